What follows belongs to an exercise in optimizing a design on an open flow for small area, a short achievable clock period and few clock cycles; a production flow would make more cautious choices.
Where RTL was checked, it was by simulation tests only, not by an equivalence proof against the original.
The runs stand in the order in which they began. Some may have run side by side, so a run need not build on the results above it, and the first need not be the original design.
The series may have gaps, and a smaller design here may also do less where the tests do not look.
Only the layout flow was run in run 2; the RTL was not checked for function there.

===== flow/run.sh =====
#!/bin/bash
# synth_recipe.tcl (not shown) runs the flow's synth.tcl, then flattens the netlist and writes it again
# the make line also repeats each setting of config.mk as NAME=value (left out here)
make -C /OpenROAD-flow-scripts/flow DESIGN_CONFIG=/design/flow/config.mk WORK_HOME=/design/flow/orfs CLKGATE_MAP_FILE= SYNTH_SCRIPT=/design/flow/synth_recipe.tcl finish

===== flow/config.mk =====
export PLATFORM = sky130hd
export DESIGN_NAME = YK_Core
export DESIGN_NICKNAME = YK_Core
export VERILOG_FILES = /design/flow/design.v
export SDC_FILE = /design/flow/constraint.sdc
export NUM_CORES = 4
export LEC_CHECK = 0
export CAP_MARGIN = 20
export CORE_MARGIN = 2
export CORE_UTILIZATION = 40
export SLEW_MARGIN = 20

===== flow/constraint.sdc =====
create_clock -name core_clock -period 20.0 [get_ports {clk}]
set_input_delay 4.0000 -clock core_clock [delete_from_list [all_inputs] [get_ports {clk}]]
set_output_delay 4.0000 -clock core_clock [all_outputs]
set_load 0.01 [all_outputs]

===== flow/design.v =====
module alu(
  input  wire [18:0] alu_op,
  input  wire [31:0] alu_src1,
  input  wire [31:0] alu_src2,
  output wire [31:0] alu_result
);
wire op_add     ;    
wire op_sub     ;    
wire op_slt     ;    
wire op_sltu    ;   
wire op_and     ;    
wire op_nor     ;    
wire op_or      ;     
wire op_xor     ;    
wire op_sll     ;    
wire op_srl     ;    
wire op_sra     ;    
wire op_lui     ;    
wire op_mod_u   ;  
wire op_mod_s   ;
wire op_div_u   ;
wire op_div_s   ;
wire op_mul_u_h ;
wire op_mul_s_h ;
wire op_mul_s_l ;
assign op_add     = alu_op[ 0];
assign op_sub     = alu_op[ 1];
assign op_slt     = alu_op[ 2];
assign op_sltu    = alu_op[ 3];
assign op_and     = alu_op[ 4];
assign op_nor     = alu_op[ 5];
assign op_or      = alu_op[ 6];
assign op_xor     = alu_op[ 7];
assign op_sll     = alu_op[ 8];
assign op_srl     = alu_op[ 9];
assign op_sra     = alu_op[10];
assign op_lui     = alu_op[11];
assign op_mod_u   = alu_op[12];  
assign op_mod_s   = alu_op[13];
assign op_div_u   = alu_op[14];
assign op_div_s   = alu_op[15];
assign op_mul_u_h = alu_op[16];
assign op_mul_s_h = alu_op[17];
assign op_mul_s_l = alu_op[18];
wire [31:0] add_sub_result;
wire [31:0] slt_result;
wire [31:0] sltu_result;
wire [31:0] and_result;
wire [31:0] nor_result;
wire [31:0] or_result;
wire [31:0] xor_result;
wire [31:0] lui_result;
wire [31:0] sll_result;
wire [63:0] sr64_result;
wire [31:0] sr_result;
wire [31:0] mod_u_result;
wire [31:0] mod_s_result;
wire [31:0] div_u_result;
wire [31:0] div_s_result;
wire [31:0] mul_u_h_result;
wire [31:0] mul_s_h_result;
wire [31:0] mul_s_l_result;
wire [31:0] adder_a;
wire [31:0] adder_b;
wire        adder_cin;
wire [31:0] adder_result;
wire        adder_cout;
assign adder_a   = alu_src1;
assign adder_b   = (op_sub | op_slt | op_sltu) ? ~alu_src2 : alu_src2;   
assign adder_cin = (op_sub | op_slt | op_sltu) ? 1'b1      : 1'b0;
assign {adder_cout, adder_result} = adder_a + adder_b + adder_cin;
assign add_sub_result = adder_result;
assign slt_result[31:1] = 31'b0;    
assign slt_result[0]    = (alu_src1[31] & ~alu_src2[31])
                        | ((alu_src1[31] ^~ alu_src2[31]) & adder_result[31]);
assign sltu_result[31:1] = 31'b0;
assign sltu_result[0]    = ~adder_cout;
assign and_result = alu_src1 & alu_src2;
assign or_result  = alu_src1 | alu_src2;
assign nor_result = ~or_result;
assign xor_result = alu_src1 ^ alu_src2;
assign lui_result = alu_src2;
assign sll_result = alu_src1 << alu_src2[4:0];    
assign sr64_result = {{32{op_sra & alu_src1[31]}}, alu_src1[31:0]} >> alu_src2[4:0];  
assign sr_result   = sr64_result[31:0];
wire [63:0] unsigned_prod, signed_prod;
assign unsigned_prod  =  alu_src1 * alu_src2;
assign signed_prod    =  $signed(alu_src1)*$signed(alu_src2);
assign mul_s_l_result =   signed_prod[31: 0];
assign mul_s_h_result =   signed_prod[63:32];
assign mul_u_h_result = unsigned_prod[63:32];
assign mod_u_result = 32'b0; 
assign mod_s_result = 32'b0; 
assign div_u_result = 32'b0; 
assign div_s_result = 32'b0; 
assign alu_result = ({32{op_add|op_sub}} & add_sub_result)
                  | ({32{op_slt       }} & slt_result)
                  | ({32{op_sltu      }} & sltu_result)
                  | ({32{op_and       }} & and_result)
                  | ({32{op_nor       }} & nor_result)
                  | ({32{op_or        }} & or_result)
                  | ({32{op_xor       }} & xor_result)
                  | ({32{op_lui       }} & lui_result)
                  | ({32{op_sll       }} & sll_result)
                  | ({32{op_srl|op_sra}} & sr_result)
                  | ({32{op_mod_u     }} & mod_u_result)
                  | ({32{op_mod_s     }} & mod_s_result)
                  | ({32{op_div_u     }} & div_u_result)
                  | ({32{op_div_s     }} & div_s_result)
                  | ({32{op_mul_u_h   }} & mul_u_h_result)
                  | ({32{op_mul_s_h   }} & mul_s_h_result)
                  | ({32{op_mul_s_l   }} & mul_s_l_result);
endmodule
module RegFile(
	input  wire			clk,
	input  wire[4:0]	r_addr1,
	input  wire[4:0]	r_addr2,
	output wire[31:0]	r_data1,
	output wire[31:0]	r_data2,
	input  wire[31:0]	w_data,
	input  wire[4:0]	w_addr,
	input  wire			w_en 
    );
	reg[31:0]	RegFile[31:0];
	always@(posedge clk)
	begin
		if(w_en)
			RegFile[w_addr]<=w_data;
	end
	assign r_data1=(r_addr1==5'b0)?32'b0:RegFile[r_addr1];
	assign r_data2=(r_addr2==5'b0)?32'b0:RegFile[r_addr2];
endmodule
module BranchUnit(
    input 							reset,
    input  wire[46-1:0]  inst_type,
    input  wire[31:0]               pred_PC,
    input  wire[31:0]               BranchUnit_src1 ,
    input  wire                     src_1_ready     ,
    input  wire[31:0]               BranchUnit_src2 ,
    input  wire                     src_2_ready     ,
    input  wire[31:0]               offset          ,
    input  wire[31:0]               inst_PC         , 
    output reg [31:0]               next_PC,
    output wire                     br_taken_cancel
);
    assign{
            inst_addi_w     ,
            inst_add_w      ,
            inst_sub_w      ,
            inst_or         ,
            inst_ori        ,
            inst_nor        ,
            inst_andi       ,
            inst_and        ,
            inst_xor        ,
            inst_xori       ,
            inst_srl_w      ,
            inst_srli_w     ,
            inst_sll_w      ,
            inst_slli_w     ,
            inst_sra_w      ,
            inst_srai_w     ,
            inst_lu12i_w    ,
            inst_pcaddu12i  ,
            inst_slt        ,
            inst_slti       ,
            inst_sltu       ,
            inst_sltui      ,
            inst_mul_w      ,
            inst_mulh_w     ,
            inst_mulh_wu    ,
            inst_div_w      ,
            inst_mod_w      ,
            inst_div_wu     ,
            inst_mod_wu     ,
            inst_jirl       ,
            inst_b          ,
            inst_beq        ,
            inst_bne        ,
            inst_bge        ,
            inst_bgeu       ,
            inst_bl         ,
            inst_blt        ,
            inst_bltu       ,
            inst_st_w       ,
            inst_ld_w       ,
            inst_st_h       ,
            inst_ld_h       ,
            inst_st_b       ,
            inst_ld_b       ,
            inst_ld_bu      ,
            inst_ld_hu      
    }=inst_type;
    assign is_branch=(inst_jirl | inst_b | inst_beq | inst_bne | inst_bl | inst_bge | inst_bgeu | inst_blt | inst_bltu);
    always@(*)
    begin
        if(reset)
            next_PC<=32'b0;
        else if(inst_jirl)
            next_PC<=BranchUnit_src1+offset;
        else if(inst_b)
            next_PC<=inst_PC+offset;
        else if(inst_beq)
            if(src_1_ready & src_2_ready  && BranchUnit_src1==BranchUnit_src2)
                next_PC<=inst_PC+offset;
            else 
                next_PC<=inst_PC+32'h0000_0004;
        else if(inst_bne)
            if(src_1_ready & src_2_ready  && BranchUnit_src1!=BranchUnit_src2)
                next_PC<=inst_PC+offset;
            else 
                next_PC<=inst_PC+32'h0000_0004;
        else if(inst_bge)
            if(src_1_ready & src_2_ready  && $signed(BranchUnit_src1)>=$signed(BranchUnit_src2))
                next_PC<=inst_PC+offset;
            else 
                next_PC<=inst_PC+32'h0000_0004;
        else if(inst_bgeu)
            if(src_1_ready & src_2_ready  && $unsigned(BranchUnit_src1)>=$unsigned(BranchUnit_src2))
                next_PC<=inst_PC+offset;
            else 
                next_PC<=inst_PC+32'h0000_0004;
        else if(inst_blt)
            if(src_1_ready & src_2_ready  && $signed(BranchUnit_src1)<$signed(BranchUnit_src2))
                next_PC<=inst_PC+offset;
            else 
                next_PC<=inst_PC+32'h0000_0004;
        else if(inst_bltu)
            if(src_1_ready & src_2_ready  && $unsigned(BranchUnit_src1)<$unsigned(BranchUnit_src2))
                next_PC<=inst_PC+offset;
            else 
                next_PC<=inst_PC+32'h0000_0004;
        else if(inst_bl)
            next_PC<=inst_PC+offset;
        else 
            next_PC<=inst_PC+32'h0000_0004;
    end
    assign br_taken_cancel=reset?1'b0:is_branch&(~(pred_PC==next_PC));
endmodule
module Bypassing(
	input  wire[40-1:0]	EXE_to_BY_bus,
	input wire[43-1:0]	PMEM_to_BY_bus,
	input  wire[82-1:0]	MEM_to_BY_bus,
	input  wire[40-1:0]	WB_to_BY_bus,
	output wire[160-1:0]	BY_to_ID_bus
    );
	wire [ 4: 0]	EXE_RegFile_w_addr	;
	wire [31: 0]	EXE_alu_result		;
	wire 	EXE_sel_RF_w_data_valid		;
	wire 	EXE_sel_rf_w_en				;
	wire [31: 0]	EXE_RegFile_w_data	;
	wire [ 2: 0]	PMEM_sel_rf_w_data_valid_stage;
	wire [ 4: 0]	PMEM_RegFile_w_addr	;
	wire [31: 0]	PMEM_alu_result		;
	wire 	PMEM_sel_RF_w_data_valid	;
	wire 	PMEM_valid					;
	wire 	PMEM_sel_rf_w_en			;
	wire [31: 0]	PMEM_RegFile_w_data	;
	wire [ 2: 0]	MEM_sel_RF_w_data_valid_stage;
	wire [ 3: 0]	MEM_data_ram_b_en	;
	wire [ 4: 0]	MEM_RegFile_w_addr	;
	wire [31: 0]	MEM_data_ram_r_data	;
	wire [31: 0]	MEM_alu_result		;
	wire 	MEM_sel_RF_w_data_valid		;
	wire [ 1: 0]	MEM_sel_data_ram_wd			;
	wire 	MEM_sel_rf_w_en				;
	reg  [31: 0]	MEM_RegFile_w_data	;
	wire [ 4: 0]	WB_RegFile_w_addr	;
	wire [31: 0]	WB_RegFile_w_data	;
	wire WB_sel_RF_w_data_valid			;
	wire WB_sel_rf_w_en				 	;
	assign EXE_RegFile_w_data=(EXE_RegFile_w_addr==5'b0)?32'b0:EXE_alu_result;
	assign PMEM_RegFile_w_data=(PMEM_RegFile_w_addr==5'b0)?32'b0:PMEM_alu_result;
    always@(*)
    begin
		if(MEM_RegFile_w_addr==5'b0_0000)
			MEM_RegFile_w_data<=32'b0;
		else if(MEM_sel_RF_w_data_valid_stage[0])
			MEM_RegFile_w_data<=MEM_alu_result;
        else if(MEM_sel_data_ram_wd[1]==1)
            if(MEM_data_ram_b_en==4'b0001)
                if(MEM_sel_data_ram_extend)
					MEM_RegFile_w_data<={24'b0,MEM_data_ram_r_data[7:0]};
				else
					MEM_RegFile_w_data<={{24{MEM_data_ram_r_data[7]}},MEM_data_ram_r_data[7:0]};
            else if(MEM_data_ram_b_en==4'b0010)
                if(MEM_sel_data_ram_extend)
					MEM_RegFile_w_data<={24'b0,MEM_data_ram_r_data[15:8]};
				else
					MEM_RegFile_w_data<={{24{MEM_data_ram_r_data[15]}},MEM_data_ram_r_data[15:8]};
            else if(MEM_data_ram_b_en==4'b0100)
                if(MEM_sel_data_ram_extend)
					MEM_RegFile_w_data<={24'b0,MEM_data_ram_r_data[23:16]};
				else
					MEM_RegFile_w_data<={{24{MEM_data_ram_r_data[23]}},MEM_data_ram_r_data[23:16]};
            else if(MEM_data_ram_b_en==4'b1000)
                if(MEM_sel_data_ram_extend)
					MEM_RegFile_w_data<={24'b0,MEM_data_ram_r_data[31:24]};
				else
					MEM_RegFile_w_data<={{24{MEM_data_ram_r_data[31]}},MEM_data_ram_r_data[31:24]};
            else 
                MEM_RegFile_w_data<=32'b0;
        else if(MEM_sel_data_ram_wd[0]==1)
            if(MEM_data_ram_b_en==4'b0011)
                if(MEM_sel_data_ram_extend)
					MEM_RegFile_w_data<={16'b0,MEM_data_ram_r_data[15: 0]};
				else
					MEM_RegFile_w_data<={{16{MEM_data_ram_r_data[15]}},MEM_data_ram_r_data[15: 0]};
            else if(MEM_data_ram_b_en==4'b1100)
                if(MEM_sel_data_ram_extend)
					MEM_RegFile_w_data<={16'b0,MEM_data_ram_r_data[31:16]};
				else
					MEM_RegFile_w_data<={{16{MEM_data_ram_r_data[31]}},MEM_data_ram_r_data[31:16]};
            else 
                MEM_RegFile_w_data<=32'b0;
		else 
            MEM_RegFile_w_data<=MEM_data_ram_r_data;
    end
	assign {
		EXE_RegFile_w_addr			, 
		EXE_alu_result				, 
		EXE_sel_RF_w_data_valid		, 
		EXE_valid					, 
		EXE_sel_rf_w_en				  
	}=EXE_to_BY_bus;
	assign {
		PMEM_sel_rf_w_data_valid_stage	, 
		PMEM_RegFile_w_addr				, 
		PMEM_alu_result					, 
		PMEM_sel_RF_w_data_valid		, 
		PMEM_valid						, 
		PMEM_sel_rf_w_en				  
	}=PMEM_to_BY_bus;
	assign {
		MEM_sel_RF_w_data_valid_stage	, 
		MEM_data_ram_b_en				, 
		MEM_RegFile_w_addr				, 
		MEM_data_ram_r_data				, 
		MEM_alu_result					, 
		MEM_sel_RF_w_data_valid			, 
		MEM_sel_data_ram_wd				, 
		MEM_sel_data_ram_extend			, 
		MEM_valid						, 
		MEM_sel_rf_w_en					  
	}=MEM_to_BY_bus;
	assign {
		WB_RegFile_w_addr			, 
		WB_RegFile_w_data			, 
		WB_sel_RF_w_data_valid		, 
		WB_valid					, 
		WB_sel_rf_w_en				  
	}=WB_to_BY_bus;
	assign BY_to_ID_bus={
		EXE_RegFile_w_addr			, 
		EXE_RegFile_w_data			, 
		EXE_sel_RF_w_data_valid		, 
		EXE_valid					, 
		EXE_sel_rf_w_en				, 
		PMEM_RegFile_w_addr			, 
		PMEM_RegFile_w_data			, 
		PMEM_sel_RF_w_data_valid	, 
		PMEM_valid					, 
		PMEM_sel_rf_w_en			, 
		MEM_RegFile_w_addr			, 
		MEM_RegFile_w_data			, 
		MEM_sel_RF_w_data_valid		, 
		MEM_valid					, 
		MEM_sel_rf_w_en				, 
		WB_RegFile_w_addr			, 
		WB_RegFile_w_data			, 
		WB_sel_RF_w_data_valid		, 
		WB_valid					, 
		WB_sel_rf_w_en				  
	};
endmodule
module WakeUP(
	input  wire[ 1: 0]					sel_alu_src1,
	input  wire[ 2: 0]					sel_alu_src2,
	input  wire							sel_bu_src1,
	input  wire							sel_bu_src2,
	input  wire[ 4: 0]					RegFile_r_addr1,
	input  wire[ 4: 0]					RegFile_r_addr2,
	input  wire							sel_data_ram_we,
	input  wire[32-1:0]	BY_to_WK_bus,
	output reg 							alu_src_1_ready,
	output reg							alu_src_2_ready,
	output reg 							bu_src_1_ready,
	output reg							bu_src_2_ready,
	output reg 							mem_w_data_ready
    );
	wire [ 4: 0]	EXE_RegFile_w_addr	;
	wire 	EXE_sel_RF_w_data_valid		;
	wire	EXE_valid					;
	wire 	EXE_sel_rf_w_en				;
	wire [ 4: 0]MEM_RegFile_w_addr		;
	wire MEM_sel_RF_w_data_valid		;
	wire MEM_valid						;
	wire MEM_sel_rf_w_en				;
	wire [ 4: 0]PMEM_RegFile_w_addr		;
	wire PMEM_sel_RF_w_data_valid		;
	wire PMEM_valid						;
	wire PMEM_sel_rf_w_en				;
	wire [ 4: 0]	WB_RegFile_w_addr	;
	wire WB_sel_RF_w_data_valid			;
	wire WB_valid						;
	wire WB_sel_rf_w_en				 	;
	always@(*)
	begin
		if(sel_bu_src1)
			if(RegFile_r_addr1==EXE_RegFile_w_addr && EXE_sel_rf_w_en && EXE_valid)
				if(EXE_sel_RF_w_data_valid)
					bu_src_1_ready<=1'b1;
				else 
					bu_src_1_ready<=1'b0;
			else if(RegFile_r_addr1==PMEM_RegFile_w_addr && PMEM_sel_rf_w_en && PMEM_valid)
				if(PMEM_sel_RF_w_data_valid)
					bu_src_1_ready<=1'b1;
				else
					bu_src_1_ready<=1'b0;
			else if(RegFile_r_addr1==MEM_RegFile_w_addr && MEM_sel_rf_w_en && MEM_valid)
				if(MEM_sel_RF_w_data_valid)
					bu_src_1_ready<=1'b1;
				else
					bu_src_1_ready<=1'b0;
			else if(RegFile_r_addr1==WB_RegFile_w_addr && WB_sel_rf_w_en && WB_valid)
				if(WB_sel_RF_w_data_valid)
					bu_src_1_ready<=1'b1;
				else
					bu_src_1_ready<=1'b0;
			else 
				bu_src_1_ready<=1'b1;
		else
			bu_src_1_ready<=1'b1;
	end
	always@(*)
	begin
		if(sel_bu_src2)
			if(RegFile_r_addr2==EXE_RegFile_w_addr && EXE_sel_rf_w_en && EXE_valid)
				if(EXE_sel_RF_w_data_valid)
					bu_src_2_ready<=1'b1;
				else 
					bu_src_2_ready<=1'b0;
			else if(RegFile_r_addr2==PMEM_RegFile_w_addr && PMEM_sel_rf_w_en && PMEM_valid)
				if(PMEM_sel_RF_w_data_valid)
					bu_src_2_ready<=1'b1;
				else
					bu_src_2_ready<=1'b0;
			else if(RegFile_r_addr2==MEM_RegFile_w_addr && MEM_sel_rf_w_en && MEM_valid)
				if(MEM_sel_RF_w_data_valid)
					bu_src_2_ready<=1'b1;
				else
					bu_src_2_ready<=1'b0;
			else if(RegFile_r_addr2==WB_RegFile_w_addr && WB_sel_rf_w_en && WB_valid)
				if(WB_sel_RF_w_data_valid)
					bu_src_2_ready<=1'b1;
				else
					bu_src_2_ready<=1'b0;
			else 
				bu_src_2_ready<=1'b1;
		else
			bu_src_2_ready<=1'b1;
	end
	always@(*)
	begin
		if(sel_alu_src1[1])
			if(RegFile_r_addr1==EXE_RegFile_w_addr && EXE_sel_rf_w_en && EXE_valid)
				if(EXE_sel_RF_w_data_valid)
					alu_src_1_ready<=1'b1;
				else 
					alu_src_1_ready<=1'b0;
			else if(RegFile_r_addr1==PMEM_RegFile_w_addr && PMEM_sel_rf_w_en && PMEM_valid)
				if(PMEM_sel_RF_w_data_valid)
					alu_src_1_ready<=1'b1;
				else
					alu_src_1_ready<=1'b0;
			else if(RegFile_r_addr1==MEM_RegFile_w_addr && MEM_sel_rf_w_en && MEM_valid)
				if(MEM_sel_RF_w_data_valid)
					alu_src_1_ready<=1'b1;
				else
					alu_src_1_ready<=1'b0;
			else if(RegFile_r_addr1==WB_RegFile_w_addr && WB_sel_rf_w_en && WB_valid)
				if(WB_sel_rf_w_en)
					alu_src_1_ready<=1'b1;
				else
					alu_src_1_ready<=1'b0;
			else 
				alu_src_1_ready<=1'b1;
		else 
			alu_src_1_ready<=1'b1;
	end
	always@(*)
	begin
		if(sel_alu_src2[1])
			if(RegFile_r_addr2==EXE_RegFile_w_addr && EXE_sel_rf_w_en && EXE_valid)
				if(EXE_sel_RF_w_data_valid)
					alu_src_2_ready<=1'b1;
				else 
					alu_src_2_ready<=1'b0;
			else if(RegFile_r_addr2==PMEM_RegFile_w_addr && PMEM_sel_rf_w_en && PMEM_valid)
				if(PMEM_sel_RF_w_data_valid)
					alu_src_2_ready<=1'b1;
				else
					alu_src_2_ready<=1'b0;
			else if(RegFile_r_addr2==MEM_RegFile_w_addr && MEM_sel_rf_w_en && MEM_valid)
				if(MEM_sel_RF_w_data_valid)
					alu_src_2_ready<=1'b1;
				else
					alu_src_2_ready<=1'b0;
			else if(RegFile_r_addr2==WB_RegFile_w_addr && WB_sel_rf_w_en && WB_valid)
				if(WB_sel_rf_w_en)
					alu_src_2_ready<=1'b1;
				else
					alu_src_2_ready<=1'b0;
			else 
				alu_src_2_ready<=1'b1;
		else 
			alu_src_2_ready<=1'b1;
	end
	always@(*)
	begin
		if(sel_data_ram_we)
			if(RegFile_r_addr2==EXE_RegFile_w_addr && EXE_sel_rf_w_en && EXE_valid)
				if(EXE_sel_RF_w_data_valid)
					mem_w_data_ready<=1'b1;
				else 
					mem_w_data_ready<=1'b0;
			else if(RegFile_r_addr2==PMEM_RegFile_w_addr && PMEM_sel_rf_w_en && PMEM_valid)
				if(PMEM_sel_RF_w_data_valid)
					mem_w_data_ready<=1'b1;
				else
					mem_w_data_ready<=1'b0;
			else if(RegFile_r_addr2==MEM_RegFile_w_addr && MEM_sel_rf_w_en && MEM_valid)
				if(MEM_sel_RF_w_data_valid)
					mem_w_data_ready<=1'b1;
				else
					mem_w_data_ready<=1'b0;
			else if(RegFile_r_addr2==WB_RegFile_w_addr && WB_sel_rf_w_en && WB_valid)
				if(WB_sel_RF_w_data_valid)
					mem_w_data_ready<=1'b1;
				else
					mem_w_data_ready<=1'b0;
			else 
				mem_w_data_ready<=1'b1;
		else
			mem_w_data_ready<=1'b1;
	end
	assign {
		EXE_RegFile_w_addr			, 
		EXE_sel_RF_w_data_valid		, 
		EXE_valid					, 
		EXE_sel_rf_w_en				, 
		PMEM_RegFile_w_addr			, 
		PMEM_sel_RF_w_data_valid	, 
		PMEM_valid					, 
		PMEM_sel_rf_w_en			, 
		MEM_RegFile_w_addr			, 
		MEM_sel_RF_w_data_valid		, 
		MEM_valid					, 
		MEM_sel_rf_w_en				, 
		WB_RegFile_w_addr			, 
		WB_sel_RF_w_data_valid		, 
		WB_valid					, 
		WB_sel_rf_w_en				  
	}=BY_to_WK_bus;
endmodule
module IF_stage(
	input 								clk,
	input 								reset,
	input  wire[33-1:0]	ID_to_IF_bus,
	output wire[64-1:0]	IF_to_IPD_bus,
	output wire							inst_ram_en, 
	output wire[31:0]					inst_ram_addr,
	output wire[3:0]					inst_ram_w_en,
    input  wire[31:0]					inst_ram_r_data,
	output wire[31:0]					inst_ram_w_data, 
	input  wire							IPD_allow_in,
	output wire							IF_to_IPD_valid,
	output wire							IF_allow_in,
	input  wire 						sel_strcture_hazard
);
	wire [31: 0]		PC_plus_4		;
	reg  [31: 0]		PC				;
	wire [31: 0]		next_PC			;
	wire				br_taken_cancel	;
	wire [31: 0]		PC_fromID		;
	wire [31: 0]		pred_PC			;
	wire				IF_ready_go		;
	reg 				IF_valid		;
	always@(posedge clk) 
	begin
		if(reset)
			IF_valid<=1'b0; 
		else if(IF_allow_in)
			IF_valid<=Pre_to_IF_valid;
		else if(br_taken_cancel)
			IF_valid<=1'b0;
		else
			IF_valid<=IF_valid;
	end
	assign IF_ready_go 		= ~sel_strcture_hazard;
	assign IF_allow_in 		= (~IF_valid) | (IF_ready_go & IPD_allow_in);
	assign Pre_to_IF_valid	= ~reset;
	assign IF_to_IPD_valid	= IF_valid & IF_ready_go;
	assign pred_PC=PC_plus_4;
	always@(posedge clk)
	begin
		if(reset)
			PC<=32'h8000_0000-32'b100; 
		else if(IF_allow_in & Pre_to_IF_valid)
			PC<=next_PC;
		else 
			PC<=PC;
	end
	assign PC_plus_4=PC+3'b100;
	assign next_PC=br_taken_cancel?PC_fromID:pred_PC;
	assign inst_ram_en=1'b1;
	assign inst_ram_addr=PC;
	assign inst_ram_w_data=32'b0;
	assign inst_ram_w_en=4'b0;
	assign {
		br_taken_cancel	, 
		PC_fromID		  
	}=ID_to_IF_bus;
	assign IF_to_IPD_bus={
			PC			 	, 
			inst_ram_r_data	  
		};
endmodule
module IPreD_stage(
    input								clk,
	input								reset,
	input  wire[64-1:0]	IF_to_IPD_bus,
	output wire[161-1:0]	IPD_to_ID_bus,
    input  wire[33-1:0]  ID_to_IPD_bus,
    output  wire[31:0]                  IPD_to_BU_bus,
	input  wire							ID_allow_in,
	input  wire							IF_to_IPD_valid,
	output wire							IPD_allow_in,
	output wire							IPD_to_ID_valid
);
    wire [31: 0]    inst_ram_r_data;
	wire [31: 0]	inst_PC;
    wire			IPD_ready_go    ;
	reg				IPD_valid       ;
    reg [64-1:0] IF_to_IPD_reg   ;
    wire            br_taken_cancel ;
    wire [31: 0]    PC_fromID       ;
    wire [46-1: 0]	inst_type;
    wire    inst_addi_w     ;
    wire    inst_add_w      ;
    wire    inst_sub_w      ;
    wire    inst_or         ;
    wire    inst_ori        ;
    wire    inst_nor        ;
    wire    inst_andi       ;
    wire    inst_and        ;
    wire    inst_xor        ;
    wire    inst_xori       ;
    wire    inst_srl_w      ;
    wire    inst_srli_w     ;
    wire    inst_sll_w      ;
    wire    inst_slli_w     ;
    wire    inst_sra_w      ;
    wire    inst_srai_w     ;
    wire    inst_lu12i_w    ;
    wire    inst_pcaddu12i  ;
    wire    inst_slt        ;
    wire    inst_slti       ;
    wire    inst_sltu       ;
    wire    inst_sltui      ;
    wire    inst_mul_w      ;
    wire    inst_mulh_w     ;
    wire    inst_mulh_wu    ;
    wire    inst_div_w      ;
    wire    inst_mod_w      ;
    wire    inst_div_wu     ;
    wire    inst_mod_wu     ;
    wire    inst_jirl       ;
    wire    inst_b          ;
    wire    inst_beq        ;
    wire    inst_bne        ;
    wire    inst_bge        ;
    wire    inst_bgeu       ;
    wire    inst_bl         ;
    wire    inst_blt        ;
    wire    inst_bltu       ;
    wire    inst_st_w       ;
    wire    inst_ld_w       ;
    wire    inst_st_h       ;
    wire    inst_ld_h       ;
    wire    inst_st_b       ;
    wire    inst_ld_b       ;
    wire    inst_ld_bu      ;
    wire    inst_ld_hu      ;
    wire [ 4: 0]                RegFile_r_addr1 ;
    wire [ 4: 0]                RegFile_r_addr2 ;
    wire [ 4: 0]                RegFile_w_addr  ;
    wire [31: 0]                immediate       ;
    wire [31: 0]                inst            ;
    wire [ 4: 0]                rk              ;
    wire [ 4: 0]                rj              ;
    wire [ 4: 0]                rd              ;
    wire [21: 0]                opcode_22b      ;
    wire [16: 0]                opcode_17b      ;
    wire [ 9: 0]                opcode_10b      ;
    wire [ 7: 0]                opcode_08b      ;
    wire [ 6: 0]                opcode_07b      ;
    wire [ 5: 0]                opcode_06b      ;
    wire [ 1: 0]                sel_alu_src1    ;
    wire [ 2: 0]                sel_alu_src2    ;
    wire                        sel_bu_src1     ;
    wire                        sel_bu_src2     ;
    wire [ 1: 0]                sel_rf_r_addr_1    ;
    wire [ 1: 0]                sel_rf_r_addr_2    ;
    wire [ 1: 0]                sel_rf_w_addr      ;
    wire [18: 0]                alu_op          ;
    wire    op_mul_s_l;
    wire    op_mul_s_h;
    wire    op_mul_u_h;
    wire    op_div_s  ;
    wire    op_div_u  ;
    wire    op_mod_s  ;
    wire    op_mod_u  ;
    wire    op_lui;
    wire    op_sra;
    wire    op_srl;
    wire    op_sll;
    wire    op_xor;
    wire    op_or ;
    wire    op_nor;
    wire    op_and;
    wire    op_sltu;
    wire    op_slt;
    wire    op_sub;
    wire    op_add;
    wire            sel_data_ram_we ;
    wire            sel_data_ram_en ;
    wire            sel_data_ram_extend ;
    wire[ 1: 0]     sel_data_ram_wd ;
    wire    sel_rf_w_en     ;
    wire    sel_rf_w_data   ;  
    wire [ 2: 0]    sel_rf_w_data_valid_stage;
    assign IPD_ready_go=1'b1;
	assign IPD_allow_in=(~IPD_valid)|(IPD_ready_go & ID_allow_in);
	assign IPD_to_ID_valid=IPD_ready_go&IPD_valid;
    always@(posedge clk)
    begin
        if(reset)
            IPD_valid<=1'b0;
        else if(IPD_allow_in)
            IPD_valid<=IF_to_IPD_valid;
        else 
            IPD_valid<=IPD_valid;
    end
    assign inst=inst_ram_r_data;
    assign rk=inst[14:10];
    assign rj=inst[ 9: 5];
    assign rd=inst[ 4: 0];
    assign opcode_22b=inst[31:10];
    assign opcode_17b=inst[31:15];
    assign opcode_10b=inst[31:22];
    assign opcode_08b=inst[31:24];
    assign opcode_07b=inst[31:25];
    assign opcode_06b=inst[31:26];
    assign inst_addi_w      = opcode_10b==10'b00_0000_1010;
    assign inst_add_w       = opcode_17b==17'b0_0000_0000_0010_0000;
    assign inst_sub_w       = opcode_17b==17'b0_0000_0000_0010_0010;
    assign inst_or          = opcode_17b==17'b0_0000_0000_0010_1010;
    assign inst_ori         = opcode_10b==10'b00_0000_1110;
    assign inst_nor         = opcode_17b==17'b0_0000_0000_0010_1000;
    assign inst_andi        = opcode_10b==10'b00_0000_1101;
    assign inst_and         = opcode_17b==17'b0_0000_0000_0010_1001;
    assign inst_xor         = opcode_17b==17'b0_0000_0000_0010_1011;
    assign inst_xori        = opcode_10b==10'b00_0000_1111;
    assign inst_srl_w       = opcode_17b==17'b0_0000_0000_0010_1111;
    assign inst_srli_w      = opcode_17b==17'b0_0000_0000_1000_1001;
    assign inst_sll_w       = opcode_17b==17'b0_0000_0000_0010_1110;
    assign inst_slli_w      = opcode_17b==17'b0_0000_0000_1000_0001;
    assign inst_sra_w       = opcode_17b==17'b0_0000_0000_0011_0000;
    assign inst_srai_w      = opcode_17b==17'b0_0000_0000_1001_0001;
    assign inst_lu12i_w     = opcode_07b==6'b000_1010;
    assign inst_pcaddu12i   = opcode_07b==6'b000_1110;
    assign inst_slt         = opcode_17b==17'b0_0000_0000_0010_0100;
    assign inst_slti        = opcode_10b==10'b00_0000_1000;
    assign inst_sltu        = opcode_17b==17'b0_0000_0000_0010_0101;
    assign inst_sltui       = opcode_10b==10'b00_0000_1001;
    assign inst_mul_w       = opcode_17b==17'b0_0000_0000_0011_1000;
    assign inst_mulh_w      = opcode_17b==17'b0_0000_0000_0011_1001;
    assign inst_mulh_wu     = opcode_17b==17'b0_0000_0000_0011_1010;
    assign inst_div_w       = opcode_17b==17'b0_0000_0000_0100_0000;
    assign inst_mod_w       = opcode_17b==17'b0_0000_0000_0100_0001;
    assign inst_div_wu      = opcode_17b==17'b0_0000_0000_0100_0010;
    assign inst_mod_wu      = opcode_17b==17'b0_0000_0000_0100_0011;
    assign inst_jirl        = opcode_06b==6'b01_0011;
    assign inst_b           = opcode_06b==6'b01_0100;
    assign inst_beq         = opcode_06b==6'b01_0110;
    assign inst_bne         = opcode_06b==6'b01_0111;
    assign inst_bge         = opcode_06b==6'b01_1001;
    assign inst_bgeu        = opcode_06b==6'b01_1011;
    assign inst_bl          = opcode_06b==6'b01_0101;
    assign inst_blt         = opcode_06b==6'b01_1000;
    assign inst_bltu        = opcode_06b==6'b01_1010;
    assign inst_st_w        = opcode_10b==10'b00_1010_0110;
    assign inst_ld_w        = opcode_10b==10'b00_1010_0010;
    assign inst_st_h        = opcode_10b==10'b00_1010_0101;
    assign inst_ld_h        = opcode_10b==10'b00_1010_0001;
    assign inst_st_b        = opcode_10b==10'b00_1010_0100;
    assign inst_ld_b        = opcode_10b==10'b00_1010_0000;
    assign inst_ld_bu       = opcode_10b==10'b00_1010_1000;
    assign inst_ld_hu       = opcode_10b==10'b00_1010_1001;
    assign inst_type        ={
            inst_addi_w     ,
            inst_add_w      ,
            inst_sub_w      ,
            inst_or         ,
            inst_ori        ,
            inst_nor        ,
            inst_andi       ,
            inst_and        ,
            inst_xor        ,
            inst_xori       ,
            inst_srl_w      ,
            inst_srli_w     ,
            inst_sll_w      ,
            inst_slli_w     ,
            inst_sra_w      ,
            inst_srai_w     ,
            inst_lu12i_w    ,
            inst_pcaddu12i  ,
            inst_slt        ,
            inst_slti       ,
            inst_sltu       ,
            inst_sltui      ,
            inst_mul_w      ,
            inst_mulh_w     ,
            inst_mulh_wu    ,
            inst_div_w      ,
            inst_mod_w      ,
            inst_div_wu     ,
            inst_mod_wu     ,
            inst_jirl       ,
            inst_b          ,
            inst_beq        ,
            inst_bne        ,
            inst_bge        ,
            inst_bgeu       ,
            inst_bl         ,
            inst_blt        ,
            inst_bltu       ,
            inst_st_w       ,
            inst_ld_w       ,
            inst_st_h       ,
            inst_ld_h       ,
            inst_st_b       ,
            inst_ld_b       ,
            inst_ld_bu      ,
            inst_ld_hu      
    };
    assign sel_rf_r_addr_1[1] = 1'b0;
    assign sel_rf_r_addr_1[0] = inst_add_w | inst_addi_w | inst_sub_w 
                                | inst_mul_w | inst_mulh_w | inst_mulh_wu
                                | inst_div_w | inst_div_wu | inst_mod_w | inst_mod_wu
                                | inst_or | inst_ori | inst_nor | inst_and | inst_andi | inst_xor | inst_xori
                                | inst_srl_w | inst_sll_w | inst_sra_w 
                                | inst_srli_w | inst_slli_w | inst_srai_w
                                | inst_slt | inst_sltu | inst_slti | inst_sltui
                                | inst_jirl | inst_beq | inst_bne | inst_bge | inst_bgeu | inst_blt | inst_bltu 
                                | inst_st_w | inst_st_h | inst_st_b | inst_ld_w | inst_ld_h | inst_ld_b
                                | inst_ld_bu | inst_ld_hu;
    assign RegFile_r_addr1    = sel_rf_r_addr_1[0]?rj:5'b0;
    assign sel_rf_r_addr_2[1] =  inst_add_w | inst_sub_w 
                                | inst_mul_w | inst_mulh_w | inst_mulh_wu 
                                | inst_div_w | inst_div_wu | inst_mod_w | inst_mod_wu
                                | inst_or | inst_nor | inst_and | inst_xor 
                                | inst_srl_w | inst_sll_w | inst_sra_w
                                | inst_slt | inst_sltu;
    assign sel_rf_r_addr_2[0] = inst_beq | inst_bne | inst_bge | inst_bgeu | inst_blt | inst_bltu
                                | inst_st_w | inst_st_h | inst_st_b;
    assign RegFile_r_addr2    = sel_rf_r_addr_2[1]?rk:
                                sel_rf_r_addr_2[0]?rd:5'b0;
    assign sel_rf_w_addr[1] = inst_addi_w | inst_add_w | inst_sub_w | inst_mul_w | inst_mulh_w | inst_mulh_wu 
                                | inst_div_w | inst_div_wu | inst_mod_w | inst_mod_wu
                                | inst_or | inst_ori | inst_nor | inst_andi | inst_and | inst_xor | inst_xori
                                | inst_srl_w | inst_srli_w | inst_sll_w | inst_slli_w | inst_sra_w | inst_srai_w   
                                | inst_lu12i_w | inst_pcaddu12i 
                                | inst_slt | inst_slti | inst_sltu | inst_sltui | inst_jirl     
                                | inst_ld_w | inst_ld_h | inst_ld_b | inst_ld_bu | inst_ld_hu;
    assign sel_rf_w_addr[0] = inst_bl;
    assign RegFile_w_addr   = sel_rf_w_addr[1]?rd:
                            sel_rf_w_addr[0]?5'b0_0001:5'b0;
    assign immediate =  (inst_addi_w | inst_st_w | inst_ld_w | inst_st_h | inst_ld_h | inst_st_b | inst_ld_b | inst_ld_bu | inst_ld_hu | inst_slti | inst_sltui)?{{20{inst[21]}},inst[21:10]}:
                        (inst_ori | inst_andi | inst_xori)?{20'b0,inst[21:10]}:
                        (inst_srli_w | inst_slli_w | inst_srai_w)?{27'b0,inst[14:10]}:
                        (inst_lu12i_w | inst_pcaddu12i)?{inst[24: 5],12'b0}:
                        (inst_jirl | inst_beq | inst_bne | inst_bge | inst_bgeu | inst_blt | inst_bltu)?{{14{inst[25]}},inst[25:10],2'b0}:
                        (inst_b | inst_bl)?{{4{inst[9]}},inst[ 9: 0],inst[25:10],2'b0}:32'b0;
    assign sel_bu_src1 = inst_jirl | inst_beq | inst_bne | inst_bge | inst_bgeu | inst_blt | inst_bltu;
    assign sel_bu_src2 = inst_beq | inst_bne | inst_bge | inst_bgeu | inst_blt | inst_bltu;
    assign op_mul_s_l  = inst_mul_w;
    assign op_mul_s_h  = inst_mulh_w;
	assign op_mul_u_h  = inst_mulh_wu;
	assign op_div_s    = inst_div_w;
	assign op_div_u    = inst_div_wu;
	assign op_mod_s    = inst_mod_w;
	assign op_mod_u    = inst_mod_wu;
	assign op_lui      = inst_lu12i_w;
	assign op_sra      = inst_srai_w | inst_sra_w;
	assign op_srl      = inst_srli_w | inst_srl_w;
	assign op_sll      = inst_slli_w | inst_sll_w;
	assign op_xor      = inst_xor | inst_xori;
	assign op_or       = inst_or | inst_ori;
	assign op_nor      = inst_nor;
	assign op_and      = inst_and | inst_andi;
	assign op_sltu     = inst_sltu | inst_sltui; 
	assign op_slt      = inst_slt | inst_slti;
	assign op_sub      = inst_sub_w;
	assign op_add      = inst_addi_w | inst_add_w 
					    | inst_jirl | inst_bl
					    | inst_st_w | inst_ld_w | inst_st_h | inst_ld_h | inst_st_b | inst_ld_b 
					    | inst_ld_bu | inst_ld_hu
                        | inst_pcaddu12i;
	assign alu_op  = {
        op_mul_s_l  ,
        op_mul_s_h  ,
        op_mul_u_h  ,
        op_div_s    ,
        op_div_u    ,
        op_mod_s    ,
        op_mod_u    ,
		op_lui	    ,
		op_sra	    ,
		op_srl	    ,
		op_sll	    ,
		op_xor	    ,
		op_or 	    ,
		op_nor	    ,
		op_and	    ,
		op_sltu	    ,
		op_slt	    ,
		op_sub	    ,
		op_add	
	};
	assign sel_alu_src1[1] =  inst_addi_w | inst_add_w | inst_sub_w
                            | inst_mul_w | inst_mulh_w | inst_mulh_wu 
                            | inst_div_w | inst_div_wu | inst_mod_w | inst_mod_wu
							| inst_or | inst_nor| inst_and | inst_xor 
                            | inst_ori | inst_andi | inst_xori
							| inst_srli_w | inst_slli_w | inst_srai_w 
                            | inst_srl_w | inst_sll_w |inst_sra_w
							| inst_slt | inst_sltu | inst_slti | inst_sltui
							| inst_st_w | inst_st_h | inst_st_b
                            | inst_ld_w | inst_ld_h | inst_ld_b
                            | inst_ld_bu | inst_ld_hu;
	assign sel_alu_src1[0] = inst_pcaddu12i | inst_bl | inst_jirl;
    assign sel_alu_src2[2] = inst_bl | inst_jirl;
	assign sel_alu_src2[1] =  inst_add_w | inst_sub_w | inst_mul_w | inst_mulh_w | inst_mulh_wu 
                            | inst_div_w | inst_div_wu | inst_mod_w | inst_mod_wu
							| inst_or | inst_nor | inst_and | inst_xor
                            | inst_srl_w | inst_sll_w | inst_sra_w
							| inst_slt | inst_sltu; 
	assign sel_alu_src2[0]=   inst_addi_w | inst_ori | inst_andi | inst_xori
                            | inst_srli_w | inst_slli_w | inst_srai_w
                            | inst_slti | inst_sltui
							| inst_lu12i_w | inst_pcaddu12i
							| inst_st_w | inst_st_h |  inst_st_b
                            | inst_ld_w | inst_ld_h | inst_ld_b
                            | inst_ld_bu | inst_ld_hu;
	assign sel_data_ram_we = inst_st_b | inst_st_w | inst_st_h;
	assign sel_data_ram_en =  inst_st_b | inst_st_w | inst_st_h
							| inst_ld_b | inst_ld_w | inst_ld_h
                            | inst_ld_bu | inst_ld_hu;
    assign sel_data_ram_extend = inst_ld_bu | inst_ld_hu;
	assign sel_data_ram_wd[1]= inst_st_b | inst_ld_b | inst_ld_bu;
    assign sel_data_ram_wd[0]= inst_st_h | inst_ld_h | inst_ld_hu;
	assign sel_rf_w_en =      inst_addi_w | inst_add_w | inst_sub_w 
                            | inst_mul_w | inst_mulh_w | inst_mulh_wu
                            | inst_div_w | inst_div_wu | inst_mod_w | inst_mod_wu
							| inst_or | inst_and | inst_xor | inst_nor
                            | inst_ori | inst_andi | inst_xori
							| inst_srli_w | inst_slli_w | inst_srai_w | 
                            | inst_srl_w | inst_sll_w | inst_sra_w
							| inst_lu12i_w | inst_pcaddu12i
                            | inst_slt | inst_sltu
                            | inst_slti | inst_sltui
                            | inst_jirl | inst_bl
                            | inst_ld_w | inst_ld_b | inst_ld_h | inst_ld_hu | inst_ld_bu;
	assign sel_rf_w_data = inst_ld_w | inst_ld_b | inst_ld_h | inst_ld_bu | inst_ld_hu;
    assign sel_rf_w_data_valid_stage[2] = 1'b0; 
    assign sel_rf_w_data_valid_stage[1] = inst_ld_w | inst_ld_b | inst_ld_h | inst_ld_hu | inst_ld_bu;
    assign sel_rf_w_data_valid_stage[0] = inst_addi_w | inst_add_w | inst_sub_w 
                                        | inst_mul_w | inst_mulh_w | inst_mulh_wu
                                        | inst_div_w | inst_div_wu | inst_mod_w | inst_mod_wu
                                        | inst_or  | inst_and | inst_xor | inst_nor 
                                        | inst_ori | inst_andi | inst_xori
                                        | inst_srli_w | inst_slli_w | inst_srai_w 
                                        | inst_srl_w | inst_sll_w | inst_sra_w
                                        | inst_lu12i_w | inst_pcaddu12i
                                        | inst_slt | inst_sltu
                                        | inst_slti | inst_sltui
                                        | inst_jirl | inst_bl;
    always@(posedge clk)
	begin
        if(reset)
            IF_to_IPD_reg<=0;
        else if(br_taken_cancel)
            IF_to_IPD_reg<=0;
        else if(IF_to_IPD_valid & IPD_allow_in)
			IF_to_IPD_reg<=IF_to_IPD_bus;
		else
			IF_to_IPD_reg<=IF_to_IPD_reg;
	end
    assign {
		inst_PC 	    , 
		inst_ram_r_data  
    } = IF_to_IPD_reg;
    assign inst=inst_ram_r_data;
    assign {
		br_taken_cancel	, 
		PC_fromID		  
	}=ID_to_IPD_bus;
    assign IPD_to_ID_bus={
            sel_rf_w_data_valid_stage   , 
            sel_alu_src2                , 
            sel_alu_src1                , 
            sel_bu_src1                 , 
            sel_bu_src2                 , 
            sel_rf_w_en		            , 
		    sel_rf_w_data	            , 
		    sel_data_ram_wd	            , 
            sel_data_ram_extend         , 
		    sel_data_ram_we	            , 
		    sel_data_ram_en	            , 
            inst_type                   , 
		    alu_op			            , 
            inst_PC                     , 
            immediate                   , 
            RegFile_w_addr              , 
            RegFile_r_addr2             , 
            RegFile_r_addr1               
    };
    assign IPD_to_BU_bus=inst_PC;
endmodule
module ID_stage(
	input								clk,
	input								reset,
    input  wire[161-1:0]	IPD_to_ID_bus,
	output wire[162-1:0]	ID_to_EXE_bus,
	output wire[33-1:0]	ID_to_IF_bus,
    output wire[33-1:0]  ID_to_IPD_bus,
	input  wire[38-1:0]	WB_to_ID_bus,
	input  wire[160-1:0]	BY_to_ID_bus,
	input  wire[31:0]					IPD_to_BU_bus,
	input  wire							IF_allow_in,
	input  wire							EXE_allow_in,
	input  wire							IPD_to_ID_valid,
	output wire							ID_allow_in,
	output wire							ID_to_EXE_valid
);
	wire [31: 0]	inst_PC;
	wire ID_ready_go;
	reg  ID_valid;
	reg [161-1:0]	IPD_to_ID_reg;
	wire [ 4: 0]	RegFile_r_addr1;
	wire [ 4: 0]	RegFile_r_addr2;
	wire [31: 0]	RegFile_r_data1;
	wire [31: 0]	RegFile_r_data2;
	wire 			w_en;
	wire [31: 0]	w_data;
	wire [ 4: 0]	w_addr;
	wire [ 4: 0]	RegFile_w_addr; 
	wire [31: 0]	immediate;
	wire [ 1: 0]	sel_alu_src1;
	wire [ 2: 0]	sel_alu_src2;
	reg  [31: 0]	alu_src1;
	reg  [31: 0]	alu_src2;
	wire [18: 0]	alu_op;
	wire 			sel_bu_src1;
	wire			sel_bu_src2;
	reg  [31: 0]	bu_src1;
	reg  [31: 0]	bu_src2;
	wire		sel_data_ram_en;
	wire 		sel_data_ram_we;
	wire [ 1:0]	sel_data_ram_wd;
	wire		sel_data_ram_extend;
	reg  [31:0]	data_ram_wdata;
	wire 		sel_rf_w_en;
	wire		sel_rf_w_data;
	wire [46-1: 0]	inst_type;
	wire [31: 0] 				pred_PC;
	wire [31: 0]				PC_fromID;
	wire 						br_taken_cancel;
	wire [32-1:0]	BY_to_WK_bus	;
	wire [ 2: 0]				sel_rf_w_data_valid_stage;
	wire 						alu_src_1_ready	;
	wire 						alu_src_2_ready	;
	wire 						bu_src_1_ready	;
	wire 						bu_src_2_ready	;
	wire						mem_w_data_ready;
	wire [ 4: 0]	EXE_RegFile_w_addr		;
	wire 			EXE_sel_RF_w_data_valid	;
	wire 			EXE_sel_rf_w_en			;
	wire [31: 0]	EXE_RegFile_w_data		;
	wire [ 4: 0]	MEM_RegFile_w_addr		;
	wire 			MEM_sel_RF_w_data_valid	;
	wire 			MEM_sel_rf_w_en			;
	wire [31: 0]	MEM_RegFile_w_data		;
	wire [ 4: 0]	PMEM_RegFile_w_addr		;
	wire 			PMEM_sel_RF_w_data_valid;
	wire 			PMEM_sel_rf_w_en		;
	wire [31: 0]	PMEM_RegFile_w_data		;
	wire [ 4: 0]	WB_RegFile_w_addr		;
	wire [31: 0]	WB_RegFile_w_data		;
	wire 			WB_sel_RF_w_data_valid	;
	wire 			WB_sel_rf_w_en			;
    assign ID_ready_go=alu_src_1_ready & alu_src_2_ready & bu_src_1_ready & bu_src_2_ready & mem_w_data_ready;
	assign ID_allow_in=(~ID_valid)|(ID_ready_go & EXE_allow_in);
	assign ID_to_EXE_valid=ID_ready_go&ID_valid;
    always@(posedge clk)
    begin
        if(reset)
            ID_valid<=1'b0;
        else if(ID_allow_in)
            ID_valid<=IPD_to_ID_valid;
        else if(br_taken_cancel)
			if(IF_allow_in)
            	ID_valid<=1'b0;
			else 
				ID_valid<=ID_valid;
        else 
            ID_valid<=ID_valid;
    end
	RegFile RF(
		.clk		(				clk),
		.r_addr1	(	RegFile_r_addr1),
		.r_addr2	(	RegFile_r_addr2),
		.r_data1	(	RegFile_r_data1),
		.r_data2	(	RegFile_r_data2),
		.w_data		(w_data	),
		.w_addr		(w_addr	),
		.w_en 		(w_en	)
    );
	assign BY_to_WK_bus={
		EXE_RegFile_w_addr			, 
		EXE_sel_RF_w_data_valid		, 
		EXE_valid					, 
		EXE_sel_rf_w_en				, 
		PMEM_RegFile_w_addr			, 
		PMEM_sel_RF_w_data_valid	, 
		PMEM_valid					, 
		PMEM_sel_rf_w_en			, 
		MEM_RegFile_w_addr			, 
		MEM_sel_RF_w_data_valid		, 
		MEM_valid					, 
		MEM_sel_rf_w_en				, 
		WB_RegFile_w_addr			, 
		WB_sel_RF_w_data_valid		, 
		WB_valid					, 
		WB_sel_rf_w_en				  
	};
	WakeUP Wake_UP(
		.sel_alu_src1			(sel_alu_src1),
		.sel_alu_src2			(sel_alu_src2),
		.sel_bu_src1			(sel_bu_src1),
		.sel_bu_src2			(sel_bu_src2),
		.RegFile_r_addr1		(RegFile_r_addr1),
		.RegFile_r_addr2		(RegFile_r_addr2),
		.sel_data_ram_we		(sel_data_ram_we),
		.BY_to_WK_bus			(BY_to_WK_bus	),
		.alu_src_1_ready		(alu_src_1_ready),
		.alu_src_2_ready		(alu_src_2_ready),
		.bu_src_1_ready			(bu_src_1_ready),
		.bu_src_2_ready			(bu_src_2_ready),
		.mem_w_data_ready		(mem_w_data_ready)
	);
	always@(*)
	begin
		if(sel_bu_src1)
			if(RegFile_r_addr1==EXE_RegFile_w_addr && EXE_sel_rf_w_en && EXE_valid)
				if(EXE_sel_RF_w_data_valid)
					bu_src1<=EXE_RegFile_w_data;
				else 
					bu_src1<=32'b0;
			else if(RegFile_r_addr1==PMEM_RegFile_w_addr && PMEM_sel_rf_w_en && PMEM_valid)
				if(PMEM_sel_RF_w_data_valid)
					bu_src1<=PMEM_RegFile_w_data;
				else
					bu_src1<=32'b0;
			else if(RegFile_r_addr1==MEM_RegFile_w_addr && MEM_sel_rf_w_en && MEM_valid)
				if(MEM_sel_RF_w_data_valid)
					bu_src1<=MEM_RegFile_w_data;
				else
					bu_src1<=32'b0;
			else if(RegFile_r_addr1==WB_RegFile_w_addr && WB_sel_rf_w_en && WB_valid)
				if(WB_sel_RF_w_data_valid)
					bu_src1<=WB_RegFile_w_data;
				else
					bu_src1<=32'b0;
			else 
				bu_src1<=RegFile_r_data1;
		else
			bu_src1<=32'b0;
	end
	always@(*)
	begin
		if(sel_bu_src2)
			if(RegFile_r_addr2==EXE_RegFile_w_addr && EXE_sel_rf_w_en && EXE_valid)
				if(EXE_sel_RF_w_data_valid)
					bu_src2<=EXE_RegFile_w_data;
				else 
					bu_src2<=32'b0;
			else if(RegFile_r_addr2==PMEM_RegFile_w_addr && PMEM_sel_rf_w_en && PMEM_valid)
				if(PMEM_sel_RF_w_data_valid)
					bu_src2<=PMEM_RegFile_w_data;
				else
					bu_src2<=32'b0;
			else if(RegFile_r_addr2==MEM_RegFile_w_addr && MEM_sel_rf_w_en && MEM_valid)
				if(MEM_sel_RF_w_data_valid)
					bu_src2<=MEM_RegFile_w_data;
				else
					bu_src2<=32'b0;
			else if(RegFile_r_addr2==WB_RegFile_w_addr && WB_sel_rf_w_en && WB_valid)
				if(WB_sel_RF_w_data_valid)
					bu_src2<=WB_RegFile_w_data;
				else
					bu_src2<=32'b0;
			else 
				bu_src2<=RegFile_r_data2;
		else
			bu_src2<=32'b0;
	end
	assign pred_PC = IPD_to_BU_bus;
	BranchUnit BU(
		.reset				(reset			),
		.inst_type			(inst_type		),
    	.pred_PC			(pred_PC		),
    	.BranchUnit_src1	(bu_src1		),
		.src_1_ready		(bu_src_1_ready	),
    	.BranchUnit_src2	(bu_src2		),
		.src_2_ready		(bu_src_2_ready	),
		.offset				(immediate		),
		.inst_PC			(inst_PC		),
    	.next_PC			(PC_fromID		),
    	.br_taken_cancel	(br_taken_cancel)
	);
	always@(*)
	begin
		if(sel_alu_src1[1])
			if(RegFile_r_addr1==EXE_RegFile_w_addr && EXE_sel_rf_w_en && EXE_valid)
				if(EXE_sel_RF_w_data_valid)
					alu_src1<=EXE_RegFile_w_data;
				else 
					alu_src1<=32'b0;
			else if(RegFile_r_addr1==PMEM_RegFile_w_addr && PMEM_sel_rf_w_en && PMEM_valid)
				if(PMEM_sel_RF_w_data_valid)
					alu_src1<=PMEM_RegFile_w_data;
				else
					alu_src1<=32'b0;
			else if(RegFile_r_addr1==MEM_RegFile_w_addr && MEM_sel_rf_w_en && MEM_valid)
				if(MEM_sel_RF_w_data_valid)
					alu_src1<=MEM_RegFile_w_data;
				else
					alu_src1<=32'b0;
			else if(RegFile_r_addr1==WB_RegFile_w_addr && WB_sel_rf_w_en && WB_valid)
				if(WB_sel_RF_w_data_valid)
					alu_src1<=WB_RegFile_w_data;
				else
					alu_src1<=32'b0;
			else 
				alu_src1<=RegFile_r_data1;
		else if(sel_alu_src1[0])
			alu_src1<=inst_PC;
		else
			alu_src1<=32'b0;
	end
	always@(*)
	begin
		if(sel_alu_src2[1])
			if(RegFile_r_addr2==EXE_RegFile_w_addr && EXE_sel_rf_w_en && EXE_valid)
				if(EXE_sel_RF_w_data_valid)
					alu_src2<=EXE_RegFile_w_data;
				else 
					alu_src2<=32'b0;
			else if(RegFile_r_addr2==PMEM_RegFile_w_addr && PMEM_sel_rf_w_en && PMEM_valid)
				if(PMEM_sel_RF_w_data_valid)
					alu_src2<=PMEM_RegFile_w_data;
				else
					alu_src2<=32'b0;
			else if(RegFile_r_addr2==MEM_RegFile_w_addr && MEM_sel_rf_w_en && MEM_valid)
				if(MEM_sel_RF_w_data_valid)
					alu_src2<=MEM_RegFile_w_data;
				else
					alu_src2<=32'b0;
			else if(RegFile_r_addr2==WB_RegFile_w_addr && WB_sel_rf_w_en && WB_valid)
				if(WB_sel_RF_w_data_valid)
					alu_src2<=WB_RegFile_w_data;
				else
					alu_src2<=32'b0;
			else 
				alu_src2<=RegFile_r_data2;
		else if(sel_alu_src2[2])
			alu_src2<=32'h0000_0004;
		else if(sel_alu_src2[0])
			alu_src2<=immediate;
		else
			alu_src2<=32'b0;
	end
	always@(*)
	begin
		if(sel_data_ram_we)
			if(RegFile_r_addr2==EXE_RegFile_w_addr && EXE_sel_rf_w_en && EXE_valid)
				if(EXE_sel_RF_w_data_valid)
					data_ram_wdata<=EXE_RegFile_w_data;
				else 
					data_ram_wdata<=32'b0;
			else if(RegFile_r_addr2==PMEM_RegFile_w_addr && PMEM_sel_rf_w_en && PMEM_valid)
				if(PMEM_sel_RF_w_data_valid)
					data_ram_wdata<=PMEM_RegFile_w_data;
				else
					data_ram_wdata<=32'b0;
			else if(RegFile_r_addr2==MEM_RegFile_w_addr && MEM_sel_rf_w_en && MEM_valid)
				if(MEM_sel_RF_w_data_valid)
					data_ram_wdata<=MEM_RegFile_w_data;
				else
					data_ram_wdata<=32'b0;
			else if(RegFile_r_addr2==WB_RegFile_w_addr && WB_sel_rf_w_en && WB_valid)
				if(WB_sel_RF_w_data_valid)
					data_ram_wdata<=WB_RegFile_w_data;
				else
					data_ram_wdata<=32'b0;
			else 
				data_ram_wdata<=RegFile_r_data2;
		else 
			data_ram_wdata<=32'b0;
	end
	always@(posedge clk)
	begin
		if(reset)
			IPD_to_ID_reg<=0;
		else if(br_taken_cancel)
			if(IF_allow_in)
				IPD_to_ID_reg<=0;
			else
				IPD_to_ID_reg<=IPD_to_ID_reg;
		else if(IPD_to_ID_valid & ID_allow_in)
			IPD_to_ID_reg<=IPD_to_ID_bus;
		else
			IPD_to_ID_reg<=IPD_to_ID_reg;
	end
	assign {
			sel_rf_w_data_valid_stage   , 
            sel_alu_src2                , 
            sel_alu_src1                , 
            sel_bu_src1                 , 
            sel_bu_src2                 , 
            sel_rf_w_en		            , 
		    sel_rf_w_data	            , 
		    sel_data_ram_wd	            , 
            sel_data_ram_extend         , 
		    sel_data_ram_we	            , 
		    sel_data_ram_en	            , 
            inst_type                   , 
		    alu_op			            , 
            inst_PC                     , 
            immediate                   , 
            RegFile_w_addr              , 
            RegFile_r_addr2             , 
            RegFile_r_addr1               
    } = IPD_to_ID_reg;
	assign {
		EXE_RegFile_w_addr			, 
		EXE_RegFile_w_data			, 
		EXE_sel_RF_w_data_valid		, 
		EXE_valid					, 
		EXE_sel_rf_w_en				, 
		PMEM_RegFile_w_addr			, 
		PMEM_RegFile_w_data			, 
		PMEM_sel_RF_w_data_valid	, 
		PMEM_valid					, 
		PMEM_sel_rf_w_en			, 
		MEM_RegFile_w_addr			, 
		MEM_RegFile_w_data			, 
		MEM_sel_RF_w_data_valid		, 
		MEM_valid					, 
		MEM_sel_rf_w_en				, 
		WB_RegFile_w_addr			, 
		WB_RegFile_w_data			, 
		WB_sel_RF_w_data_valid		, 
		WB_valid					, 
		WB_sel_rf_w_en				  
	}=BY_to_ID_bus;
	assign {
		w_en	    , 
		w_data		, 
		w_addr	 	  
	}=WB_to_ID_bus;
	assign ID_to_IF_bus={
			br_taken_cancel	, 
			PC_fromID		  
	};
	assign ID_to_IPD_bus = {
			br_taken_cancel	, 
			PC_fromID		  
	};
	assign ID_to_EXE_bus ={
		sel_rf_w_data_valid_stage	, 
		sel_rf_w_en					, 
		sel_rf_w_data				, 
		sel_data_ram_wd				, 
		sel_data_ram_extend			, 
		sel_data_ram_we				, 
		sel_data_ram_en				, 
		data_ram_wdata				, 
		RegFile_w_addr				, 
		alu_op						, 
		alu_src2					, 
		alu_src1					, 
		inst_PC						  
	};
endmodule
module EXE_stage(
	input  wire							clk,
	input  wire							reset,
	input  wire[162-1:0]	ID_to_EXE_bus,
	output wire[111-1:0]EXE_to_PMEM_bus,
	output wire[40-1:0]	EXE_to_BY_bus,
	input  wire							PMEM_allow_in,
	output wire							EXE_to_PMEM_valid,
	input  wire							ID_to_EXE_valid,
	output wire							EXE_allow_in
    );
	wire [31: 0]	inst_PC;
	wire EXE_ready_go;
	reg  EXE_valid;
	reg [162-1:0]	ID_to_EXE_reg;
	wire [18: 0]	alu_op;
	wire [31: 0]	alu_bu_src1;
	wire [31: 0]	alu_bu_src2;
	wire [31: 0]	alu_result;
	wire sel_data_ram_en;
	wire sel_data_ram_we;
	wire sel_data_ram_extend;
	wire [ 1: 0]	sel_data_ram_wd;
	wire [31: 0]	data_ram_wdata;
	wire [ 2: 0]    sel_rf_w_data_valid_stage;
	wire 			EXE_sel_rf_w_data_valid;
	wire [ 4: 0]	RegFile_w_addr;
	wire	sel_rf_w_data;
	wire 	sel_rf_w_en;
    assign EXE_ready_go=1'b1;
	assign EXE_allow_in=(~EXE_valid)|(EXE_ready_go & PMEM_allow_in);
	assign EXE_to_PMEM_valid=EXE_ready_go&EXE_valid;
    always@(posedge clk)
    begin
        if(reset)
            EXE_valid<=1'b0;
        else if(EXE_allow_in)
            EXE_valid<=ID_to_EXE_valid;
        else 
            EXE_valid<=EXE_valid;
    end
	alu ALU(
  		.alu_op			(alu_op 	),
  		.alu_src1		(alu_bu_src1),
  		.alu_src2		(alu_bu_src2),
  		.alu_result		(alu_result	)
	);
	assign EXE_sel_rf_w_data_valid = EXE_ready_go & EXE_valid & sel_rf_w_data_valid_stage[0];
	always@(posedge clk)
	begin
		if(reset)
			ID_to_EXE_reg<=0;
		else if(ID_to_EXE_valid & EXE_allow_in)
			ID_to_EXE_reg<=ID_to_EXE_bus;
		else
			ID_to_EXE_reg<=ID_to_EXE_reg;
	end
	assign  {
		sel_rf_w_data_valid_stage	, 
		sel_rf_w_en					, 
		sel_rf_w_data				, 
		sel_data_ram_wd				, 
		sel_data_ram_extend			, 
		sel_data_ram_we				, 
		sel_data_ram_en				, 
		data_ram_wdata				, 
		RegFile_w_addr				, 
		alu_op						, 
		alu_bu_src2					, 
		alu_bu_src1					, 
		inst_PC						  
	}=ID_to_EXE_reg;
	assign EXE_to_PMEM_bus = {
		sel_rf_w_data_valid_stage	, 
		sel_rf_w_en					, 
		sel_rf_w_data				, 
		sel_data_ram_wd				, 
		sel_data_ram_extend			, 
        sel_data_ram_we				, 
        sel_data_ram_en				, 
        data_ram_wdata				, 
		RegFile_w_addr				, 
		alu_result					, 
		inst_PC						  
	};
	assign EXE_to_BY_bus={
		RegFile_w_addr				, 
		alu_result					, 
		EXE_sel_rf_w_data_valid		, 
		EXE_valid					, 
		sel_rf_w_en					  
	};
endmodule
module PreMEM_stage(
    input  wire 						clk,
	input  wire							reset,
	input  wire[111-1:0]EXE_to_PMEM_bus,
	output wire[113-1:0]PMEM_to_MEM_bus,
	output wire[43-1:0]	PMEM_to_BY_bus,
	input  wire							EXE_to_PMEM_valid,
	output wire							PMEM_allow_in,
	input  wire							MEM_allow_in,
	output wire							PMEM_to_MEM_valid,
	output wire							data_ram_en,
	output wire[31:0]					data_ram_addr,
	output wire[3:0]					data_ram_w_en,
	input  wire[31:0]					data_ram_r_data,
	output reg [31:0]					data_ram_w_data
);
	wire [31: 0]	inst_PC;
	wire PMEM_ready_go;
	reg  PMEM_valid;
	wire [31: 0]	alu_result;
	wire sel_data_ram_en;
	wire sel_data_ram_we;
	wire sel_data_ram_extend;
	wire [ 1: 0]	sel_data_ram_wd;
	reg  [ 3: 0]	data_ram_b_en;
	wire [31: 0]	data_ram_wdata;
	wire [31: 0]	data_ram_addr_from_alu;
    wire [ 2: 0]    sel_rf_w_data_valid_stage;
	wire 			PMEM_sel_rf_w_data_valid;
	wire [ 4: 0]	RegFile_w_addr;
	wire	sel_rf_w_data;
	wire 	sel_rf_w_en;
	reg [111-1:0]	EXE_to_PMEM_reg;
    assign PMEM_ready_go=1'b1;
	assign PMEM_allow_in=(~PMEM_valid)|(MEM_allow_in & PMEM_ready_go);
	assign PMEM_to_MEM_valid=PMEM_valid & PMEM_ready_go;
	always@(posedge clk)
	begin
		if(reset)
			PMEM_valid<=1'b0;
		else if(PMEM_allow_in)
			PMEM_valid<=EXE_to_PMEM_valid;
		else
			PMEM_valid<=PMEM_valid;
	end
	assign PMEM_sel_rf_w_data_valid = PMEM_valid & PMEM_ready_go & sel_rf_w_data_valid_stage[0];
	assign data_ram_en=sel_data_ram_en & PMEM_valid;
	assign data_ram_addr=data_ram_addr_from_alu;
	assign data_ram_addr_from_alu=alu_result;
	always@(*)
	begin
		if(sel_data_ram_wd[1])
			begin
				if(data_ram_addr_from_alu[1:0]==2'b00)
					data_ram_b_en<=4'b0001;
				else if(data_ram_addr_from_alu[1:0]==2'b01)
					data_ram_b_en<=4'b0010;
				else if(data_ram_addr_from_alu[1:0]==2'b10)
					data_ram_b_en<=4'b0100;
				else if(data_ram_addr_from_alu[1:0]==2'b11)
					data_ram_b_en<=4'b1000;
				else 
					data_ram_b_en<=4'b0000; 
			end
		else if(sel_data_ram_wd[0])
			begin
				if(data_ram_addr_from_alu[1:0]==2'b00)
					data_ram_b_en<=4'b0011;
				else if(data_ram_addr_from_alu[1:0]==2'b01)
					data_ram_b_en<=4'b1100;
				else if(data_ram_addr_from_alu[1:0]==2'b10)
					data_ram_b_en<=4'b1100;
				else if(data_ram_addr_from_alu[1:0]==2'b11)
					data_ram_b_en<=4'b1100;
				else 
					data_ram_b_en<=4'b0000; 
			end
		else 
			data_ram_b_en<=4'b1111; 
	end
	assign data_ram_w_en = sel_data_ram_we?data_ram_b_en:4'b0000;
	always@(*)
	begin
		if(sel_data_ram_wd[1])
			begin
				if(data_ram_addr_from_alu[1:0]==2'b00)
					data_ram_w_data<={24'b0,data_ram_wdata[7:0]};
				else if(data_ram_addr_from_alu[1:0]==2'b01)
					data_ram_w_data<={16'b0,data_ram_wdata[7:0],8'b0};
				else if(data_ram_addr_from_alu[1:0]==2'b10)
					data_ram_w_data<={8'b0,data_ram_wdata[7:0],16'b0};
				else if(data_ram_addr_from_alu[1:0]==2'b11)
					data_ram_w_data<={data_ram_wdata[7:0],24'b0};
				else 
					data_ram_w_data<=32'b0; 
			end
		else if(sel_data_ram_wd[0])
			begin
				if(data_ram_addr_from_alu[1:0]==2'b00)
					data_ram_w_data<={16'b0,data_ram_wdata[15:0]};
				else if(data_ram_addr_from_alu[1:0]==2'b01)
					data_ram_w_data<={data_ram_wdata[15:0],16'b0};
				else if(data_ram_addr_from_alu[1:0]==2'b10)
					data_ram_w_data<={data_ram_wdata[15:0],16'b0};
				else if(data_ram_addr_from_alu[1:0]==2'b11)
					data_ram_w_data<={data_ram_wdata[15:0],16'b0};
				else 
					data_ram_w_data<=32'b0; 
			end
		else 
			data_ram_w_data<=data_ram_wdata; 
	end
    always@(posedge clk)
	begin
		if(reset)
			EXE_to_PMEM_reg<=0;
		else if(EXE_to_PMEM_valid & PMEM_allow_in)
			EXE_to_PMEM_reg<=EXE_to_PMEM_bus;
		else
			EXE_to_PMEM_reg<=EXE_to_PMEM_reg;
	end
    assign {
		sel_rf_w_data_valid_stage	, 
		sel_rf_w_en					, 
		sel_rf_w_data				, 
		sel_data_ram_wd				, 
		sel_data_ram_extend			, 
        sel_data_ram_we				, 
        sel_data_ram_en				, 
        data_ram_wdata				, 
		RegFile_w_addr				, 
		alu_result					, 
		inst_PC						  
	}=EXE_to_PMEM_reg;
    assign PMEM_to_MEM_bus = {
		sel_rf_w_data_valid_stage	, 
		sel_rf_w_en					, 
		sel_rf_w_data				, 
		sel_data_ram_wd				, 
		sel_data_ram_extend			, 
		data_ram_b_en				, 
		data_ram_r_data				, 
		RegFile_w_addr				, 
		alu_result					, 
		inst_PC						  
    };
	assign PMEM_to_BY_bus={
		sel_rf_w_data_valid_stage	, 
		RegFile_w_addr				, 
		alu_result					, 
		PMEM_sel_rf_w_data_valid	, 
		PMEM_valid					, 
		sel_rf_w_en					  
	};
endmodule
module MEM_stage(
    input  wire 						clk,
	input  wire							reset,
	input  wire[113-1:0]PMEM_to_MEM_bus,
	output wire[113-1:0]	MEM_to_WB_bus,
	output wire[82-1:0]	MEM_to_BY_bus,
	input  wire							PMEM_to_MEM_valid,
	output wire							MEM_allow_in,
	input  wire							WB_allow_in,
	output wire							MEM_to_WB_valid
    );
	wire [31: 0]	inst_PC;
	wire MEM_ready_go;
	reg  MEM_valid;
    reg [113-1:0]    PMEM_to_MEM_reg;
	wire [ 2: 0]    sel_rf_w_data_valid_stage;
	wire 			MEM_sel_rf_w_data_valid;
	wire [31: 0]	data_ram_r_data;
    wire [31: 0]    alu_result;
    wire [ 4: 0]    RegFile_w_addr;
    wire [ 3: 0]	data_ram_b_en;
    wire [ 1: 0]	sel_data_ram_wd;
	wire 	sel_data_ram_extend;
    wire    sel_rf_w_data;
    wire    sel_rf_w_en;
    assign MEM_ready_go=1'b1;
	assign MEM_allow_in=(~MEM_valid)|(WB_allow_in & MEM_ready_go);
	assign MEM_to_WB_valid=MEM_valid & MEM_ready_go;
	always@(posedge clk)
	begin
		if(reset)
			MEM_valid<=1'b0;
		else if(MEM_allow_in)
			MEM_valid<=PMEM_to_MEM_valid;
		else
			MEM_valid<=MEM_valid;
	end
	assign MEM_sel_rf_w_data_valid = MEM_valid & MEM_ready_go & (sel_rf_w_data_valid_stage[0] | sel_rf_w_data_valid_stage[1]);
    always@(posedge clk)
	begin
		if(reset)
			PMEM_to_MEM_reg<=0;
		else if(PMEM_to_MEM_valid & MEM_allow_in)
			PMEM_to_MEM_reg<=PMEM_to_MEM_bus;
		else
			PMEM_to_MEM_reg<=PMEM_to_MEM_bus;
	end
    assign {
		sel_rf_w_data_valid_stage	, 
		sel_rf_w_en					, 
		sel_rf_w_data				, 
		sel_data_ram_wd				, 
		sel_data_ram_extend			, 
		data_ram_b_en				, 
		data_ram_r_data				, 
		RegFile_w_addr				, 
		alu_result					, 
		inst_PC						  
	}=PMEM_to_MEM_reg;
    assign MEM_to_WB_bus = {
		sel_rf_w_data_valid_stage	, 
        sel_rf_w_en					, 
		sel_rf_w_data				, 
        sel_data_ram_wd 			, 
		sel_data_ram_extend			, 
		data_ram_b_en				, 
        data_ram_r_data 			, 
        RegFile_w_addr  			, 
		alu_result					, 
        inst_PC         			  
    };
	assign MEM_to_BY_bus={
		sel_rf_w_data_valid_stage	, 
		data_ram_b_en				, 
		RegFile_w_addr				, 
		data_ram_r_data				, 
		alu_result					, 
		MEM_sel_rf_w_data_valid		, 
		sel_data_ram_wd				, 
		sel_data_ram_extend			, 
		MEM_valid					, 
		sel_rf_w_en					  
	};
endmodule
module WB_stage(
	input  wire							clk,
	input  wire							reset,
	input  wire[113-1:0]	MEM_to_WB_bus,
	output wire[38-1:0]	WB_to_ID_bus,
    output wire[40-1:0]	WB_to_BY_bus,
	output [31:0] 						debug_wb_pc     ,
    output [3:0] 						debug_wb_rf_wen ,
    output [4:0] 						debug_wb_rf_wnum,
    output [31:0] 						debug_wb_rf_wdata,
	input  wire							MEM_to_WB_valid,
	output wire							WB_allow_in
    );
	wire [31: 0]	inst_PC;
	wire WB_ready_go;
    wire WB_to_RF_valid;
	reg  WB_valid;
    reg [113-1:0] MEM_to_WB_reg;
    wire [31: 0]	RF_w_data_from_ALU;
    reg  [31: 0]	RF_w_data_from_RAM;
    wire [31: 0]	data_ram_r_data;
    wire [31: 0]	alu_result;
    wire [ 4: 0]	RegFile_w_addr;
    wire [31: 0]    RegFile_w_data;
    wire [ 3: 0]    data_ram_b_en;
    wire    sel_rf_w_data;
    wire [ 1: 0]    sel_data_ram_wd;
    wire    sel_data_ram_extend;
    wire [ 2: 0]    sel_rf_w_data_valid_stage;
    wire RegFile_w_en;
    wire sel_rf_w_en;
    assign WB_ready_go=1'b1;
	assign WB_allow_in=(~WB_valid)|(WB_ready_go); 
    assign WB_to_RF_valid = WB_valid & WB_ready_go;
	always@(posedge clk)
	begin
		if(reset)
			WB_valid<=1'b0;
		else if(WB_allow_in)
			WB_valid<=MEM_to_WB_valid;
		else
			WB_valid<=WB_valid;
	end
    assign RegFile_w_en = WB_to_RF_valid & sel_rf_w_en;
    assign RF_w_data_from_ALU=alu_result;
    always@(*)
    begin
        if(sel_data_ram_wd[1]==1)
            if(data_ram_b_en==4'b0001)
                if(sel_data_ram_extend)
                    RF_w_data_from_RAM<={24'b0,data_ram_r_data[ 7: 0]};
                else 
                    RF_w_data_from_RAM<={{24{data_ram_r_data[7]}},data_ram_r_data[ 7: 0]};
            else if(data_ram_b_en==4'b0010)
                if(sel_data_ram_extend)
                    RF_w_data_from_RAM<={24'b0,data_ram_r_data[15:8]};
                else 
                    RF_w_data_from_RAM<={{24{data_ram_r_data[15]}},data_ram_r_data[15:8]};
            else if(data_ram_b_en==4'b0100)
                if(sel_data_ram_extend)
                    RF_w_data_from_RAM<={24'b0,data_ram_r_data[23:16]};
                else
                    RF_w_data_from_RAM<={{24{data_ram_r_data[23]}},data_ram_r_data[23:16]};
            else if(data_ram_b_en==4'b1000)
                if(sel_data_ram_extend)
                    RF_w_data_from_RAM<={24'b0,data_ram_r_data[31:24]};
                else
                    RF_w_data_from_RAM<={{24{data_ram_r_data[31]}},data_ram_r_data[31:24]};
            else 
                RF_w_data_from_RAM<=32'b0;
        else if(sel_data_ram_wd[0]==1)
            if(data_ram_b_en==4'b0011)
                if(sel_data_ram_extend)
                    RF_w_data_from_RAM<={16'b0,data_ram_r_data[15: 0]};
                else
                    RF_w_data_from_RAM<={{16{data_ram_r_data[15]}},data_ram_r_data[15: 0]};
            else if(data_ram_b_en==4'b1100)
                if(sel_data_ram_extend)
                    RF_w_data_from_RAM<={16'b0,data_ram_r_data[31:16]};
                else
                    RF_w_data_from_RAM<={{16{data_ram_r_data[31]}},data_ram_r_data[31:16]};
            else 
                RF_w_data_from_RAM<=32'b0;
        else 
            RF_w_data_from_RAM<=data_ram_r_data;
    end
    assign RegFile_w_data = (RegFile_w_addr==5'b0_0000)?32'b0:sel_rf_w_data?RF_w_data_from_RAM:RF_w_data_from_ALU;
    assign WB_sel_rf_w_data_valid = WB_valid & WB_ready_go 
                & ( sel_rf_w_data_valid_stage[0] | sel_rf_w_data_valid_stage[1] | sel_rf_w_data_valid_stage[2]);
    always@(posedge clk)
	begin
        if(reset)
            MEM_to_WB_reg<=0;
		else if(MEM_to_WB_valid & WB_allow_in)
			MEM_to_WB_reg<=MEM_to_WB_bus;
		else
			MEM_to_WB_reg<=MEM_to_WB_reg;
	end
	assign{
        sel_rf_w_data_valid_stage	, 
        sel_rf_w_en					, 
		sel_rf_w_data				, 
        sel_data_ram_wd 			, 
		sel_data_ram_extend			, 
		data_ram_b_en				, 
        data_ram_r_data 			, 
        RegFile_w_addr  			, 
		alu_result					, 
        inst_PC         			  
    }=MEM_to_WB_reg;
    assign WB_to_ID_bus={
		RegFile_w_en        , 
		RegFile_w_data	    , 
		RegFile_w_addr	      
	};
    assign WB_to_BY_bus={
		RegFile_w_addr			, 
		RegFile_w_data			, 
		WB_sel_rf_w_data_valid	, 
        WB_valid                , 
		sel_rf_w_en 		      
    };
    assign debug_wb_pc          = inst_PC;
    assign debug_wb_rf_wen      = {4{RegFile_w_en}};
    assign debug_wb_rf_wnum     = RegFile_w_addr;
    assign debug_wb_rf_wdata    = RegFile_w_data;
endmodule
module YK_Core(
    input  wire        clk,
    input  wire        reset,
    output wire        inst_sram_en,
    output wire [ 3:0] inst_sram_we,
    output wire [31:0] inst_sram_addr,
    output wire [31:0] inst_sram_wdata,
    input  wire [31:0] inst_sram_rdata,
    output wire        data_sram_en,
    output wire [ 3:0] data_sram_we,
    output wire [31:0] data_sram_addr,
    output wire [31:0] data_sram_wdata,
    input  wire [31:0] data_sram_rdata
);
	wire sel_strcture_hazard = 1'b0;
	wire 			IF_allow_in		;
    wire            IPD_allow_in    ;
    wire            IF_to_IPD_valid ;
    wire            ID_allow_in     ;
    wire            IPD_to_ID_valid ;
    wire            EXE_allow_in    ;
    wire            ID_to_EXE_valid ;
    wire            MEM_allow_in    ;    
    wire            EXE_to_MEM_valid;    
    wire            WB_allow_in     ;
    wire            MEM_to_WB_valid ;
    wire [64-1:0]    IF_to_IPD_bus   ;
    wire [161-1:0]    IPD_to_ID_bus   ;
    wire [162-1:0]    ID_to_EXE_bus   ;
    wire [111-1:0]	EXE_to_PMEM_bus	;
	wire [113-1:0]	PMEM_to_MEM_bus	;
    wire [113-1:0]    MEM_to_WB_bus   ;
    wire [38-1:0]     WB_to_ID_bus    ;
    wire [33-1:0]     ID_to_IF_bus    ;
    wire [33-1:0]    ID_to_IPD_bus   ;
	wire [31:0]						IPD_to_BU_bus	;
	wire[40-1:0]		EXE_to_BY_bus	;
	wire[43-1:0]	PMEM_to_BY_bus	;
	wire[82-1:0]		MEM_to_BY_bus	;
	wire[40-1:0]		WB_to_BY_bus	;
	wire[160-1:0]		BY_to_ID_bus	;
	wire [31:0] 					debug_wb_pc     ;
    wire [3:0] 						debug_wb_rf_we  ;
    wire [4:0] 						debug_wb_rf_wnum;
    wire [31:0] 					debug_wb_rf_wdata;
    IF_stage IF_stage(
        .clk                (clk),
        .reset              (reset),
        .ID_to_IF_bus       (ID_to_IF_bus),
        .IF_to_IPD_bus      (IF_to_IPD_bus),
        .inst_ram_en        (inst_sram_en), 
        .inst_ram_addr      (inst_sram_addr),
        .inst_ram_w_en      (inst_sram_we),
        .inst_ram_r_data    (inst_sram_rdata),
        .inst_ram_w_data    (inst_sram_wdata), 
		.IF_allow_in		(IF_allow_in),
        .IPD_allow_in       (IPD_allow_in),
        .IF_to_IPD_valid    (IF_to_IPD_valid),
        .sel_strcture_hazard(sel_strcture_hazard)
    );
    IPreD_stage IPreD_stage(
        .clk                (clk),
	    .reset              (reset),
	    .IF_to_IPD_bus      (IF_to_IPD_bus),
	    .IPD_to_ID_bus      (IPD_to_ID_bus),
        .ID_to_IPD_bus      (ID_to_IPD_bus),
		.IPD_to_BU_bus		(IPD_to_BU_bus),
	    .ID_allow_in        (ID_allow_in),
	    .IF_to_IPD_valid    (IF_to_IPD_valid),
	    .IPD_allow_in       (IPD_allow_in),
	    .IPD_to_ID_valid    (IPD_to_ID_valid)
    );
    ID_stage ID_stage(
	    .clk                (clk),
	    .reset              (reset),
        .IPD_to_ID_bus      (IPD_to_ID_bus),
	    .ID_to_EXE_bus      (ID_to_EXE_bus),
	    .ID_to_IF_bus       (ID_to_IF_bus),  
        .ID_to_IPD_bus      (ID_to_IPD_bus),
	    .WB_to_ID_bus       (WB_to_ID_bus),  
		.BY_to_ID_bus		(BY_to_ID_bus),
		.IPD_to_BU_bus		(IPD_to_BU_bus),
		.IF_allow_in		(IF_allow_in),
	    .EXE_allow_in       (EXE_allow_in),
	    .IPD_to_ID_valid    (IPD_to_ID_valid),
	    .ID_allow_in        (ID_allow_in),
	    .ID_to_EXE_valid    (ID_to_EXE_valid)
    );
    EXE_stage EXE_stage(
	    .clk                (clk),
	    .reset              (reset),
	    .ID_to_EXE_bus      (ID_to_EXE_bus),
	    .EXE_to_PMEM_bus    (EXE_to_PMEM_bus),
		.EXE_to_BY_bus		(EXE_to_BY_bus),
	    .PMEM_allow_in      (PMEM_allow_in),
	    .EXE_to_PMEM_valid  (EXE_to_PMEM_valid),
	    .ID_to_EXE_valid    (ID_to_EXE_valid),
	    .EXE_allow_in       (EXE_allow_in)
    );
	PreMEM_stage PreMEM_stage(
    	.clk				(clk),
		.reset				(reset),
		.EXE_to_PMEM_bus	(EXE_to_PMEM_bus),
		.PMEM_to_MEM_bus	(PMEM_to_MEM_bus),
		.PMEM_to_BY_bus		(PMEM_to_BY_bus),
		.EXE_to_PMEM_valid	(EXE_to_PMEM_valid),
		.PMEM_allow_in		(PMEM_allow_in),
		.MEM_allow_in		(MEM_allow_in),
		.PMEM_to_MEM_valid	(PMEM_to_MEM_valid),
	    .data_ram_en        (data_sram_en),
	    .data_ram_addr      (data_sram_addr),
	    .data_ram_w_en      (data_sram_we),
	    .data_ram_r_data    (data_sram_rdata),
	    .data_ram_w_data    (data_sram_wdata)
);
    MEM_stage MEM_stage(
        .clk                (clk),
	    .reset              (reset),
	    .PMEM_to_MEM_bus    (PMEM_to_MEM_bus),
	    .MEM_to_WB_bus      (MEM_to_WB_bus),
		.MEM_to_BY_bus		(MEM_to_BY_bus),
	    .PMEM_to_MEM_valid  (PMEM_to_MEM_valid),
	    .MEM_allow_in       (MEM_allow_in),
	    .WB_allow_in        (WB_allow_in),
	    .MEM_to_WB_valid    (MEM_to_WB_valid)
    );
    WB_stage WB_stage(
	    .clk                (clk),
	    .reset              (reset),
	    .MEM_to_WB_bus      (MEM_to_WB_bus),
	    .WB_to_ID_bus       (WB_to_ID_bus),
		.WB_to_BY_bus		(WB_to_BY_bus),
	    .debug_wb_pc        (debug_wb_pc),
        .debug_wb_rf_wen    (debug_wb_rf_we),
        .debug_wb_rf_wnum   (debug_wb_rf_wnum),
        .debug_wb_rf_wdata  (debug_wb_rf_wdata),
	    .MEM_to_WB_valid    (MEM_to_WB_valid),
	    .WB_allow_in        (WB_allow_in)
    );
	Bypassing Bypassing(
	.EXE_to_BY_bus			(EXE_to_BY_bus),
	.PMEM_to_BY_bus			(PMEM_to_BY_bus),
	.MEM_to_BY_bus			(MEM_to_BY_bus),
	.WB_to_BY_bus			(WB_to_BY_bus),
	.BY_to_ID_bus			(BY_to_ID_bus)
    );
endmodule

==> results of run 1 <==
cell families after synthesis:
logic type                 Yosys count  synth area share
adders and majority gates         2053             0.258
DFF                               1619             0.299
other                                2         0.0000527
xor gates and xnor gates           254            0.0157
AOI/OAI and AO/OA                 2387             0.115
muxes                             1019             0.130
and+or+nand+nor                   3443             0.107
buffers and inverters             2741            0.0749
area by class of cell:
class / count / area [µm²]
Fill cell: 33700 / 199000
Multi-Input combinational cell: 9193 / 89700
Sequential cell: 1619 / 42700
Inverter: 1763 / 6620
Tap cell: 4751 / 5940
Timing Repair Buffer: 576 / 4900
Clock buffer: 216 / 4780
Clock inverter: 101 / 1220
Antenna cell: 27 / 67.6
placed cells by master (no fill, tap or decap), types with 106 or more instances in the layout:
cell type and n:
inv_1 1725, a21oi_1 587, nor2b_1 118, nand2_1 1197
clkdlybuf4s50_1 165, nor2_1 1210, buf_4 398, nor3_1 121
xnor2_1 159, dfxtp_1 570, mux2i_1 322, o21ai_0 391
mux4_2 667, ha_1 579, nand3_1 235, clkbuf_16 182
edfxtp_1 1024, fa_1 1474, nand4_1 106, a211oi_1 196
a21o_1 121
per-stage QoR:
| stage | util | setup WS (ns) | cell area, µm² | hold WS (ns) | instances |
|---|---|---|---|---|---|
| finish | 0.439 | 1.35 | 156000 | 0.452 | 18200 |
| global route | 0.439 | 0.919 | 156000 | 0.465 | 18200 |
| CTS | 0.439 | 1.88 | 156000 | 0.455 | 18200 |
| detailed placement | 0.422 | 1.99 | 150000 | 0.446 | 17900 |
| global placement | 0.422 | 1.92 | 150000 | 0.443 | 17900 |
| floorplan | - | 5.46 | 143000 | 0.431 | 13600 |
layer usage:
metal | up-vias | part of all wire | track usage
met5 | - | 0.00040 | 0
met4 | 32 | 0.086 | 0.228
met3 | 1921 | 0.10 | 0.0769
met2 | 7243 | 0.45 | 0.507
met1 | 57700 | 0.36 | 0.398
li1 | 46800 | - | -
worst max-delay path: cells and delay by family, from the launching register on:
family          cells  cell delay [ns]
compound gates     18             5.68
fa+ha+maj          10             4.95
buf+inv            12             3.51
flops               1             0.31
mux                 1             0.38
simple gates       13             3.65
how the worst max path moves through the flow:
stage,slack (ns),depth (start not counted),from,endpoint
final,1.35,54,EXE_stage.ID_to_EXE_reg[70]$_SDFFE_PP0P_,ID_stage.IPD_to_ID_reg[120]$_SDFFE_PP0P_
after global routing,0.92,48,EXE_stage.ID_to_EXE_reg[65]$_SDFFE_PP0P_,ID_stage.IPD_to_ID_reg[120]$_SDFFE_PP0P_
after CTS,1.88,49,EXE_stage.ID_to_EXE_reg[65]$_SDFFE_PP0P_,ID_stage.IPD_to_ID_reg[120]$_SDFFE_PP0P_
after detailed placement,1.99,49,EXE_stage.ID_to_EXE_reg[65]$_SDFFE_PP0P_,ID_stage.IPD_to_ID_reg[120]$_SDFFE_PP0P_
after global placement,1.92,50,EXE_stage.ID_to_EXE_reg[70]$_SDFFE_PP0P_,ID_stage.IPD_to_ID_reg[120]$_SDFFE_PP0P_
after floorplan,5.46,57,EXE_stage.ID_to_EXE_reg[64]$_SDFFE_PP0P_,ID_stage.IPD_to_ID_reg[11]$_SDFFE_PP0P_
==> results.txt, run 1 <==
* First-pass GRT wire length at 844000 µm
* RSZ-0062 raised after global routing: false
* Row Count at 219
* Reg2reg setup slack at 1.35 ns
* DP HPWL at 441000 µm
* Post-synth top flop: edfxtp_1
* Critical-path maximum fanout at 45
* F_max at 0.0536 GHz
* Crit-path most repeated cell: fa_1
* Reg2Reg Depth at 54
* Synth cell count leaders: inv_1 (1732), fa_1 (1474), nor2_1 (1258), nand2_1 (1200), edfxtp_1 (1024)
* Die area at 0.361 mm²
* Die width at 601 µm
* Via Count at 114k
* Max-cap violations at 0
* Top cells by area, synth: edfxtp_1 (22%), fa_1 (21%), mux4_2 (11%)
* Ys Warns at 71
* H-tree depth at 4
* Final period util at 0.933
* Postcts setup bufs at 0
* Largest net degree at the start of global routing at 82
* Synthesized area at 0.142 mm²
* Hold_sp: EXE_stage.ID_to_EXE_reg[125]$_SDFFE_PP0P_
* Vias in the first global route at 113k
* CTS Sinks at 1619
* CTS Buf Count at 178
* Setup_tns at 0 ns
* Crit path kind: reg -> reg
* Rel. slew slack at 0.155
* Clk buf depth at 4
* CP max-delay cell: clkinv_1
* Port bufs at 166
* Type of origin of the critical path: flip-flop
* Biggest area consumer among synthesized cells: edfxtp_1
* Finish-stage setup viols at 0
* Core Footprint at 0.355 mm²
* Max stage delay on crit path at 0.92 ns
* Initial Util at 0.401
* Worst-Margin Slew at 1.26 ns
* Layout cell share with drive strength beyond 1 at 0.118
* Cells after Synth at 13.5k
* Hold Path Stages at 2
* Critical Path AT at 19.44 ns
* Skew-Pair Late Insertion Delay at 0.92 ns
* Antenna-violating nets left at 0
* Area fraction of the dominant cell type after synthesis at 0.216
* Routed Wire Length at 595000 µm
* Crit path capture type: flip-flop
* Async S/R FF share, synth at 0
* Post-synthesis cell type count at 113
* Fin. max-slew vios at 0
* IO Count at 204
* R2r endpoint: ID_stage.IPD_to_ID_reg[120]$_SDFFE_PP0P_
* Via/cell ratio at 6.23
* Post-synthesis register bit count at 1619
* DR WL/cell at 32.6 µm
* Grt ovf at 0
* Gpl congestion at 1.08
* Layout overhead on the synthesized area at 9.52%
* Syn Area/Cell at 10.5 µm²
* Total track usage at 0.325
* Reg-to-reg startpoint: EXE_stage.ID_to_EXE_reg[70]$_SDFFE_PP0P_
* Worst-path clk slew at 0.06 ns
* Layout Skew at 0.108 ns
* Fin crit period at 18.65 ns
* Outcome: complete, no violations
* Layout Nets at 15.5k
* EDFF count, synth at 1024
* CTS tree: yes
* Number of flip-flops under the largest register name at 1024
* CTS Hold Buffers Added at 0
* Residual DRC at 0
* Seq/Total Area, Yosys at 0.299
* DRT iter0 DRCs at 15.3k
* Hold Path Class: reg -> reg
* Critical Path RT at 20.79 ns
* Final hold viol count at 0
* CTS root buf: clkbuf_16
* DRT Pass-1 Iters at 10
* WHS Endpoint: EXE_stage.ID_to_EXE_reg[125]$_SDFFE_PP0P_
* Initial antenna violation count at 40
* Die Y-Extent at 601 µm
* Most frequent cell after synthesis: inv_1
* Post-cts resize count at 0
Testbench counts, summed over its fixed seeds: cycles 66,269.
Power of run 1 is not shown: the default activity estimate is doubtful for this run.
==> inputs of run 2 (changes only) <==
==> flow/design.v (replaced) <==
module YK_Core(
    input  wire        clk,
    input  wire        reset,
    output wire        inst_sram_en,
    output wire [ 3:0] inst_sram_we,
    output wire [31:0] inst_sram_addr,
    output wire [31:0] inst_sram_wdata,
    input  wire [31:0] inst_sram_rdata,
    output wire        data_sram_en,
    output wire [ 3:0] data_sram_we,
    output wire [31:0] data_sram_addr,
    output wire [31:0] data_sram_wdata,
    input  wire [31:0] data_sram_rdata
);
    reg  [31:0] e_a, e_b, e_c;    
    reg  [ 4:0] e_rd;
    reg         e_we;             
    reg         e_add, e_sub, e_slt, e_sltu;
    reg         e_and, e_or, e_xor, e_nor;
    reg         e_shl, e_shr, e_sra;
    reg         e_mul, e_mulh, e_muls;
    reg         e_link;           
    reg         e_ld, e_st;
    reg  [ 1:0] e_size;           
    reg         e_ldu;
    reg         e_jmp;            
    reg         e_jirl;           
    reg         e_bcc;            
    reg         e_beq;            
    reg         e_bu;             
    reg         e_binv;           
    reg         e_mcyc;           
    reg  [48:0] e_acc;            
    reg  [31:0] pc;               
    wire        cmp_sub = e_sub | e_slt | e_sltu | e_bcc;
    wire [32:0] sum33   = {1'b0, e_a} + {1'b0, e_b ^ {32{cmp_sub}}} + {32'b0, cmp_sub};
    wire [31:0] sum     = sum33[31:0];
    wire        ltu     = ~sum33[32];
    wire        lts     = (e_a[31] ^ e_b[31]) ? e_a[31] : sum[31];
    wire        eq      = (e_a == e_b);
    wire [31:0] a_rev;
    genvar gi;
    generate for (gi = 0; gi < 32; gi = gi + 1) begin : g_rev
        assign a_rev[gi] = e_a[31-gi];
    end endgenerate
    wire [31:0] sh_in  = e_shl ? a_rev : e_a;
    wire [32:0] sh_ext = {e_sra & e_a[31], sh_in};
    wire [32:0] sh_out = $signed(sh_ext) >>> e_b[4:0];
    wire [31:0] sh_rev;
    generate for (gi = 0; gi < 32; gi = gi + 1) begin : g_rev2
        assign sh_rev[gi] = sh_out[31-gi];
    end endgenerate
    wire        [32:0] m_a  = {e_muls & e_a[31], e_a};
    wire        [16:0] m_b  = e_mcyc ? {e_muls & e_b[31], e_b[31:16]} : {1'b0, e_b[15:0]};
    wire        [32:0] m_ad = e_mcyc ? e_acc[48:16] : 33'b0;
    wire signed [48:0] m_s  = $signed(m_a) * $signed(m_b) + $signed(m_ad);
    wire        [31:0] mul_res = e_mulh ? m_s[47:16] : {m_s[15:0], e_acc[15:0]};
    wire [ 1:0] ba = sum[1:0];
    wire [ 7:0] ld_byte = ba[1] ? (ba[0] ? data_sram_rdata[31:24] : data_sram_rdata[23:16])
                                : (ba[0] ? data_sram_rdata[15: 8] : data_sram_rdata[ 7: 0]);
    wire [15:0] ld_half = ba[1] ? data_sram_rdata[31:16] : data_sram_rdata[15:0];
    wire [31:0] ld_res  = e_size[1] ? data_sram_rdata :
                          e_size[0] ? {{16{~e_ldu & ld_half[15]}}, ld_half} :
                                      {{24{~e_ldu & ld_byte[7]}}, ld_byte};
    wire [31:0] alu_res =
          ({32{e_add | e_sub}} & sum)
        | {31'b0, (e_slt & lts) | (e_sltu & ltu)}
        | ({32{e_and}} & (e_a & e_b))
        | ({32{e_or }} & (e_a | e_b))
        | ({32{e_xor}} & (e_a ^ e_b))
        | ({32{e_nor}} & ~(e_a | e_b))
        | ({32{e_shl}} & sh_rev)
        | ({32{e_shr}} & sh_out[31:0])
        | ({32{e_link}} & e_c);
    wire [31:0] e_res = e_ld ? ld_res : e_mul ? mul_res : alu_res;
    wire stall = e_mul & ~e_mcyc;
    wire lt       = e_bu ? ltu : lts;
    wire cond     = (e_beq ? eq : lt) ^ e_binv;
    wire redirect = e_jmp | e_jirl | (e_bcc & cond);
    wire [31:0] fetch_pc = redirect ? (e_jirl ? sum : e_c) : pc;
    assign data_sram_en    = e_ld | e_st;
    assign data_sram_addr  = sum;
    assign data_sram_we    = ~e_st ? 4'b0000 :
                             e_size[1] ? 4'b1111 :
                             e_size[0] ? (ba[1] ? 4'b1100 : 4'b0011) :
                             (4'b0001 << ba);
    assign data_sram_wdata = e_size[1] ? e_c :
                             e_size[0] ? {2{e_c[15:0]}} : {4{e_c[7:0]}};
    assign inst_sram_en    = 1'b1;
    assign inst_sram_we    = 4'b0;
    assign inst_sram_addr  = fetch_pc;
    assign inst_sram_wdata = 32'b0;
    reg  [31:0] rf [1:31];
    wire        rf_we = e_we & ~stall;
    always @(posedge clk) begin
        if (rf_we) rf[e_rd] <= e_res;
    end
    wire [31:0] ir = inst_sram_rdata;
    wire [4:0]  f_rd = ir[4:0];
    wire [4:0]  f_rj = ir[9:5];
    wire [4:0]  f_rk = ir[14:10];
    wire g_br   = ir[30];
    wire g_mem  = ~ir[30] & ir[29];
    wire g_u20  = ~ir[30] & ~ir[29] & ir[28];              
    wire g_i12  = ~ir[30] & ~ir[29] & ~ir[28] & ir[25];    
    wire g_shi  = ~ir[30] & ~ir[29] & ~ir[28] & ~ir[25] & ir[22];
    wire g_3r   = ~ir[30] & ~ir[29] & ~ir[28] & ~ir[25] & ~ir[22];
    wire d_jirl = g_br & ~ir[29] & ~ir[28];
    wire d_jmp  = g_br & ~ir[29] &  ir[28] & ~ir[27];      
    wire d_bl   = d_jmp & ir[26];
    wire d_bcc  = g_br & (ir[29] | (ir[28] & ir[27]));
    wire d_beq  = ~ir[29];
    wire d_st   = g_mem & ir[24];
    wire d_ld   = g_mem & ~ir[24];
    wire d_pcu  = g_u20 & ir[27];
    wire [4:0] f3 = ir[19:15];
    wire r_add  = g_3r & (f3 == 5'b00000);
    wire r_sub  = g_3r & (f3 == 5'b00010);
    wire r_slt  = g_3r & (f3 == 5'b00100);
    wire r_sltu = g_3r & (f3 == 5'b00101);
    wire r_nor  = g_3r & (f3 == 5'b01000);
    wire r_and  = g_3r & (f3 == 5'b01001);
    wire r_or   = g_3r & (f3 == 5'b01010);
    wire r_xor  = g_3r & (f3 == 5'b01011);
    wire r_sll  = g_3r & (f3 == 5'b01110);
    wire r_srl  = g_3r & (f3 == 5'b01111);
    wire r_sra  = g_3r & (f3 == 5'b10000);
    wire r_mul  = g_3r & f3[4] & f3[3];
    wire [2:0] f2 = ir[24:22];
    wire i_slt  = g_i12 & (f2 == 3'b000);
    wire i_sltu = g_i12 & (f2 == 3'b001);
    wire i_add  = g_i12 & (f2 == 3'b010);
    wire i_and  = g_i12 & (f2 == 3'b101);
    wire i_or   = g_i12 & (f2 == 3'b110);
    wire i_xor  = g_i12 & (f2 == 3'b111);
    wire d_writes = g_3r | g_i12 | g_shi | g_u20 | d_ld | d_jirl | d_bl;
    wire [4:0] d_rd = d_bl ? 5'd1 : f_rd;
    wire d_we = d_writes & (d_rd != 5'd0);
    wire [4:0]  ra1 = f_rj;
    wire [4:0]  ra2 = g_3r ? f_rk : f_rd;
    wire [31:0] rf1 = (ra1 == 5'd0) ? 32'b0 : rf[ra1];
    wire [31:0] rf2 = (ra2 == 5'd0) ? 32'b0 : rf[ra2];
    wire        by1 = e_we & (e_rd == ra1);
    wire        by2 = e_we & (e_rd == ra2);
    wire [31:0] v1  = by1 ? e_res : rf1;
    wire [31:0] v2  = by2 ? e_res : rf2;
    wire [31:0] si12  = {{20{ir[21]}}, ir[21:10]};
    wire [31:0] ui12  = {20'b0, ir[21:10]};
    wire [31:0] si20  = {ir[24:5], 12'b0};
    wire [31:0] offs16 = {{14{ir[25]}}, ir[25:10], 2'b0};
    wire [31:0] offs26 = {{4{ir[9]}}, ir[9:0], ir[25:10], 2'b0};
    wire [31:0] br_target = fetch_pc + (d_jmp ? offs26 : offs16);
    wire [31:0] pc4       = fetch_pc + 32'd4;
    wire [31:0] d_a = (d_pcu | d_bl) ? fetch_pc : (g_u20 ? 32'b0 : v1);
    wire [31:0] d_b = (g_3r | d_bcc) ? v2 :
                      g_u20          ? si20 :
                      d_jirl         ? offs16 :
                      d_bl           ? 32'd4 :
                      (g_i12 & ir[24]) ? ui12 : si12;
    wire [31:0] d_c = d_st ? v2 : d_jirl ? pc4 : br_target;
    always @(posedge clk) begin
        if (reset) begin
            pc     <= 32'h8000_0000;
            e_we   <= 1'b0;
            e_mul  <= 1'b0;
            e_mcyc <= 1'b0;
            e_ld   <= 1'b0;
            e_st   <= 1'b0;
            e_jmp  <= 1'b0;
            e_jirl <= 1'b0;
            e_bcc  <= 1'b0;
        end else if (stall) begin
            e_mcyc <= 1'b1;
        end else begin
            pc     <= pc4;
            e_we   <= d_we;
            e_mul  <= r_mul;
            e_mcyc <= 1'b0;
            e_ld   <= d_ld;
            e_st   <= d_st;
            e_jmp  <= d_jmp;
            e_jirl <= d_jirl;
            e_bcc  <= d_bcc;
        end
    end
    always @(posedge clk) begin
        if (stall) begin
            e_acc <= m_s;
        end else begin
            e_a    <= d_a;
            e_b    <= d_b;
            e_c    <= d_c;
            e_rd   <= d_rd;
            e_add  <= r_add | i_add | g_u20 | g_mem | d_bl;
            e_sub  <= r_sub;
            e_slt  <= r_slt | i_slt;
            e_sltu <= r_sltu | i_sltu;
            e_and  <= r_and | i_and;
            e_or   <= r_or | i_or;
            e_xor  <= r_xor | i_xor;
            e_nor  <= r_nor;
            e_shl  <= r_sll | (g_shi & ~ir[19] & ~ir[18]);
            e_shr  <= r_srl | r_sra | (g_shi & (ir[19] | ir[18]));
            e_sra  <= r_sra | (g_shi & ir[19]);
            e_mulh <= ir[15] | ir[16];
            e_muls <= ~ir[16];
            e_link <= d_jirl;
            e_size <= ir[23:22];
            e_ldu  <= ir[25];
            e_beq  <= d_beq;
            e_bu   <= ir[27];
            e_binv <= ir[26];
        end
    end
endmodule
==> results.txt, run 2 <==
* Critical Path AT at 7.80 ns
* Layout Nets at 8885
* Residual DRC at 0
* DP Area at 0.0943 mm²
* Layout cell share with drive strength beyond 1 at 0.117
* CTS tree: yes
* Biggest area consumer among synthesized cells: edfxtp_1
* Seq/Total Area, Yosys at 0.401
* First-pass GRT wire length at 485000 µm
* CTS Hold Buffers Added at 0
* Postcts setup bufs at 0
* Largest net degree at the start of global routing at 143
* Synthesized area at 0.0891 mm²
* Cells after Synth at 8095
* Via/cell ratio at 6.23
* Finish-stage setup viols at 0
* Most common cell after layout, fill and taps aside: edfxtp_1
* Fin. max-slew vios at 0
* Outcome: complete, no violations
* Area fraction of the dominant cell type after synthesis at 0.392
* Fin crit period at 11.80 ns
* RSZ-0062 raised after global routing: false
* DR WL/cell at 30.6 µm
* Final period util at 0.590
* Routed Wire Length at 339000 µm
* Max-cap violations at 0
* Post-synthesis register bit count at 1202
* DRT Pass-1 Iters at 9
* Layout Skew at 0.0431 ns
* Die area at 0.227 mm²
* Initial antenna violation count at 23
* CTS Buf Count at 134
* Number of flip-flops under the largest register name at 992
* Grt ovf at 0
* Post-synth top flop: edfxtp_1
* Crit path capture type: output port
* Die Y-Extent at 476 µm
* Top reg by flops: rf
* Type of origin of the critical path: flip-flop
* Gpl congestion at 1.01
* H-tree depth at 4
* Rel. slew slack at 0.137
* Syn Area/Cell at 11.0 µm²
* IO Count at 204
* Synth cell count leaders: edfxtp_1 (1162), nand2_1 (1146), inv_1 (782), fa_1 (565), clkbuf_1 (515)
* CTS Sinks at 1202
* CTS root buf: clkbuf_16
* Total track usage at 0.297
* Antenna-violating nets left at 0
* DRT iter0 DRCs at 8587
* Ys Warns at 1
* Initial Util at 0.402
* Vias in the first global route at 67.4k
* Post-synthesis cell type count at 99
* Via Count at 69.1k
* Clk buf depth at 3
* Row Count at 173
* F_max at 0.0848 GHz
* Layout overhead on the synthesized area at 10.5%
* Final hold viol count at 0
* Most frequent cell after synthesis: edfxtp_1
* DP HPWL at 234000 µm
* Setup_tns at 0 ns
* Core Footprint at 0.222 mm²
* Die width at 476 µm
* Critical-path maximum fanout at 31
* Critical Path RT at 16.00 ns
* Async S/R FF share, synth at 0
* Worst-Margin Slew at 1.29 ns
* Crit path kind: reg -> out
* Skew-Pair Late Insertion Delay at 0.78 ns
* Post-cts resize count at 0
* Commonest non-fill, non-tap cells in the layout: edfxtp_1 (1162), nand2_1 (1146), inv_1 (781), fa_1 (565), a21oi_1 (393)
* Top cells by area, synth: edfxtp_1 (39%), fa_1 (13%), mux4_2 (8.7%)
* Hold Path Class: reg -> reg
* Worst-path clk slew at 0.06 ns
* Finished Cell Area at 0.0985 mm²
* EDFF count, synth at 1162
* Port bufs at 165
[run 2: changes by cell type after synthesis, sizes merged, moves of 158 or more]
cell / delta
dfxtp: -555
mux4: -322
a21oi: -193
fa: -909
ha: -333
nor2: -892
buf: -183
a311oi: +158
o21ai: -171
and2: +273
inv: -957
[run 2: kinds of logic after synthesis]
| family | count (synthesis) | share of synthesized area |
|---|---|---|
| compound gates | 1577 | 0.121 |
| xor+xnor | 163 | 0.0160 |
| fa+ha+maj | 811 | 0.161 |
| buf+inv | 1433 | 0.0629 |
| flops | 1202 | 0.401 |
| mux | 652 | 0.123 |
| other cells | 2 | 0.0000843 |
| simple gates | 2255 | 0.114 |
[run 2: metrics by stage]
step	util	hold WS [ns]	std cells	setup WS, ns
2_1_floorplan	-	0.432	8130	10.36
3_3_place_gp	0.425	0.441	10800	9.35
3_5_place_dp	0.425	0.451	10800	9.26
4_1_cts	0.444	0.459	11100	8.45
5_1_grt	0.444	0.481	11100	8.14
6_report	0.444	0.459	11100	8.20
[run 2: path summary, 6_finish.rpt]
kind,startpoint,end,slack [ns],cells past startpoint
max reg2reg,e_mcyc$_SDFF_PP0_,e_b[14]$_DFFE_PN_,9.44,30
min,pc[0]$_SDFFE_PP0N_,pc[0]$_SDFFE_PP0N_,0.46,2
min reg2reg,pc[0]$_SDFFE_PP0N_,pc[0]$_SDFFE_PP0N_,0.46,2
max,e_sltu$_DFFE_PN_,inst_sram_addr[6],8.20,16
[run 2: critical path: stages, from the launching register on]
cell,delay (ns)
edfxtp_1,0.45
nor4_2,0.29
buf_4,0.52
xnor2_1,0.16
ha_1,0.42
a21oi_1,0.38
o21ai_0,0.26
a211o_1,0.37
or3_1,0.37
o221ai_1,0.43
a21oi_1,0.20
a21boi_0,0.25
o21ai_4,0.72
buf_4,0.55
mux2i_2,0.73
inv_1,0.34
clkdlybuf4s50_1,0.56
[run 2: final cells by class]
type / count / area [µm²]
Clock buffer: 180 / 3630
Sequential cell: 1202 / 35700
Tap cell: 2975 / 3720
Antenna cell: 13 / 32.5
Multi-Input combinational cell: 5495 / 48500
Clock inverter: 53 / 482
Fill cell: 20500 / 123000
Timing Repair Buffer: 389 / 3460
Inverter: 786 / 2950
[run 2: per-layer routing]
layer	part of all wire	wire length, µm	track usage
met1	0.38	130000	0.390
met3	0.10	34400	0.0627
met4	0.072	24400	0.185
met5	0.00019	63	0
met2	0.44	151000	0.449
Power of run 2 is left out: the tool's default activity adds up to more than one toggle a clock period on the data nets, which glitch-free logic cannot reach.
==> inputs of run 3 (changes only) <==
--- a/flow/design.v
+++ b/flow/design.v
@@ -15,7 +15,7 @@
     reg  [31:0] e_a, e_b, e_c;    
     reg  [ 4:0] e_rd;
     reg         e_we;             
-    reg         e_add, e_sub, e_slt, e_sltu;
+    reg         e_add, e_sub, e_slt, e_cs;
     reg         e_and, e_or, e_xor, e_nor;
     reg         e_shl, e_shr, e_sra;
     reg         e_mul, e_mulh, e_muls;
@@ -27,16 +27,12 @@
     reg         e_jirl;           
     reg         e_bcc;            
     reg         e_beq;            
-    reg         e_bu;             
     reg         e_binv;           
     reg         e_mcyc;           
     reg  [48:0] e_acc;            
     reg  [31:0] pc;               
-    wire        cmp_sub = e_sub | e_slt | e_sltu | e_bcc;
-    wire [32:0] sum33   = {1'b0, e_a} + {1'b0, e_b ^ {32{cmp_sub}}} + {32'b0, cmp_sub};
-    wire [31:0] sum     = sum33[31:0];
-    wire        ltu     = ~sum33[32];
-    wire        lts     = (e_a[31] ^ e_b[31]) ? e_a[31] : sum[31];
+    wire [31:0] sum     = e_a + e_b + {31'b0, e_sub};
+    wire        lt      = $signed({e_cs & e_a[31], e_a}) < $signed({e_cs & e_b[31], e_b});
     wire        eq      = (e_a == e_b);
     wire [31:0] a_rev;
     genvar gi;
@@ -51,9 +47,33 @@
         assign sh_rev[gi] = sh_out[31-gi];
     end endgenerate
     wire        [32:0] m_a  = {e_muls & e_a[31], e_a};
-    wire        [16:0] m_b  = e_mcyc ? {e_muls & e_b[31], e_b[31:16]} : {1'b0, e_b[15:0]};
+    wire        [17:0] m_b  = {e_b[17:16] & {2{e_mcyc}}, e_b[15:0]};
     wire        [32:0] m_ad = e_mcyc ? e_acc[48:16] : 33'b0;
-    wire signed [48:0] m_s  = $signed(m_a) * $signed(m_b) + $signed(m_ad);
+    wire        [18:0] m_bx = {m_b, 1'b0};
+    reg         [48:0] m_rows [0:8];
+    reg         [48:0] m_negs;
+    integer mi;
+    always @* begin
+        m_negs = 49'b0;
+        for (mi = 0; mi < 9; mi = mi + 1) begin : booth
+            reg b0, b1, b2, one, two, neg;
+            reg [33:0] x;
+            b0  = m_bx[2*mi];
+            b1  = m_bx[2*mi+1];
+            b2  = m_bx[2*mi+2];
+            one = b1 ^ b0;
+            two = (b2 & ~b1 & ~b0) | (~b2 & b1 & b0);
+            neg = b2 & ~(b1 & b0);
+            x   = (({34{one}} & {m_a[32], m_a}) | ({34{two}} & {m_a, 1'b0})) ^ {34{neg}};
+            x[33] = ~x[33];
+            m_rows[mi] = {15'b0, x} << (2*mi);
+            m_negs[2*mi] = neg;
+        end
+    end
+    localparam [48:0] M_K = 49'h1_5555_0000_0000;
+    wire        [48:0] m_s = m_rows[0] + m_rows[1] + m_rows[2] + m_rows[3] + m_rows[4]
+                           + m_rows[5] + m_rows[6] + m_rows[7] + m_rows[8]
+                           + m_negs + {16'b0, ~m_ad[32], m_ad[31:0]} + M_K;
     wire        [31:0] mul_res = e_mulh ? m_s[47:16] : {m_s[15:0], e_acc[15:0]};
     wire [ 1:0] ba = sum[1:0];
     wire [ 7:0] ld_byte = ba[1] ? (ba[0] ? data_sram_rdata[31:24] : data_sram_rdata[23:16])
@@ -64,7 +84,7 @@
                                       {{24{~e_ldu & ld_byte[7]}}, ld_byte};
     wire [31:0] alu_res =
           ({32{e_add | e_sub}} & sum)
-        | {31'b0, (e_slt & lts) | (e_sltu & ltu)}
+        | {31'b0, e_slt & lt}
         | ({32{e_and}} & (e_a & e_b))
         | ({32{e_or }} & (e_a | e_b))
         | ({32{e_xor}} & (e_a ^ e_b))
@@ -74,10 +94,9 @@
         | ({32{e_link}} & e_c);
     wire [31:0] e_res = e_ld ? ld_res : e_mul ? mul_res : alu_res;
     wire stall = e_mul & ~e_mcyc;
-    wire lt       = e_bu ? ltu : lts;
     wire cond     = (e_beq ? eq : lt) ^ e_binv;
-    wire redirect = e_jmp | e_jirl | (e_bcc & cond);
-    wire [31:0] fetch_pc = redirect ? (e_jirl ? sum : e_c) : pc;
+    wire br_go    = e_jmp | (e_bcc & cond);
+    wire [31:0] fetch_pc = e_jirl ? sum : br_go ? e_c : pc;
     assign data_sram_en    = e_ld | e_st;
     assign data_sram_addr  = sum;
     assign data_sram_we    = ~e_st ? 4'b0000 :
@@ -138,8 +157,16 @@
     wire d_we = d_writes & (d_rd != 5'd0);
     wire [4:0]  ra1 = f_rj;
     wire [4:0]  ra2 = g_3r ? f_rk : f_rd;
-    wire [31:0] rf1 = (ra1 == 5'd0) ? 32'b0 : rf[ra1];
-    wire [31:0] rf2 = (ra2 == 5'd0) ? 32'b0 : rf[ra2];
+    reg  [31:0] rf1, rf2;
+    integer ri;
+    always @* begin
+        rf1 = 32'b0;
+        rf2 = 32'b0;
+        for (ri = 1; ri < 32; ri = ri + 1) begin
+            rf1 = rf1 | ({32{ra1 == ri}} & rf[ri]);
+            rf2 = rf2 | ({32{ra2 == ri}} & rf[ri]);
+        end
+    end
     wire        by1 = e_we & (e_rd == ra1);
     wire        by2 = e_we & (e_rd == ra2);
     wire [31:0] v1  = by1 ? e_res : rf1;
@@ -184,32 +211,35 @@
         end
     end
     always @(posedge clk) begin
-        if (stall) begin
-            e_acc <= m_s;
-        end else begin
+        if (!stall) begin
             e_a    <= d_a;
-            e_b    <= d_b;
-            e_c    <= d_c;
             e_rd   <= d_rd;
-            e_add  <= r_add | i_add | g_u20 | g_mem | d_bl;
-            e_sub  <= r_sub;
-            e_slt  <= r_slt | i_slt;
-            e_sltu <= r_sltu | i_sltu;
-            e_and  <= r_and | i_and;
-            e_or   <= r_or | i_or;
-            e_xor  <= r_xor | i_xor;
-            e_nor  <= r_nor;
-            e_shl  <= r_sll | (g_shi & ~ir[19] & ~ir[18]);
-            e_shr  <= r_srl | r_sra | (g_shi & (ir[19] | ir[18]));
-            e_sra  <= r_sra | (g_shi & ir[19]);
             e_mulh <= ir[15] | ir[16];
             e_muls <= ~ir[16];
-            e_link <= d_jirl;
-            e_size <= ir[23:22];
-            e_ldu  <= ir[25];
-            e_beq  <= d_beq;
-            e_bu   <= ir[27];
-            e_binv <= ir[26];
-        end
+        end
+    end
+    always @(posedge clk) begin
+        if (stall) e_b <= {{16{e_muls & e_b[31]}}, e_b[31:16]};
+        else       e_b <= d_b ^ {32{r_sub}};
+    end
+    always @(posedge clk) begin
+        e_acc  <= m_s;
+        e_c    <= d_c;
+        e_add  <= r_add | i_add | g_u20 | g_mem | d_bl;
+        e_sub  <= r_sub;
+        e_slt  <= r_slt | i_slt | r_sltu | i_sltu;
+        e_cs   <= r_slt | i_slt | (d_bcc & ~ir[27]);
+        e_and  <= r_and | i_and;
+        e_or   <= r_or | i_or;
+        e_xor  <= r_xor | i_xor;
+        e_nor  <= r_nor;
+        e_shl  <= r_sll | (g_shi & ~ir[19] & ~ir[18]);
+        e_shr  <= r_srl | r_sra | (g_shi & (ir[19] | ir[18]));
+        e_sra  <= r_sra | (g_shi & ir[19]);
+        e_link <= d_jirl;
+        e_size <= ir[23:22];
+        e_ldu  <= ir[25];
+        e_beq  <= d_beq;
+        e_binv <= ir[26];
     end
 endmodule
==> results.txt, run 3 <==
* Most frequent cell after synthesis: edfxtp_1
* Setup_tns at 0 ns
* Biggest area consumer among synthesized cells: edfxtp_1
* Routing usage on met1 at 0.480
* Initial Util at 0.402
* Worst-Margin Slew at 1.41 ns
* Layout Nets at 7695
* First-pass GRT wire length at 546000 µm
* Cell Chain, Critical Path: buf_4 > clkinv_1 > ha_1 > nor2b_1 > o21ai_0 > nand3b_1 > a2111oi_1 > nand4_2 > a21boi_2 > or3_1 > o221ai_1 > inv_1 > clkdlybuf4s50_1
* CTS Sinks at 1201
* Layout overhead on the synthesized area at 13.4%
* Layout cell share with drive strength beyond 1 at 0.111
* RSZ-0062 raised after global routing: false
* Final hold viol count at 0
* Post-cts resize count at 0
* IO Count at 204
* Fin. max-slew vios at 0
* CTS tree: yes
* Synthesized area at 0.0773 mm²
* Seq/Total Area, Yosys at 0.445
* Gr busiest metal: met2
* Critical Path AT at 7.75 ns
* Total track usage at 0.395
* DRT iter0 DRCs at 15.3k
* Cells after Synth at 7113
* Top cells by area, synth: edfxtp_1 (40%), fa_1 (6.6%), a22oi_1 (5.2%)
* Number of flip-flops under the largest register name at 992
* Synth cell count leaders: edfxtp_1 (1031), a22oi_1 (537), clkbuf_1 (499), nand2_1 (404), inv_1 (386)
* Postcts setup bufs at 0
* Via Count at 72.3k
* Port bufs at 165
* Ys Warns at 2
* EDFF count, synth at 1031
* GRT met2 Usage at 0.564
* Via/cell ratio at 7.40
* Max stage delay on crit path at 0.95 ns
* Finish-stage setup viols at 0
* Commonest non-fill, non-tap cells in the layout: edfxtp_1 (1031), a22oi_1 (537), nand2_1 (404), inv_1 (385), a221oi_1 (349)
* Core Footprint at 0.192 mm²
* Vias in the first global route at 67.4k
* Outcome: complete, no violations
* Most common cell after layout, fill and taps aside: edfxtp_1
* Multi-input gate area at 0.0401 mm²
* Clk buf depth at 3
* CTS Buf Count at 130
* Residual DRC at 0
* Syn Area/Cell at 10.9 µm²
* Crit path kind: reg -> out
* Rel. slew slack at 0.0510
* Grt ovf at 0
* Register Area at 0.0344 mm²
* Crit path max-delay family: compound AO/OA/AOI/OAI gates
* DRT Pass-1 Iters at 12
* Top reg by flops: rf
* Fin crit period at 11.75 ns
* Die area at 0.197 mm²
* Critical path buffers and inverters at 4
* Post-synth top flop: edfxtp_1
* GR Layer Usage met3 at 0.163
* Fillers at 17.7k
* CTS root buf: clkbuf_16
* Crit path capture type: output port
* Skew-Pair Late Insertion Delay at 0.83 ns
* Hold Path Class: reg -> reg
* Critical Path RT at 16.00 ns
* DP HPWL at 255000 µm
* Routed Wire Length at 402000 µm
* Largest net degree at the start of global routing at 76
* Initial antenna violation count at 31
* Area fraction of the dominant cell type after synthesis at 0.401
* F_max at 0.0851 GHz
* Die width at 444 µm
* Critical-path maximum fanout at 37
* DR WL/cell at 41.2 µm
* CTS Hold Buffers Added at 0
* Post-synthesis register bit count at 1201
* Layout Skew at 0.0861 ns
* CP max-delay cell: a2111oi_1
* Die Y-Extent at 444 µm
* Gpl congestion at 1.02
* Type of origin of the critical path: flip-flop
* Final period util at 0.588
* Async S/R FF share, synth at 0
* Row Count at 161
* Worst-path clk slew at 0.06 ns
* Post-synthesis cell type count at 104
* Antenna-violating nets left at 0
* Max-cap violations at 0
* H-tree depth at 4
## run 3: changes by cell type in the layout (fill, tap and decap cells not counted), sizes merged, moves of 146 or more
| cell | delta |
|---|---|
| inv | -392 |
| a221oi | +322 |
| mux2i | -146 |
| a311oi | -188 |
| nand2 | -742 |
| a22oi | +498 |
| a22o | +313 |
| a211oi | -187 |
| mux4 | -309 |
| and2 | -270 |
| fa | -312 |
## run 3: final timing paths
| path | from | endpoint | slack (ns) | cells past startpoint |
|---|---|---|---|---|
| worst max-delay path | e_b[3]$_DFF_P_ | inst_sram_addr[19] | 8.25 | 13 |
| worst max register to register | e_b[3]$_DFF_P_ | e_b[5]$_DFF_P_ | 9.79 | 31 |
| worst min-delay path | pc[1]$_SDFFE_PP0N_ | pc[1]$_SDFFE_PP0N_ | 0.45 | 2 |
| worst min register to register | pc[1]$_SDFFE_PP0N_ | pc[1]$_SDFFE_PP0N_ | 0.45 | 2 |
## run 3: cells by family after synthesis
logic type,after synthesis,synth area share
buffers and inverters,1033,0.0530
AND/OR/NAND/NOR,1456,0.0934
other,2,0.0000972
adder cells (fa/ha/maj),522,0.109
XOR/XNOR,404,0.0460
AO/OA/AOI/OAI,2321,0.225
flip-flops,1201,0.445
multiplexers,174,0.0290
## run 3: per-layer routing
| metal | vias up | wire, µm |
|---|---|---|
| met4 | 28 | 37100 |
| met1 | 35200 | 136000 |
| met3 | 2091 | 63600 |
| li1 | 27500 | - |
| met5 | - | 615 |
| met2 | 7491 | 165000 |
## run 3: worst min-delay path, stage by stage, from the launching register on
cell and delay, ns:
dfxtp_1 0.31, nand2_1 0.05, a21oi_1 0.05
## run 3: area by class of cell
type                       instances  share of cell area
clock buffer                     155              0.0394
inverter                         396              0.0170
clock inverter                    77              0.0121
antenna                           38             0.00109
timing repair buffer             464              0.0446
tap                             2526              0.0361
sequential                      1201               0.392
multi-input combinational       4914               0.457
## run 3: stage by stage
step           cell area (µm²)  instances  setup slack (ns)  utilization  hold slack, ns
6_report                 87600       9771              8.25        0.456           0.455
5_1_grt                  87500       9737              8.28        0.456           0.477
4_1_cts                  87400       9730              8.51        0.455           0.455
3_5_place_dp             82900       9498              9.35        0.431           0.449
3_3_place_gp             82900       9498              9.34        0.431           0.435
2_1_floorplan            77400       7148             11.06            -           0.428
Testbench counts for the RTL of run 3, summed over its fixed seeds: cycles 52,834.
Power of run 3 is left out for the same reason.
==> inputs of run 4 (changes only) <==
--- a/flow/design.v
+++ b/flow/design.v
@@ -12,68 +12,93 @@
     output wire [31:0] data_sram_wdata,
     input  wire [31:0] data_sram_rdata
 );
-    reg  [31:0] e_a, e_b, e_c;    
+    reg  [31:0] e_p, e_g;
+    reg  [31:0] e_c;              
     reg  [ 4:0] e_rd;
     reg         e_we;             
-    reg         e_add, e_sub, e_slt, e_cs;
+    reg         e_add, e_slt, e_cs;
     reg         e_and, e_or, e_xor, e_nor;
     reg         e_shl, e_shr, e_sra;
-    reg         e_mul, e_mulh, e_muls;
+    reg         e_mul, e_mulh;
     reg         e_link;           
     reg         e_ld, e_st;
     reg  [ 1:0] e_size;           
     reg         e_ldu;
-    reg         e_jmp;            
+    reg         e_jj;             
     reg         e_jirl;           
-    reg         e_bcc;            
-    reg         e_beq;            
-    reg         e_binv;           
+    reg         e_tbeq, e_tbne;   
+    reg         e_tblt, e_tbge;   
     reg         e_mcyc;           
     reg  [48:0] e_acc;            
+    reg  [32:0] e_ma;             
+    reg  [26:0] e_bd;             
+    reg  [26:0] e_bh;             
+    reg  [ 4:0] e_sh;             
+    reg         e_cin;            
     reg  [31:0] pc;               
-    wire [31:0] sum     = e_a + e_b + {31'b0, e_sub};
-    wire        lt      = $signed({e_cs & e_a[31], e_a}) < $signed({e_cs & e_b[31], e_b});
-    wire        eq      = (e_a == e_b);
+    reg  [32:0] ka_g, ka_p;
+    integer ki, kl;
+    always @* begin
+        ka_g = {e_g, e_cin};
+        ka_p = {e_p, 1'b0};
+        for (kl = 1; kl < 33; kl = kl * 2)
+            for (ki = 32; ki >= kl; ki = ki - 1) begin
+                ka_g[ki] = ka_g[ki] | (ka_p[ki] & ka_g[ki-kl]);
+                ka_p[ki] = ka_p[ki] & ka_p[ki-kl];
+            end
+    end
+    wire [31:0] sum     = e_p ^ ka_g[31:0];
+    wire        ltu     = ~ka_g[32];
+    wire        lt      = (e_cs & ~e_p[31]) ? e_g[31] : ltu;
+    wire        eq      = &e_p;
     wire [31:0] a_rev;
     genvar gi;
     generate for (gi = 0; gi < 32; gi = gi + 1) begin : g_rev
-        assign a_rev[gi] = e_a[31-gi];
+        assign a_rev[gi] = e_p[31-gi];
     end endgenerate
-    wire [31:0] sh_in  = e_shl ? a_rev : e_a;
-    wire [32:0] sh_ext = {e_sra & e_a[31], sh_in};
-    wire [32:0] sh_out = $signed(sh_ext) >>> e_b[4:0];
+    wire [31:0] sh_in  = e_shl ? a_rev : e_p;
+    wire [32:0] sh_ext = {e_sra & e_p[31], sh_in};
+    wire [32:0] sh_out = $signed(sh_ext) >>> e_sh;
     wire [31:0] sh_rev;
     generate for (gi = 0; gi < 32; gi = gi + 1) begin : g_rev2
         assign sh_rev[gi] = sh_out[31-gi];
     end endgenerate
-    wire        [32:0] m_a  = {e_muls & e_a[31], e_a};
-    wire        [17:0] m_b  = {e_b[17:16] & {2{e_mcyc}}, e_b[15:0]};
+    wire        [32:0] m_a  = e_ma;
     wire        [32:0] m_ad = e_mcyc ? e_acc[48:16] : 33'b0;
-    wire        [18:0] m_bx = {m_b, 1'b0};
-    reg         [48:0] m_rows [0:8];
-    reg         [48:0] m_negs;
+    localparam [48:0] M_K = 49'h1_5554_0000_0000;
+    reg         [48:0] m_rows [0:9];
     integer mi;
     always @* begin
-        m_negs = 49'b0;
         for (mi = 0; mi < 9; mi = mi + 1) begin : booth
-            reg b0, b1, b2, one, two, neg;
+            reg one, two, neg;
             reg [33:0] x;
-            b0  = m_bx[2*mi];
-            b1  = m_bx[2*mi+1];
-            b2  = m_bx[2*mi+2];
-            one = b1 ^ b0;
-            two = (b2 & ~b1 & ~b0) | (~b2 & b1 & b0);
-            neg = b2 & ~(b1 & b0);
+            one = e_bd[3*mi];
+            two = e_bd[3*mi+1];
+            neg = e_bd[3*mi+2];
             x   = (({34{one}} & {m_a[32], m_a}) | ({34{two}} & {m_a, 1'b0})) ^ {34{neg}};
             x[33] = ~x[33];
             m_rows[mi] = {15'b0, x} << (2*mi);
-            m_negs[2*mi] = neg;
-        end
-    end
-    localparam [48:0] M_K = 49'h1_5555_0000_0000;
-    wire        [48:0] m_s = m_rows[0] + m_rows[1] + m_rows[2] + m_rows[3] + m_rows[4]
-                           + m_rows[5] + m_rows[6] + m_rows[7] + m_rows[8]
-                           + m_negs + {16'b0, ~m_ad[32], m_ad[31:0]} + M_K;
+            if (mi > 0) m_rows[mi][2*mi-2] = e_bd[3*mi-1];
+        end
+        m_rows[0] = m_rows[0] | M_K;
+        m_rows[9] = {15'b0, ~m_ad[32], m_ad[32], m_ad[31:0]};
+    end
+    function [97:0] csa;
+        input [48:0] x, y, z;
+        begin
+            csa[48:0]  = x ^ y ^ z;
+            csa[97:49] = {(x[47:0] & y[47:0]) | (x[47:0] & z[47:0]) | (y[47:0] & z[47:0]), 1'b0};
+        end
+    endfunction
+    wire [97:0] t1a = csa(m_rows[0], m_rows[1], m_rows[2]);
+    wire [97:0] t1b = csa(m_rows[3], m_rows[4], m_rows[5]);
+    wire [97:0] t1c = csa(m_rows[6], m_rows[7], m_rows[8]);
+    wire [97:0] t2a = csa(t1a[48:0], t1a[97:49], t1b[48:0]);
+    wire [97:0] t2b = csa(t1b[97:49], t1c[48:0], t1c[97:49]);
+    wire [97:0] t3a = csa(t2a[48:0], t2a[97:49], m_rows[9]);
+    wire [97:0] t4a = csa(t3a[48:0], t3a[97:49], t2b[48:0]);
+    wire [97:0] t5a = csa(t4a[48:0], t4a[97:49], t2b[97:49]);
+    wire        [48:0] m_s = t5a[48:0] + t5a[97:49];
     wire        [31:0] mul_res = e_mulh ? m_s[47:16] : {m_s[15:0], e_acc[15:0]};
     wire [ 1:0] ba = sum[1:0];
     wire [ 7:0] ld_byte = ba[1] ? (ba[0] ? data_sram_rdata[31:24] : data_sram_rdata[23:16])
@@ -83,20 +108,21 @@
                           e_size[0] ? {{16{~e_ldu & ld_half[15]}}, ld_half} :
                                       {{24{~e_ldu & ld_byte[7]}}, ld_byte};
     wire [31:0] alu_res =
-          ({32{e_add | e_sub}} & sum)
+          ({32{e_add}} & sum)
         | {31'b0, e_slt & lt}
-        | ({32{e_and}} & (e_a & e_b))
-        | ({32{e_or }} & (e_a | e_b))
-        | ({32{e_xor}} & (e_a ^ e_b))
-        | ({32{e_nor}} & ~(e_a | e_b))
+        | ({32{e_and}} & e_g)
+        | ({32{e_or }} & (e_g | e_p))
+        | ({32{e_xor}} & e_p)
+        | ({32{e_nor}} & ~(e_g | e_p))
         | ({32{e_shl}} & sh_rev)
         | ({32{e_shr}} & sh_out[31:0])
         | ({32{e_link}} & e_c);
-    wire [31:0] e_res = e_ld ? ld_res : e_mul ? mul_res : alu_res;
+    wire [31:0] e_byp = e_ld ? ld_res : alu_res;
+    wire [31:0] e_res = e_mul ? mul_res : e_byp;
     wire stall = e_mul & ~e_mcyc;
-    wire cond     = (e_beq ? eq : lt) ^ e_binv;
-    wire br_go    = e_jmp | (e_bcc & cond);
-    wire [31:0] fetch_pc = e_jirl ? sum : br_go ? e_c : pc;
+    wire        redirect = e_jj | (e_tbeq & eq) | (e_tbne & ~eq) | (e_tblt & lt) | (e_tbge & ~lt);
+    wire [31:0] target   = e_jirl ? sum : e_c;
+    wire [31:0] fetch_pc = redirect ? target : pc;
     assign data_sram_en    = e_ld | e_st;
     assign data_sram_addr  = sum;
     assign data_sram_we    = ~e_st ? 4'b0000 :
@@ -152,6 +178,8 @@
     wire i_and  = g_i12 & (f2 == 3'b101);
     wire i_or   = g_i12 & (f2 == 3'b110);
     wire i_xor  = g_i12 & (f2 == 3'b111);
+    wire d_shift = r_sll | r_srl | r_sra | g_shi;
+    wire d_cin = r_sub | r_slt | r_sltu | i_slt | i_sltu | d_bcc;
     wire d_writes = g_3r | g_i12 | g_shi | g_u20 | d_ld | d_jirl | d_bl;
     wire [4:0] d_rd = d_bl ? 5'd1 : f_rd;
     wire d_we = d_writes & (d_rd != 5'd0);
@@ -169,13 +197,31 @@
     end
     wire        by1 = e_we & (e_rd == ra1);
     wire        by2 = e_we & (e_rd == ra2);
-    wire [31:0] v1  = by1 ? e_res : rf1;
-    wire [31:0] v2  = by2 ? e_res : rf2;
+    wire [31:0] v1  = by1 ? e_byp : rf1;
+    wire [31:0] v2  = by2 ? e_byp : rf2;
+    wire        use1 = ~g_u20 & ~d_jmp;
+    wire        use2 = g_3r | d_bcc | d_st;
+    wire        hazard = e_mul & e_mcyc & ((by1 & use1) | (by2 & use2));
     wire [31:0] si12  = {{20{ir[21]}}, ir[21:10]};
     wire [31:0] ui12  = {20'b0, ir[21:10]};
     wire [31:0] si20  = {ir[24:5], 12'b0};
     wire [31:0] offs16 = {{14{ir[25]}}, ir[25:10], 2'b0};
     wire [31:0] offs26 = {{4{ir[9]}}, ir[9:0], ir[25:10], 2'b0};
+    wire        d_ms = ~ir[16] & v2[31];
+    wire [18:0] d_mlo = {2'b00, v2[15:0], 1'b0};
+    wire [18:0] d_mhi = {d_ms, d_ms, v2[31:16], 1'b0};
+    reg  [26:0] d_bd_lo, d_bd_hi;
+    integer di;
+    always @* begin
+        for (di = 0; di < 9; di = di + 1) begin
+            d_bd_lo[3*di]   = d_mlo[2*di+1] ^ d_mlo[2*di];
+            d_bd_lo[3*di+1] = (d_mlo[2*di+2] & ~d_mlo[2*di+1] & ~d_mlo[2*di]) | (~d_mlo[2*di+2] & d_mlo[2*di+1] & d_mlo[2*di]);
+            d_bd_lo[3*di+2] = d_mlo[2*di+2] & ~(d_mlo[2*di+1] & d_mlo[2*di]);
+            d_bd_hi[3*di]   = d_mhi[2*di+1] ^ d_mhi[2*di];
+            d_bd_hi[3*di+1] = (d_mhi[2*di+2] & ~d_mhi[2*di+1] & ~d_mhi[2*di]) | (~d_mhi[2*di+2] & d_mhi[2*di+1] & d_mhi[2*di]);
+            d_bd_hi[3*di+2] = d_mhi[2*di+2] & ~(d_mhi[2*di+1] & d_mhi[2*di]);
+        end
+    end
     wire [31:0] br_target = fetch_pc + (d_jmp ? offs26 : offs16);
     wire [31:0] pc4       = fetch_pc + 32'd4;
     wire [31:0] d_a = (d_pcu | d_bl) ? fetch_pc : (g_u20 ? 32'b0 : v1);
@@ -185,6 +231,7 @@
                       d_bl           ? 32'd4 :
                       (g_i12 & ir[24]) ? ui12 : si12;
     wire [31:0] d_c = d_st ? v2 : d_jirl ? pc4 : br_target;
+    wire [31:0] d_bx = d_shift ? 32'b0 : d_b ^ {32{d_cin}};
     always @(posedge clk) begin
         if (reset) begin
             pc     <= 32'h8000_0000;
@@ -193,11 +240,24 @@
             e_mcyc <= 1'b0;
             e_ld   <= 1'b0;
             e_st   <= 1'b0;
-            e_jmp  <= 1'b0;
-            e_jirl <= 1'b0;
-            e_bcc  <= 1'b0;
+            e_jj   <= 1'b0;
+            e_tbeq <= 1'b0;
+            e_tbne <= 1'b0;
+            e_tblt <= 1'b0;
+            e_tbge <= 1'b0;
         end else if (stall) begin
             e_mcyc <= 1'b1;
+        end else if (hazard) begin
+            e_we   <= 1'b0;
+            e_mul  <= 1'b0;
+            e_mcyc <= 1'b0;
+            e_ld   <= 1'b0;
+            e_st   <= 1'b0;
+            e_jj   <= 1'b0;
+            e_tbeq <= 1'b0;
+            e_tbne <= 1'b0;
+            e_tblt <= 1'b0;
+            e_tbge <= 1'b0;
         end else begin
             pc     <= pc4;
             e_we   <= d_we;
@@ -205,28 +265,36 @@
             e_mcyc <= 1'b0;
             e_ld   <= d_ld;
             e_st   <= d_st;
-            e_jmp  <= d_jmp;
-            e_jirl <= d_jirl;
-            e_bcc  <= d_bcc;
+            e_jj   <= d_jmp | d_jirl;
+            e_tbeq <= d_bcc & d_beq & ~ir[26];
+            e_tbne <= d_bcc & d_beq & ir[26];
+            e_tblt <= d_bcc & ~d_beq & ~ir[26];
+            e_tbge <= d_bcc & ~d_beq & ir[26];
         end
     end
     always @(posedge clk) begin
         if (!stall) begin
-            e_a    <= d_a;
             e_rd   <= d_rd;
             e_mulh <= ir[15] | ir[16];
-            e_muls <= ~ir[16];
-        end
-    end
-    always @(posedge clk) begin
-        if (stall) e_b <= {{16{e_muls & e_b[31]}}, e_b[31:16]};
-        else       e_b <= d_b ^ {32{r_sub}};
+        end
+    end
+    always @(posedge clk) begin
+        if (stall) begin
+            e_bd <= e_bh;
+        end else if (r_mul) begin
+            e_ma <= {~ir[16] & v1[31], v1};
+            e_bd <= d_bd_lo;
+            e_bh <= d_bd_hi;
+        end
     end
     always @(posedge clk) begin
         e_acc  <= m_s;
+        e_p    <= d_a ^ d_bx;
+        e_g    <= d_a & d_bx;
+        e_cin  <= d_cin;
+        e_sh   <= d_b[4:0];
         e_c    <= d_c;
-        e_add  <= r_add | i_add | g_u20 | g_mem | d_bl;
-        e_sub  <= r_sub;
+        e_add  <= r_add | r_sub | i_add | g_u20 | g_mem | d_bl;
         e_slt  <= r_slt | i_slt | r_sltu | i_sltu;
         e_cs   <= r_slt | i_slt | (d_bcc & ~ir[27]);
         e_and  <= r_and | i_and;
@@ -239,7 +307,6 @@
         e_link <= d_jirl;
         e_size <= ir[23:22];
         e_ldu  <= ir[25];
-        e_beq  <= d_beq;
-        e_binv <= ir[26];
+        e_jirl <= d_jirl;
     end
 endmodule
==> flow/flow/run.sh (new file) <==
#!/bin/bash
# The standard layout, with timing repair aimed below the design's period:
# gate sizing at the floorplan, then sizing and buffering after CTS and global
# routing, each with a setup margin.
set -euo pipefail
SETUP_SLACK_MARGIN=13 bash standard.sh synth floorplan > flow_synth_floorplan.log 2>&1
SETUP_SLACK_MARGIN=12.5 bash standard.sh finish > flow_place_route.log 2>&1
==> flow/standard.sh (new file) <==
#!/bin/bash
# synth_recipe.tcl (not shown) runs the flow's synth.tcl, then flattens the netlist and writes it again
# the make line also repeats each setting of config.mk as NAME=value (left out here)
make -C /OpenROAD-flow-scripts/flow DESIGN_CONFIG=/design/flow/config.mk WORK_HOME=/design/flow/orfs CLKGATE_MAP_FILE= SYNTH_SCRIPT=/design/flow/synth_recipe.tcl "${@:-finish}"
--- a/flow/config.mk
+++ b/flow/config.mk
@@ -7,5 +7,5 @@
 export LEC_CHECK = 0
 export CAP_MARGIN = 20
 export CORE_MARGIN = 2
-export CORE_UTILIZATION = 40
+export CORE_UTILIZATION = 45
 export SLEW_MARGIN = 20
removed: flow/run.sh
==> results.txt, run 4 <==
* CP max-delay cell: dfxtp_4
* Antenna-violating nets left at 0
* Fin crit period at 7.73 ns
* CTS Sinks at 1290
* Area fraction of the dominant cell type after synthesis at 0.414
* Gpl congestion at 1.03
* Ys Warns at 2
* Post-synthesis register bit count at 1290
* Top reg by flops: rf
* Finish-stage setup viols at 0
* Grt ovf at 0
* Worst-path clk slew at 0.07 ns
* Layout Skew at 0.0480 ns
* Rel. slew slack at 0.112
* Row Count at 153
* Critical path buffers and inverters at 6
* Commonest non-fill, non-tap cells in the layout: edfxtp_1 (1083), a22oi_1 (675), buf_4 (523), nand2_1 (365), inv_1 (352)
* CTS root buf: clkbuf_16
* Crit path kind: reg -> out
* Biggest area consumer among synthesized cells: edfxtp_1
* Via/cell ratio at 7.47
* Port bufs at 165
* Clk buf depth at 3
* DP HPWL at 240000 µm
* Layout Nets at 7993
* Synthesized area at 0.0785 mm²
* Max-cap violations at 0
* Crit path max-delay family: simple AND/OR/NAND/NOR gates
* Final hold viol count at 0
* Core Footprint at 0.174 mm²
* CTS Hold Buffers Added at 0
* Register Area at 0.0368 mm²
* Worst-Margin Slew at 1.33 ns
* Cell count along the critical path at 14
* Post-synth top flop: edfxtp_1
* Critical-path maximum fanout at 10
* Max stage delay on crit path at 0.43 ns
* Top cells by area, synth: edfxtp_1 (41%), a22oi_1 (6.5%), fa_1 (6.5%)
* Layout cell share with drive strength beyond 1 at 0.216
* Vias in the first global route at 68.4k
* Critical Path RT at 16.00 ns
* Seq/Total Area, Yosys at 0.467
* Most frequent cell after synthesis: edfxtp_1
* Via Count at 74.4k
* Die Y-Extent at 422 µm
* CTS Buf Count at 138
* First-pass GRT wire length at 538000 µm
* Synth cell count leaders: edfxtp_1 (1083), a22oi_1 (678), clkbuf_1 (429), nor2_1 (402), nand2_1 (378)
* Reg2Reg Depth at 20
* Multi-input gate area at 0.0415 mm²
* Number of flip-flops under the largest register name at 992
* Fillers at 14.6k
* Skew-Pair Late Insertion Delay at 0.83 ns
* Die area at 0.178 mm²
* Fin. max-slew vios at 0
* Crit path capture type: output port
* Initial Util at 0.452
* Critical Path AT at 3.73 ns
* Cells after Synth at 7080
* Final period util at 0.387
* RSZ-0062 raised after global routing: true
* Most common cell after layout, fill and taps aside: edfxtp_1
* Syn Area/Cell at 11.1 µm²
* DRT Pass-1 Iters at 13
* Cell Chain, Critical Path: nand4_1 > nor3_4 > buf_4 > a31oi_4 > nor3b_2 > nand4_1 > nand3_4 > buf_6 > buf_16 > buf_12 > nor2_4 > a21oi_4 > inv_4 > buf_6
* Layout overhead on the synthesized area at 22.5%
* Setup_tns at 0 ns
* Reg2reg setup slack at 12.70 ns
* Die width at 422 µm
* DRT iter0 DRCs at 16.8k
* Total track usage at 0.429
* Hold Path Class: reg -> reg
* Async S/R FF share, synth at 0
* Hold Path Stages at 1
* Outcome: complete, no violations
* F_max at 0.129 GHz
* Routed Wire Length at 399000 µm
* EDFF count, synth at 1083
* IO Count at 204
* Largest net degree at the start of global routing at 56
* DR WL/cell at 40.0 µm
* Residual DRC at 0
* Initial antenna violation count at 39
* H-tree depth at 4
* Type of origin of the critical path: flip-flop
* CTS tree: yes
* Post-synthesis cell type count at 106
[run 4: changes by cell type in the layout (fill, tap and decap cells not counted), sizes merged, moves of 37 or more]
cell,previous run,this run
a221oi,350,310
edfxtp,1031,1083
o21ai,254,208
a22oi,537,678
dfxtp,170,207
o211ai,79,28
buf,299,741
clkdlybuf4s50,164,107
ha,269,170
xnor2,239,300
nor2,329,402
[run 4: kinds of logic (layout without fill, tap and decap cells)]
group           count (synthesis)  after routing  synth area share
other cells                     2             65         0.0000956
flops                        1290           1290             0.467
xor+xnor                      452            452            0.0504
compound gates               2232           2242             0.214
fa+ha+maj                     424            424            0.0918
mux                           216            216            0.0355
simple gates                 1436           1440            0.0878
buf+inv                      1028           1513            0.0541
[run 4: path summary, 6_finish.rpt]
kind	startpoint	end
setup reg to reg	e_bd[12]$_DFFE_PP_	rf[12][11]$_DFFE_PP_
hold / removal	e_tbne$_SDFFE_PP0N_	e_tbne$_SDFFE_PP0N_
hold reg to reg	e_tbne$_SDFFE_PP0N_	e_tbne$_SDFFE_PP0N_
setup / recovery	e_p[8]$_DFF_P_	inst_sram_addr[24]
[run 4: worst register-to-register path, delay by kind of cell (launching register included)]
family | cells | cell delay, ns
fa+ha+maj | 6 | 2.89
mux | 1 | 0.92
xor+xnor | 2 | 0.37
buf+inv | 4 | 0.72
flops | 1 | 0.35
compound gates | 7 | 1.75
[run 4: area by class of cell]
type,count,share of cell area
tap,2325,0.0302
antenna,27,0.000702
inverter,381,0.0150
sequential,1290,0.382
multi-input combinational,4812,0.431
clock inverter,84,0.0102
clock buffer,168,0.0379
timing repair buffer,880,0.0925
[run 4: layer usage]
layer	track usage	part of all wire
met1	0.522	0.33
met2	0.592	0.39
met3	0.205	0.18
met4	0.301	0.097
met5	0.00806	0.0011
[run 4: stage by stage]
step	utilization	cells	hold WS [ns]	worst slack, ns	instance area, µm²
floorplan	-	7116	0.442	12.60	79300
global placement	0.483	9226	0.460	9.76	83800
detailed placement	0.483	9226	0.472	9.73	83800
CTS	0.541	9808	0.487	12.31	93900
global route	0.554	9950	0.513	12.24	96200
finish	0.554	9967	0.492	12.27	96200
[run 4: what timing repair did]
action,in CTS,in global routing
pin swaps,127,99
gates resized for setup,674,300
setup endpoints to repair,1016,905
gates cloned,19,8
setup buffers,311,123
Testbench counts for the RTL of run 4, summed over its fixed seeds: cycles 53,018.
Power of run 4 is not shown: the default activity estimate is doubtful for this run.
==> inputs of run 5 (changes only) <==
--- a/flow/flow/run.sh
+++ b/flow/flow/run.sh
@@ -4,4 +4,4 @@
 # routing, each with a setup margin.
 set -euo pipefail
 SETUP_SLACK_MARGIN=13 bash standard.sh synth floorplan > flow_synth_floorplan.log 2>&1
-SETUP_SLACK_MARGIN=12.5 bash standard.sh finish > flow_place_route.log 2>&1
+SETUP_SLACK_MARGIN=12.25 bash standard.sh finish > flow_place_route.log 2>&1
==> results.txt, run 5 <==
* Setup_tns at 0 ns
* Biggest area consumer among synthesized cells: edfxtp_1
* Top cells by area, synth: edfxtp_1 (41%), a22oi_1 (6.5%), fa_1 (6.5%)
* Cells after Synth at 7080
* Synth cell count leaders: edfxtp_1 (1083), a22oi_1 (678), clkbuf_1 (429), nor2_1 (402), nand2_1 (378)
* Layout overhead on the synthesized area at 19.8%
* Ys Warns at 2
* DR WL/cell at 39.7 µm
* Worst-Margin Slew at 1.25 ns
* Final period util at 0.400
* CTS Sinks at 1290
* H-tree depth at 4
* Die Y-Extent at 422 µm
* Top reg by flops: rf
* Crit path capture type: flip-flop
* Grt ovf at 0
* Row Count at 153
* Type of origin of the critical path: input pin
* RSZ-0062 raised after global routing: true
* Critical Path RT at 20.69 ns
* CTS tree: yes
* Outcome: complete, no violations
* Cell Chain, Critical Path: clkdlybuf4s50_1 > or3b_2 > nor2_4 > buf_4 > a222oi_1 > nand3_1 > nor3_4 > a21oi_1 > a22o_1 > ha_1
* Via Count at 73.0k
* Die area at 0.178 mm²
* CTS root buf: clkbuf_16
* Max stage delay on crit path at 0.76 ns
* Finished Cell Area at 0.0941 mm²
* Fin. max-slew vios at 0
* Via/cell ratio at 7.43
* DP Area at 0.0838 mm²
* Commonest non-fill, non-tap cells in the layout: edfxtp_1 (1083), a22oi_1 (678), buf_4 (434), nand2_1 (371), inv_1 (356)
* DRT Pass-1 Iters at 15
* Hold Path Class: reg -> reg
* Crit path kind: in -> reg
* DP HPWL at 240000 µm
* Antenna-violating nets left at 0
* Layout cell share with drive strength beyond 1 at 0.187
* Layout Nets at 7859
* Most common cell after layout, fill and taps aside: edfxtp_1
* Finish-stage setup viols at 0
* Clk buf depth at 3
* Worst-path clk slew at 0.06 ns
* Seq/Total Area, Yosys at 0.467
* Largest net degree at the start of global routing at 56
* Crit path max-delay family: simple AND/OR/NAND/NOR gates
* Async S/R FF share, synth at 0
* Most frequent cell after synthesis: edfxtp_1
* Vias in the first global route at 67.2k
* Post-synthesis register bit count at 1290
* Layout Skew at 0.0376 ns
* F_max at 0.125 GHz
* Worst hold slack at 0.486 ns
* Port bufs at 165
* Number of flip-flops under the largest register name at 992
* IO Count at 204
* Max-cap violations at 0
* Routed Wire Length at 390000 µm
* CP max-delay cell: clkdlybuf4s50_1
* Initial antenna violation count at 27
* Die width at 422 µm
* Area fraction of the dominant cell type after synthesis at 0.414
* Critical path buffers and inverters at 2
* Skew-Pair Late Insertion Delay at 0.82 ns
* Rel. slew slack at 0.161
* First-pass GRT wire length at 529000 µm
* Total track usage at 0.421
* Syn Area/Cell at 11.1 µm²
* Core Footprint at 0.174 mm²
* DRT iter0 DRCs at 16.1k
* Residual DRC at 0
* DP Worst Slack at 9.73 ns
* EDFF count, synth at 1083
* Synthesized area at 0.0785 mm²
* Gpl congestion at 1.03
* Critical Path AT at 8.69 ns
* Post-synthesis cell type count at 106
* Post-synth top flop: edfxtp_1
* Initial Util at 0.452
* CTS Buf Count at 138
* Critical-path maximum fanout at 21
* Final hold viol count at 0
* Final WS setup at 12.00 ns
* Fin crit period at 8.00 ns
run 5: cell counts after synthesis:
Identical to the previous run, type by type.
run 5: worst paths after layout:
| path | startpoint | end | slack [ns] | cells past startpoint |
|---|---|---|---|---|
| hold reg to reg | pc[15]$_SDFFE_PP0P_ | pc[15]$_SDFFE_PP0P_ | 0.49 | 2 |
| setup / recovery | inst_sram_rdata[8] | e_p[16]$_DFF_P_ | 12.00 | 10 |
| hold / removal | pc[15]$_SDFFE_PP0P_ | pc[15]$_SDFFE_PP0P_ | 0.49 | 2 |
| setup reg to reg | e_bd[7]$_DFFE_PP_ | rf[15][23]$_DFFE_PP_ | 12.48 | 26 |
run 5: area by class of cell:
cell class	count	area, µm²
clock buffers	168	3650
multi-input cells	4810	40800
repair buffers	748	7460
clock inverters	84	982
fillers	14800	79500
inverters	381	1440
diodes	20	50.0
flip-flops and latches	1290	36800
well taps	2325	2910
run 5: repair_timing:
action,CTS,global route
gates resized for setup,417,201
pin swaps,74,91
setup endpoints to repair,710,743
setup buffers,177,129
hold buffers,0,0
gates cloned,14,6
run 5: kinds of logic (layout without fill, tap and decap cells):
| kind of cell | after synthesis | count (layout) | synth area share |
|---|---|---|---|
| AO/OA/AOI/OAI | 2232 | 2239 | 0.214 |
| other | 2 | 58 | 0.0000956 |
| AND/OR/NAND/NOR | 1436 | 1441 | 0.0878 |
| flip-flops | 1290 | 1290 | 0.467 |
| multiplexers | 216 | 216 | 0.0355 |
| buffers and inverters | 1028 | 1381 | 0.0541 |
| XOR/XNOR | 452 | 452 | 0.0504 |
| adder cells (fa/ha/maj) | 424 | 424 | 0.0918 |
run 5: per-layer routing:
| layer | routed length, µm | global-route usage | share of wire |
|---|---|---|---|
| met1 | 131000 | 0.517 | 0.33 |
| met2 | 156000 | 0.587 | 0.40 |
| met3 | 68500 | 0.197 | 0.18 |
| met4 | 35200 | 0.280 | 0.090 |
| met5 | 323 | 0.00349 | 0.00083 |
run 5: per-stage QoR:
stage / util / std cells
6_report: 0.542 / 9826
5_1_grt: 0.542 / 9810
4_1_cts: 0.529 / 9669
3_5_place_dp: 0.483 / 9226
3_3_place_gp: 0.483 / 9226
2_1_floorplan: - / 7116
run 5: worst min-delay path, delay by kind of cell (launching register included):
family	cells	cell delay (ns)
DFF	1	0.33
AOI/OAI and AO/OA	1	0.05
and+or+nand+nor	1	0.06
Power of run 5 is not shown: the default activity estimate is doubtful for this run.

==> port drivers added, routing unchanged <==
How much do the figures lean on ideal ports? The routed layouts below were timed once more, with nothing changed but the port constraints.
Step 1 (the two cells are an assumption about what drives the block):
set clk [get_ports {clk}]
set_driving_cell -lib_cell sky130_fd_sc_hd__clkbuf_16 $clk
set_driving_cell -lib_cell sky130_fd_sc_hd__buf_2 [delete_from_list [all_inputs] $clk]
Step 2 moves the port delays by t, midway between the first and last clock arrival at a register: inputs arrive t later, outputs are due t later. That takes back most of the time a late clock gives input paths.
Three values: ideal ports, drivers, drivers and shift; two values: the first two.
run | t, ns | slack for setup (ns) | worst hold slack (ns) | worst register clock-pin slew, ns | pins driven straight from the clock port
run 1 | 0.978 | 1.350 / 1.350 / 1.350 | 0.452 / 0.452 / 0.452 | 0.07 / 0.07 | 1
run 2 | 0.847 | 8.203 / 8.117 / 8.964 | 0.459 / 0.459 / 0.459 | 0.07 / 0.07 | 1
run 3 | 0.875 | 8.248 / 8.159 / 9.034 | 0.455 / 0.455 / 0.455 | 0.07 / 0.07 | 1
run 4 | 0.888 | 12.265 / 12.183 / 11.516 | 0.492 / 0.492 / 0.492 | 0.07 / 0.07 | 1
run 5 | 0.885 | 11.999 / 12.036 / 11.151 | 0.486 / 0.486 / 0.486 | 0.07 / 0.07 | 1
After both steps every run listed still meets setup and hold. The setup slack of run 5, which loses most, moves by +0.037 ns with the drivers and by -0.848 ns with both steps.
